Source: an optimization exercise on an open RTL-to-GDS flow (aim: small area and a short achievable clock period). Production flows keep margins and buffers that such runs may drop. In this exercise RTL edits were held to simulation tests only and were not proved equivalent to the original. Runs are listed by start time; runs that overlapped did not see each other's results, and the first one shown may already differ from the original design. Not every run is shown, and edits may drop behaviour that the tests do not exercise. Power and IR drop assume default switching activity.

==> flow/design.v <==
module PC(
    input [31:0]npc,
    input clk,
    input rst_n,
    input stall_PC,
    output [31:0]pc
);
reg rst_n_reg;
reg [31:0]pc_reg;
assign pc=pc_reg;
always@(posedge clk)
begin
    rst_n_reg<=rst_n;    
end
always@(posedge clk or negedge rst_n)
begin
    if(~rst_n)
    begin
        pc_reg <= 0;
    end
    else if(~rst_n_reg)
    begin
        pc_reg <=0;
    end
    else if(stall_PC)
    begin
        pc_reg<=pc_reg;
    end
    else
    begin
        pc_reg <= npc;
    end
end
endmodule
module NPC(
    input [31:0]pc,
    input [31:0]c,
    input npc_op,
    output [31:0]pc_4,
    output [31:0]npc
);
reg [31:0]pc_4_reg;
reg [31:0]npc_reg;
assign pc_4=pc_4_reg;
assign npc=npc_reg;
always@(*)
begin
    pc_4_reg=pc+4;
end
always@(*)
begin
    case (npc_op)
        1'b0:
        begin
            npc_reg=pc+4;
        end 
        1'b1:
        begin
            npc_reg=c;
        end
        default: npc_reg=pc+4;
    endcase
end
endmodule
module RF(
    input [31:0]wD,
    input rst_n,
    input [4:0]wR,
    input [4:0]rR1,
    input [4:0]rR2,
    input we,
    input clk,
    output [31:0]rD1,
    output [31:0]rD2,
    output wire [31:0]rdata_19
);
reg [31:0]dataReg[31:0];
assign rD1 = (rR1 == 5'b0)?32'b0:dataReg[rR1];
assign rD2 = (rR2 == 5'b0)?32'b0:dataReg[rR2];
assign rdata_19 = dataReg[19];
always @(posedge clk or negedge rst_n) 
begin
    if(!rst_n)
    begin
        dataReg[0]  <= 32'b0;
        dataReg[1]  <= 32'b0;
        dataReg[2]  <= 32'b0;
        dataReg[3]  <= 32'b0;
        dataReg[4]  <= 32'b0;
        dataReg[5]  <= 32'b0;
        dataReg[6]  <= 32'b0;
        dataReg[7]  <= 32'b0;
        dataReg[8]  <= 32'b0;
        dataReg[9]  <= 32'b0;
        dataReg[10] <= 32'b0;
        dataReg[11] <= 32'b0;
        dataReg[12] <= 32'b0;
        dataReg[13] <= 32'b0;
        dataReg[14] <= 32'b0;
        dataReg[15] <= 32'b0;
        dataReg[16] <= 32'b0;
        dataReg[17] <= 32'b0;
        dataReg[18] <= 32'b0;
        dataReg[19] <= 32'b0;
        dataReg[20] <= 32'b0;
        dataReg[21] <= 32'b0;
        dataReg[22] <= 32'b0;
        dataReg[23] <= 32'b0;
        dataReg[24] <= 32'b0;
        dataReg[25] <= 32'b0;
        dataReg[26] <= 32'b0;
        dataReg[27] <= 32'b0;
        dataReg[28] <= 32'b0;
        dataReg[29] <= 32'b0;
        dataReg[30] <= 32'b0;
        dataReg[31] <= 32'b0;
    end
    else if(we && wR<32)
    begin
        dataReg[wR]<=wD;    
    end    
end
endmodule
module SEXT(
    input [24:0]din,
    input [2:0]sext_op,
    output [31:0]ext
);
reg [31:0] ext_reg;
assign ext=ext_reg;
always@(*)
begin
    case (sext_op)
        3'b000: 
        begin
            ext_reg={{20{din[24]}},din[24:13]};
        end
        3'b001: 
        begin
            ext_reg={{20{din[24]}},din[24:18],din[4:0]};
        end
        3'b010: 
        begin
            ext_reg={din[24:5],{12{1'b0}}};
        end
        3'b011: 
        begin
            ext_reg={{12{din[24]}},din[12:5],din[13],din[23:14],1'b0};
        end
        3'b100:
        begin
            ext_reg={{20{din[24]}},din[0],din[23:18],din[4:1],1'b0};
        end
        default: 
            ext_reg={{7{1'b0}},din[24:0]};
    endcase
end
endmodule
module Control(
    input [31:0]inst,
    input breq,
    input brlt,
    output npc_op,
    output rf_we,
    output brun,
    output asel,
    output bsel,
    output [1:0]wbsel,
    output dram_we,
    output [3:0]alu_op,
    output [2:0]sext_op,
    output reg rR1_use,
    output reg rR2_use
);
wire [10:0] op;
reg npc_op_reg;
reg rf_we_reg;
reg asel_reg;
reg bsel_reg;
reg [1:0]wbsel_reg;
reg dram_we_reg;
reg [3:0]alu_op_reg;
reg [2:0]sext_op_reg;
assign npc_op=npc_op_reg;
assign rf_we=rf_we_reg;
assign asel=asel_reg;
assign bsel=bsel_reg;
assign wbsel=wbsel_reg;
assign dram_we=dram_we_reg;
assign alu_op=alu_op_reg;
assign sext_op=sext_op_reg;
assign op = {inst[30],inst[14:12],inst[6:0]};
always@(*)
begin
    case (op)
        11'b00001100111:
        begin
            npc_op_reg=1;
        end
        11'b10001100111:
        begin
            npc_op_reg=1;
        end
        11'b00001100011:
        begin
            if (breq==1) 
            begin
                npc_op_reg=1;    
            end
            else
            begin
                npc_op_reg=0;
            end
        end
        11'b10001100011:
        begin
            if (breq==1) 
            begin
                npc_op_reg=1;    
            end
            else
            begin
                npc_op_reg=0;
            end
        end
        11'b00011100011:
        begin
            if (breq==1) 
            begin
                npc_op_reg=0;    
            end
            else
            begin
                npc_op_reg=1;
            end
        end
        11'b10011100011:
        begin
            if (breq==1) 
            begin
                npc_op_reg=0;    
            end
            else
            begin
                npc_op_reg=1;
            end
        end
        11'b01001100011:
        begin
            if (brlt==1) 
            begin
                npc_op_reg=1;    
            end
            else
            begin
                npc_op_reg=0;
            end
        end
        11'b11001100011:
        begin
            if (brlt==1) 
            begin
                npc_op_reg=1;    
            end
            else
            begin
                npc_op_reg=0;
            end
        end
        11'b01011100011:
        begin
            if (brlt==1) 
            begin
                npc_op_reg=0;    
            end
            else
            begin
                npc_op_reg=1;
            end
        end
        11'b11011100011:
        begin
            if (brlt==1) 
            begin
                npc_op_reg=0;    
            end
            else
            begin
                npc_op_reg=1;
            end
        end
        default:
        begin
            case (op[6:0])
                7'b1101111: 
                begin
                    npc_op_reg=1;
                end
                default: npc_op_reg=0;
            endcase
        end
    endcase
end
always@(*)
begin
    sext_op_reg=0;
    case(op)
        11'b00000110011:
        begin
            alu_op_reg=0;
            rf_we_reg=1;
            asel_reg=1;
            bsel_reg=0;
            dram_we_reg=0;
            wbsel_reg=1;
            rR1_use=1;
            rR2_use=1;
        end
        11'b10000110011:
        begin
            alu_op_reg=1;
            rf_we_reg=1;
            asel_reg=1;
            bsel_reg=0;
            dram_we_reg=0;
            wbsel_reg=1;
            rR1_use=1;
            rR2_use=1;
        end
        11'b01110110011:
        begin
            alu_op_reg=2;
            rf_we_reg=1;
            asel_reg=1;
            bsel_reg=0;
            dram_we_reg=0;
            wbsel_reg=1;
            rR1_use=1;
            rR2_use=1;
        end
        11'b01100110011:
        begin
            alu_op_reg=3;
            rf_we_reg=1;
            asel_reg=1;
            bsel_reg=0;
            dram_we_reg=0;
            wbsel_reg=1;
            rR1_use=1;
            rR2_use=1;
        end
        11'b01000110011:
        begin
            alu_op_reg=4;
            rf_we_reg=1;
            asel_reg=1;
            bsel_reg=0;
            dram_we_reg=0;
            wbsel_reg=1;
            rR1_use=1;
            rR2_use=1;
        end
        11'b00010110011:
        begin
            alu_op_reg=5;
            rf_we_reg=1;
            asel_reg=1;
            bsel_reg=0;
            dram_we_reg=0;
            wbsel_reg=1;
            rR1_use=1;
            rR2_use=1;
        end
        11'b01010110011:
        begin
            alu_op_reg=6;
            rf_we_reg=1;
            asel_reg=1;
            bsel_reg=0;
            dram_we_reg=0;
            wbsel_reg=1;
            rR1_use=1;
            rR2_use=1;
        end
        11'b11010110011:
        begin
            alu_op_reg=7;
            rf_we_reg=1;
            asel_reg=1;
            bsel_reg=0;
            dram_we_reg=0;
            wbsel_reg=1;
            rR1_use=1;
            rR2_use=1;
        end
        11'b00000010011:
        begin
            alu_op_reg=0;
            sext_op_reg=0;
            rf_we_reg=1;
            asel_reg=1;
            bsel_reg=1;
            dram_we_reg=0;
            wbsel_reg=1;
            rR1_use=1;
            rR2_use=0;
        end
        11'b10000010011:
        begin
            alu_op_reg=0;
            sext_op_reg=0;
            rf_we_reg=1;
            asel_reg=1;
            bsel_reg=1;
            dram_we_reg=0;
            wbsel_reg=1;
            rR1_use=1;
            rR2_use=0;
        end
        11'b01110010011:
        begin
            alu_op_reg=2;
            sext_op_reg=0;
            rf_we_reg=1;
            asel_reg=1;
            bsel_reg=1;
            dram_we_reg=0;
            wbsel_reg=1;
            rR1_use=1;
            rR2_use=0;
        end
        11'b11110010011:
        begin
            alu_op_reg=2;
            sext_op_reg=0;
            rf_we_reg=1;
            asel_reg=1;
            bsel_reg=1;
            dram_we_reg=0;
            wbsel_reg=1;
            rR1_use=1;
            rR2_use=0;
        end
        11'b01100010011:
        begin
            alu_op_reg=3;
            sext_op_reg=0;
            rf_we_reg=1;
            asel_reg=1;
            bsel_reg=1;
            dram_we_reg=0;
            wbsel_reg=1;
            rR1_use=1;
            rR2_use=0;
        end
        11'b11100010011:
        begin
            alu_op_reg=3;
            sext_op_reg=0;
            rf_we_reg=1;
            asel_reg=1;
            bsel_reg=1;
            dram_we_reg=0;
            wbsel_reg=1;
            rR1_use=1;
            rR2_use=0;
        end
        11'b01000010011:
        begin
            alu_op_reg=4;
            sext_op_reg=0;
            rf_we_reg=1;
            asel_reg=1;
            bsel_reg=1;
            dram_we_reg=0;
            wbsel_reg=1;
            rR1_use=1;
            rR2_use=0;
        end
        11'b11000010011:
        begin
            alu_op_reg=4;
            sext_op_reg=0;
            rf_we_reg=1;
            asel_reg=1;
            bsel_reg=1;
            dram_we_reg=0;
            wbsel_reg=1;
            rR1_use=1;
            rR2_use=0;
        end
        11'b00010010011:
        begin
            alu_op_reg=5;
            sext_op_reg=0;
            rf_we_reg=1;
            asel_reg=1;
            bsel_reg=1;
            dram_we_reg=0;
            wbsel_reg=1;
            rR1_use=1;
            rR2_use=0;
        end
        11'b01010010011:
        begin
            alu_op_reg=6;
            sext_op_reg=0;
            rf_we_reg=1;
            asel_reg=1;
            bsel_reg=1;
            dram_we_reg=0;
            wbsel_reg=1;
            rR1_use=1;
            rR2_use=0;
        end
        11'b11010010011:
        begin
            alu_op_reg=7;
            sext_op_reg=0;
            rf_we_reg=1;
            asel_reg=1;
            bsel_reg=1;
            dram_we_reg=0;
            wbsel_reg=1;
            rR1_use=1;
            rR2_use=0;
        end
        11'b00100000011:
        begin
            alu_op_reg=0;
            sext_op_reg=0;
            rf_we_reg=1;
            asel_reg=1;
            bsel_reg=1;
            dram_we_reg=0;
            wbsel_reg=2;
            rR1_use=1;
            rR2_use=0;
        end
        11'b10100000011:
        begin
            alu_op_reg=0;
            sext_op_reg=0;
            rf_we_reg=1;
            asel_reg=1;
            bsel_reg=1;
            dram_we_reg=0;
            wbsel_reg=2;
            rR1_use=1;
            rR2_use=0;
        end
        11'b00001100111:
        begin
            alu_op_reg=0;
            sext_op_reg=0;
            rf_we_reg=1;
            asel_reg=1;
            bsel_reg=1;
            dram_we_reg=0;
            wbsel_reg=0;
            rR1_use=1;
            rR2_use=0;
        end
        11'b10001100111:
        begin
            alu_op_reg=0;
            sext_op_reg=0;
            rf_we_reg=1;
            asel_reg=1;
            bsel_reg=1;
            dram_we_reg=0;
            wbsel_reg=0;
            rR1_use=1;
            rR2_use=0;
        end
        11'b00100100011:
        begin
            alu_op_reg=0;
            sext_op_reg=1;
            rf_we_reg=0;
            asel_reg=1;
            bsel_reg=1;
            dram_we_reg=1;
            wbsel_reg=1;
            rR1_use=1;
            rR2_use=1;
        end
        11'b10100100011:
        begin
            alu_op_reg=0;
            sext_op_reg=1;
            rf_we_reg=0;
            asel_reg=1;
            bsel_reg=1;
            dram_we_reg=1;
            wbsel_reg=1;
            rR1_use=1;
            rR2_use=1;
        end
        11'b00001100011:
        begin
            alu_op_reg=0;
            sext_op_reg=4;
            rf_we_reg=0;
            asel_reg=0;
            bsel_reg=1;
            dram_we_reg=0;
            wbsel_reg=1;
            rR1_use=1;
            rR2_use=1;
        end
        11'b10001100011:
        begin
            alu_op_reg=0;
            sext_op_reg=4;
            rf_we_reg=0;
            asel_reg=0;
            bsel_reg=1;
            dram_we_reg=0;
            wbsel_reg=1;
            rR1_use=1;
            rR2_use=1;
        end
        11'b00011100011:
        begin
            alu_op_reg=0;
            sext_op_reg=4;
            rf_we_reg=0;
            asel_reg=0;
            bsel_reg=1;
            dram_we_reg=0;
            wbsel_reg=1;
            rR1_use=1;
            rR2_use=1;
        end
        11'b10011100011:
        begin
            alu_op_reg=0;
            sext_op_reg=4;
            rf_we_reg=0;
            asel_reg=0;
            bsel_reg=1;
            dram_we_reg=0;
            wbsel_reg=1;
            rR1_use=1;
            rR2_use=1;
        end
        11'b01001100011:
        begin
            alu_op_reg=0;
            sext_op_reg=4;
            rf_we_reg=0;
            asel_reg=0;
            bsel_reg=1;
            dram_we_reg=0;
            wbsel_reg=1;
            rR1_use=1;
            rR2_use=1;
        end
        11'b11001100011:
        begin
            alu_op_reg=0;
            sext_op_reg=4;
            rf_we_reg=0;
            asel_reg=0;
            bsel_reg=1;
            dram_we_reg=0;
            wbsel_reg=1;
            rR1_use=1;
            rR2_use=1;
        end
        11'b01011100011:
        begin
            alu_op_reg=0;
            sext_op_reg=4;
            rf_we_reg=0;
            asel_reg=0;
            bsel_reg=1;
            dram_we_reg=0;
            wbsel_reg=1;
            rR1_use=1;
            rR2_use=1;
        end
        11'b11011100011:
        begin
            alu_op_reg=0;
            sext_op_reg=4;
            rf_we_reg=0;
            asel_reg=0;
            bsel_reg=1;
            dram_we_reg=0;
            wbsel_reg=1;
            rR1_use=1;
            rR2_use=1;
        end
        default:
        begin
            case (op[6:0])
                7'b0110111: 
                begin
                    alu_op_reg=8;
                    sext_op_reg=2;
                    rf_we_reg=1;
                    asel_reg=0;
                    bsel_reg=1;
                    dram_we_reg=0;
                    wbsel_reg=1;
                    rR1_use=0;
                    rR2_use=0;
                end
                7'b1101111: 
                begin
                    alu_op_reg=0;
                    sext_op_reg=3;
                    rf_we_reg=1;
                    asel_reg=0;
                    bsel_reg=1;
                    dram_we_reg=0;
                    wbsel_reg=0;
                    rR1_use=0;
                    rR2_use=0;
                end
                default:
                begin
                    alu_op_reg=15;
                    sext_op_reg=0;
                    rf_we_reg=0;
                    asel_reg=1;
                    bsel_reg=0;
                    dram_we_reg=0;
                    wbsel_reg=1;
                    rR1_use=0;
                    rR2_use=0;
                end
            endcase
        end
    endcase
end
endmodule
module BC(
    input [31:0]a,
    input [31:0]b,
    input BrUn,
    output BrEq,
    output BrLt
);
reg BrEq_reg;
reg BrLt_reg;
assign BrEq = BrEq_reg;
assign BrLt = BrLt_reg;
always@(*)
begin
    if(a==b)
    begin
        BrEq_reg = 1;
        BrLt_reg = 0;
    end
    else if($signed(a)<$signed(b))
    begin
        BrLt_reg = 1;
        BrEq_reg = 0;
    end
    else
    begin
        BrEq_reg = 0;
        BrLt_reg = 0;
    end
end
endmodule
module ALU(
    input [31:0]a,
    input [31:0]b,
    input [3:0]op,
    output [31:0]c
);
reg [31:0]c_reg;
wire [4:0] shift;
assign c=c_reg;
assign shift = b[4:0];
always@(*)
begin
    case(op)
        4'b0000:
        begin
            c_reg=a+b;
        end
        4'b0001:
        begin
            c_reg=a-b;
        end
        4'b0010:
        begin
            c_reg=a&b;
        end
        4'b0011:
        begin
            c_reg=a|b;
        end
        4'b0100:
        begin
            c_reg=a^b;
        end
        4'b0101:
        begin
            case(shift)
                5'd00: c_reg = a;
                5'd01: c_reg = a << 01;
                5'd02: c_reg = a << 02;
                5'd03: c_reg = a << 03;
                5'd04: c_reg = a << 04;
                5'd05: c_reg = a << 05;
                5'd06: c_reg = a << 06;
                5'd07: c_reg = a << 07;
                5'd08: c_reg = a << 08;
                5'd09: c_reg = a << 09;
                5'd10: c_reg = a << 10;
                5'd11: c_reg = a << 11;
                5'd12: c_reg = a << 12;
                5'd13: c_reg = a << 13;
                5'd14: c_reg = a << 14;
                5'd15: c_reg = a << 15;
                5'd16: c_reg = a << 16;
                5'd17: c_reg = a << 17;
                5'd18: c_reg = a << 18;
                5'd19: c_reg = a << 19;
                5'd20: c_reg = a << 20;
                5'd21: c_reg = a << 21;
                5'd22: c_reg = a << 22;
                5'd23: c_reg = a << 23;
                5'd24: c_reg = a << 24;
                5'd25: c_reg = a << 25;
                5'd26: c_reg = a << 26;
                5'd27: c_reg = a << 27;
                5'd28: c_reg = a << 28;
                5'd29: c_reg = a << 29;
                5'd30: c_reg = a << 30;
                5'd31: c_reg = a << 31;
                default: c_reg = a;
            endcase
        end
        4'b0110:
        begin
            case(shift)
                5'd00: c_reg = a;
                5'd01: c_reg = a >> 01;
                5'd02: c_reg = a >> 02;
                5'd03: c_reg = a >> 03;
                5'd04: c_reg = a >> 04;
                5'd05: c_reg = a >> 05;
                5'd06: c_reg = a >> 06;
                5'd07: c_reg = a >> 07;
                5'd08: c_reg = a >> 08;
                5'd09: c_reg = a >> 09;
                5'd10: c_reg = a >> 10;
                5'd11: c_reg = a >> 11;
                5'd12: c_reg = a >> 12;
                5'd13: c_reg = a >> 13;
                5'd14: c_reg = a >> 14;
                5'd15: c_reg = a >> 15;
                5'd16: c_reg = a >> 16;
                5'd17: c_reg = a >> 17;
                5'd18: c_reg = a >> 18;
                5'd19: c_reg = a >> 19;
                5'd20: c_reg = a >> 20;
                5'd21: c_reg = a >> 21;
                5'd22: c_reg = a >> 22;
                5'd23: c_reg = a >> 23;
                5'd24: c_reg = a >> 24;
                5'd25: c_reg = a >> 25;
                5'd26: c_reg = a >> 26;
                5'd27: c_reg = a >> 27;
                5'd28: c_reg = a >> 28;
                5'd29: c_reg = a >> 29;
                5'd30: c_reg = a >> 30;
                5'd31: c_reg = a >> 31;
                default: c_reg = a;
            endcase
        end
        4'b0111:
        begin
            case(shift)
                5'd00: c_reg = a;
                5'd01: c_reg = $signed(a) >>> 01;
                5'd02: c_reg = $signed(a) >>> 02;
                5'd03: c_reg = $signed(a) >>> 03;
                5'd04: c_reg = $signed(a) >>> 04;
                5'd05: c_reg = $signed(a) >>> 05;
                5'd06: c_reg = $signed(a) >>> 06;
                5'd07: c_reg = $signed(a) >>> 07;
                5'd08: c_reg = $signed(a) >>> 08;
                5'd09: c_reg = $signed(a) >>> 09;
                5'd10: c_reg = $signed(a) >>> 10;
                5'd11: c_reg = $signed(a) >>> 11;
                5'd12: c_reg = $signed(a) >>> 12;
                5'd13: c_reg = $signed(a) >>> 13;
                5'd14: c_reg = $signed(a) >>> 14;
                5'd15: c_reg = $signed(a) >>> 15;
                5'd16: c_reg = $signed(a) >>> 16;
                5'd17: c_reg = $signed(a) >>> 17;
                5'd18: c_reg = $signed(a) >>> 18;
                5'd19: c_reg = $signed(a) >>> 19;
                5'd20: c_reg = $signed(a) >>> 20;
                5'd21: c_reg = $signed(a) >>> 21;
                5'd22: c_reg = $signed(a) >>> 22;
                5'd23: c_reg = $signed(a) >>> 23;
                5'd24: c_reg = $signed(a) >>> 24;
                5'd25: c_reg = $signed(a) >>> 25;
                5'd26: c_reg = $signed(a) >>> 26;
                5'd27: c_reg = $signed(a) >>> 27;
                5'd28: c_reg = $signed(a) >>> 28;
                5'd29: c_reg = $signed(a) >>> 29;
                5'd30: c_reg = $signed(a) >>> 30;
                5'd31: c_reg = $signed(a) >>> 31;
                default: c_reg = a;
            endcase
        end
        4'b1000:
        begin
            c_reg=b;
        end
        default:c_reg=a;
    endcase
end
endmodule
module hazard_ctrl(
    input   [4:0] wR_EX,
    input   [4:0] wR_MEM,
    input   [4:0] wR_WB,
    input   rf_we_EX,
    input   rf_we_MEM,
    input   rf_we_WB,
    input   [4:0] rR1_ID,
    input   [4:0] rR2_ID,
    input   rR1_use,
    input   rR2_use,
    input   [31:0] pc4_EX,
    input   [31:0] c_EX,
    input   [31:0] wD_MEM,
    input   [31:0] wD_WB,
    input   [1:0] WBsel_EX,
    input   npc_op_EX,
    output  reg [31:0] rD1_fw,
    output  reg [31:0] rD2_fw,
    output  rD1_fw_op,
    output  rD2_fw_op,
    output  reg stall_PC,
    output  reg stall_IF_ID,
    output  reg flush_IF_ID,
    output  reg flush_ID_EX
);
wire [31:0] wD_EX = (WBsel_EX==0)?pc4_EX:c_EX;
wire r1_wb_hazard_EX,r1_wb_hazard_MEM,r1_wb_hazard_WB;
wire r2_wb_hazard_EX,r2_wb_hazard_MEM,r2_wb_hazard_WB;
assign rD1_fw_op=((r1_wb_hazard_EX&(WBsel_EX!=1))|r1_wb_hazard_MEM|r1_wb_hazard_WB);
assign rD2_fw_op=((r2_wb_hazard_EX&(WBsel_EX!=1))|r2_wb_hazard_MEM|r2_wb_hazard_WB);
assign r1_wb_hazard_EX = ((wR_EX==rR1_ID)&rf_we_EX&rR1_use&(wR_EX!=5'b0));
assign r1_wb_hazard_MEM= ((wR_MEM==rR1_ID)&rf_we_MEM&rR1_use&(wR_MEM!=5'b0));
assign r1_wb_hazard_WB = ((wR_WB==rR1_ID)&rf_we_WB&rR1_use&(wR_WB!=5'b0));
assign r2_wb_hazard_EX = ((wR_EX==rR2_ID)&rf_we_EX&rR2_use&(wR_EX!=5'b0));
assign r2_wb_hazard_MEM= ((wR_MEM==rR2_ID)&rf_we_MEM&rR2_use&(wR_MEM!=5'b0));
assign r2_wb_hazard_WB = ((wR_WB==rR2_ID)&rf_we_WB&rR2_use&(wR_WB!=5'b0));
always@(*)
begin
    if(r1_wb_hazard_EX) rD1_fw=wD_EX;
    else if(r1_wb_hazard_MEM) rD1_fw=wD_MEM;
    else if(r1_wb_hazard_WB) rD1_fw=wD_WB;
    else    rD1_fw=0;
end
always@(*)
begin
    if(r2_wb_hazard_EX) rD2_fw=wD_EX;
    else if(r2_wb_hazard_MEM) rD2_fw=wD_MEM;
    else if(r2_wb_hazard_WB) rD2_fw=wD_WB;
    else    rD2_fw=0;
end
wire load_hazard = ((r1_wb_hazard_EX | r2_wb_hazard_EX)&(WBsel_EX==1));
always@(*)
begin
    if(load_hazard) stall_PC=1;
    else    stall_PC=0;
end
always@(*)
begin
    if(load_hazard) stall_IF_ID=1;
    else    stall_IF_ID=0;
end
wire ctrl_hazard = npc_op_EX;
always@(*)
begin
    if(ctrl_hazard) flush_IF_ID=1;
    else    flush_IF_ID=0;
end
always@(*)
begin
    if(ctrl_hazard) flush_ID_EX=1;
    else if(load_hazard)    flush_ID_EX=1;
    else    flush_ID_EX=0;
end
endmodule
module Reg_IF_ID(
    input   clk,
    input   rst_n,
    input   [31:0]inst_IF,
    input   [31:0]pc_IF,
    input   [31:0]pc4_IF,
    input   stall_IF_ID,
    input   flush_IF_ID,
    output  reg [31:0]inst_ID,
    output  reg [31:0]pc_ID,
    output  reg [31:0]pc4_ID
);
always@(posedge clk or negedge rst_n)
begin
    if(~rst_n)
    begin
        inst_ID<=0;
    end
    else if(flush_IF_ID)
    begin
        inst_ID<=0;
    end
    else if(stall_IF_ID)
    begin
        inst_ID<=inst_ID;
    end
    else
    begin
        inst_ID<=inst_IF;
    end
end
always@(posedge clk or negedge rst_n)
begin
    if(~rst_n)
    begin
        pc_ID<=0;
    end
    else if(flush_IF_ID)
    begin
        pc_ID<=0;
    end
    else if(stall_IF_ID)
    begin
        pc_ID<=pc_ID;
    end
    else
    begin
        pc_ID<=pc_IF;
    end
end
always@(posedge clk or negedge rst_n)
begin
    if(~rst_n)
    begin
        pc4_ID<=0;
    end
    else if(flush_IF_ID)
    begin
        pc4_ID<=0;
    end
    else if(stall_IF_ID)
    begin
        pc4_ID<=pc4_ID;
    end
    else
    begin
        pc4_ID<=pc4_IF;
    end
end
endmodule
module Reg_ID_EX(
    input   clk,
    input   rst_n,
    input   [31:0]pc_ID,
    input   [31:0]pc4_ID,
    input   [31:0]rD1_ID,
    input   [31:0]rD2_ID,
    input   [31:0]ext_ID,
    input   [4:0]wR_ID,
    input   Bsel_ID,
    input   Asel_ID,
    input   [3:0]Alu_op_ID,
    input   RF_we_ID,
    input   Dram_we_ID,
    input   [1:0]WBsel_ID,
    input   npc_op_ID,
    input   flush_ID_EX,
    input   [31:0]rD1_fw,
    input   [31:0]rD2_fw,
    input   rD1_fw_op,
    input   rD2_fw_op,
    output  reg [31:0]pc_EX,
    output  reg [31:0]pc4_EX,
    output  reg [31:0]rD1_EX,
    output  reg [31:0]rD2_EX,
    output  reg [31:0]ext_EX,
    output  reg [4:0]wR_EX,
    output  reg Bsel_EX,
    output  reg Asel_EX,
    output  reg [3:0]Alu_op_EX,
    output  reg RF_we_EX,
    output  reg Dram_we_EX,
    output  reg [1:0]WBsel_EX,
    output  reg npc_op_EX
);
always@(posedge clk or negedge rst_n)
begin
    if(~rst_n)
    begin
        npc_op_EX<=0;
    end
    else
    begin
        npc_op_EX<=npc_op_ID;
    end
end
always@(posedge clk or negedge rst_n)
begin
    if(~rst_n)
    begin
        WBsel_EX<=0;
    end
    else if(flush_ID_EX)
    begin
        WBsel_EX<=0;
    end
    else
    begin
        WBsel_EX<=WBsel_ID;
    end
end
always@(posedge clk or negedge rst_n)
begin
    if(~rst_n)
    begin
        Dram_we_EX<=0;
    end
    else if(flush_ID_EX)
    begin
        Dram_we_EX<=0;
    end
    else
    begin
        Dram_we_EX<=Dram_we_ID;
    end
end
always@(posedge clk or negedge rst_n)
begin
    if(~rst_n)
    begin
        RF_we_EX<=0;
    end
    else if(flush_ID_EX)
    begin
        RF_we_EX<=0;
    end
    else
    begin
        RF_we_EX<=RF_we_ID;
    end
end
always@(posedge clk or negedge rst_n)
begin
    if(~rst_n)
    begin
        Alu_op_EX<=0;
    end
    else if(flush_ID_EX)
    begin
        Alu_op_EX<=0;
    end
    else
    begin
        Alu_op_EX<=Alu_op_ID;
    end
end
always@(posedge clk or negedge rst_n)
begin
    if(~rst_n)
    begin
        Asel_EX<=0;
    end
    else
    begin
        Asel_EX<=Asel_ID;
    end
end
always@(posedge clk or negedge rst_n)
begin
    if(~rst_n)
    begin
        Bsel_EX<=0;
    end
    else
    begin
        Bsel_EX<=Bsel_ID;
    end
end
always@(posedge clk or negedge rst_n)
begin
    if(~rst_n)
    begin
        wR_EX<=0;
    end
    else
    begin
        wR_EX<=wR_ID;
    end
end
always@(posedge clk or negedge rst_n)
begin
    if(~rst_n)
    begin
        pc_EX<=0;
    end
    else
    begin
        pc_EX<=pc_ID;
    end
end
always@(posedge clk or negedge rst_n)
begin
    if(~rst_n)
    begin
        pc4_EX<=0;
    end
    else
    begin
        pc4_EX<=pc4_ID;
    end
end
always@(posedge clk or negedge rst_n)
begin
    if(~rst_n)
    begin
        rD1_EX<=0;
    end
    else if(rD1_fw_op)
    begin
        rD1_EX<=rD1_fw;
    end
    else
    begin
        rD1_EX<=rD1_ID;
    end
end
always@(posedge clk or negedge rst_n)
begin
    if(~rst_n)
    begin
        rD2_EX<=0;
    end
    else if(rD2_fw_op)
    begin
        rD2_EX<=rD2_fw;
    end
    else
    begin
        rD2_EX<=rD2_ID;
    end
end
always@(posedge clk or negedge rst_n)
begin
    if(~rst_n)
    begin
        ext_EX<=0;
    end
    else
    begin
        ext_EX<=ext_ID;
    end
end
endmodule
module Reg_EX_MEM(
    input   clk,
    input   rst_n,
    input   [31:0]pc4_EX,
    input   [31:0]c_EX,
    input   [31:0]rD2_EX,
    input   [4:0]wR_EX,
    input   RF_we_EX,
    input   Dram_we_EX,
    input   [1:0]WBsel_EX,
    output  reg [31:0] pc4_MEM,
    output  reg [31:0] c_MEM,
    output  reg [31:0] rD2_MEM,
    output  reg [4:0] wR_MEM,
    output  reg RF_we_MEM,
    output  reg Dram_we_MEM,
    output  reg [1:0] WBsel_MEM
);
always@(posedge clk or negedge rst_n)
begin
    if(~rst_n)
    begin
        rD2_MEM<=0;
    end
    else
    begin
        rD2_MEM<=rD2_EX;
    end
end
always@(posedge clk or negedge rst_n)
begin
    if(~rst_n)
    begin
        pc4_MEM<=0;
    end
    else
    begin
        pc4_MEM<=pc4_EX;
    end
end
always@(posedge clk or negedge rst_n)
begin
    if(~rst_n)
    begin
        c_MEM<=0;
    end
    else
    begin
        c_MEM<=c_EX;
    end
end
always@(posedge clk or negedge rst_n)
begin
    if(~rst_n)
    begin
        wR_MEM<=0;
    end
    else
    begin
        wR_MEM<=wR_EX;
    end
end
always@(posedge clk or negedge rst_n)
begin
    if(~rst_n)
    begin
        RF_we_MEM<=0;
    end
    else
    begin
        RF_we_MEM<=RF_we_EX;
    end
end
always@(posedge clk or negedge rst_n)
begin
    if(~rst_n)
    begin
        Dram_we_MEM<=0;
    end
    else
    begin
        Dram_we_MEM<=Dram_we_EX;
    end
end
always@(posedge clk or negedge rst_n)
begin
    if(~rst_n)
    begin
        WBsel_MEM<=0;
    end
    else
    begin
        WBsel_MEM<=WBsel_EX;
    end
end
endmodule
module Reg_MEM_WB(
    input   clk,
    input   rst_n,
    input   [31:0]RF_wd_MEM,
    input   [4:0]wR_MEM,
    input   RF_we_MEM,
    output  reg [31:0] RF_wd_WB,
    output  reg [4:0] wR_WB,
    output  reg RF_we_WB
);
always@(posedge clk or negedge rst_n)
begin
    if(~rst_n)
    begin
        RF_wd_WB<=0;
    end
    else
    begin
        RF_wd_WB<=RF_wd_MEM;
    end
end
always@(posedge clk or negedge rst_n)
begin
    if(~rst_n)
    begin
        wR_WB<=0;
    end
    else
    begin
        wR_WB<=wR_MEM;
    end
end
always@(posedge clk or negedge rst_n)
begin
    if(~rst_n)
    begin
        RF_we_WB<=0;
    end
    else
    begin
        RF_we_WB<=RF_we_MEM;
    end
end
endmodule
module cpu_top(
    input wire clk,
    input wire rst_n,
    input wire [31:0] rData,
    input wire [31:0] inst,
    output wire [31:0] pc,
    output wire [31:0] display,
    output wire [31:0] addr,
    output wire [31:0] wData,
    output wire wen,
    output wire [31:0] rdata_19
);
wire [31:0] rdata_19_out;
assign rdata_19 = rdata_19_out;
assign display = inst;
wire [31:0] npc;
wire npc_op;
wire [31:0] pc_4;
wire [2:0] sext_op;
wire [31:0] ext;
wire rf_we;
wire [31:0] regData_1;
wire [31:0] regData_2;
wire [31:0] regData_wb;
wire brun;
wire breq;
wire brlt;
wire bsel;
wire asel;
wire [31:0] alu_a;
wire [31:0] alu_b;
wire [31:0] alu_c;
wire [3:0] alu_op;
wire dram_we;
wire [31:0] dram_rd;
wire [1:0] wbsel;
assign alu_a = (Asel_EX_con==1)?rD1_EX_con:pc_EX_con;
assign alu_b = (Bsel_EX_con==1)?ext_EX_con:rD2_EX_con;
assign regData_wb = (WBsel_MEM_con==0)?pc4_MEM_con:((WBsel_MEM_con==1)?c_MEM_con:dram_rd);
assign addr=c_MEM_con;
assign wData=rD2_MEM_con;
assign wen = Dram_we_MEM_con;
assign dram_rd=rData;
wire [31:0]inst_ID_con;
wire [31:0]pc_ID_con,pc_EX_con;
wire [31:0]pc4_ID_con,pc4_EX_con,pc4_MEM_con;
wire [31:0]rD1_EX_con,rD2_EX_con,rD2_MEM_con;
wire [31:0]ext_EX_con;
wire [4:0]wR_EX_con,wR_MEM_con,wR_WB_con;
wire Asel_EX_con,Bsel_EX_con;
wire [3:0]Alu_op_EX_con;
wire RF_we_EX_con,RF_we_MEM_con,RF_we_WB_con;
wire Dram_we_EX_con,Dram_we_MEM_con;
wire [1:0]WBsel_EX_con,WBsel_MEM_con;
wire [31:0]c_MEM_con;
wire [31:0]RF_wd_WB_con;
wire [31:0]rD1_fw_con,rD2_fw_con;
wire stall_PC_con,stall_IF_ID_con;
wire flush_IF_ID_con,flush_ID_EX_con;
wire rD1_fw_op_con,rD2_fw_op_con;
wire rR1_use_con,rR2_use_con;
wire npc_op_EX_con;
hazard_ctrl U_hazard_ctrl(
    .wR_EX(wR_EX_con),
    .wR_MEM(wR_MEM_con),
    .wR_WB(wR_WB_con),
    .rf_we_EX(RF_we_EX_con),
    .rf_we_MEM(RF_we_MEM_con),
    .rf_we_WB(RF_we_WB_con),
    .rR1_ID(inst_ID_con[19:15]),
    .rR2_ID(inst_ID_con[24:20]),
    .pc4_EX(pc4_EX_con),
    .c_EX(alu_c),
    .wD_MEM(regData_wb),
    .wD_WB(RF_wd_WB_con),
    .WBsel_EX(WBsel_EX_con),
    .npc_op_EX(npc_op_EX_con),
    .rR1_use(rR1_use_con),
    .rR2_use(rR2_use_con),
    .rD1_fw(rD1_fw_con),
    .rD2_fw(rD2_fw_con),
    .rD1_fw_op(rD1_fw_op_con),
    .rD2_fw_op(rD2_fw_op_con),
    .stall_PC(stall_PC_con),
    .stall_IF_ID(stall_IF_ID_con),
    .flush_IF_ID(flush_IF_ID_con),
    .flush_ID_EX(flush_ID_EX_con)
);
NPC npcImpl(
    .pc(pc),
    .c(alu_c),
    .npc_op(npc_op_EX_con),
    .pc_4(pc_4),
    .npc(npc)
);
PC pcImpl(
    .pc(pc),
    .clk(clk),
    .rst_n(rst_n),
    .stall_PC(stall_PC_con),
    .npc(npc)
);
Reg_IF_ID U_Reg_IF_ID(
    .clk(clk),
    .rst_n(rst_n),
    .inst_IF(inst),
    .pc_IF(pc),
    .pc4_IF(pc_4),
    .stall_IF_ID(stall_IF_ID_con),
    .flush_IF_ID(flush_IF_ID_con),
    .inst_ID(inst_ID_con),
    .pc_ID(pc_ID_con),
    .pc4_ID(pc4_ID_con)
);
RF rfImpl(
    .wD(RF_wd_WB_con),
    .wR(wR_WB_con),
    .rR1(inst_ID_con[19:15]),
    .rR2(inst_ID_con[24:20]),
    .we(RF_we_WB_con),
    .clk(clk),
    .rst_n(rst_n),
    .rD1(regData_1),
    .rD2(regData_2),
    .rdata_19(rdata_19_out)
);
SEXT sextImpl(
    .din(inst_ID_con[31:7]),
    .sext_op(sext_op),
    .ext(ext)
);
Reg_ID_EX U_Reg_ID_EX(
    .clk(clk),
    .rst_n(rst_n),
    .pc_ID(pc_ID_con),
    .pc4_ID(pc4_ID_con),
    .rD1_ID(regData_1),
    .rD2_ID(regData_2),
    .ext_ID(ext),
    .wR_ID(inst_ID_con[11:7]),
    .Bsel_ID(bsel),
    .Asel_ID(asel),
    .Alu_op_ID(alu_op),
    .RF_we_ID(rf_we),
    .Dram_we_ID(dram_we),
    .WBsel_ID(wbsel),
    .npc_op_ID(npc_op),
    .flush_ID_EX(flush_ID_EX_con),
    .rD1_fw(rD1_fw_con),
    .rD2_fw(rD2_fw_con),
    .rD1_fw_op(rD1_fw_op_con),
    .rD2_fw_op(rD2_fw_op_con),
    .npc_op_EX(npc_op_EX_con),
    .pc_EX(pc_EX_con),
    .pc4_EX(pc4_EX_con),
    .rD1_EX(rD1_EX_con),
    .rD2_EX(rD2_EX_con),
    .ext_EX(ext_EX_con),
    .wR_EX(wR_EX_con),
    .Bsel_EX(Bsel_EX_con),
    .Asel_EX(Asel_EX_con),
    .Alu_op_EX(Alu_op_EX_con),
    .RF_we_EX(RF_we_EX_con),
    .Dram_we_EX(Dram_we_EX_con),
    .WBsel_EX(WBsel_EX_con)
);
BC bcImpl(
    .a(regData_1),
    .b(regData_2),
    .BrUn(brun),
    .BrEq(breq),
    .BrLt(brlt)
);
ALU aluImpl(
    .a(alu_a),
    .b(alu_b),
    .op(Alu_op_EX_con),
    .c(alu_c)
);
Reg_EX_MEM U_Reg_EX_MEM(
    .clk(clk),
    .rst_n(rst_n),
    .pc4_EX(pc4_EX_con),
    .c_EX(alu_c),
    .rD2_EX(rD2_EX_con),
    .wR_EX(wR_EX_con),
    .RF_we_EX(RF_we_EX_con),
    .Dram_we_EX(Dram_we_EX_con),
    .WBsel_EX(WBsel_EX_con),
    .pc4_MEM(pc4_MEM_con),
    .c_MEM(c_MEM_con),
    .rD2_MEM(rD2_MEM_con),
    .wR_MEM(wR_MEM_con),
    .RF_we_MEM(RF_we_MEM_con),
    .Dram_we_MEM(Dram_we_MEM_con),
    .WBsel_MEM(WBsel_MEM_con)
);
Reg_MEM_WB U_Reg_MEM_WB(
    .clk(clk),
    .rst_n(rst_n),
    .RF_wd_MEM(regData_wb),
    .wR_MEM(wR_MEM_con),
    .RF_we_MEM(RF_we_MEM_con),
    .RF_wd_WB(RF_wd_WB_con),
    .wR_WB(wR_WB_con),
    .RF_we_WB(RF_we_WB_con)
);
Control controlImpl(
    .inst(inst_ID_con),
    .breq(breq),
    .brlt(brlt),
    .npc_op(npc_op),
    .rf_we(rf_we),
    .brun(brun),
    .asel(asel),
    .bsel(bsel),
    .wbsel(wbsel),
    .dram_we(dram_we),
    .alu_op(alu_op),
    .sext_op(sext_op),
    .rR1_use(rR1_use_con),
    .rR2_use(rR2_use_con)
);
endmodule
==> flow/run.sh <==
#!/bin/bash
# synth_recipe.tcl (not shown) runs the flow's synth.tcl, then flattens the netlist and writes it again
# the make line also repeats each setting of config.mk as NAME=value (left out here)
make -C /OpenROAD-flow-scripts/flow DESIGN_CONFIG=/design/flow/config.mk WORK_HOME=/design/flow/orfs CLKGATE_MAP_FILE= SYNTH_SCRIPT=/design/flow/synth_recipe.tcl finish
==> flow/config.mk <==
export PLATFORM = sky130hd
export DESIGN_NAME = cpu_top
export DESIGN_NICKNAME = cpu_top
export VERILOG_FILES = /design/flow/design.v
export SDC_FILE = /design/flow/constraint.sdc
export NUM_CORES = 4
export LEC_CHECK = 0
export CAP_MARGIN = 20
export CORE_MARGIN = 2
export CORE_UTILIZATION = 30
export PLACE_DENSITY = 0.38
export SLEW_MARGIN = 20
==> flow/constraint.sdc <==
create_clock -name core_clock -period 8.5 [get_ports {clk}]
set_input_delay 1.7000 -clock core_clock [delete_from_list [all_inputs] [get_ports {clk}]]
set_output_delay 1.7000 -clock core_clock [all_outputs]
set_load 0.01 [all_outputs]
==> results of run 1 <==
-- worst register-to-register path: stages (launching register included) --
cell      delay [ps]
dfrtp_2         1050
mux2i_1          580
ha_1             310
nand2_1          130
nor4_1           480
o21ai_1          220
or3_1            520
nor2_1           180
nor2_1            70
xnor2_1          130
ha_1             380
o21ai_0          190
o21bai_1         180
a21o_1           220
a21o_1           190
a41o_1           240
a211oi_1         440
xor2_1           210
o21ai_0          180
or3_1            440
o21ai_1          420
o21ai_0          250
-- metal layers --
metal  GRT usage  up-vias  wire (um)
met1       0.485    40400     211000
li1            -    29700          -
met4       0.285       32      49500
met3      0.0971     2018      49100
met5     0.00140        -        324
met2       0.606     5822     241000
-- stage by stage --
step / hold WS [ps] / util / instances / cell area [um2]
finish: 351 / 0.354 / 11500 / 93800
global route: 368 / 0.354 / 11400 / 93800
CTS: 344 / 0.354 / 11400 / 93700
detailed placement: 349 / 0.332 / 11100 / 87800
global placement: 344 / 0.330 / 11100 / 87500
floorplan: 331 / - / 7731 / 79800
-- report_power, final --
group	total (mW)	internal, mW	leakage, nW	switching (mW)
Combinational	1.76	0.443	18.7	1.32
Sequential	7.11	6.93	19.7	0.175
Clock	7.81	4.43	2.85	3.38
Total	16.7	11.8	41.3	4.88
-- worst min path at each step --
stage / depth (start not counted) / from / endpoint
4_1_cts: 0 / U_Reg_IF_ID.pc_ID[21]$_DFFE_PN0P_ / U_Reg_ID_EX.pc_EX[21]$_DFF_PN0_
6_report: 0 / U_Reg_IF_ID.pc_ID[21]$_DFFE_PN0P_ / U_Reg_ID_EX.pc_EX[21]$_DFF_PN0_
2_1_floorplan: 0 / U_Reg_ID_EX.Dram_we_EX$_DFF_PN0_ / U_Reg_EX_MEM.Dram_we_MEM$_DFF_PN0_
3_3_place_gp: 0 / U_Reg_ID_EX.Dram_we_EX$_DFF_PN0_ / U_Reg_EX_MEM.Dram_we_MEM$_DFF_PN0_
5_1_grt: 0 / U_Reg_IF_ID.pc_ID[21]$_DFFE_PN0P_ / U_Reg_ID_EX.pc_EX[21]$_DFF_PN0_
3_5_place_dp: 0 / U_Reg_ID_EX.Dram_we_EX$_DFF_PN0_ / U_Reg_EX_MEM.Dram_we_MEM$_DFF_PN0_
-- layout make-up --
cell class | instances | area share
clock buffer | 248 | 0.0536
timing repair buffer | 659 | 0.0625
multi-input combinational | 5387 | 0.440
sequential | 1436 | 0.383
inverter | 106 | 0.00424
clock inverter | 64 | 0.00916
antenna | 26 | 0.000693
tap | 3533 | 0.0471
-- cell usage after synthesis (22+ instances only) --
master / n / area, um2
a221o_1: 27 / 270
a22oi_1: 420 / 3150
clkbuf_1: 588 / 2210
nor4_1: 24 / 150
nand3_1: 155 / 776
nand2b_1: 36 / 225
and2_1: 26 / 163
dfrtp_1: 1435 / 35900
xnor2_1: 65 / 569
a31oi_1: 54 / 338
buf_1: 104 / 390
nor2_1: 347 / 1300
o211ai_1: 30 / 225
mux2_2: 999 / 11200
o21ai_0: 282 / 1410
a211oi_1: 48 / 360
a222oi_1: 87 / 871
nor2b_1: 22 / 138
buf_2: 61 / 305
nand2_1: 568 / 2130
inv_1: 95 / 357
xor2_1: 33 / 289
a21o_1: 64 / 480
a221oi_1: 339 / 2970
ha_1: 133 / 1660
o22ai_1: 99 / 619
buf_4: 42 / 315
a22o_1: 268 / 2350
nand4_1: 180 / 1130
nor3_1: 135 / 676
o31ai_1: 50 / 375
a21oi_1: 433 / 2170
mux2i_1: 101 / 1010
-- kinds of logic after synthesis --
family | after synthesis
AOI/OAI and AO/OA | 2438
and+or+nand+nor | 1605
DFF | 1436
muxes | 1112
buffers and inverters | 908
adders and majority gates | 134
xor gates and xnor gates | 98
==> results.toml, run 1 <==
[run_status]
outcome = "no timing/DRC/antenna violations"

[global_routing]
antenna_found_initial = 43
grt_usage = 0.395
grt_first_pass_wirelength_um = 730000
grt-ovfl-total = 0
grt_pass1_vias = 75400
grt_start_max_net_pins = 166

[yosys]
synth-async-reset-ratio = 0.999
synth_ff_type = "dfrtp_1"
synth-compound-area-share = 0.221
synth_xor_area_frac = 0.0107
avgSynthCellArea_um2 = 10.3
synth_fa_ha_area_frac = 0.0211
synth_top_family_by_area = "compound AO/OA/AOI/OAI gates"
synth_area_um2 = 79800
synth_cell_type_count = 109
postSynthCellCount = 7731
yosysWarnings = 13
muxShareOfSynthArea = 0.156
synth_edf_count = 0
ys_ff_latch = 1436
synth-simple-area-share = 0.0944
yosysSeqAreaShare = 0.450

[cells_and_area]
largest_reg_flops = 992
final_common_cell = "dfrtp_1"
nFillCells = 26600
regMostFlops = "rfImpl.dataReg"
area_growth_pct = 17.5
multi_input_area_um2 = 41200
register_area_um2 = 36000
drive_gt1_frac = 0.246
final_net_count = 7965
mostFrequentLayoutCells = "1420 x dfrtp_1, 999 x mux2_2, 555 x nand2_1, 430 x a21oi_1, 420 x a22oi_1"

[sta]
worst_pin_slew_ps = 1350
tns_ps = 0
fin_skew_ps = 65.4
timing.max_slew.rel_slack = 0.0898
hold_violations = 0
finalSetupViolCount = 0
setup_slack_ps = 1300
fmaxAchievable_ghz = 0.139
period_minus_slack_ps = 7200
rsz0062_at_grt = "false"
fin_crit_sh = 0.847
maxSlewViolCount = 0

[clocking]
cts_root_buffer = "clkbuf_16"
h-tree-depth = 4
ctsResizeCount = 0
postCtsHoldBufs = 0
cts_sinks = 1436
clk_path_buf_depth = 3
numCtsBuffers = 175
cts_tree = "yes"
clock_latency_ps = 870
cts_setup_buffers = 0
clk_pin_slew_worst_paths_ps = 60

[critical_path]
cp_data_required_time_ps = 9160
crit_buf_inv = 0
crit_path_start_kind = "flip-flop"
r2r_end = "U_Reg_ID_EX.rD2_EX[28]$_DFF_PN0_"
worst_r2r_path_depth = 21
crit_start = "U_Reg_ID_EX.Bsel_EX$_DFF_PN0_"
path_class = "flip-flop to flip-flop"
crit_family = "compound AO/OA/AOI/OAI gates"
worstReg2RegStart = "U_Reg_ID_EX.Bsel_EX$_DFF_PN0_"
path_common_cell = "o21ai_0"
cp.depth = 21
critPathArrivalTime_ps = 7860
worstSetupEndpoint = "U_Reg_ID_EX.rD2_EX[28]$_DFF_PN0_"
critPathCaptureType = "flip-flop"
reg2reg_setup_slack_ps = 1300
crit_path_max_incr_delay_ps = 1050
cp_max_fo = 39
crit_chain = "mux2i_1, ha_1, nand2_1, nor4_1, o21ai_1, or3_1, nor2_1, nor2_1, xnor2_1, ha_1, o21ai_0, o21bai_1, a21o_1, a21o_1, a41o_1, a211oi_1, xor2_1, o21ai_0, or3_1, o21ai_1, o21ai_0"
slowest_stage = "dfrtp_2"

[floorplanning]
die_h_um = 520
die_width_um = 520
die_area_um2 = 270000
start_util = 0.301
core_region_area_um2 = 265000
rows = 189
io_pins = 227

[placement]
dp_slack_ps = 1480
place_congestion = 1.06
hpwl_um = 368000
port_buffers = 226

[routing]
drtIter0Drc = 11900
vias = 77900
dr.pass1.iters = 9
drcViolationCount = 0
wire_per_inst_um = 48.1
routed_wl_um = 551000
routed_via_density = 6.80
ant_nets = 0

[pwr]
p_per_area_nw_per_um2 = 178
ir_worst_vdd_uv = 245
power_mw = 16.7
leakagePower_nw = 41.3

[job]
maxCapViolCount = 0

[min_path]
hold_class = "flip-flop to flip-flop"
==> run 2: changes to the inputs <==
==> flow/design.v (replaced) <==
module cpu_top(
    input wire clk,
    input wire rst_n,
    input wire [31:0] rData,
    input wire [31:0] inst,
    output wire [31:0] pc,
    output wire [31:0] display,
    output wire [31:0] addr,
    output wire [31:0] wData,
    output wire wen,
    output wire [31:0] rdata_19
);
assign display = inst;
assign pc = pc_r;
reg         rst_n_reg;
reg  [31:0] pc_r;
reg  [31:0] inst_ID;
reg         valid_ID;
reg         first_ID;
reg  [31:0] rD1_EX;       
reg  [31:0] opB_EX;       
reg  [20:0] imm_EX;       
reg  [4:0]  wR_EX;
reg         A_reg, A_c, A_slot, A_wb;
reg         B_imm, B_reg, B_c, B_slot, B_wb;
reg         S_reg, S_c, S_slot, S_wb;
reg         H_imm, H_reg, H_c, H_slot, H_wb;
reg         op_sub, op_and, op_or, op_xor, op_sll, op_srl, op_sra;
reg         RF_we_EX, Dram_we_EX, link_EX, load_EX;
reg         br_EX, jmp_EX, brlt_EX, brinv_EX;
reg  [3:0]  eqg_EX, ltg_EX;
wire breq_EX = &eqg_EX;
wire brlt_v  = ltg_EX[3] | eqg_EX[3] & (ltg_EX[2] | eqg_EX[2] & (ltg_EX[1] | eqg_EX[1] & ltg_EX[0]));
wire npc_op_EX = jmp_EX | br_EX & ((brlt_EX ? brlt_v : breq_EX) ^ brinv_EX);
reg  [31:0] c_MEM;
reg  [31:0] slot_MEM;
reg  [4:0]  wR_MEM;
reg         RF_we_MEM, Dram_we_MEM, link_MEM, load_MEM;
reg  [31:0] RF_wd_WB;
reg  [4:0]  wR_WB;
reg         RF_we_WB;
wire [31:0] a = ({32{A_reg}}  & rD1_EX)
              | ({32{A_c}}    & c_MEM)
              | ({32{A_slot}} & slot_MEM)
              | ({32{A_wb}}   & RF_wd_WB);
wire [31:0] b = ({32{B_imm}}  & {{11{imm_EX[20]}}, imm_EX})
              | ({32{B_reg}}  & opB_EX)
              | ({32{B_c}}    & c_MEM)
              | ({32{B_slot}} & slot_MEM)
              | ({32{B_wb}}   & RF_wd_WB);
wire [31:0] rd2eff = ({32{S_reg}}  & opB_EX)
                   | ({32{S_c}}    & c_MEM)
                   | ({32{S_slot}} & slot_MEM)
                   | ({32{S_wb}}   & RF_wd_WB);
wire [32:0] sum_x = {a, 1'b1} + {b ^ {32{op_sub}}, op_sub};
wire [31:0] sum = sum_x[32:1];
wire [4:0]  shamt = ({5{H_imm}}  & imm_EX[4:0])
                  | ({5{H_reg}}  & opB_EX[4:0])
                  | ({5{H_c}}    & c_MEM[4:0])
                  | ({5{H_slot}} & slot_MEM[4:0])
                  | ({5{H_wb}}   & RF_wd_WB[4:0]);
wire [31:0] a_rev;
genvar gi;
generate for (gi = 0; gi < 32; gi = gi + 1) begin : g_rev
    assign a_rev[gi] = a[31-gi];
end endgenerate
wire [31:0] sh_in = op_sll ? a_rev : a;
wire        sh_fill = op_sra & a[31];
wire [31:0] sh_out = $signed({sh_fill, sh_in}) >>> shamt;
wire [31:0] sh_rev;
generate for (gi = 0; gi < 32; gi = gi + 1) begin : g_rev2
    assign sh_rev[gi] = sh_out[31-gi];
end endgenerate
wire op_addsub = ~(op_and | op_or | op_xor | op_sll | op_srl | op_sra);
wire [31:0] c_other = ({32{op_and}} & (a & b))
                    | ({32{op_or}}  & (a | b))
                    | ({32{op_xor}} & (a ^ b))
                    | ({32{op_sll}} & sh_rev)
                    | ({32{op_srl | op_sra}} & sh_out);
wire [31:0] c_EX = op_addsub ? sum : c_other;
wire [31:0] regData_wb = link_MEM ? slot_MEM : (load_MEM ? rData : c_MEM);
assign addr  = c_MEM;
assign wData = slot_MEM;
assign wen   = Dram_we_MEM;
reg  [31:0] R [1:31];      
reg  [31:0] R19;
reg  [31:1] rvalid;
wire [4:0]  rs1 = inst_ID[19:15];
wire [4:0]  rs2 = inst_ID[24:20];
wire [31:1] s1, s2;
generate for (gi = 1; gi < 32; gi = gi + 1) begin : g_sel
    if (gi == 19) begin : g_s19
        assign s1[gi] = (rs1 == gi);
        assign s2[gi] = (rs2 == gi);
    end else begin : g_sn
        assign s1[gi] = (rs1 == gi) & rvalid[gi];
        assign s2[gi] = (rs2 == gi) & rvalid[gi];
    end
end endgenerate
wire [31:0] rf_rd1, rf_rd2;
genvar gb;
generate for (gb = 0; gb < 32; gb = gb + 1) begin : g_rd
    wire [31:1] d;
    for (gi = 1; gi < 32; gi = gi + 1) begin : g_d
        if (gi == 19) begin : g_d19
            assign d[gi] = R19[gb];
        end else begin : g_dn
            assign d[gi] = R[gi][gb];
        end
    end
    rf_bit u_rd1(.sel(s1), .d(d), .o(rf_rd1[gb]));
    rf_bit u_rd2(.sel(s2), .d(d), .o(rf_rd2[gb]));
end endgenerate
always @(posedge clk or negedge rst_n)
    if (!rst_n) R19 <= 32'b0;
    else if (RF_we_WB && wR_WB == 5'd19) R19 <= RF_wd_WB;
generate for (gi = 1; gi < 32; gi = gi + 1) begin : g_rf
    if (gi != 19) begin : g_rn
        always @(posedge clk)
            if (RF_we_WB && wR_WB == gi) R[gi] <= RF_wd_WB;
        always @(posedge clk or negedge rst_n)
            if (!rst_n) rvalid[gi] <= 1'b0;
            else if (RF_we_WB && wR_WB == gi) rvalid[gi] <= 1'b1;
    end
end endgenerate
assign rdata_19 = R19;
wire [6:0] opc = inst_ID[6:0];
wire [2:0] f3  = inst_ID[14:12];
wire       b30 = inst_ID[30];
wire isR    = valid_ID & (opc == 7'b0110011) &
              ((f3 == 3'b000) | (f3 == 3'b101) |
               (~b30 & ((f3 == 3'b001) | (f3 == 3'b100) | (f3 == 3'b110) | (f3 == 3'b111))));
wire isI    = valid_ID & (opc == 7'b0010011) &
              ((f3 == 3'b000) | (f3 == 3'b100) | (f3 == 3'b110) | (f3 == 3'b111) |
               (f3 == 3'b101) | ((f3 == 3'b001) & ~b30));
wire isLW   = valid_ID & (opc == 7'b0000011) & (f3 == 3'b010);
wire isJALR = valid_ID & (opc == 7'b1100111) & (f3 == 3'b000);
wire isSW   = valid_ID & (opc == 7'b0100011) & (f3 == 3'b010);
wire isBR   = valid_ID & (opc == 7'b1100011) & ((f3 == 3'b000) | (f3 == 3'b001) | (f3 == 3'b100) | (f3 == 3'b101));
wire isLUI  = valid_ID & (opc == 7'b0110111);
wire isJAL  = valid_ID & (opc == 7'b1101111);
wire isDEF  = valid_ID & ~(isR | isI | isLW | isJALR | isSW | isBR | isLUI | isJAL);
wire rf_we  = isR | isI | isLW | isJALR | isLUI | isJAL;
wire use1   = isR | isI | isLW | isJALR | isSW | isBR;
wire use2   = isR | isSW | isBR;
wire asel   = isR | isI | isLW | isJALR | isSW | isDEF;
wire selImm = isI | isLW | isJALR | isSW | isBR | isJAL;
wire [3:0] eqg_ID, ltg_ID;
generate for (gi = 0; gi < 4; gi = gi + 1) begin : g_cmp
    assign eqg_ID[gi] = rf_rd1[8*gi+7:8*gi] == rf_rd2[8*gi+7:8*gi];
    if (gi == 3) begin : g_s
        assign ltg_ID[gi] = $signed(rf_rd1[31:24]) < $signed(rf_rd2[31:24]);
    end else begin : g_u
        assign ltg_ID[gi] = rf_rd1[8*gi+7:8*gi] < rf_rd2[8*gi+7:8*gi];
    end
end endgenerate
wire hE1 = RF_we_EX  & (wR_EX  == rs1) & (wR_EX  != 5'd0) & use1;
wire hM1 = RF_we_MEM & (wR_MEM == rs1) & (wR_MEM != 5'd0) & use1;
wire hW1 = RF_we_WB  & (wR_WB  == rs1) & (wR_WB  != 5'd0) & use1;
wire hE2 = RF_we_EX  & (wR_EX  == rs2) & (wR_EX  != 5'd0) & use2;
wire hM2 = RF_we_MEM & (wR_MEM == rs2) & (wR_MEM != 5'd0) & use2;
wire hW2 = RF_we_WB  & (wR_WB  == rs2) & (wR_WB  != 5'd0) & use2;
wire aluEX = ~link_EX & ~load_EX;
wire stall = (hE1 | hE2) & aluEX;
wire flushX = npc_op_EX | stall;
wire f1_slot = hE1 & link_EX;
wire f1_c    = hE1 & ~link_EX & (load_EX | hM1 | hW1);
wire f1_wbd  = ~hE1 & hM1;
wire f1_wbr  = ~hE1 & ~hM1 & hW1;           
wire f1_reg  = ~(f1_slot | f1_c | f1_wbd);
wire f2_slot = hE2 & link_EX;
wire f2_c    = hE2 & ~link_EX & (load_EX | hM2 | hW2);
wire f2_wbd  = ~hE2 & hM2;
wire f2_wbr  = ~hE2 & ~hM2 & hW2;
wire f2_reg  = ~(f2_slot | f2_c | f2_wbd);
wire [31:0] pc_ID   = first_ID ? 32'd0 : {pc_r[31:2] - 30'd1, pc_r[1:0]};
wire [31:0] link_ID = first_ID ? 32'd4 : pc_r;
wire [31:0] rd1_ID = f1_wbr ? RF_wd_WB : rf_rd1;
wire [31:0] rd2_ID = f2_wbr ? RF_wd_WB : rf_rd2;
wire [20:0] imm_I = {{9{inst_ID[31]}}, inst_ID[31:20]};
wire [20:0] imm_S = {{9{inst_ID[31]}}, inst_ID[31:25], inst_ID[11:7]};
wire [20:0] imm_B = {{9{inst_ID[31]}}, inst_ID[7], inst_ID[30:25], inst_ID[11:8], 1'b0};
wire [20:0] imm_J = {inst_ID[31], inst_ID[19:12], inst_ID[20], inst_ID[30:21], 1'b0};
wire [20:0] imm_ID = isSW ? imm_S : isBR ? imm_B : isJAL ? imm_J : imm_I;
wire a_on  = valid_ID & ~(isLUI & ~flushX);
wire a_fw  = asel;
wire b_on  = valid_ID & ~(isDEF & ~flushX);
wire aluI  = (isR | isI) & ~flushX;
wire d_sub = aluI & isR & (f3 == 3'b000) & b30;
wire d_and = aluI & (f3 == 3'b111);
wire d_or  = aluI & (f3 == 3'b110);
wire d_xor = aluI & (f3 == 3'b100);
wire d_sll = aluI & (f3 == 3'b001);
wire d_srl = aluI & (f3 == 3'b101) & ~b30;
wire d_sra = aluI & (f3 == 3'b101) & b30;
wire d_shift = d_sll | d_srl | d_sra;
always @(posedge clk) rst_n_reg <= rst_n;
always @(posedge clk or negedge rst_n)
    if (!rst_n)          pc_r <= 32'b0;
    else if (!rst_n_reg) pc_r <= 32'b0;
    else if (!stall)     pc_r <= npc_op_EX ? c_EX : pc_r + 32'd4;
always @(posedge clk)
    if (!stall) begin
        inst_ID  <= inst;
        first_ID <= ~rst_n_reg;
    end
always @(posedge clk or negedge rst_n)
    if (!rst_n)          valid_ID <= 1'b0;
    else if (npc_op_EX)  valid_ID <= 1'b0;
    else if (!stall)     valid_ID <= 1'b1;
always @(posedge clk) begin
    rD1_EX <= a_fw ? rd1_ID : pc_ID;
    opB_EX <= isLUI ? {inst_ID[31:12], 12'b0} : ((isJAL | isJALR) ? link_ID : rd2_ID);
    imm_EX <= imm_ID;
    eqg_EX <= eqg_ID;
    ltg_EX <= ltg_ID;
    brlt_EX  <= f3[2];
    brinv_EX <= f3[0];
    wR_EX  <= inst_ID[11:7];
end
always @(posedge clk or negedge rst_n)
    if (!rst_n) begin
        A_reg <= 1'b0; A_c <= 1'b0; A_slot <= 1'b0; A_wb <= 1'b0;
        B_reg <= 1'b0; B_c <= 1'b0; B_slot <= 1'b0; B_wb <= 1'b0;
        B_imm <= 1'b0;
        S_reg <= 1'b0; S_c <= 1'b0; S_slot <= 1'b0; S_wb <= 1'b0;
        H_imm <= 1'b0; H_reg <= 1'b0; H_c <= 1'b0; H_slot <= 1'b0; H_wb <= 1'b0;
        op_sub <= 1'b0; op_and <= 1'b0; op_or <= 1'b0; op_xor <= 1'b0;
        op_sll <= 1'b0; op_srl <= 1'b0; op_sra <= 1'b0;
        RF_we_EX <= 1'b0; Dram_we_EX <= 1'b0; link_EX <= 1'b0; load_EX <= 1'b0;
        br_EX <= 1'b0; jmp_EX <= 1'b0;
    end else begin
        A_reg  <= a_on & (~a_fw | f1_reg);
        A_c    <= a_on &   a_fw & f1_c;
        A_slot <= a_on &   a_fw & f1_slot;
        A_wb   <= a_on &   a_fw & f1_wbd;
        B_imm  <= selImm;
        B_reg  <= b_on & ~selImm & f2_reg;
        B_c    <= b_on & ~selImm & f2_c;
        B_slot <= b_on & ~selImm & f2_slot;
        B_wb   <= b_on & ~selImm & f2_wbd;
        H_imm  <= d_shift & selImm;
        H_reg  <= d_shift & ~selImm & f2_reg;
        H_c    <= d_shift & ~selImm & f2_c;
        H_slot <= d_shift & ~selImm & f2_slot;
        H_wb   <= d_shift & ~selImm & f2_wbd;
        S_reg  <= b_on & f2_reg;
        S_c    <= b_on & f2_c;
        S_slot <= b_on & f2_slot;
        S_wb   <= b_on & f2_wbd;
        op_sub <= d_sub; op_and <= d_and; op_or <= d_or; op_xor <= d_xor;
        op_sll <= d_sll; op_srl <= d_srl; op_sra <= d_sra;
        RF_we_EX   <= rf_we & ~flushX;
        Dram_we_EX <= isSW  & ~flushX;
        link_EX    <= isJAL | isJALR;
        load_EX    <= isLW;
        br_EX      <= isBR;
        jmp_EX     <= isJAL | isJALR;
    end
always @(posedge clk or negedge rst_n)
    if (!rst_n) begin
        c_MEM <= 32'b0;
        RF_we_MEM <= 1'b0; Dram_we_MEM <= 1'b0;
    end else begin
        c_MEM <= c_EX;
        RF_we_MEM <= RF_we_EX; Dram_we_MEM <= Dram_we_EX;
    end
always @(posedge clk) begin
    slot_MEM <= rd2eff;
    wR_MEM   <= wR_EX;
    link_MEM <= link_EX;
    load_MEM <= load_EX;
end
always @(posedge clk or negedge rst_n)
    if (!rst_n) RF_we_WB <= 1'b0;
    else        RF_we_WB <= RF_we_MEM;
always @(posedge clk) begin
    RF_wd_WB <= regData_wb;
    wR_WB    <= wR_MEM;
end
endmodule
module rf_bit(
    input  wire [31:1] sel,
    input  wire [31:1] d,
    output wire        o
);
assign o = |(sel & d);
endmodule
--- a/flow/config.mk
+++ b/flow/config.mk
@@ -8,5 +8,7 @@
 export CAP_MARGIN = 20
 export CORE_MARGIN = 2
-export CORE_UTILIZATION = 30
-export PLACE_DENSITY = 0.38
+export CORE_UTILIZATION = 40
+export CTS_BUF_LIST = sky130_fd_sc_hd__clkbuf_8
+export PLACE_DENSITY = 0.5
+export SETUP_SLACK_MARGIN = 4.7
 export SLEW_MARGIN = 20
==> results.toml, run 2 <==
[pwr]
p_seq_frac = 0.508
combinationalPowerShare = 0.058
leakagePower_nw = 29.0
clock_power_share = 0.433
switchingPower_mw = 3.57
p_per_area_nw_per_um2 = 179
ir_worst_vdd_uv = 188
p_int_mw = 10.5
swShare = 0.253

[yosys]
yosysWarnings = 2
synth_cell_type_count = 97
synth-simple-area-share = 0.103
synth_top_area_frac = 0.463
synth-async-reset-ratio = 0.120
yosysSeqAreaShare = 0.581
synth_top_family_by_area = "compound AO/OA/AOI/OAI gates"
synth_area_um2 = 64400
synth_top_area_cell = "edfxtp_1"
synth_ff_type = "edfxtp_1"
avgSynthCellArea_um2 = 11.9
synth_most_common_cell = "edfxtp_1"
synth-compound-area-share = 0.216
synth_edf_count = 993
ys_ff_latch = 1330
postSynthCellCount = 5421
synth_fa_ha_area_frac = 0.0251
ys_top_cells_by_area = "edfxtp_1 46%, a22oi_1 7.9%, dfrtp_1 6.2%, dfxtp_1 5.5%, a221oi_1 3.0%"
muxShareOfSynthArea = 0.0225
synth_xor_area_frac = 0.0162
synth_common_cells = "993 x edfxtp_1, 676 x a22oi_1, 377 x clkbuf_1, 328 x nand2_1, 298 x nand3_1"

[floorplanning]
die_area_um2 = 164000
start_util = 0.402
die_width_um = 405
rows = 147
io_pins = 227
core_region_area_um2 = 160000
die_h_um = 405

[clocking]
h-tree-depth = 4
cts_sinks = 1330
clk_pin_slew_worst_paths_ps = 60
postCtsHoldBufs = 0
cts_root_buffer = "clkbuf_8"
numCtsBuffers = 223
clock_latency_ps = 1040
clk_path_buf_depth = 3
cts_tree = "yes"

[routing]
vias = 61100
routed_via_density = 7.44
dr.pass1.iters = 12
drcViolationCount = 0
ant_nets = 0
drtIter0Drc = 13400
routed_wl_um = 388000
wire_per_inst_um = 47.2

[global_routing]
grt-ovfl-total = 0
antenna_found_initial = 28
grt_start_max_net_pins = 73
grt_pass1_vias = 56500
grt_first_pass_wirelength_um = 500000
grt_usage = 0.451

[placement]
port_buffers = 226
dp_slack_ps = 3400
place_congestion = 1.05
hpwl_um = 228000

[cells_and_area]
mostFrequentLayoutCells = "993 x edfxtp_1, 667 x a22oi_1, 340 x buf_4, 308 x nand2_1, 288 x nand3_1"
final_common_cell = "edfxtp_1"
final_net_count = 6034
final_util = 0.491
largest_reg_flops = 960
area_growth_pct = 22.2
drive_gt1_frac = 0.227
regMostFlops = "R"

[sta]
worst_pin_slew_ps = 1250
period_minus_slack_ps = 4180
hold_ws_ps = 351
maxSlewViolCount = 0
fin_skew_ps = 95.2
setup_slack_ps = 4320
fmaxAchievable_ghz = 0.239
timing.max_slew.rel_slack = 0.166
fin_crit_sh = 0.492
tns_ps = 0
hold_violations = 0
finalSetupViolCount = 0
rsz0062_at_grt = "true"

[critical_path]
crit_buf_inv = 1
cp.depth = 15
crit_family = "compound AO/OA/AOI/OAI gates"
worst_r2r_path_depth = 15
crit_start = "B_wb$_DFF_PN0_"
cp_max_fo = 32
critPathCaptureType = "flip-flop"
r2r_end = "pc_r[31]$_DFFE_PN0P_"
path_class = "flip-flop to flip-flop"
slowest_stage = "or4_1"
reg2reg_setup_slack_ps = 4320
worstSetupEndpoint = "pc_r[31]$_DFFE_PN0P_"
crit_chain = "buf_12, a222oi_1, nand2_1, xor2_1, ha_1, and3_1, and3_2, a211oi_4, o21a_4, o311a_4, nor2_2, or4_1, a31o_1, a21o_1, a21oi_2"
cp_data_required_time_ps = 9400
crit_path_start_kind = "flip-flop"
worstReg2RegStart = "B_wb$_DFF_PN0_"
crit_path_max_incr_delay_ps = 500
critPathArrivalTime_ps = 5080

[run_status]
outcome = "no timing/DRC/antenna violations"

[min_path]
whs_path_depth = 0
hold_class = "flip-flop to flip-flop"

[job]
maxCapViolCount = 0
run 2: cell families after synthesis:
family | after synthesis
DFF | 1330
AOI/OAI and AO/OA | 1835
xor gates and xnor gates | 119
and+or+nand+nor | 1293
buffers and inverters | 588
other | 1
adders and majority gates | 129
muxes | 126
run 2: layout make-up:
cell class | instances | area, um2
clock buffers | 254 | 3500
diodes | 17 | 42.5
fillers | 14400 | 81600
clock inverters | 168 | 1180
inverters | 93 | 353
flip-flops and latches | 1330 | 37500
repair buffers | 686 | 6770
well taps | 2160 | 2700
multi-input cells | 3505 | 26600
run 2: what timing repair did:
action	in CTS	in global routing
pin swaps	70	84
buffers inserted	162	85
hold endpoints to repair	0	0
cloned	4	11
gates resized for setup	637	258
setup endpoints to repair	246	104
run 2: how the worst min path moves through the flow:
stage,slack (ps),from,endpoint
5_1_grt,360,Dram_we_EX$_DFF_PN0_,Dram_we_MEM$_DFF_PN0_
2_1_floorplan,330,Dram_we_EX$_DFF_PN0_,Dram_we_MEM$_DFF_PN0_
3_3_place_gp,340,Dram_we_EX$_DFF_PN0_,Dram_we_MEM$_DFF_PN0_
6_report,350,Dram_we_EX$_DFF_PN0_,Dram_we_MEM$_DFF_PN0_
4_1_cts,350,Dram_we_EX$_DFF_PN0_,Dram_we_MEM$_DFF_PN0_
3_5_place_dp,330,Dram_we_EX$_DFF_PN0_,Dram_we_MEM$_DFF_PN0_
run 2: metal layers:
layer / share of wire / vias to the layer above / GRT usage
met5: 0.00075 / - / 0
met4: 0.071 / 26 / 0.236
met3: 0.16 / 1641 / 0.197
met2: 0.39 / 6320 / 0.615
met1: 0.37 / 30400 / 0.599
li1: - / 22700 / -
run 2: power by group through the flow:
stage                     sequential [mW]  combinational [mW]  clock, mW
after floorplan                      7.28               0.305          0
after global placement               7.32               0.686          0
after detailed placement             7.31               0.683          0
after CTS                            7.16               0.753       6.11
after global routing                 7.16               0.849       6.39
final                                7.17               0.825       6.11
run 2: metrics by stage:
step                total power, mW  instance area [um2]  cells
CTS                            14.0                76600   8100
finish                         14.1                78600   8213
global placement               8.00                69200   7510
floorplan                      7.59                64400   5421
detailed placement             8.00                69200   7512
global route                   14.4                78600   8201
==> run 3: changes to the inputs <==
--- a/flow/design.v
+++ b/flow/design.v
@@ -19,17 +19,20 @@
 reg         first_ID;
 reg  [31:0] rD1_EX;       
-reg  [31:0] opB_EX;       
-reg  [20:0] imm_EX;       
+reg  [31:0] bq_EX;        
+reg  [31:0] sd_EX;        
 reg  [4:0]  wR_EX;
 reg         A_reg, A_c, A_slot, A_wb;
-reg         B_imm, B_reg, B_c, B_slot, B_wb;
+reg         B_q, B_c, B_cn, B_slot, B_slotn, B_wb, B_wbn;
 reg         S_reg, S_c, S_slot, S_wb;
-reg         H_imm, H_reg, H_c, H_slot, H_wb;
+reg         H_q, H_c, H_slot, H_wb;
 reg         op_sub, op_and, op_or, op_xor, op_sll, op_srl, op_sra;
 reg         RF_we_EX, Dram_we_EX, link_EX, load_EX;
 reg         br_EX, jmp_EX, brlt_EX, brinv_EX;
-reg  [3:0]  eqg_EX, ltg_EX;
+reg  [7:0]  eqg_EX, ltg_EX;
 wire breq_EX = &eqg_EX;
-wire brlt_v  = ltg_EX[3] | eqg_EX[3] & (ltg_EX[2] | eqg_EX[2] & (ltg_EX[1] | eqg_EX[1] & ltg_EX[0]));
+wire [3:0] eqh = {eqg_EX[7] & eqg_EX[6], eqg_EX[5] & eqg_EX[4], eqg_EX[3] & eqg_EX[2], eqg_EX[1] & eqg_EX[0]};
+wire [3:0] lth = {ltg_EX[7] | eqg_EX[7] & ltg_EX[6], ltg_EX[5] | eqg_EX[5] & ltg_EX[4],
+                  ltg_EX[3] | eqg_EX[3] & ltg_EX[2], ltg_EX[1] | eqg_EX[1] & ltg_EX[0]};
+wire brlt_v  = lth[3] | eqh[3] & (lth[2] | eqh[2] & (lth[1] | eqh[1] & lth[0]));
 wire npc_op_EX = jmp_EX | br_EX & ((brlt_EX ? brlt_v : breq_EX) ^ brinv_EX);
 reg  [31:0] c_MEM;
@@ -44,17 +47,35 @@
               | ({32{A_slot}} & slot_MEM)
               | ({32{A_wb}}   & RF_wd_WB);
-wire [31:0] b = ({32{B_imm}}  & {{11{imm_EX[20]}}, imm_EX})
-              | ({32{B_reg}}  & opB_EX)
-              | ({32{B_c}}    & c_MEM)
-              | ({32{B_slot}} & slot_MEM)
-              | ({32{B_wb}}   & RF_wd_WB);
-wire [31:0] rd2eff = ({32{S_reg}}  & opB_EX)
+wire [31:0] b = ({32{B_q}}     & bq_EX)
+              | ({32{B_c}}     & c_MEM)
+              | ({32{B_cn}}    & ~c_MEM)
+              | ({32{B_slot}}  & slot_MEM)
+              | ({32{B_slotn}} & ~slot_MEM)
+              | ({32{B_wb}}    & RF_wd_WB)
+              | ({32{B_wbn}}   & ~RF_wd_WB);
+wire [31:0] rd2eff = ({32{S_reg}}  & sd_EX)
                    | ({32{S_c}}    & c_MEM)
                    | ({32{S_slot}} & slot_MEM)
                    | ({32{S_wb}}   & RF_wd_WB);
-wire [32:0] sum_x = {a, 1'b1} + {b ^ {32{op_sub}}, op_sub};
-wire [31:0] sum = sum_x[32:1];
-wire [4:0]  shamt = ({5{H_imm}}  & imm_EX[4:0])
-                  | ({5{H_reg}}  & opB_EX[4:0])
+wire [31:0] ad_p = a ^ b;
+wire [31:0] ad_g = a & b;
+wire [32:0] ad_G [0:5];
+wire [32:0] ad_P [0:5];
+assign ad_G[0] = {ad_g, op_sub};
+assign ad_P[0] = {ad_p, 1'b0};
+genvar gl;
+generate for (gl = 0; gl < 5; gl = gl + 1) begin : g_pfx
+    for (gi = 0; gi < 33; gi = gi + 1) begin : g_bit
+        if ((gi >> gl) & 1) begin : g_node
+            assign ad_G[gl+1][gi] = ad_G[gl][gi] | (ad_P[gl][gi] & ad_G[gl][((gi >> gl) << gl) - 1]);
+            assign ad_P[gl+1][gi] = ad_P[gl][gi] & ad_P[gl][((gi >> gl) << gl) - 1];
+        end else begin : g_pass
+            assign ad_G[gl+1][gi] = ad_G[gl][gi];
+            assign ad_P[gl+1][gi] = ad_P[gl][gi];
+        end
+    end
+end endgenerate
+wire [31:0] sum = ad_p ^ ad_G[5][31:0];
+wire [4:0]  shamt = ({5{H_q}}    & bq_EX[4:0])
                   | ({5{H_c}}    & c_MEM[4:0])
                   | ({5{H_slot}} & slot_MEM[4:0])
@@ -146,11 +167,11 @@
 wire asel   = isR | isI | isLW | isJALR | isSW | isDEF;
 wire selImm = isI | isLW | isJALR | isSW | isBR | isJAL;
-wire [3:0] eqg_ID, ltg_ID;
-generate for (gi = 0; gi < 4; gi = gi + 1) begin : g_cmp
-    assign eqg_ID[gi] = rf_rd1[8*gi+7:8*gi] == rf_rd2[8*gi+7:8*gi];
-    if (gi == 3) begin : g_s
-        assign ltg_ID[gi] = $signed(rf_rd1[31:24]) < $signed(rf_rd2[31:24]);
+wire [7:0] eqg_ID, ltg_ID;
+generate for (gi = 0; gi < 8; gi = gi + 1) begin : g_cmp
+    assign eqg_ID[gi] = rf_rd1[4*gi+3:4*gi] == rf_rd2[4*gi+3:4*gi];
+    if (gi == 7) begin : g_s
+        assign ltg_ID[gi] = $signed(rf_rd1[31:28]) < $signed(rf_rd2[31:28]);
     end else begin : g_u
-        assign ltg_ID[gi] = rf_rd1[8*gi+7:8*gi] < rf_rd2[8*gi+7:8*gi];
+        assign ltg_ID[gi] = rf_rd1[4*gi+3:4*gi] < rf_rd2[4*gi+3:4*gi];
     end
 end endgenerate
@@ -199,5 +220,5 @@
     if (!rst_n)          pc_r <= 32'b0;
     else if (!rst_n_reg) pc_r <= 32'b0;
-    else if (!stall)     pc_r <= npc_op_EX ? c_EX : pc_r + 32'd4;
+    else if (!stall)     pc_r <= npc_op_EX ? sum : pc_r + 32'd4;    
 always @(posedge clk)
     if (!stall) begin
@@ -211,6 +232,8 @@
 always @(posedge clk) begin
     rD1_EX <= a_fw ? rd1_ID : pc_ID;
-    opB_EX <= isLUI ? {inst_ID[31:12], 12'b0} : ((isJAL | isJALR) ? link_ID : rd2_ID);
-    imm_EX <= imm_ID;
+    bq_EX  <= selImm ? {{11{imm_ID[20]}}, imm_ID} :
+              isLUI  ? {inst_ID[31:12], 12'b0} :
+              d_sub  ? ~rd2_ID : rd2_ID;
+    sd_EX  <= (isJAL | isJALR) ? link_ID : rd2_ID;
     eqg_EX <= eqg_ID;
     ltg_EX <= ltg_ID;
@@ -222,8 +245,8 @@
     if (!rst_n) begin
         A_reg <= 1'b0; A_c <= 1'b0; A_slot <= 1'b0; A_wb <= 1'b0;
-        B_reg <= 1'b0; B_c <= 1'b0; B_slot <= 1'b0; B_wb <= 1'b0;
-        B_imm <= 1'b0;
+        B_q <= 1'b0; B_c <= 1'b0; B_cn <= 1'b0; B_slot <= 1'b0; B_slotn <= 1'b0;
+        B_wb <= 1'b0; B_wbn <= 1'b0;
         S_reg <= 1'b0; S_c <= 1'b0; S_slot <= 1'b0; S_wb <= 1'b0;
-        H_imm <= 1'b0; H_reg <= 1'b0; H_c <= 1'b0; H_slot <= 1'b0; H_wb <= 1'b0;
+        H_q <= 1'b0; H_c <= 1'b0; H_slot <= 1'b0; H_wb <= 1'b0;
         op_sub <= 1'b0; op_and <= 1'b0; op_or <= 1'b0; op_xor <= 1'b0;
         op_sll <= 1'b0; op_srl <= 1'b0; op_sra <= 1'b0;
@@ -235,11 +258,12 @@
         A_slot <= a_on &   a_fw & f1_slot;
         A_wb   <= a_on &   a_fw & f1_wbd;
-        B_imm  <= selImm;
-        B_reg  <= b_on & ~selImm & f2_reg;
-        B_c    <= b_on & ~selImm & f2_c;
-        B_slot <= b_on & ~selImm & f2_slot;
-        B_wb   <= b_on & ~selImm & f2_wbd;
-        H_imm  <= d_shift & selImm;
-        H_reg  <= d_shift & ~selImm & f2_reg;
+        B_q     <= selImm | (b_on & f2_reg);
+        B_c     <= b_on & ~selImm & f2_c    & ~d_sub;
+        B_cn    <= b_on & ~selImm & f2_c    &  d_sub;
+        B_slot  <= b_on & ~selImm & f2_slot & ~d_sub;
+        B_slotn <= b_on & ~selImm & f2_slot &  d_sub;
+        B_wb    <= b_on & ~selImm & f2_wbd  & ~d_sub;
+        B_wbn   <= b_on & ~selImm & f2_wbd  &  d_sub;
+        H_q     <= d_shift & (selImm | f2_reg);
         H_c    <= d_shift & ~selImm & f2_c;
         H_slot <= d_shift & ~selImm & f2_slot;
@@ -285,4 +309,23 @@
     output wire        o
 );
-assign o = |(sel & d);
+wire [10:0] g;
+genvar i;
+generate for (i = 0; i < 10; i = i + 1) begin : g_grp
+    rf_aoi3 u_aoi(.s(sel[3*i+3:3*i+1]), .d(d[3*i+3:3*i+1]), .o(g[i]));
+end endgenerate
+assign g[10] = ~(sel[31] & d[31]);
+rf_nand11 u_nand(.x(g), .o(o));
+endmodule
+module rf_aoi3(
+    input  wire [2:0] s,
+    input  wire [2:0] d,
+    output wire       o
+);
+assign o = ~|(s & d);
+endmodule
+module rf_nand11(
+    input  wire [10:0] x,
+    output wire        o
+);
+assign o = ~&x;
 endmodule
--- a/flow/config.mk
+++ b/flow/config.mk
@@ -9,6 +9,9 @@
 export CORE_MARGIN = 2
 export CORE_UTILIZATION = 40
-export CTS_BUF_LIST = sky130_fd_sc_hd__clkbuf_8
+export CTS_CLUSTER_DIAMETER = 90
+export CTS_CLUSTER_SIZE = 25
 export PLACE_DENSITY = 0.5
 export SETUP_SLACK_MARGIN = 4.7
 export SLEW_MARGIN = 20
+export SYNTH_HIERARCHICAL = 1
+export SYNTH_MINIMUM_KEEP_SIZE = 0
==> results.toml, run 3 <==
[yosys]
synth_cell_type_count = 95
avgSynthCellArea_um2 = 13.0
synth_area_um2 = 63100
synth_ff_type = "edfxtp_1"
synth_common_cells = "993 x edfxtp_1, 670 x a222oi_1, 307 x nand2_1, 230 x mux2i_1, 218 x nor2_1"
ys_ff_latch = 1350
postSynthCellCount = 4866
yosysWarnings = 8
synth_top_area_cell = "edfxtp_1"
ys_top_cells_by_area = "edfxtp_1 47%, a222oi_1 11%, dfrtp_1 6.4%, dfxtp_1 6.2%, mux2i_1 3.6%"
yosysSeqAreaShare = 0.599
synth_most_common_cell = "edfxtp_1"
synth_edf_count = 993
synth-async-reset-ratio = 0.119
synth_top_area_frac = 0.473

[sta]
setup_slack_ps = 4580
hold_violations = 0
period_minus_slack_ps = 3920
fmaxAchievable_ghz = 0.255
fin_skew_ps = 63.9
fin_crit_sh = 0.461
tns_ps = 0
rsz0062_at_grt = "true"
maxSlewViolCount = 0
worst_pin_slew_ps = 1160
timing.max_slew.rel_slack = 0.222
finalSetupViolCount = 0

[global_routing]
grt_usage = 0.371
grt_first_pass_wirelength_um = 416000
grt_use_met3 = 0.104
grt-ovfl-total = 0
grt_start_max_net_pins = 72
antenna_found_initial = 41
grt_pass1_vias = 47800
use_met1 = 0.536
grt-busiest-layer = "met1"
grtUsageMet2 = 0.529

[clocking]
cts_tree = "yes"
cts_sinks = 1350
h-tree-depth = 3
clk_path_buf_depth = 3
clock_latency_ps = 740
cts_root_buffer = "clkbuf_16"
postCtsHoldBufs = 0
numCtsBuffers = 74
clk_pin_slew_worst_paths_ps = 110

[routing]
routed_via_density = 7.13
drtIter0Drc = 11400
vias = 52300
ant_nets = 0
drcViolationCount = 0
wire_per_inst_um = 42.4
routed_wl_um = 311000
dr.pass1.iters = 11

[cells_and_area]
final_net_count = 5379
largest_reg_flops = 960
final_common_cell = "edfxtp_1"
fin_cells = 7339
mostFrequentLayoutCells = "993 x edfxtp_1, 670 x a222oi_1, 293 x nand2_1, 223 x mux2i_1, 198 x buf_4"
final_cell_area_um2 = 73400
area_growth_pct = 16.4
regMostFlops = "R"
drive_gt1_frac = 0.165

[floorplanning]
start_util = 0.403
rows = 145
die_width_um = 401
die_area_um2 = 161000
io_pins = 227
core_region_area_um2 = 156000
die_h_um = 401

[placement]
place_congestion = 1.00
port_buffers = 226
place_inst = 7085
dp_slack_ps = 3770
placed_area_um2 = 68400
hpwl_um = 207000

[job]
maxCapViolCount = 0

[critical_path]
worstReg2RegStart = "inst_ID[24]$_DFFE_PN_"
cp_data_required_time_ps = 9170
cp_max_fo = 32
critPathCaptureType = "flip-flop"
crit_path_start_kind = "flip-flop"
critPathArrivalTime_ps = 4580
crit_start = "inst_ID[24]$_DFFE_PN_"
path_class = "flip-flop to flip-flop"

[min_path]
holdCritStartpoint = "Dram_we_EX$_DFF_PN0_"
hold_class = "flip-flop to flip-flop"

[pwr]
p_per_area_nw_per_um2 = 178
power_mw = 13.1
ir_worst_vdd_uv = 176
leakagePower_nw = 25.2

[run_status]
outcome = "no timing/DRC/antenna violations"
-- run 3: changes by cell type after synthesis, moves of 154 or more --
| cell | delta |
|---|---|
| a222oi_1 | +585 |
| clkbuf_1 | -224 |
| a22o_1 | -206 |
| mux2i_1 | +154 |
| a221oi_1 | -182 |
| a22oi_1 | -537 |
| nand3_1 | -160 |
-- run 3: worst paths after layout --
check | to | cells after the start | slack (ps)
worst min-delay path | Dram_we_MEM$_DFF_PN0_ | 0 | 370
min in group asynchronous | R19[22]$_DFFE_PN0P_ | 1 | 950
max in group asynchronous | pc_r[28]$_DFFE_PN0P_ | 2 | 5880
worst max-delay path | ltg_EX[1]$_DFF_P_ | 13 | 4580
worst min register to register | Dram_we_MEM$_DFF_PN0_ | 0 | 370
worst max register to register | ltg_EX[1]$_DFF_P_ | 13 | 4580
-- run 3: layout make-up --
class                           instances  area, um2
Sequential cell                      1350      37800
Antenna cell                           11       27.5
Timing Repair Buffer                  508       4840
Fill cell                           14100      82900
Inverter                              155        582
Tap cell                             2058       2570
Multi-Input combinational cell       3121      25100
Clock buffer                          109       2090
Clock inverter                         27        378
-- run 3: kinds of logic after synthesis --
| kind of cell | synth area share |
|---|---|
| flip-flops | 0.599 |
| AO/OA/AOI/OAI | 0.174 |
| AND/OR/NAND/NOR | 0.102 |
| buffers and inverters | 0.0284 |
| multiplexers | 0.0602 |
| XOR/XNOR | 0.0157 |
| adder cells (fa/ha/maj) | 0.0210 |
| other | 0.0000594 |
-- run 3: modules after synthesis, one instance, submodules excluded --
module | cells inside | area, um2
rf_bit | 1 | 3.75
rf_nand11 | 4 | 23.8
rf_aoi3 | 1 | 10.0
cpu_top | 3906 | 54900
-- run 3: timing repair --
| action | 4_1_cts | 5_1_grt |
|---|---|---|
| endpoints found under the hold margin | 0 | 0 |
| setup endpoints to repair | 218 | 112 |
| buffers inserted | 52 | 44 |
| resized for setup | 384 | 178 |
| cloned | 6 | 5 |
| pin swaps | 60 | 89 |
-- run 3: routing by layer --
layer  wire length, um  up-vias
met5               176        -
met4             15200       22
met3             42600      553
met2            128000     4007
met1            125000    26600
li1                  -    21100
-- run 3: critical path, stage by stage, from the launching register on --
cell and delay (ps):
edfxtp_1 390, buf_6 190, and3_1 270, and3_1 210
buf_6 210, a222oi_1 430, nand4_1 630, or3_4 670
inv_2 100, ha_4 200, nor2b_1 120, o21ai_1 130
nand2b_1 70, a21oi_1 150
-- run 3: power by group --
part           leakage (nW)  total, mW  switching [mW]  internal (mW)
sequential             12.7       7.46           0.176           7.29
combinational          11.3       1.37           0.947          0.423
clock                  1.18       4.28            2.41           1.86
total                  25.2       13.1            3.54           9.57
-- run 3: per-stage QoR --
| step | hold WS [ps] | utilization |
|---|---|---|
| finish | 373 | 0.470 |
| global route | 386 | 0.469 |
| CTS | 367 | 0.461 |
| detailed placement | 345 | 0.437 |
| global placement | 339 | 0.437 |
| floorplan | 331 | - |
==> run 4: changes to the inputs <==
==> flow/flow/run.sh (new file) <==
#!/bin/bash
set -uo pipefail
export BUFFER_PORTS_ARGS="-buffer_cell sky130_fd_sc_hd__buf_1"
export CTS_ARGS="-sink_clustering_enable -repair_clock_nets -sink_clustering_size 25 -sink_clustering_max_diameter 90 -dont_use_dummy_load"
bash standard.sh > standard.log 2>&1
status=$?
echo "standard.sh exited with $status"
exit $status
==> flow/standard.sh (new file) <==
#!/bin/bash
# synth_recipe.tcl (not shown) runs the flow's synth.tcl, then flattens the netlist and writes it again
# the make line also repeats each setting of config.mk as NAME=value (left out here)
make -C /OpenROAD-flow-scripts/flow DESIGN_CONFIG=/design/flow/config.mk WORK_HOME=/design/flow/orfs CLKGATE_MAP_FILE= SYNTH_SCRIPT=/design/flow/synth_recipe.tcl "${@:-finish}"
removed: flow/run.sh
==> results.toml, run 4 <==
[run_status]
outcome = "no timing/DRC/antenna violations"

[critical_path]
worstReg2RegStart = "inst_ID[16]$_DFFE_PN_"
cp_max_fo = 32
critPathCaptureType = "flip-flop"
path_class = "flip-flop to flip-flop"
critPathArrivalTime_ps = 4520
reg2reg_setup_slack_ps = 4600
crit_path_start_kind = "flip-flop"
cp_data_required_time_ps = 9120
r2r_end = "ltg_EX[0]$_DFF_P_"
worst_r2r_path_depth = 13

[floorplanning]
io_pins = 227
die_h_um = 401
die_width_um = 401
core_region_area_um2 = 156000
start_util = 0.403
rows = 145
die_area_um2 = 161000

[placement]
port_buffers = 226
hpwl_um = 200000
dp_slack_ps = 3670
place_congestion = 1.02

[job]
maxCapViolCount = 0

[pwr]
clock_power_share = 0.300
combinationalPowerShare = 0.104
switchingPower_mw = 3.28
ir_worst_vdd_uv = 139
power_mw = 12.5
swShare = 0.263
p_per_area_nw_per_um2 = 176
leakagePower_nw = 24.2
p_int_mw = 9.20
p_seq_frac = 0.596

[sta]
maxSlewViolCount = 0
finalSetupViolCount = 0
worst_pin_slew_ps = 1220
tns_ps = 0
fmaxAchievable_ghz = 0.256
fin_skew_ps = 131
rsz0062_at_grt = "true"
timing.max_slew.rel_slack = 0.181
fin_crit_sh = 0.459
period_minus_slack_ps = 3900
hold_violations = 0
setup_slack_ps = 4600

[yosys]
yosysWarnings = 8
synth_common_cells = "993 x edfxtp_1, 670 x a222oi_1, 307 x nand2_1, 230 x mux2i_1, 218 x nor2_1"
synth_top_area_cell = "edfxtp_1"
synth_area_um2 = 63100
postSynthCellCount = 4866
avgSynthCellArea_um2 = 13.0
synth-async-reset-ratio = 0.119
synth_ff_type = "edfxtp_1"
yosysSeqAreaShare = 0.599
synth_most_common_cell = "edfxtp_1"
ys_top_cells_by_area = "edfxtp_1 47%, a222oi_1 11%, dfrtp_1 6.4%, dfxtp_1 6.2%, mux2i_1 3.6%"
synth_cell_type_count = 95
ys_ff_latch = 1350
synth_top_area_frac = 0.473
synth_edf_count = 993

[clocking]
h-tree-depth = 3
cts_sinks = 1350
numCtsBuffers = 74
cts_tree = "yes"
clk_path_buf_depth = 3
clk_pin_slew_worst_paths_ps = 100
cts_root_buffer = "clkbuf_16"
clock_latency_ps = 740

[routing]
dr.pass1.iters = 13
routed_via_density = 7.19
routed_wl_um = 304000
wire_per_inst_um = 41.9
ant_nets = 0
drcViolationCount = 0
vias = 52100
drtIter0Drc = 11600

[cells_and_area]
nFillCells = 14300
final_net_count = 5352
largest_reg_flops = 960
final_util = 0.454
regMostFlops = "R"
final_common_cell = "edfxtp_1"
drive_gt1_frac = 0.143
mostFrequentLayoutCells = "993 x edfxtp_1, 670 x a222oi_1, 291 x nand2_1, 223 x buf_1, 222 x mux2i_1"
area_growth_pct = 12.5

[global_routing]
grt_first_pass_wirelength_um = 405000
grt_start_max_net_pins = 106
antenna_found_initial = 41
grt_usage = 0.361
grt-ovfl-total = 0
grt_pass1_vias = 47200

[min_path]
hold_class = "flip-flop to flip-flop"
whs_path_depth = 0
holdCritStartpoint = "Dram_we_EX$_DFF_PN0_"
min_to = "Dram_we_MEM$_DFF_PN0_"
[run 4: area by class of cell]
type	count	area [um2]	area share
timing repair buffer	481	3150	0.0445
inverter	155	586	0.00825
sequential	1350	37800	0.533
tap	2058	2570	0.0363
multi-input combinational	3120	25000	0.352
timing repair inverter	1	5.00	0.0000705
antenna	5	12.5	0.000176
clock buffer	74	1850	0.0261
[run 4: critical path: stages, from the launching register on]
cell      delay, ps
edfxtp_1        520
buf_4           190
nor2_1          500
and3_2          300
buf_4           550
a222oi_1        200
nand4_1         520
or3_4           320
inv_1            70
ha_1            200
nor2b_1         110
o21ai_0          90
nand2b_1         80
a21oi_1          60
[run 4: routing by layer]
layer,GRT usage,wire length [um]
met3,0.100,42100
met4,0.125,12500
met1,0.525,123000
met5,0,218
met2,0.512,126000
[run 4: how the worst max path moves through the flow]
stage / start / to / slack, ps / cells after the start
after global routing: B_wbn$_DFF_PN0_ / pc_r[15]$_DFFE_PN0P_ / 4550 / 14
after floorplan: inst_ID[14]$_DFFE_PN_ / pc_r[7]$_DFFE_PN0P_ / 4880 / 11
after detailed placement: eqg_EX[7]$_DFF_P_ / bq_EX[9]$_DFF_P_ / 3670 / 11
after CTS: A_reg$_DFF_PN0_ / pc_r[22]$_DFFE_PN0P_ / 4680 / 12
final: inst_ID[16]$_DFFE_PN_ / ltg_EX[0]$_DFF_P_ / 4600 / 13
after global placement: eqg_EX[7]$_DFF_P_ / bq_EX[9]$_DFF_P_ / 3620 / 11
[run 4: cell families after synthesis]
family / Yosys count / share of synthesized area
flip-flops: 1350 / 0.599
AO/OA/AOI/OAI: 1329 / 0.174
AND/OR/NAND/NOR: 1244 / 0.102
buffers and inverters: 400 / 0.0284
multiplexers: 326 / 0.0602
XOR/XNOR: 113 / 0.0157
adder cells (fa/ha/maj): 103 / 0.0210
other: 1 / 0.0000594
[run 4: modules after synthesis, one instance, submodules excluded]
module,copies in the design,cell area [um2],flip-flops and latches
cpu_top,1,54900,1350
rf_aoi3,640,10.0,0
rf_bit,64,3.75,0
rf_nand11,64,23.8,0
[run 4: stage by stage]
step	instance area, um2	hold slack (ps)	cells
floorplan	63100	331	4867
global placement	66900	337	7073
detailed placement	66900	338	7074
finish	71000	357	7244
CTS	69800	358	7199
global route	70900	360	7240
[run 4: power by group through the flow]
stage | combinational [mW] | sequential (mW) | clock (mW)
floorplan | 0.453 | 7.61 | 0
global placement | 1.12 | 7.59 | 0
detailed placement | 1.12 | 7.59 | 0
CTS | 1.20 | 7.43 | 3.77
global route | 1.33 | 7.44 | 3.98
finish | 1.29 | 7.44 | 3.74
[run 4: timing repair]
action | 4_1_cts | 5_1_grt
buffers inserted | 49 | 36
setup endpoints to repair | 164 | 107
gates cloned | 2 | 4
hold buffers | 0 | 0
gates resized for setup | 142 | 176
pin swaps | 34 | 70
==> run 5: changes to the inputs <==
--- a/flow/design.v
+++ b/flow/design.v
@@ -119,5 +119,7 @@
     end
 end endgenerate
-wire [31:0] rf_rd1, rf_rd2;
+wire [31:0] rf_rd1_n, rf_rd2_n;       
+wire [31:0] rf_rd1 = ~rf_rd1_n;
+wire [31:0] rf_rd2 = ~rf_rd2_n;
 genvar gb;
 generate for (gb = 0; gb < 32; gb = gb + 1) begin : g_rd
@@ -130,6 +132,6 @@
         end
     end
-    rf_bit u_rd1(.sel(s1), .d(d), .o(rf_rd1[gb]));
-    rf_bit u_rd2(.sel(s2), .d(d), .o(rf_rd2[gb]));
+    rf_bit u_rd1(.sel(s1), .d(d), .o_n(rf_rd1_n[gb]));
+    rf_bit u_rd2(.sel(s2), .d(d), .o_n(rf_rd2_n[gb]));
 end endgenerate
 always @(posedge clk or negedge rst_n)
@@ -307,5 +309,5 @@
     input  wire [31:1] sel,
     input  wire [31:1] d,
-    output wire        o
+    output wire        o_n
 );
 wire [10:0] g;
@@ -315,5 +317,5 @@
 end endgenerate
 assign g[10] = ~(sel[31] & d[31]);
-rf_nand11 u_nand(.x(g), .o(o));
+rf_and11 u_and(.x(g), .o(o_n));
 endmodule
 module rf_aoi3(
@@ -324,8 +326,8 @@
 assign o = ~|(s & d);
 endmodule
-module rf_nand11(
+module rf_and11(
     input  wire [10:0] x,
     output wire        o
 );
-assign o = ~&x;
+assign o = &x;
 endmodule
==> results.toml, run 5 <==
[yosys]
yosysSeqAreaShare = 0.599
synth_common_cells = "993 x edfxtp_1, 641 x a222oi_1, 388 x nand2_1, 240 x o21ai_0, 196 x dfxtp_1"
synth_most_common_cell = "edfxtp_1"
ys_top_cells_by_area = "edfxtp_1 47%, a222oi_1 10%, dfrtp_1 6.4%, dfxtp_1 6.2%, mux2i_1 2.5%"
yosysWarnings = 8
avgSynthCellArea_um2 = 12.8
synth_ff_type = "edfxtp_1"
synth_area_um2 = 63100
postSynthCellCount = 4916
synth-async-reset-ratio = 0.119
synth_fa_ha_area_frac = 0.0210
synth_edf_count = 993
synth-simple-area-share = 0.108
synth-compound-area-share = 0.182
synth_xor_area_frac = 0.0157
synth_top_family_by_area = "compound AO/OA/AOI/OAI gates"
ys_ff_latch = 1350
synth_top_area_cell = "edfxtp_1"
synth_cell_type_count = 89
synth_top_area_frac = 0.473
muxShareOfSynthArea = 0.0472

[critical_path]
crit_chain = "buf_6, nor2b_1, and2_1, and3_4, buf_4, a222oi_1, nand4_1, nor3_4, buf_4, buf_12, ha_1, o21ai_0, nand2b_1, a21oi_1"
path_class = "flip-flop to flip-flop"
critPathArrivalTime_ps = 4500
path_common_cell = "buf_4"
r2r_end = "ltg_EX[0]$_DFF_P_"
worstReg2RegStart = "inst_ID[22]$_DFFE_PN_"
crit_path_max_incr_delay_ps = 710
reg2reg_setup_slack_ps = 4660
cp_data_required_time_ps = 9160
slowest_stage = "nand4_1"
worst_r2r_path_depth = 14
crit_path_start_kind = "flip-flop"
cp_max_fo = 12
critPathCaptureType = "flip-flop"

[floorplanning]
start_util = 0.403
core_region_area_um2 = 156000
rows = 145
io_pins = 227
die_area_um2 = 161000
die_h_um = 401
die_width_um = 401

[cells_and_area]
final_net_count = 5361
fin_cells = 7251
nFillCells = 14400
mostFrequentLayoutCells = "993 x edfxtp_1, 641 x a222oi_1, 373 x nand2_1, 225 x o21ai_0, 221 x buf_1"
area_growth_pct = 11.1
drive_gt1_frac = 0.130
largest_reg_flops = 960
regMostFlops = "R"
final_common_cell = "edfxtp_1"

[placement]
port_buffers = 226
place_inst = 7133
hpwl_um = 192000
place_congestion = 0.967

[min_path]
holdCritStartpoint = "Dram_we_EX$_DFF_PN0_"
whs_path_depth = 0
min_to = "Dram_we_MEM$_DFF_PN0_"
hold_class = "flip-flop to flip-flop"

[sta]
fin_crit_sh = 0.451
finalSetupViolCount = 0
rsz0062_at_grt = "true"
timing.max_slew.rel_slack = 0.249
fmaxAchievable_ghz = 0.261
tns_ps = 0
period_minus_slack_ps = 3840
worst_pin_slew_ps = 1130
fin_skew_ps = 116
hold_violations = 0
maxSlewViolCount = 0

[run_status]
outcome = "no timing/DRC/antenna violations"

[routing]
met1_length_um = 111000
routed_via_density = 7.15
met3WireLength_um = 35700
routed_wl_um = 294000
wl_met2_um = 128000
vias = 51900
top_layer_used = "met5"
ant_nets = 0
wire_per_inst_um = 40.6
drtIter0Drc = 10800
drcViolationCount = 0
dr.pass1.iters = 14

[pwr]
ir_worst_vdd_uv = 155
p_per_area_nw_per_um2 = 172
leakagePower_nw = 24.2
power_mw = 12.0

[clocking]
cts_root_buffer = "clkbuf_16"
postCtsHoldBufs = 0
numCtsBuffers = 72
clock_latency_ps = 740
cts_tree = "yes"
cts_sinks = 1350
h-tree-depth = 3
clk_path_buf_depth = 3
clk_pin_slew_worst_paths_ps = 100

[global_routing]
grt_pass1_vias = 47600
grt_first_pass_wirelength_um = 399000
grt_start_max_net_pins = 118
antenna_found_initial = 10
grt_usage = 0.352
grt-ovfl-total = 0

[job]
maxCapViolCount = 0
==> run 5: cell types whose count changed after synthesis, sizes merged, moves of 51 or more <==
cell   previous run  this run
nand2           310       392
mux2i           231       158
nor2            218       160
o21ai           173       295
nor3             42       109
or3              75        24
==> run 5: timing repair <==
| item | CTS | global route |
|---|---|---|
| gates resized for setup | 104 | 125 |
| pin swaps | 38 | 58 |
| buffers inserted | 22 | 19 |
| setup endpoints to repair | 139 | 127 |
| cloned | 2 | 0 |
==> run 5: kinds of logic after synthesis <==
family          Yosys count
compound gates         1443
flops                  1350
simple gates           1283
buf+inv                 377
mux                     246
xor+xnor                113
fa+ha+maj               103
other cells               1
==> run 5: modules after synthesis, one instance, submodules excluded <==
module | area [um2] | cells
cpu_top | 54700 | 3956
rf_aoi3 | 10.0 | 1
rf_bit | 3.75 | 1
rf_and11 | 27.5 | 4
==> run 5: power by group <==
part	total (mW)	internal, mW	switching, mW	leakage (nW)
combinational	0.959	0.271	0.688	10.6
clock	3.67	1.52	2.15	0.887
sequential	7.40	7.23	0.169	12.7
total	12.0	9.02	3.01	24.2
==> run 5: critical path: cells and delay by family, from the launching register on <==
| family | cells | cell delay [ps] |
|---|---|---|
| DFF | 1 | 390 |
| buffers and inverters | 4 | 710 |
| and+or+nand+nor | 6 | 1740 |
| adders and majority gates | 1 | 220 |
| AOI/OAI and AO/OA | 3 | 690 |
==> run 5: final cells by class <==
class                           instances  area (um2)  area share
Sequential cell                      1350       37800       0.540
Multi-Input combinational cell       3192       24500       0.350
Timing Repair Buffer                  453        2890      0.0412
Tap cell                             2058        2570      0.0368
Clock buffer                           72        1800      0.0257
Inverter                              123         467     0.00666
Antenna cell                            3        7.51    0.000107
==> run 5: how the worst max path moves through the flow <==
| stage | from | endpoint | slack [ps] | cells past startpoint |
|---|---|---|---|---|
| 2_1_floorplan | RF_wd_WB[0]$_DFF_P_ | pc_r[30]$_DFFE_PN0P_ | 4800 | 12 |
| 3_3_place_gp | brlt_EX$_DFF_P_ | bq_EX[11]$_DFF_P_ | 3800 | 11 |
| 3_5_place_dp | brlt_EX$_DFF_P_ | bq_EX[11]$_DFF_P_ | 3780 | 11 |
| 4_1_cts | B_cn$_DFF_PN0_ | pc_r[25]$_DFFE_PN0P_ | 4670 | 15 |
| 5_1_grt | inst_ID[16]$_DFFE_PN_ | ltg_EX[5]$_DFF_P_ | 4640 | 12 |
| 6_report | inst_ID[22]$_DFFE_PN_ | ltg_EX[0]$_DFF_P_ | 4660 | 14 |
==> run 5: per-stage QoR <==
step / setup WS, ps / instance area, um2 / util / hold WS (ps)
finish: 4660 / 70100 / 0.448 / 349
CTS: 4670 / 69400 / 0.444 / 356
detailed placement: 3780 / 67000 / 0.428 / 336
floorplan: 4800 / 63100 / - / 331
global placement: 3800 / 67000 / 0.428 / 336
global route: 4640 / 70100 / 0.448 / 363
==> run 5: layer usage <==
metal  vias to the layer above  track usage
met3                       655       0.0735
met2                      4021        0.529
met4                         4        0.181
met5                         -            0
met1                     26200        0.480
li1                      21000            -
==> run 6: changes to the inputs <==
--- a/flow/config.mk
+++ b/flow/config.mk
@@ -8,8 +8,8 @@
 export CAP_MARGIN = 20
 export CORE_MARGIN = 2
-export CORE_UTILIZATION = 40
+export CORE_UTILIZATION = 50
 export CTS_CLUSTER_DIAMETER = 90
 export CTS_CLUSTER_SIZE = 25
-export PLACE_DENSITY = 0.5
+export PLACE_DENSITY = 0.62
 export SETUP_SLACK_MARGIN = 4.7
 export SLEW_MARGIN = 20
==> results.toml, run 6 <==
[global_routing]
grt_pass1_vias = 47600
grt_start_max_net_pins = 126
grt-ovfl-total = 0
grt_usage = 0.425
grt_first_pass_wirelength_um = 387000
antenna_found_initial = 12

[pwr]
p_int_mw = 8.91
leakagePower_nw = 24.2
p_seq_frac = 0.621
p_per_area_nw_per_um2 = 171
combinationalPowerShare = 0.082
power_mw = 11.9
switchingPower_mw = 2.96
swShare = 0.249
ir_worst_vdd_uv = 152
clock_power_share = 0.297

[sta]
period_minus_slack_ps = 3890
maxSlewViolCount = 0
fin_crit_sh = 0.457
tns_ps = 0
hold_violations = 0
timing.max_slew.rel_slack = 0.253
fin_skew_ps = 74.6
rsz0062_at_grt = "true"
fmaxAchievable_ghz = 0.257
worst_pin_slew_ps = 1110
finalSetupViolCount = 0

[floorplanning]
die_area_um2 = 129000
start_util = 0.503
rows = 130
io_pins = 227
core_region_area_um2 = 125000
die_width_um = 359
die_h_um = 359

[critical_path]
cp_max_fo = 32
reg2reg_setup_slack_ps = 4610
critPathCaptureType = "flip-flop"
crit_path_start_kind = "flip-flop"
path_class = "flip-flop to flip-flop"
critPathArrivalTime_ps = 4480
r2r_end = "ltg_EX[7]$_DFF_P_"
worstReg2RegStart = "inst_ID[16]$_DFFE_PN_"
worst_r2r_path_depth = 11
cp_data_required_time_ps = 9090

[clocking]
clk_path_buf_depth = 3
cts_root_buffer = "clkbuf_16"
clk_pin_slew_worst_paths_ps = 100
numCtsBuffers = 67
clock_latency_ps = 710
postCtsHoldBufs = 0
h-tree-depth = 3
cts_sinks = 1350
cts_tree = "yes"

[yosys]
ys_ff_latch = 1350
avgSynthCellArea_um2 = 12.8
synth_cell_type_count = 89
synth-async-reset-ratio = 0.119
synth_edf_count = 993
synth_ff_type = "edfxtp_1"
synth_common_cells = "993 x edfxtp_1, 641 x a222oi_1, 388 x nand2_1, 240 x o21ai_0, 196 x dfxtp_1"
synth_top_area_frac = 0.473
yosysWarnings = 8
ys_top_cells_by_area = "edfxtp_1 47%, a222oi_1 10%, dfrtp_1 6.4%, dfxtp_1 6.2%, mux2i_1 2.5%"
synth_area_um2 = 63100
yosysSeqAreaShare = 0.599
synth_most_common_cell = "edfxtp_1"
postSynthCellCount = 4916
synth_top_area_cell = "edfxtp_1"

[cells_and_area]
largest_reg_flops = 960
final_common_cell = "edfxtp_1"
fin_cells = 6841
mostFrequentLayoutCells = "993 x edfxtp_1, 641 x a222oi_1, 379 x nand2_1, 229 x o21ai_0, 215 x buf_1"
final_cell_area_um2 = 69300
multi_input_area_um2 = 24600
final_net_count = 5359
nFillCells = 10500
drive_gt1_frac = 0.126
final_util = 0.553
regMostFlops = "R"
area_growth_pct = 9.93
register_area_um2 = 37800

[routing]
routed_wl_um = 285000
routed_via_density = 7.75
wire_per_inst_um = 41.6
ant_nets = 0
drtIter0Drc = 13000
drcViolationCount = 0
dr.pass1.iters = 13
vias = 53000

[placement]
place_congestion = 1.05
port_buffers = 226
place_inst = 6722
placed_area_um2 = 66400
hpwl_um = 186000

[min_path]
whs_path_depth = 0
min_to = "Dram_we_MEM$_DFF_PN0_"
holdCritStartpoint = "Dram_we_EX$_DFF_PN0_"
hold_class = "flip-flop to flip-flop"

[job]
maxCapViolCount = 0

[run_status]
outcome = "no timing/DRC/antenna violations"
[run 6: metrics by stage]
stage	hold slack, ps	setup slack [ps]
3_3_place_gp	335	3670
2_1_floorplan	331	4800
6_report	362	4610
3_5_place_dp	343	3690
4_1_cts	364	4570
5_1_grt	368	4480
[run 6: cell type report]
cell class | instances | share of cell area
flip-flops and latches | 1350 | 0.545
multi-input cells | 3191 | 0.354
repair buffers | 457 | 0.0399
well taps | 1650 | 0.0298
clock buffers | 67 | 0.0242
inverters | 123 | 0.00673
diodes | 3 | 0.000108
[run 6: per-layer routing]
metal / part of all wire / vias to the layer above / global-route usage
met1: 0.35 / 26100 / 0.563
li1: - / 21000 / -
met4: 0.079 / 2 / 0.253
met5: 0.00034 / - / 0
met2: 0.41 / 5004 / 0.610
met3: 0.16 / 926 / 0.138
[run 6: Yosys stat by module, one instance, submodules excluded]
| module | flops+latches | times used |
|---|---|---|
| rf_and11 | 0 | 64 |
| rf_aoi3 | 0 | 640 |
| cpu_top | 1350 | 1 |
| rf_bit | 0 | 64 |
[run 6: cells by family after synthesis]
| family | count (synthesis) | share of synthesized area |
|---|---|---|
| xor gates and xnor gates | 113 | 0.0157 |
| buffers and inverters | 377 | 0.0265 |
| adders and majority gates | 103 | 0.0210 |
| other | 1 | 0.0000595 |
| muxes | 246 | 0.0472 |
| DFF | 1350 | 0.599 |
| AOI/OAI and AO/OA | 1443 | 0.182 |
| and+or+nand+nor | 1283 | 0.108 |
[run 6: critical path, cell delays in order (launching register included)]
cell and delay (ps):
edfxtp_1 550, and2_1 340, and3_1 230, buf_4 300, a222oi_1 480, nand4_1 600
nor3_4 610, inv_1 90, ha_1 290, nand3_1 100, nor2_1 100, a21oi_1 50
[run 6: how the worst max path moves through the flow]
stage,cells past startpoint,start,end
6_report,11,inst_ID[16]$_DFFE_PN_,ltg_EX[7]$_DFF_P_
5_1_grt,14,RF_wd_WB[19]$_DFF_P_,c_MEM[27]$_DFF_PN0_
4_1_cts,11,inst_ID[22]$_DFFE_PN_,bq_EX[11]$_DFF_P_
3_5_place_dp,11,brlt_EX$_DFF_P_,bq_EX[9]$_DFF_P_
3_3_place_gp,11,brlt_EX$_DFF_P_,bq_EX[9]$_DFF_P_
2_1_floorplan,12,RF_wd_WB[0]$_DFF_P_,pc_r[30]$_DFFE_PN0P_
[run 6: timing repair]
item	CTS	global route
pin swaps	18	63
setup endpoints to repair	166	130
resized for setup	60	133
setup buffers	18	28
gates cloned	1	2
[run 6: power groups by stage]
stage               Combinational, mW  Clock [mW]  Sequential, mW
finish                          0.976        3.52            7.38
global route                    0.997        3.71            7.37
CTS                             0.898        3.50            7.36
detailed placement              0.879           0            7.51
global placement                0.871           0            7.51
floorplan                       0.373           0            7.52
==> run 7: changes to the inputs <==
--- a/flow/design.v
+++ b/flow/design.v
@@ -16,4 +16,5 @@
 reg  [31:0] pc_r;
 reg  [31:0] inst_ID;
+reg  [3:0]  rs1_hi, rs2_hi;    
 reg         valid_ID;
 reg         first_ID;
@@ -112,9 +113,9 @@
 generate for (gi = 1; gi < 32; gi = gi + 1) begin : g_sel
     if (gi == 19) begin : g_s19
-        assign s1[gi] = (rs1 == gi);
-        assign s2[gi] = (rs2 == gi);
+        assign s1[gi] = rs1_hi[gi >> 3] & (rs1[2:0] == (gi & 7));
+        assign s2[gi] = rs2_hi[gi >> 3] & (rs2[2:0] == (gi & 7));
     end else begin : g_sn
-        assign s1[gi] = (rs1 == gi) & rvalid[gi];
-        assign s2[gi] = (rs2 == gi) & rvalid[gi];
+        assign s1[gi] = rs1_hi[gi >> 3] & (rs1[2:0] == (gi & 7)) & rvalid[gi];
+        assign s2[gi] = rs2_hi[gi >> 3] & (rs2[2:0] == (gi & 7)) & rvalid[gi];
     end
 end endgenerate
@@ -226,4 +227,6 @@
     if (!stall) begin
         inst_ID  <= inst;
+        rs1_hi   <= 4'b0001 << inst[19:18];
+        rs2_hi   <= 4'b0001 << inst[24:23];
         first_ID <= ~rst_n_reg;
     end
--- a/flow/config.mk
+++ b/flow/config.mk
@@ -8,8 +8,8 @@
 export CAP_MARGIN = 20
 export CORE_MARGIN = 2
-export CORE_UTILIZATION = 50
+export CORE_UTILIZATION = 40
 export CTS_CLUSTER_DIAMETER = 90
 export CTS_CLUSTER_SIZE = 25
-export PLACE_DENSITY = 0.62
+export PLACE_DENSITY = 0.5
 export SETUP_SLACK_MARGIN = 4.7
 export SLEW_MARGIN = 20
==> results.toml, run 7 <==
[floorplanning]
die_h_um = 402
rows = 146
start_util = 0.402
io_pins = 227
die_width_um = 402
die_area_um2 = 162000
core_region_area_um2 = 158000

[cells_and_area]
final_net_count = 5408
largest_reg_flops = 960
nFillCells = 14600
final_common_cell = "edfxtp_1"
area_growth_pct = 11.7
drive_gt1_frac = 0.141
regMostFlops = "R"
mostFrequentLayoutCells = "1001 x edfxtp_1, 642 x a222oi_1, 366 x nand2_1, 237 x buf_4, 220 x buf_1"

[yosys]
ys_ff_latch = 1358
synth_top_area_cell = "edfxtp_1"
synth_common_cells = "1001 x edfxtp_1, 642 x a222oi_1, 381 x nand2_1, 218 x o21ai_0, 196 x dfxtp_1"
synth_most_common_cell = "edfxtp_1"
ys_top_cells_by_area = "edfxtp_1 47%, a222oi_1 10%, dfrtp_1 6.4%, dfxtp_1 6.2%, mux2i_1 2.6%"
synth_top_area_frac = 0.474
postSynthCellCount = 4926
synth_ff_type = "edfxtp_1"
yosysSeqAreaShare = 0.600
synth_edf_count = 1001
synth_cell_type_count = 87
synth_area_um2 = 63400
synth-async-reset-ratio = 0.119
yosysWarnings = 8
avgSynthCellArea_um2 = 12.9

[routing]
ant_nets = 0
drtIter0Drc = 9338
routed_via_density = 7.05
dr.pass1.iters = 14
wire_per_inst_um = 39.0
drcViolationCount = 0
vias = 51600
routed_wl_um = 285000

[sta]
hold_violations = 0
worst_pin_slew_ps = 1090
maxSlewViolCount = 0
rsz0062_at_grt = "true"
timing.max_slew.rel_slack = 0.270
tns_ps = 0
fmaxAchievable_ghz = 0.261
fin_crit_sh = 0.450
hold_ws_ps = 352
setup_slack_ps = 4680
fin_skew_ps = 72.8
finalSetupViolCount = 0
period_minus_slack_ps = 3820

[critical_path]
reg2reg_setup_slack_ps = 4680
critPathCaptureType = "flip-flop"
worst_r2r_path_depth = 16
critPathArrivalTime_ps = 4320
crit_path_max_incr_delay_ps = 450
crit_chain = "buf_12, nor2b_4, a221oi_2, nand3_2, fa_2, a21oi_4, nand3b_1, buf_4, a21o_1, a211oi_4, buf_12, buf_4, o41ai_2, xnor2_2, o22ai_1, o21ai_0"
slowest_stage = "o41ai_2"
cp_data_required_time_ps = 9000
cp_max_fo = 8
crit_path_start_kind = "flip-flop"
path_class = "flip-flop to flip-flop"

[pwr]
leakagePower_nw = 24.5
p_seq_frac = 0.613
swShare = 0.249
p_per_area_nw_per_um2 = 171
combinationalPowerShare = 0.083
clock_power_share = 0.304
switchingPower_mw = 3.01
p_int_mw = 9.10
ir_worst_vdd_uv = 149

[clocking]
cts_sinks = 1358
postCtsHoldBufs = 0
cts_root_buffer = "clkbuf_16"
h-tree-depth = 3
cts_tree = "yes"
clock_latency_ps = 730
clk_pin_slew_worst_paths_ps = 90
clk_path_buf_depth = 3
numCtsBuffers = 72

[placement]
port_buffers = 226
dp_slack_ps = 3650
hpwl_um = 188000
place_congestion = 1.07

[global_routing]
grt_first_pass_wirelength_um = 389000
antenna_found_initial = 5
grt-ovfl-total = 0
grt_usage = 0.339
grt_start_max_net_pins = 120
grt_pass1_vias = 48800

[min_path]
whs_path_depth = 0
hold_class = "flip-flop to flip-flop"

[run_status]
outcome = "no timing/DRC/antenna violations"

[job]
maxCapViolCount = 0
[run 7: cell types whose count changed in the layout (fill, tap and decap cells not counted), sizes merged, moves of 9 or more]
cell	delta
nor3	+12
a22oi	+10
o31ai	+25
o22ai	-17
xnor2	-29
nor3b	-13
buf	+32
nand2	-9
o211ai	+24
o21ai	-68
xor2	+29
[run 7: logic make-up (layout without fill, tap and decap cells)]
family | count (synthesis) | count (layout) | share of synthesized area
buffers and inverters | 376 | 686 | 0.0258
adder cells (fa/ha/maj) | 103 | 103 | 0.0209
AO/OA/AOI/OAI | 1434 | 1434 | 0.183
XOR/XNOR | 113 | 113 | 0.0156
flip-flops | 1358 | 1358 | 0.600
multiplexers | 251 | 251 | 0.0474
AND/OR/NAND/NOR | 1290 | 1290 | 0.107
other | 1 | 5 | 0.0000592
[run 7: final cells by class]
cell class | count | area (um2) | share of cell area
Antenna cell | 3 | 7.51 | 0.000106
Clock buffer | 72 | 1800 | 0.0254
Inverter | 122 | 458 | 0.00647
Multi-Input combinational cell | 3193 | 24800 | 0.350
Sequential cell | 1358 | 38000 | 0.537
Tap cell | 2072 | 2590 | 0.0366
Timing Repair Buffer | 492 | 3130 | 0.0441
[run 7: modules after synthesis, one instance, submodules excluded]
module / cells inside / flip-flops and latches / cell area [um2] / copies in the design
cpu_top: 3966 / 1358 / 55000 / 1
rf_bit: 1 / 0 / 3.75 / 64
rf_aoi3: 1 / 0 / 10.0 / 640
rf_and11: 4 / 0 / 27.5 / 64
[run 7: worst paths after layout]
| path | to | startpoint |
|---|---|---|
| max | c_MEM[20]$_DFF_PN0_ | B_slotn$_DFF_PN0_ |
| min | Dram_we_MEM$_DFF_PN0_ | Dram_we_EX$_DFF_PN0_ |
| max reg2reg | c_MEM[20]$_DFF_PN0_ | B_slotn$_DFF_PN0_ |
| min reg2reg | Dram_we_MEM$_DFF_PN0_ | Dram_we_EX$_DFF_PN0_ |
| max in group asynchronous | rvalid[14]$_DFFE_PN0P_ | rst_n |
| min in group asynchronous | c_MEM[29]$_DFF_PN0_ | rst_n |
[run 7: stage by stage]
stage               area [um2]  power [mW]  cells   util
floorplan                63400        7.97   4927      -
global placement         67400        8.47   7155  0.427
detailed placement       67400        8.48   7155  0.427
finish                   70800        12.1   7312  0.449
global route             70800        12.4   7310  0.449
CTS                      69800        12.1   7261  0.443
[run 7: layer usage]
metal,GRT usage,vias to the layer above,routed length (um)
met3,0.0726,696,30700
met2,0.530,3565,128000
met4,0.182,4,17800
met1,0.442,26200,109000
met5,0,-,23
li1,-,21200,-
[run 7: power by group through the flow]
stage | Sequential (mW) | Combinational [mW] | Clock [mW]
3_3_place_gp | 7.58 | 0.899 | 0
4_1_cts | 7.42 | 0.941 | 3.74
5_1_grt | 7.43 | 1.05 | 3.95
3_5_place_dp | 7.57 | 0.901 | 0
6_report | 7.43 | 0.999 | 3.68
2_1_floorplan | 7.58 | 0.396 | 0
[run 7: worst max-delay path, delay by kind of cell, from the launching register on]
| family | cells | cell delay [ps] |
|---|---|---|
| and+or+nand+nor | 3 | 470 |
| xor gates and xnor gates | 1 | 250 |
| AOI/OAI and AO/OA | 7 | 1470 |
| buffers and inverters | 4 | 570 |
| adders and majority gates | 1 | 440 |
| DFF | 1 | 430 |
[run 7: what timing repair did]
item / in CTS / in global routing
hold endpoints to repair: 0 / 0
cloned: 0 / 4
endpoints found under the setup margin: 99 / 159
buffers inserted: 34 / 44
pin swaps: 30 / 54
gates resized for setup: 93 / 116
==> run 8: changes to the inputs <==
--- a/flow/design.v
+++ b/flow/design.v
@@ -16,5 +16,4 @@
 reg  [31:0] pc_r;
 reg  [31:0] inst_ID;
-reg  [3:0]  rs1_hi, rs2_hi;    
 reg         valid_ID;
 reg         first_ID;
@@ -30,10 +29,7 @@
 reg         RF_we_EX, Dram_we_EX, link_EX, load_EX;
 reg         br_EX, jmp_EX, brlt_EX, brinv_EX;
-reg  [7:0]  eqg_EX, ltg_EX;
-wire breq_EX = &eqg_EX;
-wire [3:0] eqh = {eqg_EX[7] & eqg_EX[6], eqg_EX[5] & eqg_EX[4], eqg_EX[3] & eqg_EX[2], eqg_EX[1] & eqg_EX[0]};
-wire [3:0] lth = {ltg_EX[7] | eqg_EX[7] & ltg_EX[6], ltg_EX[5] | eqg_EX[5] & ltg_EX[4],
-                  ltg_EX[3] | eqg_EX[3] & ltg_EX[2], ltg_EX[1] | eqg_EX[1] & ltg_EX[0]};
-wire brlt_v  = lth[3] | eqh[3] & (lth[2] | eqh[2] & (lth[1] | eqh[1] & lth[0]));
+reg  [31:0] rs1raw_EX;    
+wire breq_EX = (rs1raw_EX == sd_EX);
+wire brlt_v  = $signed(rs1raw_EX) < $signed(sd_EX);
 wire npc_op_EX = jmp_EX | br_EX & ((brlt_EX ? brlt_v : breq_EX) ^ brinv_EX);
 reg  [31:0] c_MEM;
@@ -113,9 +109,9 @@
 generate for (gi = 1; gi < 32; gi = gi + 1) begin : g_sel
     if (gi == 19) begin : g_s19
-        assign s1[gi] = rs1_hi[gi >> 3] & (rs1[2:0] == (gi & 7));
-        assign s2[gi] = rs2_hi[gi >> 3] & (rs2[2:0] == (gi & 7));
+        assign s1[gi] = (rs1 == gi);
+        assign s2[gi] = (rs2 == gi);
     end else begin : g_sn
-        assign s1[gi] = rs1_hi[gi >> 3] & (rs1[2:0] == (gi & 7)) & rvalid[gi];
-        assign s2[gi] = rs2_hi[gi >> 3] & (rs2[2:0] == (gi & 7)) & rvalid[gi];
+        assign s1[gi] = (rs1 == gi) & rvalid[gi];
+        assign s2[gi] = (rs2 == gi) & rvalid[gi];
     end
 end endgenerate
@@ -170,13 +166,4 @@
 wire asel   = isR | isI | isLW | isJALR | isSW | isDEF;
 wire selImm = isI | isLW | isJALR | isSW | isBR | isJAL;
-wire [7:0] eqg_ID, ltg_ID;
-generate for (gi = 0; gi < 8; gi = gi + 1) begin : g_cmp
-    assign eqg_ID[gi] = rf_rd1[4*gi+3:4*gi] == rf_rd2[4*gi+3:4*gi];
-    if (gi == 7) begin : g_s
-        assign ltg_ID[gi] = $signed(rf_rd1[31:28]) < $signed(rf_rd2[31:28]);
-    end else begin : g_u
-        assign ltg_ID[gi] = rf_rd1[4*gi+3:4*gi] < rf_rd2[4*gi+3:4*gi];
-    end
-end endgenerate
 wire hE1 = RF_we_EX  & (wR_EX  == rs1) & (wR_EX  != 5'd0) & use1;
 wire hM1 = RF_we_MEM & (wR_MEM == rs1) & (wR_MEM != 5'd0) & use1;
@@ -227,6 +214,4 @@
     if (!stall) begin
         inst_ID  <= inst;
-        rs1_hi   <= 4'b0001 << inst[19:18];
-        rs2_hi   <= 4'b0001 << inst[24:23];
         first_ID <= ~rst_n_reg;
     end
@@ -240,7 +225,6 @@
               isLUI  ? {inst_ID[31:12], 12'b0} :
               d_sub  ? ~rd2_ID : rd2_ID;
-    sd_EX  <= (isJAL | isJALR) ? link_ID : rd2_ID;
-    eqg_EX <= eqg_ID;
-    ltg_EX <= ltg_ID;
+    sd_EX  <= (isJAL | isJALR) ? link_ID : (isBR ? rf_rd2 : rd2_ID);
+    rs1raw_EX <= rf_rd1;
     brlt_EX  <= f3[2];
     brinv_EX <= f3[0];
==> results.toml, run 8 <==
[run_status]
outcome = "no timing/DRC/antenna violations"

[critical_path]
r2r_end = "c_MEM[30]$_DFF_PN0_"
crit_path_start_kind = "flip-flop"
worst_r2r_path_depth = 14
critPathCaptureType = "flip-flop"
cp_max_fo = 5
worstReg2RegStart = "B_cn$_DFF_PN0_"
cp_data_required_time_ps = 9080
path_class = "flip-flop to flip-flop"
critPathArrivalTime_ps = 4560
reg2reg_setup_slack_ps = 4520

[global_routing]
grt-ovfl-total = 0
use_met1 = 0.506
antenna_found_initial = 13
grt_start_max_net_pins = 65
grt_usage = 0.357
grt_pass1_vias = 48200
grtUsageMet2 = 0.509
grt_use_met3 = 0.102
grt-busiest-layer = "met2"
grt_first_pass_wirelength_um = 406000

[sta]
finalSetupViolCount = 0
fin_crit_sh = 0.468
rsz0062_at_grt = "true"
maxSlewViolCount = 0
hold_violations = 0
fin_skew_ps = 133
fmaxAchievable_ghz = 0.252
timing.max_slew.rel_slack = 0.185
worst_pin_slew_ps = 1220
period_minus_slack_ps = 3980
tns_ps = 0

[yosys]
synth-async-reset-ratio = 0.118
avgSynthCellArea_um2 = 12.7
synth_top_area_cell = "edfxtp_1"
synth_top_area_frac = 0.465
yosysSeqAreaShare = 0.594
synth_cell_type_count = 96
yosysWarnings = 8
synth_common_cells = "993 x edfxtp_1, 641 x a222oi_1, 367 x nand2_1, 226 x nor2_1, 212 x dfxtp_1"
ys_ff_latch = 1366
synth_most_common_cell = "edfxtp_1"
ys_top_cells_by_area = "edfxtp_1 46%, a222oi_1 10%, dfxtp_1 6.6%, dfrtp_1 6.3%, mux2i_1 2.7%"
synth_ff_type = "edfxtp_1"
postSynthCellCount = 5051
synth_area_um2 = 64200
synth_edf_count = 993

[routing]
drcViolationCount = 0
routed_via_density = 7.17
ant_nets = 0
vias = 53100
drtIter0Drc = 10700
dr.pass1.iters = 14
wire_per_inst_um = 40.9
routed_wl_um = 303000

[floorplanning]
die_h_um = 404
die_area_um2 = 164000
start_util = 0.404
rows = 146
die_width_um = 404
io_pins = 227
core_region_area_um2 = 159000

[placement]
place_congestion = 1.00
hpwl_um = 193000
place_inst = 7244
port_buffers = 226

[cells_and_area]
mostFrequentLayoutCells = "993 x edfxtp_1, 641 x a222oi_1, 360 x nand2_1, 223 x buf_1, 211 x buf_4"
area_growth_pct = 11.7
drive_gt1_frac = 0.142
final_common_cell = "edfxtp_1"
final_util = 0.452
fin_cells = 7412
regMostFlops = "R"
largest_reg_flops = 960
final_net_count = 5505

[clocking]
clk_pin_slew_worst_paths_ps = 100
numCtsBuffers = 73
clock_latency_ps = 770
cts_root_buffer = "clkbuf_16"
cts_sinks = 1366
h-tree-depth = 3
clk_path_buf_depth = 3
postCtsHoldBufs = 0
cts_tree = "yes"

[min_path]
hold_class = "flip-flop to flip-flop"
holdCritStartpoint = "RF_we_MEM$_DFF_PN0_"
min_to = "RF_we_WB$_DFF_PN0_"
whs_path_depth = 0

[pwr]
ir_worst_vdd_uv = 143
p_per_area_nw_per_um2 = 170
power_mw = 12.2
leakagePower_nw = 24.9

[job]
maxCapViolCount = 0
## run 8: cell types whose count changed in the layout (fill, tap and decap cells not counted), sizes merged, moves of 16 or more
cell   previous run  this run
a21oi           135       187
dfxtp           196       212
inv             122       163
nor2            168       226
nor4              7        29
o21ai           227       189
o22ai            18        36
xnor2            53        75
xor2             60        25
## run 8: cells by family after synthesis
kind of cell / count (synthesis) / synth area share
compound gates: 1439 / 0.181
flops: 1366 / 0.594
simple gates: 1347 / 0.111
buf+inv: 442 / 0.0314
mux: 253 / 0.0479
fa+ha+maj: 103 / 0.0207
xor+xnor: 100 / 0.0137
other cells: 1 / 0.0000584
## run 8: what timing repair did
action                                 CTS  global route
endpoints found under the hold margin    0             0
buffers inserted                        35            47
resized for setup                      136           137
cloned                                   3             4
setup endpoints to repair              176           158
pin swaps                               44            73
## run 8: stage by stage
| stage | setup WS (ps) | instance area, um2 | hold WS (ps) |
|---|---|---|---|
| after floorplan | 4760 | 64200 | 331 |
| after global placement | 3650 | 67800 | 353 |
| after detailed placement | 3620 | 67800 | 351 |
| after global routing | 4450 | 71700 | 339 |
| final | 4520 | 71700 | 343 |
| after CTS | 4660 | 70600 | 334 |
## run 8: how the worst max path moves through the flow
| stage | start | end | slack, ps | cells past startpoint |
|---|---|---|---|---|
| 6_report | B_cn$_DFF_PN0_ | c_MEM[30]$_DFF_PN0_ | 4520 | 14 |
| 5_1_grt | B_wb$_DFF_PN0_ | pc_r[25]$_DFFE_PN0P_ | 4450 | 15 |
| 4_1_cts | B_wb$_DFF_PN0_ | pc_r[31]$_DFFE_PN0P_ | 4660 | 14 |
| 3_5_place_dp | sd_EX[19]$_DFF_P_ | H_q$_DFF_PN0_ | 3620 | 13 |
| 3_3_place_gp | sd_EX[19]$_DFF_P_ | H_c$_DFF_PN0_ | 3650 | 13 |
| 2_1_floorplan | RF_wd_WB[2]$_DFF_P_ | c_MEM[16]$_DFF_PN0_ | 4760 | 16 |
## run 8: critical path, cell delays in order, from the launching register on
cell,delay (ps)
dfrtp_4,510
buf_4,200
nor2b_1,140
a221oi_1,370
nand3_2,250
ha_1,420
inv_1,180
o21bai_4,130
o31a_1,370
o211ai_1,180
nand3b_1,190
a311oi_2,400
xnor2_1,250
nor2_1,100
a31oi_1,160
## run 8: power breakdown
| part | leakage [nW] | total [mW] | switching [mW] | internal, mW |
|---|---|---|---|---|
| sequential | 12.8 | 7.49 | 0.204 | 7.28 |
| combinational | 11.1 | 0.970 | 0.680 | 0.290 |
| clock | 0.900 | 3.73 | 2.20 | 1.54 |
| total | 24.9 | 12.2 | 3.08 | 9.11 |
## run 8: per-module statistics from Yosys (local to each module, per instance)
module | cells inside | flip-flops and latches
cpu_top | 4091 | 1366
rf_aoi3 | 1 | 0
rf_and11 | 4 | 0
rf_bit | 1 | 0
## run 8: cell type report
type                    instances  area (um2)
inverters                     164         628
fillers                     14500       87100
well taps                    2072        2590
clock buffers                  73        1830
diodes                          6        15.0
flip-flops and latches       1366       38200
multi-input cells            3248       25300
repair buffers                483        3130
## run 8: per-layer routing
metal	vias up	wire length [um]	share of wire
li1	21400	-	-
met4	8	14900	0.049
met5	-	54	0.00018
met3	598	40500	0.13
met2	3990	126000	0.42
met1	27100	121000	0.40
==> run 9: changes to the inputs <==
--- a/flow/design.v
+++ b/flow/design.v
@@ -29,7 +29,10 @@
 reg         RF_we_EX, Dram_we_EX, link_EX, load_EX;
 reg         br_EX, jmp_EX, brlt_EX, brinv_EX;
-reg  [31:0] rs1raw_EX;    
-wire breq_EX = (rs1raw_EX == sd_EX);
-wire brlt_v  = $signed(rs1raw_EX) < $signed(sd_EX);
+reg  [7:0]  eqg_EX, ltg_EX;
+wire breq_EX = &eqg_EX;
+wire [3:0] eqh = {eqg_EX[7] & eqg_EX[6], eqg_EX[5] & eqg_EX[4], eqg_EX[3] & eqg_EX[2], eqg_EX[1] & eqg_EX[0]};
+wire [3:0] lth = {ltg_EX[7] | eqg_EX[7] & ltg_EX[6], ltg_EX[5] | eqg_EX[5] & ltg_EX[4],
+                  ltg_EX[3] | eqg_EX[3] & ltg_EX[2], ltg_EX[1] | eqg_EX[1] & ltg_EX[0]};
+wire brlt_v  = lth[3] | eqh[3] & (lth[2] | eqh[2] & (lth[1] | eqh[1] & lth[0]));
 wire npc_op_EX = jmp_EX | br_EX & ((brlt_EX ? brlt_v : breq_EX) ^ brinv_EX);
 reg  [31:0] c_MEM;
@@ -116,7 +119,5 @@
     end
 end endgenerate
-wire [31:0] rf_rd1_n, rf_rd2_n;       
-wire [31:0] rf_rd1 = ~rf_rd1_n;
-wire [31:0] rf_rd2 = ~rf_rd2_n;
+wire [31:0] rf_rd1, rf_rd2;
 genvar gb;
 generate for (gb = 0; gb < 32; gb = gb + 1) begin : g_rd
@@ -129,6 +130,6 @@
         end
     end
-    rf_bit u_rd1(.sel(s1), .d(d), .o_n(rf_rd1_n[gb]));
-    rf_bit u_rd2(.sel(s2), .d(d), .o_n(rf_rd2_n[gb]));
+    rf_bit u_rd1(.sel(s1), .d(d), .o(rf_rd1[gb]));
+    rf_bit u_rd2(.sel(s2), .d(d), .o(rf_rd2[gb]));
 end endgenerate
 always @(posedge clk or negedge rst_n)
@@ -166,4 +167,13 @@
 wire asel   = isR | isI | isLW | isJALR | isSW | isDEF;
 wire selImm = isI | isLW | isJALR | isSW | isBR | isJAL;
+wire [7:0] eqg_ID, ltg_ID;
+generate for (gi = 0; gi < 8; gi = gi + 1) begin : g_cmp
+    assign eqg_ID[gi] = rf_rd1[4*gi+3:4*gi] == rf_rd2[4*gi+3:4*gi];
+    if (gi == 7) begin : g_s
+        assign ltg_ID[gi] = $signed(rf_rd1[31:28]) < $signed(rf_rd2[31:28]);
+    end else begin : g_u
+        assign ltg_ID[gi] = rf_rd1[4*gi+3:4*gi] < rf_rd2[4*gi+3:4*gi];
+    end
+end endgenerate
 wire hE1 = RF_we_EX  & (wR_EX  == rs1) & (wR_EX  != 5'd0) & use1;
 wire hM1 = RF_we_MEM & (wR_MEM == rs1) & (wR_MEM != 5'd0) & use1;
@@ -225,6 +235,7 @@
               isLUI  ? {inst_ID[31:12], 12'b0} :
               d_sub  ? ~rd2_ID : rd2_ID;
-    sd_EX  <= (isJAL | isJALR) ? link_ID : (isBR ? rf_rd2 : rd2_ID);
-    rs1raw_EX <= rf_rd1;
+    sd_EX  <= (isJAL | isJALR) ? link_ID : rd2_ID;
+    eqg_EX <= eqg_ID;
+    ltg_EX <= ltg_ID;
     brlt_EX  <= f3[2];
     brinv_EX <= f3[0];
@@ -296,5 +307,5 @@
     input  wire [31:1] sel,
     input  wire [31:1] d,
-    output wire        o_n
+    output wire        o
 );
 wire [10:0] g;
@@ -304,5 +315,13 @@
 end endgenerate
 assign g[10] = ~(sel[31] & d[31]);
-rf_and11 u_and(.x(g), .o(o_n));
+wire [3:0] h;
+wire [1:0] k;
+rf_nand3 u_h0(.a(g[0]), .b(g[1]), .c(g[2]), .y(h[0]));
+rf_nand3 u_h1(.a(g[3]), .b(g[4]), .c(g[5]), .y(h[1]));
+rf_nand3 u_h2(.a(g[6]), .b(g[7]), .c(g[8]), .y(h[2]));
+rf_nand2 u_h3(.a(g[9]), .b(g[10]), .y(h[3]));
+rf_nor2  u_k0(.a(h[0]), .b(h[1]), .y(k[0]));
+rf_nor2  u_k1(.a(h[2]), .b(h[3]), .y(k[1]));
+rf_nand2 u_o (.a(k[0]), .b(k[1]), .y(o));
 endmodule
 module rf_aoi3(
@@ -313,8 +332,11 @@
 assign o = ~|(s & d);
 endmodule
-module rf_and11(
-    input  wire [10:0] x,
-    output wire        o
-);
-assign o = &x;
+module rf_nand3(input wire a, input wire b, input wire c, output wire y);
+assign y = ~(a & b & c);
+endmodule
+module rf_nand2(input wire a, input wire b, output wire y);
+assign y = ~(a & b);
+endmodule
+module rf_nor2(input wire a, input wire b, output wire y);
+assign y = ~(a | b);
 endmodule
==> results.toml, run 9 <==
[run_status]
outcome = "no timing/DRC/antenna violations"

[cells_and_area]
drive_gt1_frac = 0.132
nFillCells = 14500
final_net_count = 5519
mostFrequentLayoutCells = "993 x edfxtp_1, 670 x a222oi_1, 412 x nand2_1, 277 x nor2_1, 237 x nand3_1"
largest_reg_flops = 960
regMostFlops = "R"
area_growth_pct = 11.5
final_common_cell = "edfxtp_1"

[sta]
hold_violations = 0
maxSlewViolCount = 0
rsz0062_at_grt = "true"
fmaxAchievable_ghz = 0.252
finalSetupViolCount = 0
fin_crit_sh = 0.467
period_minus_slack_ps = 3970
worst_pin_slew_ps = 1110
fin_skew_ps = 82.3
hold_ws_ps = 362
timing.max_slew.rel_slack = 0.260
tns_ps = 0

[yosys]
synth_edf_count = 993
ys_ff_latch = 1350
synth_most_common_cell = "edfxtp_1"
synth_top_area_frac = 0.470
synth_top_area_cell = "edfxtp_1"
postSynthCellCount = 5058
synth_area_um2 = 63500
ys_top_cells_by_area = "edfxtp_1 47%, a222oi_1 11%, dfrtp_1 6.3%, dfxtp_1 6.2%, mux2i_1 3.6%"
synth_common_cells = "993 x edfxtp_1, 670 x a222oi_1, 435 x nand2_1, 346 x nor2_1, 266 x nand3_1"
yosysWarnings = 8
avgSynthCellArea_um2 = 12.6
synth_ff_type = "edfxtp_1"
yosysSeqAreaShare = 0.595
synth-async-reset-ratio = 0.119
synth_cell_type_count = 95

[floorplanning]
die_width_um = 402
core_region_area_um2 = 158000
die_area_um2 = 162000
rows = 146
start_util = 0.402
io_pins = 227
die_h_um = 402

[pwr]
p_seq_frac = 0.608
switchingPower_mw = 3.24
p_int_mw = 9.13
ir_worst_vdd_uv = 129
leakagePower_nw = 24.9
p_per_area_nw_per_um2 = 175
clock_power_share = 0.295
combinationalPowerShare = 0.097
swShare = 0.262

[critical_path]
crit_family = "simple AND/OR/NAND/NOR gates"
cp_data_required_time_ps = 9050
worst_r2r_path_depth = 12
crit_buf_inv = 2
crit_path_max_incr_delay_ps = 520
critPathArrivalTime_ps = 4520
critPathCaptureType = "flip-flop"
r2r_end = "bq_EX[4]$_DFF_P_"
worstReg2RegStart = "inst_ID[21]$_DFFE_PN_"
reg2reg_setup_slack_ps = 4530
path_class = "flip-flop to flip-flop"
crit_path_start_kind = "flip-flop"
cp_max_fo = 32
slowest_stage = "nor2_1"
crit_chain = "buf_4, and2_1, nor2b_2, and3_1, buf_6, a222oi_1, nand3_1, nor2_1, nand2_1, mux2i_1, xor2_1, o22ai_1"

[global_routing]
antenna_found_initial = 12
grt_start_max_net_pins = 67
grt_first_pass_wirelength_um = 390000
grt_pass1_vias = 48000
grt_usage = 0.342
grt-ovfl-total = 0

[clocking]
clk_path_buf_depth = 3
cts_tree = "yes"
clock_latency_ps = 720
cts_root_buffer = "clkbuf_16"
h-tree-depth = 3
postCtsHoldBufs = 0
clk_pin_slew_worst_paths_ps = 100
cts_sinks = 1350
numCtsBuffers = 71

[min_path]
holdCritStartpoint = "Dram_we_EX$_DFF_PN0_"
hold_class = "flip-flop to flip-flop"
min_to = "Dram_we_MEM$_DFF_PN0_"
whs_path_depth = 0

[routing]
dr.pass1.iters = 13
ant_nets = 0
routed_via_density = 6.95
drcViolationCount = 0
drtIter0Drc = 10500
vias = 51600
routed_wl_um = 290000
wire_per_inst_um = 39.0

[placement]
port_buffers = 226
place_congestion = 1.03
hpwl_um = 186000

[job]
maxCapViolCount = 0
-- run 9: cell count changes in the layout (fill, tap and decap cells not counted), moves of 23 or more --
| cell | previous run | this run |
|---|---|---|
| nand4_1 | 148 | 18 |
| nand3_1 | 148 | 237 |
| nor2_1 | 192 | 277 |
| mux2i_1 | 160 | 226 |
| nand2_1 | 360 | 412 |
| nor3_2 | 44 | 2 |
| xor2_1 | 21 | 61 |
| dfxtp_1 | 193 | 162 |
| a222oi_1 | 641 | 670 |
| a21oi_1 | 174 | 148 |
| and3_2 | 27 | 1 |
| buf_4 | 211 | 186 |
| nor3_4 | 26 | 1 |
| nand3_2 | 6 | 29 |
-- run 9: cells by family (layout without fill, tap and decap cells) --
kind of cell | after synthesis | after routing | share of synthesized area
adders and majority gates | 103 | 103 | 0.0209
xor gates and xnor gates | 113 | 113 | 0.0156
other | 1 | 8 | 0.0000591
and+or+nand+nor | 1436 | 1437 | 0.107
AOI/OAI and AO/OA | 1329 | 1329 | 0.173
muxes | 326 | 326 | 0.0598
buffers and inverters | 400 | 688 | 0.0282
DFF | 1350 | 1350 | 0.595
-- run 9: metal layers --
| layer | vias up | GRT usage | routed length (um) | part of all wire |
|---|---|---|---|---|
| met5 | - | 0 | 40 | 0.00014 |
| met4 | 8 | 0.202 | 21400 | 0.074 |
| met3 | 633 | 0.0691 | 33200 | 0.11 |
| met2 | 3678 | 0.504 | 123000 | 0.43 |
| met1 | 26100 | 0.466 | 112000 | 0.39 |
| li1 | 21300 | - | - | - |
-- run 9: final cells by class --
| type | count | area (um2) | share of cell area |
|---|---|---|---|
| clock buffer | 71 | 1780 | 0.0251 |
| inverter | 155 | 586 | 0.00827 |
| sequential | 1350 | 37800 | 0.534 |
| multi-input combinational | 3310 | 25100 | 0.354 |
| timing repair inverter | 1 | 5.00 | 0.0000707 |
| timing repair buffer | 461 | 2930 | 0.0414 |
| tap | 2072 | 2590 | 0.0366 |
| antenna | 6 | 15.0 | 0.000212 |
-- run 9: repair_timing --
| item | CTS | global route |
|---|---|---|
| cloned | 1 | 1 |
| endpoints found under the setup margin | 159 | 106 |
| gates resized for setup | 132 | 148 |
| pin swaps | 12 | 39 |
| setup buffers | 29 | 39 |
-- run 9: worst max path at each step --
stage / to / slack (ps) / from / depth (start not counted)
after floorplan: pc_r[7]$_DFFE_PN0P_ / 4880 / inst_ID[14]$_DFFE_PN_ / 11
after global placement: c_MEM[18]$_DFF_PN0_ / 4180 / RF_wd_WB[12]$_DFF_P_ / 11
after detailed placement: c_MEM[18]$_DFF_PN0_ / 4160 / RF_wd_WB[12]$_DFF_P_ / 11
after CTS: ltg_EX[4]$_DFF_P_ / 4620 / inst_ID[23]$_DFFE_PN_ / 14
after global routing: ltg_EX[7]$_DFF_P_ / 4640 / inst_ID[16]$_DFFE_PN_ / 11
final: bq_EX[4]$_DFF_P_ / 4530 / inst_ID[21]$_DFFE_PN_ / 12
-- run 9: per-stage QoR --
step	worst slack [ps]	total power, mW	utilization	cell area, um2	cells
2_1_floorplan	4880	8.06	-	63500	5059
3_3_place_gp	4180	8.71	0.426	67300	7279
3_5_place_dp	4160	8.71	0.426	67300	7279
4_1_cts	4620	12.3	0.441	69700	7380
5_1_grt	4640	12.6	0.448	70800	7420
6_report	4530	12.4	0.448	70800	7426
-- run 9: power by group through the flow --
stage | logic, mW | registers, mW | clock network, mW
CTS | 1.07 | 7.53 | 3.68
finish | 1.20 | 7.53 | 3.65
global route | 1.24 | 7.53 | 3.88
floorplan | 0.454 | 7.61 | 0
detailed placement | 1.02 | 7.69 | 0
global placement | 1.02 | 7.69 | 0
-- run 9: per-module statistics from Yosys, one instance, submodules excluded --
module	area (um2)	flip-flops and latches	times used
rf_aoi3	10.0	0	640
rf_bit	3.75	0	64
cpu_top	54900	1350	1
rf_nand3	5.00	0	192
rf_nor2	3.75	0	128
rf_nand2	3.75	0	128
==> run 10: changes to the inputs <==
--- a/flow/design.v
+++ b/flow/design.v
@@ -119,5 +119,7 @@
     end
 end endgenerate
-wire [31:0] rf_rd1, rf_rd2;
+wire [31:0] rf_rd1_n, rf_rd2_n;       
+wire [31:0] rf_rd1 = ~rf_rd1_n;
+wire [31:0] rf_rd2 = ~rf_rd2_n;
 genvar gb;
 generate for (gb = 0; gb < 32; gb = gb + 1) begin : g_rd
@@ -130,6 +132,6 @@
         end
     end
-    rf_bit u_rd1(.sel(s1), .d(d), .o(rf_rd1[gb]));
-    rf_bit u_rd2(.sel(s2), .d(d), .o(rf_rd2[gb]));
+    rf_bit u_rd1(.sel(s1), .d(d), .o_n(rf_rd1_n[gb]));
+    rf_bit u_rd2(.sel(s2), .d(d), .o_n(rf_rd2_n[gb]));
 end endgenerate
 always @(posedge clk or negedge rst_n)
@@ -307,5 +309,5 @@
     input  wire [31:1] sel,
     input  wire [31:1] d,
-    output wire        o
+    output wire        o_n
 );
 wire [10:0] g;
@@ -315,13 +317,5 @@
 end endgenerate
 assign g[10] = ~(sel[31] & d[31]);
-wire [3:0] h;
-wire [1:0] k;
-rf_nand3 u_h0(.a(g[0]), .b(g[1]), .c(g[2]), .y(h[0]));
-rf_nand3 u_h1(.a(g[3]), .b(g[4]), .c(g[5]), .y(h[1]));
-rf_nand3 u_h2(.a(g[6]), .b(g[7]), .c(g[8]), .y(h[2]));
-rf_nand2 u_h3(.a(g[9]), .b(g[10]), .y(h[3]));
-rf_nor2  u_k0(.a(h[0]), .b(h[1]), .y(k[0]));
-rf_nor2  u_k1(.a(h[2]), .b(h[3]), .y(k[1]));
-rf_nand2 u_o (.a(k[0]), .b(k[1]), .y(o));
+rf_and11 u_and(.x(g), .o(o_n));
 endmodule
 module rf_aoi3(
@@ -332,11 +326,8 @@
 assign o = ~|(s & d);
 endmodule
-module rf_nand3(input wire a, input wire b, input wire c, output wire y);
-assign y = ~(a & b & c);
-endmodule
-module rf_nand2(input wire a, input wire b, output wire y);
-assign y = ~(a & b);
-endmodule
-module rf_nor2(input wire a, input wire b, output wire y);
-assign y = ~(a | b);
+module rf_and11(
+    input  wire [10:0] x,
+    output wire        o
+);
+assign o = &x;
 endmodule
--- a/flow/config.mk
+++ b/flow/config.mk
@@ -12,5 +12,5 @@
 export CTS_CLUSTER_SIZE = 25
 export PLACE_DENSITY = 0.5
-export SETUP_SLACK_MARGIN = 4.7
+export SETUP_SLACK_MARGIN = 4.8
 export SLEW_MARGIN = 20
 export SYNTH_HIERARCHICAL = 1
==> results.toml, run 10 <==
[pwr]
p_seq_frac = 0.613
p_per_area_nw_per_um2 = 170
clock_power_share = 0.305
p_int_mw = 9.04
combinationalPowerShare = 0.082
leakagePower_nw = 24.7
ir_worst_vdd_uv = 155
switchingPower_mw = 3.03
swShare = 0.251

[placement]
place_congestion = 0.967
hpwl_um = 192000
port_buffers = 226

[clocking]
clk_path_buf_depth = 3
clock_latency_ps = 740
numCtsBuffers = 72
h-tree-depth = 3
clk_pin_slew_worst_paths_ps = 90
cts_root_buffer = "clkbuf_16"
cts_sinks = 1350
cts_tree = "yes"
postCtsHoldBufs = 0

[min_path]
holdCritStartpoint = "Dram_we_EX$_DFF_PN0_"
whs_path_depth = 0
min_to = "Dram_we_MEM$_DFF_PN0_"
hold_class = "flip-flop to flip-flop"

[critical_path]
cp_data_required_time_ps = 9010
crit_path_start_kind = "flip-flop"
path_class = "flip-flop to flip-flop"
critPathArrivalTime_ps = 4250
worstReg2RegStart = "B_cn$_DFF_PN0_"
cp_max_fo = 7
worst_r2r_path_depth = 15
critPathCaptureType = "flip-flop"
r2r_end = "c_MEM[25]$_DFF_PN0_"
reg2reg_setup_slack_ps = 4750

[sta]
timing.max_slew.rel_slack = 0.300
tns_ps = 0
fin_crit_sh = 0.441
fmaxAchievable_ghz = 0.267
hold_violations = 0
finalSetupViolCount = 0
period_minus_slack_ps = 3750
fin_skew_ps = 111
maxSlewViolCount = 0
rsz0062_at_grt = "true"
worst_pin_slew_ps = 1040

[routing]
ant_nets = 0
routed_via_density = 7.17
drcViolationCount = 0
routed_wl_um = 299000
vias = 52400
wire_per_inst_um = 40.9
drtIter0Drc = 11300
dr.pass1.iters = 14

[yosys]
ys_ff_latch = 1350
synth_most_common_cell = "edfxtp_1"
postSynthCellCount = 4916
yosysWarnings = 8
synth_fa_ha_area_frac = 0.0210
synth-compound-area-share = 0.182
synth_edf_count = 993
synth_xor_area_frac = 0.0157
synth_common_cells = "993 x edfxtp_1, 641 x a222oi_1, 388 x nand2_1, 240 x o21ai_0, 196 x dfxtp_1"
synth_top_area_cell = "edfxtp_1"
synth_cell_type_count = 89
synth_area_um2 = 63100
synth_ff_type = "edfxtp_1"
synth-simple-area-share = 0.108
synth_top_area_frac = 0.473
avgSynthCellArea_um2 = 12.8
ys_top_cells_by_area = "edfxtp_1 47%, a222oi_1 10%, dfrtp_1 6.4%, dfxtp_1 6.2%, mux2i_1 2.5%"
synth_top_family_by_area = "compound AO/OA/AOI/OAI gates"
synth-async-reset-ratio = 0.119
muxShareOfSynthArea = 0.0472
yosysSeqAreaShare = 0.599

[floorplanning]
io_pins = 227
die_area_um2 = 161000
die_width_um = 401
start_util = 0.403
rows = 145
die_h_um = 401
core_region_area_um2 = 156000

[global_routing]
grt_usage = 0.352
grt_first_pass_wirelength_um = 399000
antenna_found_initial = 14
grt_pass1_vias = 47700
grt_start_max_net_pins = 118
grt-ovfl-total = 0

[cells_and_area]
final_util = 0.455
regMostFlops = "R"
area_growth_pct = 12.9
drive_gt1_frac = 0.151
final_net_count = 5412
largest_reg_flops = 960
nFillCells = 14300
mostFrequentLayoutCells = "993 x edfxtp_1, 641 x a222oi_1, 369 x nand2_1, 214 x o21ai_0, 206 x buf_1"
final_common_cell = "edfxtp_1"

[run_status]
outcome = "no timing/DRC/antenna violations"

[job]
maxCapViolCount = 0
## run 10: cell types whose count changed after synthesis, sizes merged, moves of 34 or more
cell,change
nand4,+122
nor2,-186
inv,-34
mux2i,-73
nand3,-130
nand2,-46
o21ai,+122
nor3,+67
## run 10: worst max-delay path by stage
stage                             start                   end  slack [ps]  cells past startpoint
finish                   B_cn$_DFF_PN0_   c_MEM[25]$_DFF_PN0_        4750                     15
global route             B_cn$_DFF_PN0_   c_MEM[25]$_DFF_PN0_        4660                     15
CTS                      B_cn$_DFF_PN0_  pc_r[25]$_DFFE_PN0P_        4760                     14
detailed placement      brlt_EX$_DFF_P_     bq_EX[11]$_DFF_P_        3780                     11
global placement        brlt_EX$_DFF_P_     bq_EX[11]$_DFF_P_        3800                     11
floorplan           RF_wd_WB[0]$_DFF_P_  pc_r[30]$_DFFE_PN0P_        4800                     12
## run 10: cells by family (layout without fill, tap and decap cells)
| logic type | Yosys count | count (layout) |
|---|---|---|
| other | 1 | 7 |
| XOR/XNOR | 113 | 113 |
| AND/OR/NAND/NOR | 1283 | 1286 |
| buffers and inverters | 377 | 698 |
| adder cells (fa/ha/maj) | 103 | 103 |
| multiplexers | 246 | 246 |
| AO/OA/AOI/OAI | 1443 | 1443 |
| flip-flops | 1350 | 1350 |
## run 10: Yosys stat by module (local to each module, per instance)
module    flops+latches  area (um2)  copies in the design  cells inside
rf_aoi3               0        10.0                   640             1
rf_bit                0        3.75                    64             1
rf_and11              0        27.5                    64             4
cpu_top            1350       54700                     1          3956
## run 10: worst max-delay path, stage by stage (launching register included)
cell and delay [ps]:
dfrtp_2 430, buf_12 140, nor2b_4 120, a221oi_2 200
nand3_2 150, fa_2 420, a211o_1 360, a221oi_4 330
a211oi_4 100, buf_6 150, o21ai_4 220, o21ai_4 140
a21o_1 230, a21oi_2 190, xor2_2 280, a32oi_1 100
## run 10: power groups by stage
stage	combinational (mW)	clock, mW	sequential (mW)
6_report	0.991	3.68	7.40
5_1_grt	1.02	3.91	7.40
4_1_cts	0.914	3.71	7.39
3_5_place_dp	0.871	0	7.54
3_3_place_gp	0.869	0	7.54
2_1_floorplan	0.373	0	7.52
## run 10: cell type report
cell class | count | area, um2 | share of cell area
Sequential cell | 1350 | 37800 | 0.531
Clock buffer | 72 | 1800 | 0.0253
Tap cell | 2058 | 2570 | 0.0362
Timing Repair Buffer | 503 | 3700 | 0.0520
Inverter | 123 | 472 | 0.00662
Antenna cell | 5 | 12.5 | 0.000176
Multi-Input combinational cell | 3193 | 24800 | 0.349
## run 10: per-stage QoR
stage               setup WS, ps  hold WS [ps]  power (mW)  area (um2)  cells
floorplan                   4800           331        7.89       63100   4917
global placement            3800           336        8.41       67000   7133
detailed placement          3780           336        8.41       67000   7133
CTS                         4760           356        12.0       69700   7235
global route                4660           363        12.3       71200   7299
finish                      4750           349        12.1       71200   7304
## run 10: metal layers
layer,vias to the layer above,global-route usage,share of wire
met2,4137,0.532,0.44
met1,26400,0.478,0.38
met3,643,0.0735,0.12
met5,-,0,0.000090
met4,4,0.183,0.064
li1,21100,-,-
## run 10: repair_timing
item                       4_1_cts  5_1_grt
resized for setup              176      226
buffers inserted                27       55
pin swaps                       66       93
gates cloned                     3        9
setup endpoints to repair      171      141
hold endpoints to repair         0        0

afterwards: timing with drivers on the ports:
In the flow no input, the clock included, has a driving cell. The finished layouts below were timed again as built, in two steps.
Step 1: set_driving_cell puts a clkbuf_16 on clk and a buf_2 on each other input, an assumption about the parent block.
Step 2 times the ports against the registers' clock, not the clock port: input delays grow and output delays shrink by t, the midpoint of the rising clock arrivals with the driver on.
Slacks: no drivers / after step 1 / after step 2; pairs: no drivers / after step 1.
run	shift t [ns]	setup WS [ns]	worst hold slack (ns)	worst setup path at the end
run 1	0.935	1.298 / 1.298 / 1.298	0.351 / 0.351 / 0.351	register to register
run 2	1.091	4.315 / 4.315 / 4.315	0.351 / 0.351 / 0.351	register to register
run 3	0.798	4.583 / 4.583 / 4.583	0.373 / 0.373 / 0.373	register to register
run 4	0.758	4.597 / 4.597 / 4.597	0.357 / 0.357 / 0.357	register to register
run 5	0.761	4.663 / 4.663 / 4.663	0.349 / 0.349 / 0.349	register to register
run 6	0.744	4.615 / 4.615 / 4.615	0.362 / 0.362 / 0.362	register to register
run 7	0.772	4.676 / 4.676 / 4.676	0.352 / 0.352 / 0.352	register to register
run 8	0.784	4.525 / 4.525 / 4.525	0.343 / 0.343 / 0.343	register to register
run 9	0.768	4.528 / 4.528 / 4.528	0.362 / 0.362 / 0.362	register to register
run 10	0.763	4.753 / 4.753 / 4.753	0.349 / 0.349 / 0.349	register to register
After both steps setup and hold are still met in every run listed.
